This design comes from an exercise in tuning for small area on the open sky130 flow, not from production work. Where RTL was checked, it was by simulation tests only, not by an equivalence proof against the original. Order is by start time. A run may have started before the one above it ended, and the first run may already hold edits. Some runs may be left out. An edit can pass the tests and still lose a function that they never use. For runs 9 to 14, 21 and 22, only the layout was checked, not whether the RTL still works. No driver is modelled on the clock port, so clocking that relies on it looks cheaper here than on a real chip. Power is estimated from default activity; no workload was simulated.

[flow/run.sh]
#!/bin/bash
# synth_recipe.tcl (not shown) runs the flow's synth.tcl, then flattens the netlist and writes it again
# the make line also repeats each setting of config.mk as NAME=value (left out here)
make -C /OpenROAD-flow-scripts/flow DESIGN_CONFIG=/design/flow/config.mk WORK_HOME=/design/flow/orfs CLKGATE_MAP_FILE= SYNTH_SCRIPT=/design/flow/synth_recipe.tcl finish
[flow/config.mk]
export PLATFORM = sky130hd
export DESIGN_NAME = CPU
export DESIGN_NICKNAME = CPU
export VERILOG_FILES = /design/flow/design.v
export SDC_FILE = /design/flow/constraint.sdc
export NUM_CORES = 4
export LEC_CHECK = 0
export CAP_MARGIN = 20
export CORE_MARGIN = 2
export CORE_UTILIZATION = 40
export SLEW_MARGIN = 20
[flow/constraint.sdc]
create_clock -name core_clock -period 6.0 [get_ports {clk}]
set_input_delay 1.2000 -clock core_clock [delete_from_list [all_inputs] [get_ports {clk}]]
set_output_delay 1.2000 -clock core_clock [all_outputs]
set_load 0.01 [all_outputs]
[flow/design.v]
module Controller (
    opcode,
    func,
    jump,
    store,
    inc,
    load,
    reg_write,
	ADD
);
    input [3:0] opcode;
    output [1:0] func;
    output jump;
    output store;
    output inc;
    output load;
    output reg_write;
	input ADD;
    assign func = opcode[1:0];
    assign load = opcode [2];
    assign store = opcode[1] & (~opcode[0]);
    assign jump = opcode[3];
    assign reg_write = opcode[3] | (~(opcode[3])& (~opcode[1]) );
    assign inc = ~opcode[3];
endmodule
module ALU(
func,
in1,
in2,
alu_out
);
input [1:0] func;
input [7:0] in1;
input [7:0] in2;
output reg [7:0] alu_out;
always @(*)
	begin
	alu_out <= 0;
	begin
      if(func == 2'b00) begin
	  alu_out <= in1 + in2;
	  end
      if(func == 2'b01) begin 
	  alu_out <= in1 - in2;
	  end
      if(func == 2'b10) begin
	  alu_out <= in1;
	  end
	  if(func ==2'b11) begin
	  alu_out <= 0;
	  end
	end
  end
endmodule
module Adder(in1,in2,out);
input [7:0] in1;
input [7:0] in2;
output reg [7:0] out;
always@(*)
	begin
	out <= in1 + in2 ;
	end
endmodule
module IR(	clk,
	reset,
	ir_in,
	ir_out
);
input reset, clk;
input [7:0] ir_in;
output reg [7:0] ir_out;
always @(posedge clk) 
		if (reset)
			ir_out <= 0;
		else
			ir_out <= ir_in;
endmodule
module PC(clk, c_inc, reset, c_jump,selected_address,pc_out);
input	clk;
input	reset;
input	c_inc;
output	reg [7:0]	pc_out;
input	[7:0]	selected_address;
input	c_jump;
always @(posedge clk)
	begin
		if (reset)
			pc_out <= 8'b0;
		else if (c_inc == 1)
			pc_out <= pc_out + 1;
		else if(c_jump == 1)
			pc_out <= selected_address;
	end
endmodule
module RegisterFile(clk,reset,reg_write,in_write,R1_out,R2_out,R1,R2);
input [1:0] R1;
input [1:0] R2;
input clk;
input reset;
input reg_write;
input [7:0]in_write;
output [7:0] R1_out;
output [7:0] R2_out;
reg [7:0] register [0:3];
assign R1_out = register[R1];
assign R2_out = register[R2];
always@(posedge clk)begin
	if (reset == 1) begin
		register[0] <= 0;
		register[1] <= 0;
		register[2] <= 0;
		register[3] <= 0;
	end
	else if(reg_write ==1)
	begin
		register[R1] <= in_write;
	end
end
endmodule
module Mux2(
in1,
in2,
sel,
out
);
input [7:0] in1;
input [7:0] in2;
input sel;
output reg [7:0] out;
always@ (*) 
	begin
		if(sel == 1)
			out <= in2; 
		else
			out <= in1;
	end
endmodule
module CPU(
    clk,
    inst,
    reset,
    address,
    out_data,
    store
);
    input clk;
    input reset;
    input [7:0] inst;
    output [7:0] address;
    output [7:0] out_data;
    output store;
    wire [7:0] ir_out;
    IR ir (.clk(clk), .reset(reset), .ir_in(inst), .ir_out(ir_out));
    wire [1:0] c_func;
    wire c_jump;
    wire c_store;
    wire c_inc;
    wire c_load;
    wire c_reg_write;
    wire ADD;
    Controller controller(.opcode(ir_out[7:4]), 
        .func(c_func), .jump(c_jump), .store(c_store), .inc(c_inc), .load(c_load) ,.reg_write(c_reg_write),.ADD(ADD));
    wire [7:0] alu_in1;
    wire [7:0] alu_in2;
    wire [7:0] alu_out;
    ALU alu(.func(c_func), .in1(alu_in1), .in2(alu_in2), .alu_out(alu_out));
    wire [7:0] selected_reg_write;
    Mux2 reg_file_selector(.in1(alu_out) ,.in2({6'd0,ir_out[1:0]}), .sel(c_load) ,.out(selected_reg_write));
    wire [7:0] R1_out;
    wire [7:0] R2_out;
    RegisterFile registerfile(.clk(clk), .reset(reset), .reg_write(c_reg_write), .in_write(selected_reg_write), 
        .R1(ir_out[3:2]), .R2(ir_out[1:0]) ,.R1_out(R1_out),.R2_out(R2_out));
    assign alu_in1 = R1_out;
    assign alu_in2 = R2_out;
    wire [7:0] selected_address;
    wire [7:0] pc_out; 
    PC pc(clk, c_inc, reset, c_jump,selected_address,pc_out);
    wire [7:0] added_address;
    Adder adder (.in1(pc_out), .in2({4'd0,ir_out[3:0]}), .out(added_address));
    Mux2 address_selector(.in1(pc_out) ,.in2(added_address),.sel(c_jump), .out(selected_address));
    assign out_data = alu_out;
    assign address = selected_address;
    assign store = c_store;
endmodule
==> summary.txt, run 1 <==
hold path depth=3; Synth async-reset ratio=0; Synth area leader=edfxtp_1; period utilisation layout=0.884; RSZ-0062 raised after global routing=no; commonest non-fill, non-tap cell in the layout=nor2_1; layout net count=364; worst-case clock buffer depth=2; initial antenna violation count=0; Yosys cell types=52; f_max=189 MHz; Synth Area in Adders=0.0926; H-tree levels=2; routed via count=2324; status=no timing/DRC/antenna violations; post-synthesis cell area=3220 sq um; Crit Path Category=flop to output pin; Gate Count Post-Synth=313; layout cells sized above 1=0.0931; ys flop type=edfxtp_1; P&R area growth vs syn=13.5%; largest cells by area after synthesis=edfxtp_1 30%, mux4_2 11%, dfxtp_1 10%; TritonCTS clock tree=built; hold buffer count at cts=0; complex-gate fraction of the synthesized area=0.126; TritonCTS Buffers=5; Die Area=8770 sq um; first-pass GRT wire length=10900 um; Top Ports=27; worst hold margin=565 ps; Critical Path Sink=out_data[6]; peak supply drop=0.128 mV; Hold Vio Cnt, Final=0; core area=7770 sq um; largest family of logic cells by synthesized area=simple AND/OR/NAND/NOR gates; area share of the largest cell type after synthesis=0.299; RePlAce Congestion=0.872; Chip Width=93.7 um; flops & latches, synth=48; crit path DAT=4100 ps; worst r2r dst=registerfile.register[2][6]$_SDFFCE_PN0P_; slew of the pin with the lowest slew margin=770 ps; Routed Antenna Nets=0; Lkg Pwr=1.40 nW; Post-synth EDFFs=32; Fin Clk Skew=16.4 ps; setup TNS=0 ps; Routed wire per std cell=16.0 um; Clk pin slew, worst setup/hold paths=90 ps; gr usage total=0.162; root buffer cell=clkbuf_8; I/O Buffers=26; post-CTS sizing=0; FF-to-FF Start=ir.ir_out[2]$_SDFF_PP0_; ANT cells=0; critical path startpoint category=flop; Sink Count=48; WP data required=4800 ps; CP endpoint kind=output pin; critical-path maximum fanout=13; Starting Density=0.414; Post-Syn Area per Cell=10.3 sq um; Vert. Die Dim=93.7 um; routed wire length=6970 um; syn nets=345; clock latency (worst-skew pair)=300 ps; site row count=32; postcts setup bufs=0; crit path launch=ir.ir_out[2]$_SDFF_PP0_; Hold WC Path Type=flop to flop; mux share of post-synthesis cell area=0.122; commonest cells after routing, fill and taps aside=35 x nor2_1, 32 x edfxtp_1, 26 x clkdlybuf4s50_1, 25 x inv_1, 21 x a21oi_1; via/cell ratio=5.34; Finish-stage setup viols=0; pin count of the biggest net entering global routing=23; register area share after synthesis=0.398; r2r worst-path depth=11; R2R setup slack=2410 ps; Synth Warn #=6; First-pass DRT Iterations=4; vias in the first global route=2143; grt total ovfl=0; min Tclk post-route=5300 ps; pwr dens=255 nW/um^2; XOR/XNOR share of the synthesized area=0.0490; register area=1280 sq um; max cap viols=0; Slew Viols, Final=0; relative slew slack=0.485; DR iter-0 viols=136; Multi-input gate area=1770 sq um; DR DRC count=0; dpl hpwl=5170 um; post-synthesis simple-gate area fraction=0.160; Filler cells=760
==> power by group <==
part | total [W] | leakage (nW) | internal (W) | switching (W)
clock | 0.000239 | 0.0588 | 0.000134 | 0.000105
combinational | 0.000292 | 0.871 | 0.000139 | 0.000153
sequential | 0.000399 | 0.467 | 0.000377 | 0.0000223
total | 0.000931 | 1.40 | 0.000650 | 0.000281
==> kinds of logic after synthesis <==
logic type      count (synthesis)
fa+ha+maj                      22
mux                            19
buf+inv                        40
flops                          48
xor+xnor                       18
compound gates                 61
simple gates                  105
==> critical path: stages (launching register included) <==
cell             delay [ps]
dfxtp_1                 800
mux4_2                  620
inv_1                    70
ha_1                    160
inv_1                    50
fa_1                    390
a21o_1                  190
a21oi_1                 220
o21bai_1                110
a2111oi_0               370
nand3b_1                270
nor2_1                   60
clkdlybuf4s50_1         500
==> registers in the layout, indices dropped and copies added (netlist names) <==
| signal | cells |
|---|---|
| ir.ir_out | 8 |
| pc.pc_out | 8 |
| registerfile.register | 32 |
==> layout make-up <==
| type | instances | area share |
|---|---|---|
| Sequential cell | 48 | 0.351 |
| Multi-Input combinational cell | 225 | 0.484 |
| Timing Repair Buffer | 26 | 0.0713 |
| Tap cell | 102 | 0.0350 |
| Clock inverter | 2 | 0.00925 |
| Clock buffer | 6 | 0.0226 |
| Inverter | 26 | 0.0267 |
==> synth_stat cells, types with 4 or more instances <==
master,instances
nor2b_1,14
nand2b_1,11
clkbuf_1,7
o21a_1,5
ha_1,19
xor2_1,4
xnor2_1,14
a21oi_1,21
edfxtp_1,32
dfxtp_1,16
buf_2,4
inv_1,25
nand2_1,19
nor3_1,10
mux4_2,16
o21ai_0,6
a21o_1,7
nor2_1,35
==> worst min path at each step <==
stage	from	to	slack, ps
2_1_floorplan	ir.ir_out[7]$_SDFF_PP0_	pc.pc_out[2]$_SDFF_PP0_	500
3_3_place_gp	pc.pc_out[6]$_SDFF_PP0_	pc.pc_out[6]$_SDFF_PP0_	540
3_5_place_dp	pc.pc_out[7]$_SDFF_PP0_	pc.pc_out[7]$_SDFF_PP0_	560
4_1_cts	pc.pc_out[7]$_SDFF_PP0_	pc.pc_out[7]$_SDFF_PP0_	570
5_1_grt	pc.pc_out[7]$_SDFF_PP0_	pc.pc_out[7]$_SDFF_PP0_	600
6_report	pc.pc_out[7]$_SDFF_PP0_	pc.pc_out[7]$_SDFF_PP0_	560
==> routing by layer <==
metal,GRT usage,wire length [um],part of all wire,up-vias
met1,0.231,3380,0.49,1116
met4,0.0459,78,0.011,0
met5,0,0,0,-
met2,0.258,3240,0.46,52
met3,0.0241,270,0.039,6
li1,-,-,-,1150
==> per-stage QoR <==
| step | instances | setup slack [ps] | total power [W] | utilization | instance area (sq um) |
|---|---|---|---|---|---|
| after floorplan | 313 | 1940 | 0.000605 | - | 3220 |
| after global placement | 427 | 1030 | 0.000694 | 0.455 | 3530 |
| after detailed placement | 427 | 976 | 0.000698 | 0.455 | 3530 |
| after CTS | 435 | 654 | 0.000935 | 0.470 | 3650 |
| after global routing | 435 | 331 | 0.000979 | 0.470 | 3650 |
| final | 435 | 696 | 0.000931 | 0.470 | 3650 |
==> run 2, diff against run 1 <==
==> flow/design.v (replaced) <==
module CPU(
    clk,
    inst,
    reset,
    address,
    out_data,
    store
);
    input clk;
    input reset;
    input [7:0] inst;
    output [7:0] address;
    output [7:0] out_data;
    output store;
    reg [7:0] ir;
    reg [7:0] pc;
    reg [7:0] r0, r1, r2, r3;
    wire [3:0] op = ir[7:4];
    always @(posedge clk) begin
        ir[3:0] <= inst[3:0];
        ir[6]   <= inst[6];
        ir[7]   <= inst[7] & ~reset;
        ir[5]   <= inst[5] | reset;
        ir[4]   <= inst[4] | reset;
    end
    reg [7:0] a, b;
    always @(*) begin
        case (ir[3:2])
            2'd0: a = r0;
            2'd1: a = r1;
            2'd2: a = r2;
            default: a = r3;
        endcase
        case (ir[1:0])
            2'd0: b = r0;
            2'd1: b = r1;
            2'd2: b = r2;
            default: b = r3;
        endcase
    end
    wire [7:0] sum = a + (b ^ {8{op[0]}}) + {7'd0, op[0]};
    wire [7:0] alu = op[1] ? (a & {8{~op[0]}}) : sum;
    wire we = op[3] | ~op[1];
    wire [7:0] wd = op[2] ? {6'd0, ir[1:0]} : alu;
    wire [7:0] wdr = wd & {8{~reset}};
    wire [3:0] sel = {ir[3:2] == 2'd3, ir[3:2] == 2'd2, ir[3:2] == 2'd1, ir[3:2] == 2'd0};
    wire [3:0] en = {4{reset}} | ({4{we}} & sel);
    always @(posedge clk) begin
        if (en[0]) r0 <= wdr;
        if (en[1]) r1 <= wdr;
        if (en[2]) r2 <= wdr;
        if (en[3]) r3 <= wdr;
    end
    wire [7:0] addr = pc + {4'd0, ir[3:0] & {4{op[3]}}};
    always @(posedge clk) begin
        if (reset)
            pc <= 8'd0;
        else
            pc <= addr + {7'd0, ~op[3]};
    end
    assign out_data = alu;
    assign address = addr;
    assign store = op[1] & ~op[0];
endmodule
==> run 2 against run 1 <==
  * Final cell count is 25% lower
  * Clock power decreased by about 20%
  * Critical path type unchanged
  * Power fell by 8.8%
  * Clock-buffer cell count is 1 lower
  * Synthesized area down 15%
  * Worst hold slack improved by 41 ps
  * Critical endpoint is now out_data[7]
  * Synthesized cell count down 30%
  * Global-route usage shrank 0.37 points
  * Setup slack gained 310 ps
  * Combinational power shrank 13%
  * Non-clock buffer count grew 3
  * Largest cell class unchanged
  * Wire length decreased by 21%
==> summary.txt, run 2 <==
gr usage total=0.158 (-0.00369); first-pass GRT wire length=9080 um (-17%); Top Ports=27 (unchanged); pin count of the biggest net entering global routing=18 (-22%); largest cells by area after synthesis=edfxtp_1 35%, dfxtp_1 12%, mux4_2 7.4%; via/cell ratio=5.49 (+2.7%); slowest stage delay, CP=720 ps (-80 ps); Clk pin slew, worst setup/hold paths=90 ps (about the same); min Tclk post-route=4990 ps (-309 ps); postcts setup bufs=0 (unchanged); ANT cells=0 (unchanged); most numerous cell in the Yosys netlist=edfxtp_1; Synth area leader=edfxtp_1; setup TNS=0 ps (unchanged); vias in the first global route=1802 (-16%); f_max=200 MHz (+6.2%); H-tree levels=2 (unchanged); Hold Vio Cnt, Final=0 (unchanged); WP data required=4800 ps (about the same); Die Area=7510 sq um (-14%); worst r2r dst=r0[7]$_DFFE_PP_; routed via count=1794 (-23%); Critical Path Sink=out_data[7]; RePlAce Congestion=0.825 (-5.3%); pwr dens=269 nW/um^2 (+5.5%); max cap viols=0 (unchanged); Post-synth EDFFs=32 (unchanged); Yosys cell types=43 (-17%); routed wire length=5510 um (-21%); grt total ovfl=0 (unchanged); RSZ-0062 raised after global routing=no; r2r worst-path depth=8 (-3); Routed Antenna Nets=0 (unchanged); hold buffer count at cts=0 (unchanged); met2 WL=2680 um (-17%); CP endpoint kind=output pin; initial antenna violation count=0 (unchanged); Routed wire per std cell=16.8 um (+5.0%); Synth Warn #=1 (-5); Place WS=1300 ps (+327 ps); layout cells sized above 1=0.101 (+0.00812); post-synthesis cell area=2730 sq um (-15%); Post-Syn Area per Cell=12.4 sq um (+21%); TritonCTS Buffers=5 (unchanged); worst path bufs/invs=1 (-2); P&R area growth vs syn=15.5%; commonest cells after routing, fill and taps aside=32 x edfxtp_1, 26 x clkdlybuf4s50_1, 17 x nand2_1, 16 x dfxtp_1; relative slew slack=0.391 (-0.0942); Metal-1 WL=2570 um (-24%); status=no timing/DRC/antenna violations; Fin Clk Skew=6.58 ps (-9.82 ps); Lkg Pwr=1.22 nW (-12%); Synth async-reset ratio=0 (unchanged); crit path DAT=3790 ps (-310 ps); Starting Density=0.407 (-0.00728); Chip Width=86.7 um (-7.5%); DR DRC count=0 (unchanged); Vert. Die Dim=86.7 um (-7.5%); Post-synth top cells=32 x edfxtp_1, 17 x nand2_1, 16 x dfxtp_1; Gate Count Post-Synth=220 (-30%); met3 WL=189 um (-30%); setup ws final=1010 ps (+309 ps); peak supply drop=0.156 mV (+22%); WP depth=9 (-3); Top Metal Used=met4; DR iter-0 viols=90 (-34%); critical-path maximum fanout=10 (-3); worst-case clock buffer depth=2 (unchanged); flops & latches, synth=48 (unchanged); core area=6720 sq um (-13%); First-pass DRT Iterations=4 (unchanged); crit path cell chain=mux4_1 > xor2_1 > ha_1 > a2111o_1 > o221ai_1 > o21ai_2 > xnor2_1 > o21ai_0 > clkdlybuf4s50_1; dpl hpwl=4070 um (-21%); TritonCTS clock tree=built; Slew Viols, Final=0 (unchanged); period utilisation layout=0.832 (-0.0516); CP max stage cell=dfxtp_1; register area share after synthesis=0.469 (+0.0704); area share of the largest cell type after synthesis=0.352 (+0.0528); post-CTS sizing=0 (unchanged); layout net count=270 (-26%); site row count=30 (-6.3%); root buffer cell=clkbuf_8; R2R setup slack=2230 ps (-180 ps); critical path startpoint category=flop; FF-to-FF Start=ir[0]$_DFF_P_; Finish-stage setup viols=0 (unchanged); slew of the pin with the lowest slew margin=901 ps (+132 ps); Tot Pwr=0.000849 W (-8.8%); commonest non-fill, non-tap cell in the layout=edfxtp_1; ys flop type=edfxtp_1; Hold WC Path Type=flop to flop; Crit Path Category=flop to output pin; Largest delay share family, worst path=compound AO/OA/AOI/OAI gates; clock latency (worst-skew pair)=300 ps (about the same); I/O Buffers=26 (unchanged); syn nets=244 (-29%); Sink Count=48 (unchanged); crit path launch=ir[0]$_DFF_P_
## run 2: worst min-delay path by stage
stage | start | end | depth (start not counted)
global placement | pc[7]$_SDFF_PP0_ | pc[7]$_SDFF_PP0_ | 3
finish | pc[7]$_SDFF_PP0_ | pc[7]$_SDFF_PP0_ | 3
CTS | pc[7]$_SDFF_PP0_ | pc[7]$_SDFF_PP0_ | 3
floorplan | pc[6]$_SDFF_PP0_ | pc[6]$_SDFF_PP0_ | 3
detailed placement | pc[7]$_SDFF_PP0_ | pc[7]$_SDFF_PP0_ | 3
global route | pc[7]$_SDFF_PP0_ | pc[7]$_SDFF_PP0_ | 3
## run 2: metrics by stage
step	area, sq um	cells	hold slack, ps	util
CTS	3160	327	603	0.470
finish	3160	327	605	0.470
global placement	3060	319	588	0.456
detailed placement	3060	319	584	0.456
floorplan	2730	220	591	-
global route	3160	327	640	0.470
## run 2: power by group
part	switching [W]	leakage [nW]	internal, W	total [W]
registers	0.0000216	0.467	0.000384	0.000405
logic	0.000124	0.716	0.000129	0.000253
clock network	0.000108	0.0404	0.0000825	0.000191
total	0.000254	1.22	0.000595	0.000849
## run 2: kinds of logic (layout without fill, tap and decap cells)
family | count (synthesis) | in the layout | share of synthesized area
xor gates and xnor gates | 22 | 22 | 0.0705
muxes | 19 | 19 | 0.152
and+or+nand+nor | 57 | 57 | 0.109
adders and majority gates | 14 | 14 | 0.0696
buffers and inverters | 22 | 49 | 0.0353
AOI/OAI and AO/OA | 38 | 38 | 0.0939
DFF | 48 | 48 | 0.469
## run 2: tightest hold or removal path, delay by kind of cell, from the launching register on
kind            cells  cell delay (ps)
xor+xnor            1              100
flops               1              330
compound gates      2              130
## run 2: cell type report
class	instances	area (sq um)
Timing Repair Buffer	29	283
Fill cell	624	3560
Clock buffer	5	68.8
Clock inverter	3	23.8
Multi-Input combinational cell	150	1360
Inverter	12	45.0
Sequential cell	48	1280
Tap cell	80	100
## run 2: per-layer routing
layer | GRT usage | vias to the layer above
met5 | 0 | -
met4 | 0.0469 | 0
met3 | 0.0267 | 6
met2 | 0.271 | 38
met1 | 0.206 | 874
li1 | - | 876
==> run 3, diff against run 2 <==
==> flow/design.v (replaced) <==
module CPU(
    clk,
    inst,
    reset,
    address,
    out_data,
    store
);
    input clk;
    input reset;
    input [7:0] inst;
    output [7:0] address;
    output [7:0] out_data;
    output store;
    reg [7:0] ir;
    reg [7:0] pc;
    reg [7:0] r0, r1, r2, r3;
    wire [3:0] op = ir[7:4];
    always @(posedge clk) begin
        ir[3:0] <= inst[3:0];
        ir[6]   <= inst[6];
        ir[7]   <= inst[7] & ~reset;
        ir[5]   <= inst[5] | reset;
        ir[4]   <= inst[4] | reset;
    end
    wire [3:0] irn;
    g_inv u_irn0 (.a(ir[0]), .y(irn[0]));
    g_inv u_irn1 (.a(ir[1]), .y(irn[1]));
    g_inv u_irn2 (.a(ir[2]), .y(irn[2]));
    g_inv u_irn3 (.a(ir[3]), .y(irn[3]));
    wire ena, enb, cin;
    g_nand2 u_ena (.a(op[1]), .b(op[0]), .y(ena));
    g_inv   u_enb (.a(op[1]), .y(enb));
    g_or2   u_cin (.a(op[1]), .b(op[0]), .y(cin));
    wire [3:0] na, nb;
    g_nand3 u_na0 (.a(irn[3]), .b(irn[2]), .c(ena), .y(na[0]));
    g_nand3 u_na1 (.a(irn[3]), .b(ir[2]),  .c(ena), .y(na[1]));
    g_nand3 u_na2 (.a(ir[3]),  .b(irn[2]), .c(ena), .y(na[2]));
    g_nand3 u_na3 (.a(ir[3]),  .b(ir[2]),  .c(ena), .y(na[3]));
    g_nand3 u_nb0 (.a(irn[1]), .b(irn[0]), .c(enb), .y(nb[0]));
    g_nand3 u_nb1 (.a(irn[1]), .b(ir[0]),  .c(enb), .y(nb[1]));
    g_nand3 u_nb2 (.a(ir[1]),  .b(irn[0]), .c(enb), .y(nb[2]));
    g_nand3 u_nb3 (.a(ir[1]),  .b(ir[0]),  .c(enb), .y(nb[3]));
    wire [7:0] a, b, bx, alu;
    wire [8:0] c;
    assign c[0] = cin;
    genvar i;
    generate
        for (i = 0; i < 8; i = i + 1) begin : g_bit
            rd_mux u_ma (.r0(r0[i]), .r1(r1[i]), .r2(r2[i]), .r3(r3[i]), .n(na), .y(a[i]));
            rd_mux u_mb (.r0(r0[i]), .r1(r1[i]), .r2(r2[i]), .r3(r3[i]), .n(nb), .y(b[i]));
            g_xor2 u_bx (.a(b[i]), .b(op[0]), .y(bx[i]));
            g_fa   u_fa (.a(a[i]), .b(bx[i]), .ci(c[i]), .s(alu[i]), .co(c[i+1]));
        end
    endgenerate
    wire keep, ldr, we, rstn;
    g_inv   u_rstn (.a(reset), .y(rstn));
    g_nor2  u_keep (.a(op[2]), .b(reset), .y(keep));
    g_and2  u_ldr  (.a(op[2]), .b(rstn), .y(ldr));
    g_orn   u_we   (.a(op[3]), .bn(op[1]), .y(we));
    wire [7:0] wdr;
    g_a22o u_wd0 (.a1(alu[0]), .a2(keep), .b1(ir[0]), .b2(ldr), .y(wdr[0]));
    g_a22o u_wd1 (.a1(alu[1]), .a2(keep), .b1(ir[1]), .b2(ldr), .y(wdr[1]));
    generate
        for (i = 2; i < 8; i = i + 1) begin : g_wd
            g_and2 u_wd (.a(alu[i]), .b(keep), .y(wdr[i]));
        end
    endgenerate
    wire [3:0] en;
    g_a31o u_en0 (.a1(we), .a2(irn[3]), .a3(irn[2]), .b(reset), .y(en[0]));
    g_a31o u_en1 (.a1(we), .a2(irn[3]), .a3(ir[2]),  .b(reset), .y(en[1]));
    g_a31o u_en2 (.a1(we), .a2(ir[3]),  .a3(irn[2]), .b(reset), .y(en[2]));
    g_a31o u_en3 (.a1(we), .a2(ir[3]),  .a3(ir[2]),  .b(reset), .y(en[3]));
    always @(posedge clk) begin
        if (en[0]) r0 <= wdr;
        if (en[1]) r1 <= wdr;
        if (en[2]) r2 <= wdr;
        if (en[3]) r3 <= wdr;
    end
    wire [3:0] imm;
    generate
        for (i = 0; i < 4; i = i + 1) begin : g_imm
            g_and2 u_imm (.a(ir[i]), .b(op[3]), .y(imm[i]));
        end
    endgenerate
    wire [7:0] addr, npc, pcd;
    wire [8:1] ca;
    wire [8:0] ci;
    g_ha  u_a0 (.a(pc[0]), .b(imm[0]), .s(addr[0]), .co(ca[1]));
    g_fa  u_a1 (.a(pc[1]), .b(imm[1]), .ci(ca[1]), .s(addr[1]), .co(ca[2]));
    g_fa  u_a2 (.a(pc[2]), .b(imm[2]), .ci(ca[2]), .s(addr[2]), .co(ca[3]));
    g_fa  u_a3 (.a(pc[3]), .b(imm[3]), .ci(ca[3]), .s(addr[3]), .co(ca[4]));
    g_ha  u_a4 (.a(pc[4]), .b(ca[4]), .s(addr[4]), .co(ca[5]));
    g_ha  u_a5 (.a(pc[5]), .b(ca[5]), .s(addr[5]), .co(ca[6]));
    g_ha  u_a6 (.a(pc[6]), .b(ca[6]), .s(addr[6]), .co(ca[7]));
    g_xor2 u_a7 (.a(pc[7]), .b(ca[7]), .y(addr[7]));
    g_inv u_ci (.a(op[3]), .y(ci[0]));
    generate
        for (i = 0; i < 7; i = i + 1) begin : g_inc
            g_ha u_inc (.a(addr[i]), .b(ci[i]), .s(npc[i]), .co(ci[i+1]));
        end
        for (i = 0; i < 8; i = i + 1) begin : g_pcr
            g_and2 u_pcr (.a(npc[i]), .b(rstn), .y(pcd[i]));
        end
    endgenerate
    g_xor2 u_inc7 (.a(addr[7]), .b(ci[7]), .y(npc[7]));
    always @(posedge clk)
        pc <= pcd;
    assign store = op[1] & ~op[0];
    assign out_data = alu;
    assign address = addr;
endmodule
module rd_mux(r0, r1, r2, r3, n, y);
    input r0, r1, r2, r3;
    input [3:0] n;
    output y;
    wire x01, x23;
    g_o22ai u_01 (.a1(r0), .a2(n[0]), .b1(r1), .b2(n[1]), .y(x01));
    g_o22ai u_23 (.a1(r2), .a2(n[2]), .b1(r3), .b2(n[3]), .y(x23));
    g_nor2  u_y  (.a(x01), .b(x23), .y(y));
endmodule
module g_inv(a, y);
    input a; output y;
    assign y = ~a;
endmodule
module g_nand2(a, b, y);
    input a, b; output y;
    assign y = ~(a & b);
endmodule
module g_nor2(a, b, y);
    input a, b; output y;
    assign y = ~(a | b);
endmodule
module g_or2(a, b, y);
    input a, b; output y;
    assign y = a | b;
endmodule
module g_and2(a, b, y);
    input a, b; output y;
    assign y = a & b;
endmodule
module g_orn(a, bn, y);
    input a, bn; output y;
    assign y = a | ~bn;
endmodule
module g_nand3(a, b, c, y);
    input a, b, c; output y;
    assign y = ~(a & b & c);
endmodule
module g_xor2(a, b, y);
    input a, b; output y;
    assign y = a ^ b;
endmodule
module g_o22ai(a1, a2, b1, b2, y);
    input a1, a2, b1, b2; output y;
    assign y = ~((a1 | a2) & (b1 | b2));
endmodule
module g_a22o(a1, a2, b1, b2, y);
    input a1, a2, b1, b2; output y;
    assign y = (a1 & a2) | (b1 & b2);
endmodule
module g_a31o(a1, a2, a3, b, y);
    input a1, a2, a3, b; output y;
    assign y = (a1 & a2 & a3) | b;
endmodule
module g_ha(a, b, s, co);
    input a, b; output s, co;
    assign s = a ^ b;
    assign co = a & b;
endmodule
module g_fa(a, b, ci, s, co);
    input a, b, ci; output s, co;
    assign s = a ^ b ^ ci;
    assign co = (a & b) | (ci & (a ^ b));
endmodule
--- a/flow/config.mk
+++ b/flow/config.mk
@@ -9,3 +9,4 @@
 export CORE_MARGIN = 2
 export CORE_UTILIZATION = 40
 export SLEW_MARGIN = 20
+export SYNTH_HIERARCHICAL = 1
==> run 3 against run 2 <==
  * Synthesized cell count decreased by 20%
  * Sequential power increased by 4.9%
  * Design area decreased by 10%
  * Critical path depth increased by 5
  * Flip-flop and latch count unchanged
  * Clock-buffer cell count increased by 1
==> summary.txt, run 3 <==
status=no timing/DRC/antenna violations; First-pass DRT Iterations=4 (unchanged); largest cells by area after synthesis=edfxtp_1 42%, dfxtp_1 14%, fa_1 9.7%; clock latency (worst-skew pair)=300 ps (about the same); worst r2r dst=r1[7]$_DFFE_PP_; CP endpoint kind=output pin; slew of the pin with the lowest slew margin=640 ps (-262 ps); crit path cell chain=inv_2 > nand3_2 > o22ai_2 > nor2_1 > xor2_1 > fa_2 > fa_2 > fa_1 > fa_2 > fa_2 > fa_1 > fa_2 > fa_1 > clkdlybuf4s15_2; Crit Path Category=flop to output pin; grt total ovfl=0 (unchanged); Top Ports=27 (unchanged); Most common cell on crit path=fa_2; pin count of the biggest net entering global routing=15 (-3); Synth async-reset ratio=0 (unchanged); routed wire length=5250 um (-4.7%); Hold WC Path Type=flop to flop; ys flop type=edfxtp_1; vias in the first global route=1623 (-9.9%); commonest non-fill, non-tap cell in the layout=edfxtp_1; Yosys cell types=16 (-63%); TritonCTS Buffers=5 (unchanged); Die Area=6290 sq um (-16%); Vert. Die Dim=79.3 um (-8.5%); DR iter-0 viols=108 (+20%); crit path DAT=4610 ps (+820 ps); pwr dens=313 nW/um^2 (+16%); routed via count=1586 (-12%); Finish-stage setup viols=0 (unchanged); Net Switching=0.000232 W (-8.5%); critical path startpoint category=flop; critical-path maximum fanout=5 (-5); RSZ-0062 raised after global routing=no; post-synthesis cell area=2270 sq um (-17%); switching fraction of total power=0.262 (-0.0375); design area=2840 sq um (-10%); dpl hpwl=3760 um (-7.7%); flops & latches, synth=48 (unchanged); syn nets=208 (-15%); max cap viols=0 (unchanged); register area=1280 sq um (+0.29%); commonest cells after routing, fill and taps aside=32 x edfxtp_1, 31 x o22ai_1, 25 x clkdlybuf4s50_1, 19 x and2_1, 17 x nor2_1; R2R setup slack=1520 ps (-710 ps); Internal Power=0.000656 W (+10%); worst hold margin=650 ps (+44.9 ps); WP depth=14 (+5); Post-synth EDFFs=32 (unchanged); area share of the largest cell type after synthesis=0.423 (+0.0717); worst path bufs/invs=2 (+1); gr usage total=0.180 (+0.0217); register area share after synthesis=0.564 (+0.0956); Comb power frac=0.257 (-0.041); Slew Viols, Final=0 (unchanged); worst-case clock buffer depth=2 (unchanged); Fin Clk Skew=8.10 ps (+1.52 ps); Clk pin slew, worst setup/hold paths=90 ps (about the same); period utilisation layout=0.969 (+0.136); r2r worst-path depth=14 (+6); Flop pwr share=0.478 (about the same); Hold Vio Cnt, Final=0 (unchanged); Synth area leader=edfxtp_1; ANT cells=0 (unchanged); relative slew slack=0.572 (+0.181); Starting Density=0.412 (+0.00548); core area=5510 sq um (-18%); layout net count=250 (-7.4%); via/cell ratio=5.45 (-0.66%); CP max stage cell=fa_1; first-pass GRT wire length=8280 um (-8.8%); TritonCTS clock tree=built; setup TNS=0 ps (unchanged); RePlAce Congestion=0.873 (+5.7%); clock network power share=0.265 (+0.040); initial antenna violation count=0 (unchanged); Lkg Pwr=1.12 nW (-8.8%); layout cells sized above 1=0.146 (+0.0449); FF-to-FF Start=ir[5]$_DFF_P_; Filler cells=488 (-22%); Synth Warn #=7 (+6); Gate Count Post-Synth=176 (-20%); Post-Syn Area per Cell=12.9 sq um (+3.8%); Chip Width=79.3 um (-8.5%); slowest stage delay, CP=560 ps (-160 ps); Critical Path Sink=out_data[7]; Routed Antenna Nets=0 (unchanged); P&R area growth vs syn=25.1%; Multi-input gate area=993 sq um (-27%); f_max=172 MHz (-14%); H-tree levels=2 (unchanged); Largest delay share family, worst path=adder cells; root buffer cell=clkbuf_8; Tot Pwr=0.000888 W (+4.6%); WP data required=4800 ps (about the same); DR DRC count=0 (unchanged); Sink Count=48 (unchanged); placed instance area=2690 sq um (-12%); crit path launch=ir[5]$_DFF_P_; I/O Buffers=26 (unchanged); peak supply drop=0.133 mV (-15%); site row count=27 (-10%); fin util=0.516 (+0.0460); min Tclk post-route=5810 ps (+818 ps); Routed wire per std cell=18.0 um (+7.1%); Post-synth top cells=32 x edfxtp_1, 32 x o22ai_1, 19 x and2_1
[run 3: cell count changes after synthesis, sizes merged, moves of 5 or more]
cell	before	now
buf	5	0
o22ai	0	32
clkbuf	5	0
inv	12	7
mux4	16	0
o21ai	16	0
nand2	17	1
xnor2	13	0
and2	6	19
nor2	10	17
fa	2	11
[run 3: worst min path at each step]
stage | startpoint | end | slack [ps] | depth (start not counted)
3_5_place_dp | ir[7]$_DFF_P_ | pc[0]$_DFF_P_ | 640 | 3
6_report | ir[7]$_DFF_P_ | pc[0]$_DFF_P_ | 650 | 3
5_1_grt | ir[7]$_DFF_P_ | pc[0]$_DFF_P_ | 690 | 3
3_3_place_gp | ir[7]$_DFF_P_ | pc[0]$_DFF_P_ | 640 | 3
2_1_floorplan | ir[7]$_DFF_P_ | pc[0]$_DFF_P_ | 590 | 3
4_1_cts | ir[7]$_DFF_P_ | pc[0]$_DFF_P_ | 660 | 3
[run 3: final cells by class]
cell class | count | area share
repair buffers | 35 | 0.116
inverters | 7 | 0.00925
clock inverters | 2 | 0.0119
multi-input cells | 121 | 0.350
clock buffers | 6 | 0.0291
well taps | 72 | 0.0317
flip-flops and latches | 48 | 0.452
[run 3: power groups by stage]
stage	logic, W	clock network, W	registers [W]
final	0.000228	0.000235	0.000425
after global routing	0.000254	0.000250	0.000430
after CTS	0.000227	0.000240	0.000424
after detailed placement	0.000226	0	0.000432
after global placement	0.000222	0	0.000428
after floorplan	0.000123	0	0.000425
[run 3: tightest hold or removal path: stages, from the launching register on]
cell     delay, ps
dfxtp_1        350
inv_1           60
ha_1           100
and2_1         110
[run 3: Yosys stat by module (local to each module, per instance), excerpt]
module / flip-flops and latches / times used / cell area [sq um]
g_and2: 0 / 19 / 6.26
g_a31o: 0 / 4 / 8.76
g_nor2: 0 / 17 / 3.75
g_or2: 0 / 1 / 6.26
g_xor2: 0 / 10 / 8.76
g_orn: 0 / 1 / 6.26
g_fa: 0 / 11 / 20.0
g_nand3: 0 / 8 / 5.00
g_o22ai: 0 / 32 / 6.26
g_nand2: 0 / 1 / 3.75
CPU: 48 / 1 / 1310
g_a22o: 0 / 2 / 8.76
g_ha: 0 / 11 / 12.5
g_inv: 0 / 7 / 3.75
[run 3: cell families after synthesis]
kind of cell / Yosys count / synth area share
compound gates: 38 / 0.111
buf+inv: 7 / 0.0116
fa+ha+maj: 22 / 0.158
xor+xnor: 10 / 0.0386
flops: 48 / 0.564
simple gates: 51 / 0.116
[run 3: per-stage QoR]
stage | worst slack, ps | instances
3_5_place_dp | -30.7 | 283
5_1_grt | 24.5 | 291
6_report | 187 | 291
4_1_cts | 17.5 | 291
3_3_place_gp | 77.2 | 283
2_1_floorplan | 503 | 176
[run 3: what timing repair did]
item                       4_1_cts  5_1_grt
setup endpoints to repair        2        2
pin swaps                        0        2
gates resized for setup          6       12
setup buffers                    0        0
hold buffers                     0        0
[run 3: routing by layer]
layer | track usage | share of wire | up-vias
li1 | - | - | 737
met1 | 0.232 | 0.42 | 786
met2 | 0.303 | 0.52 | 52
met3 | 0.0409 | 0.045 | 11
met4 | 0.0552 | 0.014 | 0
met5 | 0 | 0 | -
==> run 4, diff against run 3 <==
--- a/flow/design.v
+++ b/flow/design.v
@@ -42,7 +42,7 @@
     g_nand3 u_nb2 (.a(ir[1]),  .b(irn[0]), .c(enb), .y(nb[2]));
     g_nand3 u_nb3 (.a(ir[1]),  .b(ir[0]),  .c(enb), .y(nb[3]));
     wire [7:0] a, b, bx, alu;
-    wire [8:0] c;
+    wire [7:0] c;
     assign c[0] = cin;
     genvar i;
     generate
@@ -50,7 +50,13 @@
             rd_mux u_ma (.r0(r0[i]), .r1(r1[i]), .r2(r2[i]), .r3(r3[i]), .n(na), .y(a[i]));
             rd_mux u_mb (.r0(r0[i]), .r1(r1[i]), .r2(r2[i]), .r3(r3[i]), .n(nb), .y(b[i]));
             g_xor2 u_bx (.a(b[i]), .b(op[0]), .y(bx[i]));
-            g_fa   u_fa (.a(a[i]), .b(bx[i]), .ci(c[i]), .s(alu[i]), .co(c[i+1]));
+            if (i < 7) begin : g_lo
+                g_fa u_fa (.a(a[i]), .b(bx[i]), .ci(c[i]), .s(alu[i]), .co(c[i+1]));
+            end else begin : g_hi
+                wire t;
+                g_xor2 u_x0 (.a(a[i]), .b(c[i]), .y(t));
+                g_xor2 u_x1 (.a(t), .b(bx[i]), .y(alu[i]));
+            end
         end
     endgenerate
     wire keep, ldr, we, rstn;
@@ -66,44 +72,53 @@
             g_and2 u_wd (.a(alu[i]), .b(keep), .y(wdr[i]));
         end
     endgenerate
-    wire [3:0] en;
-    g_a31o u_en0 (.a1(we), .a2(irn[3]), .a3(irn[2]), .b(reset), .y(en[0]));
-    g_a31o u_en1 (.a1(we), .a2(irn[3]), .a3(ir[2]),  .b(reset), .y(en[1]));
-    g_a31o u_en2 (.a1(we), .a2(ir[3]),  .a3(irn[2]), .b(reset), .y(en[2]));
-    g_a31o u_en3 (.a1(we), .a2(ir[3]),  .a3(ir[2]),  .b(reset), .y(en[3]));
-    always @(posedge clk) begin
-        if (en[0]) r0 <= wdr;
-        if (en[1]) r1 <= wdr;
-        if (en[2]) r2 <= wdr;
-        if (en[3]) r3 <= wdr;
-    end
-    wire [3:0] imm;
+    wire [3:0] enn, en;
+    g_a31oi u_en0 (.a1(we), .a2(irn[3]), .a3(irn[2]), .b(reset), .y(enn[0]));
+    g_a31oi u_en1 (.a1(we), .a2(irn[3]), .a3(ir[2]),  .b(reset), .y(enn[1]));
+    g_a31oi u_en2 (.a1(we), .a2(ir[3]),  .a3(irn[2]), .b(reset), .y(enn[2]));
+    g_a31oi u_en3 (.a1(we), .a2(ir[3]),  .a3(ir[2]),  .b(reset), .y(enn[3]));
+    g_inv u_enp0 (.a(enn[0]), .y(en[0]));
+    g_inv u_enp1 (.a(enn[1]), .y(en[1]));
+    g_inv u_enp2 (.a(enn[2]), .y(en[2]));
+    g_inv u_enp3 (.a(enn[3]), .y(en[3]));
+    wire [7:0] d0, d1, d2, d3;
     generate
-        for (i = 0; i < 4; i = i + 1) begin : g_imm
-            g_and2 u_imm (.a(ir[i]), .b(op[3]), .y(imm[i]));
+        for (i = 0; i < 8; i = i + 1) begin : g_rf
+            g_a22o u_d0 (.a1(en[0]), .a2(wdr[i]), .b1(enn[0]), .b2(r0[i]), .y(d0[i]));
+            g_a22o u_d1 (.a1(en[1]), .a2(wdr[i]), .b1(enn[1]), .b2(r1[i]), .y(d1[i]));
+            g_a22o u_d2 (.a1(en[2]), .a2(wdr[i]), .b1(enn[2]), .b2(r2[i]), .y(d2[i]));
+            g_a22o u_d3 (.a1(en[3]), .a2(wdr[i]), .b1(enn[3]), .b2(r3[i]), .y(d3[i]));
         end
     endgenerate
-    wire [7:0] addr, npc, pcd;
-    wire [8:1] ca;
-    wire [8:0] ci;
-    g_ha  u_a0 (.a(pc[0]), .b(imm[0]), .s(addr[0]), .co(ca[1]));
-    g_fa  u_a1 (.a(pc[1]), .b(imm[1]), .ci(ca[1]), .s(addr[1]), .co(ca[2]));
-    g_fa  u_a2 (.a(pc[2]), .b(imm[2]), .ci(ca[2]), .s(addr[2]), .co(ca[3]));
-    g_fa  u_a3 (.a(pc[3]), .b(imm[3]), .ci(ca[3]), .s(addr[3]), .co(ca[4]));
-    g_ha  u_a4 (.a(pc[4]), .b(ca[4]), .s(addr[4]), .co(ca[5]));
-    g_ha  u_a5 (.a(pc[5]), .b(ca[5]), .s(addr[5]), .co(ca[6]));
-    g_ha  u_a6 (.a(pc[6]), .b(ca[6]), .s(addr[6]), .co(ca[7]));
-    g_xor2 u_a7 (.a(pc[7]), .b(ca[7]), .y(addr[7]));
-    g_inv u_ci (.a(op[3]), .y(ci[0]));
+    always @(posedge clk) begin
+        r0 <= d0;
+        r1 <= d1;
+        r2 <= d2;
+        r3 <= d3;
+    end
+    wire op3n;
+    g_inv u_op3n (.a(op[3]), .y(op3n));
+    wire [3:0] bi;
+    g_nand2 u_b0 (.a(irn[0]), .b(op[3]), .y(bi[0]));
+    g_nor2  u_b1 (.a(irn[1]), .b(op3n), .y(bi[1]));
+    g_nor2  u_b2 (.a(irn[2]), .b(op3n), .y(bi[2]));
+    g_nor2  u_b3 (.a(irn[3]), .b(op3n), .y(bi[3]));
+    wire [7:0] npc, pcd, addr;
+    wire [7:1] k;
+    g_ha  u_p0 (.a(pc[0]), .b(bi[0]), .s(npc[0]), .co(k[1]));
+    g_fa  u_p1 (.a(pc[1]), .b(bi[1]), .ci(k[1]), .s(npc[1]), .co(k[2]));
+    g_fa  u_p2 (.a(pc[2]), .b(bi[2]), .ci(k[2]), .s(npc[2]), .co(k[3]));
+    g_fa  u_p3 (.a(pc[3]), .b(bi[3]), .ci(k[3]), .s(npc[3]), .co(k[4]));
+    g_ha  u_p4 (.a(pc[4]), .b(k[4]), .s(npc[4]), .co(k[5]));
+    g_ha  u_p5 (.a(pc[5]), .b(k[5]), .s(npc[5]), .co(k[6]));
+    g_ha  u_p6 (.a(pc[6]), .b(k[6]), .s(npc[6]), .co(k[7]));
+    g_xor2 u_p7 (.a(pc[7]), .b(k[7]), .y(npc[7]));
     generate
-        for (i = 0; i < 7; i = i + 1) begin : g_inc
-            g_ha u_inc (.a(addr[i]), .b(ci[i]), .s(npc[i]), .co(ci[i+1]));
-        end
-        for (i = 0; i < 8; i = i + 1) begin : g_pcr
+        for (i = 0; i < 8; i = i + 1) begin : g_pc
             g_and2 u_pcr (.a(npc[i]), .b(rstn), .y(pcd[i]));
+            g_a22o u_adr (.a1(npc[i]), .a2(op[3]), .b1(pc[i]), .b2(op3n), .y(addr[i]));
         end
     endgenerate
-    g_xor2 u_inc7 (.a(addr[7]), .b(ci[7]), .y(npc[7]));
     always @(posedge clk)
         pc <= pcd;
     assign store = op[1] & ~op[0];
@@ -159,9 +174,9 @@
     input a1, a2, b1, b2; output y;
     assign y = (a1 & a2) | (b1 & b2);
 endmodule
-module g_a31o(a1, a2, a3, b, y);
+module g_a31oi(a1, a2, a3, b, y);
     input a1, a2, a3, b; output y;
-    assign y = (a1 & a2 & a3) | b;
+    assign y = ~((a1 & a2 & a3) | b);
 endmodule
 module g_ha(a, b, s, co);
     input a, b; output s, co;
==> run 4 against run 3 <==
  * Register-to-register slack got worse by 150 ps
  * Largest power group unchanged
  * Worst hold slack worse by 140 ps
  * Flip-flop and latch count unchanged
  * Sequential share of layout area down 9.8 points
  * Sequential power shrank 4%
  * Still clean on timing, DRC and antenna
  * Critical path depth rose by 1
  * Synthesized cell count is 21% higher
  * Wire length is 7.5% higher
  * Design area decreased by 4.4%
  * Global-route usage is 2.0 points higher
  * Largest cell class is now multi-input gates
  * Synthesized area is 3.3% lower
  * Clock skew decreased by 1.3 ps
==> summary.txt, run 4 <==
Synth async-reset ratio=0 (unchanged); TritonCTS clock tree=built; Crit Path Category=flop to output pin; site row count=26 (-3.7%); gr usage total=0.200 (+0.0197); H-tree levels=2 (unchanged); root buffer cell=clkbuf_8; crit path cell chain=inv_1 > nand3_1 > o22ai_1 > nor2_1 > xor2_1 > fa_1 > fa_1 > fa_1 > fa_1 > fa_1 > fa_1 > fa_1 > xor2_1 > xor2_1 > clkbuf_2; worst path bufs/invs=2 (unchanged); Post-synth EDFFs=0 (-100%); Largest delay share family, worst path=adder cells; P&R area growth vs syn=23.7%; routed via count=1831 (+15%); TritonCTS Buffers=5 (unchanged); core area=5200 sq um (-5.5%); RePlAce Congestion=0.838 (-4.0%); postcts setup bufs=0 (unchanged); Fin Clk Skew=6.75 ps (-1.35 ps); max cap viols=0 (unchanged); pwr dens=328 nW/um^2 (+5.0%); layout cells sized above 1=0.0820 (-0.0641); design area=2720 sq um (-4.4%); Routed wire per std cell=17.3 um (-4.0%); clock latency (worst-skew pair)=300 ps (about the same); critical-path maximum fanout=5 (unchanged); First-pass DRT Iterations=4 (unchanged); placed insts=318 (+12%); pin count of the biggest net entering global routing=15 (unchanged); Hold WC Path Type=flop to flop; min Tclk post-route=5790 ps (-20.7 ps); Finish-stage setup viols=0 (unchanged); setup TNS=0 ps (unchanged); CP max stage cell=fa_1; critical path startpoint category=flop; Sink Count=48 (unchanged); Die Area=6100 sq um (-3.1%); slew of the pin with the lowest slew margin=1100 ps (+465 ps); I/O Buffers=26 (unchanged); commonest cells after routing, fill and taps aside=46 x dfxtp_1, 42 x a22o_1, 31 x o22ai_1, 24 x clkdlybuf4s50_1, 20 x nor2_1; dpl hpwl=3850 um (+2.4%); CP endpoint kind=output pin; placed instance area=2610 sq um (-2.8%); area share of the largest cell type after synthesis=0.438 (+0.0142); via/cell ratio=5.62 (+3.1%); slowest stage delay, CP=430 ps (-130 ps); status=no timing/DRC/antenna violations; Gate Count Post-Synth=213 (+21%); commonest non-fill, non-tap cell in the layout=dfxtp_1; Post-Syn Area per Cell=10.3 sq um (-20%); worst-case clock buffer depth=2 (unchanged); Hold Vio Cnt, Final=0 (unchanged); first-pass GRT wire length=9230 um (+11%); flops & latches, synth=48 (unchanged); Post-synth top cells=48 x dfxtp_1, 42 x a22o_1, 32 x o22ai_1; Synth area leader=dfxtp_1; Post-Layout Cell Count=326 (+12%); Top Ports=27 (unchanged); R2R setup slack=1370 ps (-150 ps); Routed Antenna Nets=0 (unchanged); DR iter-0 viols=184 (+70%); crit path launch=ir[5]$_DFF_P_; grt total ovfl=0 (unchanged); Most common cell on crit path=fa_1; vias in the first global route=1822 (+12%); routed wire length=5640 um (+7.5%); ANT cells=0 (unchanged); f_max=173 MHz (+0.36%); Chip Width=78.1 um (-1.6%); worst r2r dst=r3[7]$_DFF_P_; r2r worst-path depth=16 (+2); peak supply drop=0.137 mV (+3.3%); Critical Path Sink=out_data[7]; register area share after synthesis=0.438 (-0.127); Lkg Pwr=1.13 nW (+1.5%); period utilisation layout=0.965 (-0.00345); DR DRC count=0 (unchanged); syn nets=237 (+14%); crit path DAT=4590 ps (-20 ps); Clk pin slew, worst setup/hold paths=80 ps (about the same); Yosys cell types=15 (-1); most numerous cell in the Yosys netlist=dfxtp_1; relative slew slack=0.260 (-0.312); post-synthesis cell area=2200 sq um (-3.3%); WP depth=15 (+1); FF-to-FF Start=ir[5]$_DFF_P_; Slew Viols, Final=0 (unchanged); Synth Warn #=7 (unchanged); initial antenna violation count=0 (unchanged); fin util=0.522 (+0.00608); Starting Density=0.422 (+0.00970); WP data required=4800 ps (about the same); Vert. Die Dim=78.1 um (-1.6%); layout net count=279 (+12%); hold buffer count at cts=0 (unchanged); largest cells by area after synthesis=dfxtp_1 44%, a22o_1 17%, fa_1 9.1%; ys flop type=dfxtp_1
## run 4: modules after synthesis (local to each module, per instance), a selection
| module | copies in the design | cell area (sq um) |
|---|---|---|
| g_inv | 11 | 3.75 |
| g_nor2 | 20 | 3.75 |
| g_a22o | 42 | 8.76 |
| g_orn | 1 | 6.26 |
| CPU | 1 | 986 |
| g_fa | 10 | 20.0 |
| g_a31oi | 4 | 6.26 |
| g_and2 | 15 | 6.26 |
| g_o22ai | 32 | 6.26 |
| g_ha | 4 | 12.5 |
| g_nand3 | 8 | 5.00 |
## run 4: timing repair
action | CTS | global route
pin swaps | 0 | 1
resized for setup | 1 | 7
endpoints found under the setup margin | 1 | 2
## run 4: worst reg2reg max path: stages (launching register included)
cell,delay [ps]
dfxtp_2,350
inv_1,110
nand3_1,110
o22ai_1,180
nor2_1,70
xor2_1,160
fa_1,430
fa_1,390
fa_1,380
fa_1,380
fa_1,390
fa_1,390
fa_1,390
xor2_1,180
xor2_1,180
and2_1,220
a22o_1,220
## run 4: power breakdown
part           internal (W)  total [W]  switching [W]
clock network     0.0000938   0.000203       0.000109
registers          0.000368   0.000409      0.0000408
logic              0.000151   0.000280       0.000130
## run 4: worst min-delay path by stage
stage | depth (start not counted) | to | start | slack, ps
final | 1 | r1[5]$_DFF_P_ | r1[5]$_DFF_P_ | 510
after global routing | 1 | r2[6]$_DFF_P_ | r2[6]$_DFF_P_ | 540
after CTS | 1 | r3[7]$_DFF_P_ | r3[7]$_DFF_P_ | 510
after detailed placement | 1 | r0[7]$_DFF_P_ | r0[7]$_DFF_P_ | 480
after global placement | 1 | r3[7]$_DFF_P_ | r3[7]$_DFF_P_ | 480
after floorplan | 1 | r1[0]$_DFF_P_ | r1[0]$_DFF_P_ | 460
## run 4: layout make-up
type / count / area, sq um
inverter: 11 / 41.3
clock buffer: 7 / 86.3
clock inverter: 1 / 7.51
tap: 70 / 87.6
multi-input combinational: 154 / 1200
timing repair buffer: 35 / 325
sequential: 48 / 963
fill: 498 / 2490
## run 4: cell families after synthesis
group | share of synthesized area
buffers and inverters | 0.0188
flip-flops | 0.438
adder cells (fa/ha/maj) | 0.114
AND/OR/NAND/NOR | 0.116
XOR/XNOR | 0.0439
AO/OA/AOI/OAI | 0.270
## run 4: metal layers
metal	GRT usage	vias to the layer above	share of wire
met3	0.0494	10	0.090
met4	0.0912	0	0.018
met1	0.291	853	0.47
li1	-	887	-
met5	0	-	0
met2	0.278	81	0.42
## run 4: metrics by stage
stage	total power, W	hold WS (ps)	worst slack (ps)
6_report	0.000892	510	208
5_1_grt	0.000946	536	-11.1
4_1_cts	0.000901	508	70.3
3_5_place_dp	0.000701	482	149
3_3_place_gp	0.000701	479	205
2_1_floorplan	0.000578	464	602
==> run 5, diff against run 4 <==
--- a/flow/config.mk
+++ b/flow/config.mk
@@ -8,5 +8,9 @@
 export CAP_MARGIN = 20
 export CORE_MARGIN = 2
 export CORE_UTILIZATION = 40
+export CTS_BUF_LIST = sky130_fd_sc_hd__clkbuf_8 sky130_fd_sc_hd__clkbuf_16
+export CTS_CLUSTER_DIAMETER = 300
+export CTS_CLUSTER_SIZE = 50
+export GPL_TIMING_DRIVEN = 0
 export SLEW_MARGIN = 20
 export SYNTH_HIERARCHICAL = 1
==> run 5 against run 4 <==
  * Setup slack lost 19 ps
  * Clock power up 18%
  * Design area increased by 5.8%
  * Critical endpoint unchanged
  * Highest routed layer unchanged
  * Register-to-register slack about the same
  * Sequential share of layout area down 1.7 points
  * Via count up 2.2%
  * Clock-buffer cell count fell by 2
  * Synthesized cell count unchanged
  * Critical path depth is the same
  * First-iteration DRC count shrank 29%
==> summary.txt, run 5 <==
Crit Path Category=flop to output pin; routed via count=1872 (+2.2%); Hold WC Path Type=flop to flop; worst r2r dst=r1[7]$_DFF_P_; placed instance area=2540 sq um (-2.6%); DR iter-0 viols=131 (-29%); TritonCTS Buffers=5 (unchanged); initial antenna violation count=0 (unchanged); gr usage total=0.196 (-0.00382); Chip Width=78.1 um (unchanged); largest cells by area after synthesis=dfxtp_1 44%, a22o_1 17%, fa_1 9.1%; period utilisation layout=0.968 (+0.00315); Post-synth top cells=48 x dfxtp_1, 42 x a22o_1, 32 x o22ai_1; Clk pin slew, worst setup/hold paths=100 ps (+20 ps); Slew Viols, Final=0 (unchanged); layout cells sized above 1=0.171 (+0.0885); site row count=26 (unchanged); crit path launch=ir[0]$_DFF_P_; vias in the first global route=1835 (+0.71%); min Tclk post-route=5810 ps (+18.9 ps); syn nets=237 (unchanged); Finish-stage setup viols=0 (unchanged); slowest stage delay, CP=400 ps (-30 ps); worst hold margin=512 ps (+1.54 ps); via/cell ratio=5.71 (+1.6%); routed wire length=5820 um (+3.1%); ys flop type=dfxtp_1; crit path cell chain=inv_2 > nand3_4 > o22ai_1 > nor2_1 > xor2_1 > fa_2 > fa_2 > fa_2 > fa_1 > fa_1 > fa_1 > fa_1 > xor2_1 > xor2_1 > buf_2; DR DRC count=0 (unchanged); fin util=0.552 (+0.0300); commonest cells after routing, fill and taps aside=42 x a22o_1, 42 x dfxtp_1, 31 x o22ai_1, 24 x clkdlybuf4s50_1, 20 x nor2_1; worst-case clock buffer depth=2 (unchanged); relative slew slack=0.298 (+0.0375); Most common cell on crit path=fa_1; TritonCTS clock tree=built; Die Area=6100 sq um (unchanged); Starting Density=0.422 (unchanged); design area=2870 sq um (+5.8%); hold path depth=1 (unchanged); Post-synth EDFFs=0 (unchanged); Synth area leader=dfxtp_1; slew of the pin with the lowest slew margin=1050 ps (-55.9 ps); status=no timing/DRC/antenna violations; WP data required=4800 ps (about the same); peak supply drop=0.212 mV (+55%); FF-to-FF Start=ir[0]$_DFF_P_; Fin Clk Skew=13.6 ps (+6.87 ps); Top Ports=27 (unchanged); Critical Path Sink=out_data[7]; Yosys cell types=15 (unchanged); P&R area growth vs syn=30.8%; pwr dens=326 nW/um^2 (-0.72%); Routed Antenna Nets=0 (unchanged); register area share after synthesis=0.438 (unchanged); grt total ovfl=0 (unchanged); Synth async-reset ratio=0 (unchanged); most numerous cell in the Yosys netlist=dfxtp_1; critical path startpoint category=flop; R2R setup slack=1360 ps (about the same); hold buffer count at cts=0 (unchanged); critical-path maximum fanout=4 (-1); Routed wire per std cell=17.7 um (+2.5%); Gate Count Post-Synth=213 (unchanged); Hold Vio Cnt, Final=0 (unchanged); CP endpoint kind=output pin; f_max=172 MHz (-0.33%); Filler cells=483 (-3.0%); Post-Syn Area per Cell=10.3 sq um (unchanged); max cap viols=0 (unchanged); first-pass GRT wire length=9140 um (-0.97%); Lkg Pwr=1.16 nW (+2.0%); clock latency (worst-skew pair)=300 ps (about the same); root buffer cell=clkbuf_8; ANT cells=0 (unchanged); Vert. Die Dim=78.1 um (unchanged); RePlAce Congestion=0.787 (-6.2%); flops & latches, synth=48 (unchanged); H-tree levels=2 (unchanged); layout net count=281 (+0.72%); crit path DAT=4610 ps (+20 ps); post-synthesis cell area=2200 sq um (unchanged); pin count of the biggest net entering global routing=17 (+2); I/O Buffers=26 (unchanged); CP max stage cell=fa_2; First-pass DRT Iterations=4 (unchanged); dpl hpwl=3650 um (-5.2%); setup TNS=0 ps (unchanged); Synth Warn #=7 (unchanged); r2r worst-path depth=16 (unchanged); Sink Count=48 (unchanged); core area=5200 sq um (unchanged); area share of the largest cell type after synthesis=0.438 (unchanged)
run 5: how the worst min path moves through the flow:
| stage | from | endpoint | slack (ps) |
|---|---|---|---|
| after global routing | r1[1]$_DFF_P_ | r1[1]$_DFF_P_ | 530 |
| after global placement | r3[6]$_DFF_P_ | r3[6]$_DFF_P_ | 480 |
| final | r0[7]$_DFF_P_ | r0[7]$_DFF_P_ | 510 |
| after CTS | r1[2]$_DFF_P_ | r1[2]$_DFF_P_ | 510 |
| after floorplan | r1[0]$_DFF_P_ | r1[0]$_DFF_P_ | 460 |
| after detailed placement | r1[1]$_DFF_P_ | r1[1]$_DFF_P_ | 480 |
run 5: kinds of logic (layout without fill, tap and decap cells):
kind of cell | count (synthesis) | after routing | share of synthesized area
and+or+nand+nor | 51 | 51 | 0.116
xor gates and xnor gates | 11 | 11 | 0.0439
DFF | 48 | 48 | 0.438
buffers and inverters | 11 | 56 | 0.0188
adders and majority gates | 14 | 14 | 0.114
AOI/OAI and AO/OA | 78 | 78 | 0.270
run 5: layout make-up:
type | count | area (sq um) | area share
clock buffer | 5 | 68.8 | 0.0240
inverter | 11 | 43.8 | 0.0152
clock inverter | 3 | 46.3 | 0.0161
tap | 70 | 87.6 | 0.0305
sequential | 48 | 971 | 0.338
multi-input combinational | 154 | 1320 | 0.458
timing repair buffer | 37 | 340 | 0.118
run 5: per-stage QoR:
stage	worst slack, ps	std cells	total power [W]
after global routing	-7.18	328	0.000992
after global placement	-519	309	0.000689
final	189	328	0.000936
after floorplan	602	213	0.000578
after CTS	8.26	320	0.000940
after detailed placement	-502	309	0.000692
run 5: repair_timing:
item / 4_1_cts / 5_1_grt
resized for setup: 34 / 6
pin swaps: 3 / 3
endpoints found under the setup margin: 3 / 2
buffers inserted: 3 / 8
run 5: critical path, delay by kind of cell (launching register included):
family,cells,cell delay (ps)
adders and majority gates,7,2720
AOI/OAI and AO/OA,1,200
xor gates and xnor gates,3,550
buffers and inverters,2,290
DFF,1,380
and+or+nand+nor,2,170
run 5: per-module statistics from Yosys (local to each module, per instance), excerpt:
module,times used,area [sq um],flops+latches,cells inside
g_a22o,42,8.76,0,1
g_ha,4,12.5,0,1
g_nand2,2,3.75,0,1
g_o22ai,32,6.26,0,1
g_nand3,8,5.00,0,1
g_xor2,11,8.76,0,1
g_a31oi,4,6.26,0,1
g_nor2,20,3.75,0,1
g_fa,10,20.0,0,1
CPU,1,986,48,52
run 5: routing by layer:
layer  track usage  wire [um]  vias to the layer above
met5             0          0                        -
met4        0.0632         70                        0
met3        0.0287        391                        6
met2         0.305       2740                       64
met1         0.280       2620                      910
li1              -          -                      892
run 5: power breakdown:
| part | total [W] | internal (W) | switching (W) | leakage [nW] |
|---|---|---|---|---|
| Combinational | 0.000287 | 0.000155 | 0.000133 | 0.705 |
| Clock | 0.000240 | 0.000126 | 0.000114 | 0.0548 |
| Sequential | 0.000409 | 0.000368 | 0.0000411 | 0.396 |
==> run 6, diff against run 5 <==
--- a/flow/config.mk
+++ b/flow/config.mk
@@ -8,9 +8,6 @@
 export CAP_MARGIN = 20
 export CORE_MARGIN = 2
 export CORE_UTILIZATION = 40
-export CTS_BUF_LIST = sky130_fd_sc_hd__clkbuf_8 sky130_fd_sc_hd__clkbuf_16
-export CTS_CLUSTER_DIAMETER = 300
-export CTS_CLUSTER_SIZE = 50
 export GPL_TIMING_DRIVEN = 0
 export SLEW_MARGIN = 20
 export SYNTH_HIERARCHICAL = 1
==> run 6 against run 5 <==
  * Synthesized area unchanged
  * Fmax unchanged
  * Design area is the same
  * Final cell count unchanged
  * Register-to-register slack is essentially flat
  * Die area unchanged
==> summary.txt, run 6 <==
hold endpoint=r0[7]$_DFF_P_; Sink Count=48 (unchanged); critical path startpoint category=flop; commonest cells after routing, fill and taps aside=42 x a22o_1, 42 x dfxtp_1, 31 x o22ai_1, 24 x clkdlybuf4s50_1, 20 x nor2_1; Crit Path Category=flop to output pin; Post-synth EDFFs=0 (unchanged); ys flop type=dfxtp_1; Gate Count Post-Synth=213 (unchanged); crit path DAT=4610 ps (about the same); CP endpoint kind=output pin; Clk pin slew, worst setup/hold paths=100 ps (about the same); Hold Vio Cnt, Final=0 (unchanged); Hold WC Path Type=flop to flop; gr usage total=0.196 (unchanged); peak supply drop=0.212 mV (unchanged); first-pass GRT wire length=9140 um (unchanged); Synth Warn #=7 (unchanged); Synth async-reset ratio=0 (unchanged); vias in the first global route=1835 (unchanged); slew of the pin with the lowest slew margin=1050 ps (unchanged); Slew Viols, Final=0 (unchanged); Top Ports=27 (unchanged); First-pass DRT Iterations=4 (unchanged); ANT cells=0 (unchanged); pwr dens=326 nW/um^2 (unchanged); worst-case clock buffer depth=2 (unchanged); worst hold margin=512 ps (unchanged); post-synthesis cell area=2200 sq um (unchanged); pin count of the biggest net entering global routing=17 (unchanged); Tot Pwr=0.000936 W (unchanged); Yosys cell types=15 (unchanged); Hold Crit Start=r0[7]$_DFF_P_; r2r worst-path depth=16 (unchanged); crit path launch=ir[0]$_DFF_P_; clock latency (worst-skew pair)=300 ps (about the same); f_max=172 MHz (unchanged); status=no timing/DRC/antenna violations; period utilisation layout=0.968 (unchanged); Routed Antenna Nets=0 (unchanged); max cap viols=0 (unchanged); M1 GR Usage=0.280 (unchanged); TritonCTS Buffers=5 (unchanged); placed instance area=2540 sq um (unchanged); met2 Use GR=0.305 (unchanged); flops & latches, synth=48 (unchanged); Post-synth top cells=48 x dfxtp_1, 42 x a22o_1, 32 x o22ai_1; Fin Clk Skew=13.6 ps (unchanged); via/cell ratio=5.71 (unchanged); Routed wire per std cell=17.7 um (unchanged); site row count=26 (unchanged); min Tclk post-route=5810 ps (unchanged); core area=5200 sq um (unchanged); largest cells by area after synthesis=dfxtp_1 44%, a22o_1 17%, fa_1 9.1%; Chip Width=78.1 um (unchanged); DR DRC count=0 (unchanged); met3 global-route usage=0.0287 (unchanged); setup TNS=0 ps (unchanged); RePlAce Congestion=0.787 (unchanged); DR iter-0 viols=131 (unchanged); most numerous cell in the Yosys netlist=dfxtp_1; design area=2870 sq um (unchanged); routed via count=1872 (unchanged); Vert. Die Dim=78.1 um (unchanged); I/O Buffers=26 (unchanged); area share of the largest cell type after synthesis=0.438 (unchanged); worst r2r dst=r1[7]$_DFF_P_; P&R area growth vs syn=30.8% (unchanged); Synth area leader=dfxtp_1; WP data required=4800 ps (about the same); register area share after synthesis=0.438 (unchanged); Post-Syn Area per Cell=10.3 sq um (unchanged); layout net count=281 (unchanged); critical-path maximum fanout=4 (unchanged); hold path depth=1 (unchanged); grt peak-use layer=met2; routed wire length=5820 um (unchanged); syn nets=237 (unchanged); dpl hpwl=3650 um (unchanged); FF-to-FF Start=ir[0]$_DFF_P_; Die Area=6100 sq um (unchanged); Finish-stage setup viols=0 (unchanged); initial antenna violation count=0 (unchanged); Starting Density=0.422 (unchanged); R2R setup slack=1360 ps (about the same); Lkg Pwr=1.16 nW (unchanged); fin util=0.552 (unchanged); grt total ovfl=0 (unchanged); Filler cells=483 (unchanged); TritonCTS clock tree=built; H-tree levels=2 (unchanged); relative slew slack=0.298 (unchanged); root buffer cell=clkbuf_8; layout cells sized above 1=0.171 (unchanged)
run 6: critical path, cell delays in order, from the launching register on:
cell     delay (ps)
dfxtp_2         380
inv_2           120
nand3_4          90
o22ai_1         200
nor2_1           80
xor2_1          160
fa_2            400
fa_2            360
fa_2            360
fa_1            400
fa_1            400
fa_1            400
fa_1            400
xor2_1          180
xor2_1          210
buf_2           170
run 6: final cells by class:
| cell class | count | area (sq um) | area share |
|---|---|---|---|
| clock buffer | 5 | 68.8 | 0.0240 |
| inverter | 11 | 43.8 | 0.0152 |
| timing repair buffer | 37 | 340 | 0.118 |
| sequential | 48 | 971 | 0.338 |
| clock inverter | 3 | 46.3 | 0.0161 |
| tap | 70 | 87.6 | 0.0305 |
| multi-input combinational | 154 | 1320 | 0.458 |
run 6: kinds of logic after synthesis:
kind of cell             count (synthesis)  share of synthesized area
AO/OA/AOI/OAI                           78                      0.270
XOR/XNOR                                11                     0.0439
adder cells (fa/ha/maj)                 14                      0.114
buffers and inverters                   11                     0.0188
flip-flops                              48                      0.438
AND/OR/NAND/NOR                         51                      0.116
run 6: repair_timing:
item,4_1_cts,5_1_grt
hold buffers,0,0
pin swaps,3,3
setup buffers,3,8
endpoints found under the hold margin,0,0
resized for setup,34,6
endpoints found under the setup margin,3,2
gates cloned,0,0
run 6: report_power, final:
part / internal (W) / switching [W]
logic: 0.000155 / 0.000133
registers: 0.000368 / 0.0000411
clock network: 0.000126 / 0.000114
total: 0.000648 / 0.000288
run 6: per-module statistics from Yosys, one instance, submodules excluded, a selection:
module   area (sq um)  cells
CPU               986     52
g_ha             12.5      1
g_a22o           8.76      1
g_or2            6.26      1
g_orn            6.26      1
g_a31oi          6.26      1
g_o22ai          6.26      1
g_nand3          5.00      1
g_nor2           3.75      1
run 6: worst max-delay path by stage:
stage	to	slack (ps)	cells past startpoint
floorplan	out_data[7]	600	13
global placement	out_data[7]	-520	14
detailed placement	out_data[7]	-500	14
CTS	out_data[7]	8	15
global route	out_data[7]	-7	15
finish	out_data[7]	190	15
run 6: per-layer routing:
layer / up-vias / share of wire
li1: 892 / -
met1: 910 / 0.45
met2: 64 / 0.47
met3: 6 / 0.067
met4: 0 / 0.012
met5: - / 0
run 6: per-stage QoR:
step / instances / worst slack [ps]
finish: 328 / 189
global route: 328 / -7.18
CTS: 320 / 8.26
detailed placement: 309 / -502
global placement: 309 / -519
floorplan: 213 / 602
==> run 7, diff against run 6 <==
==> flow/flow/run.sh (new file) <==
#!/bin/bash
set -e
export BUFFER_PORTS_ARGS="-buffer_cell sky130_fd_sc_hd__buf_1"
bash standard.sh > standard.log 2>&1
==> flow/standard.sh (new file) <==
#!/bin/bash
# synth_recipe.tcl (not shown) runs the flow's synth.tcl, then flattens the netlist and writes it again
# the make line also repeats each setting of config.mk as NAME=value (left out here)
make -C /OpenROAD-flow-scripts/flow DESIGN_CONFIG=/design/flow/config.mk WORK_HOME=/design/flow/orfs CLKGATE_MAP_FILE= SYNTH_SCRIPT=/design/flow/synth_recipe.tcl "${@:-finish}"
--- a/flow/config.mk
+++ b/flow/config.mk
@@ -8,6 +8,5 @@
 export CAP_MARGIN = 20
 export CORE_MARGIN = 2
 export CORE_UTILIZATION = 40
-export GPL_TIMING_DRIVEN = 0
 export SLEW_MARGIN = 20
 export SYNTH_HIERARCHICAL = 1
removed: flow/run.sh
==> run 7 against run 6 <==
  * Combinational power is 17% lower
  * Design area fell by 10%
  * Global-route usage hardly changed
==> summary.txt, run 7 <==
status=no timing/DRC/antenna violations; Synth Area in Adders=0.114 (unchanged); Comb power frac=0.271 (-0.036); largest family of logic cells by synthesized area=compound AO/OA/AOI/OAI gates; syn nets=237 (unchanged); core area=5200 sq um (unchanged); P&R area growth vs syn=17.6%; crit path cell chain=inv_1 > nand3_1 > o22ai_1 > nor2_1 > xor2_1 > fa_1 > fa_2 > fa_2 > fa_1 > fa_1 > fa_1 > fa_1 > xor2_1 > xor2_1 > buf_2; most numerous cell in the Yosys netlist=dfxtp_1; min Tclk post-route=5680 ps (-127 ps); first-pass GRT wire length=9140 um (about the same); layout cells sized above 1=0.0853 (-0.0853); Starting Density=0.422 (unchanged); largest cells by area after synthesis=dfxtp_1 44%, a22o_1 17%, fa_1 9.1%; area share of the largest cell type after synthesis=0.438 (unchanged); Fin Clk Skew=2.74 ps (-10.9 ps); Synth async-reset ratio=0 (unchanged); XOR/XNOR share of the synthesized area=0.0439 (unchanged); Hold WC Path Type=flop to flop; r2r worst-path depth=16 (unchanged); mux share of post-synthesis cell area=0 (unchanged); pwr dens=342 nW/um^2 (+4.9%); Chip Width=78.1 um (unchanged); slew of the pin with the lowest slew margin=1020 ps (-33.1 ps); CP endpoint kind=output pin; initial antenna violation count=0 (unchanged); max cap viols=0 (unchanged); routed wire length=5550 um (-4.6%); TritonCTS clock tree=built; period utilisation layout=0.947 (-0.0211); RSZ-0062 raised after global routing=no; relative slew slack=0.320 (+0.0222); register area share after synthesis=0.438 (unchanged); commonest non-fill, non-tap cell in the layout=dfxtp_1; Clk pin slew, worst setup/hold paths=90 ps (about the same); I/O Buffers=26 (unchanged); hold path depth=1 (unchanged); Most common cell on crit path=fa_1; pin count of the biggest net entering global routing=16 (-1); TritonCTS Buffers=5 (unchanged); critical-path maximum fanout=5 (+1); Net Switching=0.000282 W (-2.3%); Routed wire per std cell=16.9 um (-4.6%); post-synthesis cell area=2200 sq um (unchanged); Internal Power=0.000601 W (-7.2%); DR DRC count=0 (unchanged); root buffer cell=clkbuf_8; Flop pwr share=0.462 (+0.025); worst hold margin=509 ps (-2.80 ps); switching fraction of total power=0.319 (+0.0112); Top Ports=27 (unchanged); critical path startpoint category=flop; worst-case clock buffer depth=2 (unchanged); ANT cells=0 (unchanged); Gate Count Post-Synth=213 (unchanged); WP data required=4800 ps (about the same); gr usage total=0.196 (+0.000289); Sink Count=48 (unchanged); site row count=26 (unchanged); vias in the first global route=1733 (-5.6%); setup TNS=0 ps (unchanged); routed via count=1886 (+0.75%); dpl hpwl=3750 um (+2.9%); grt total ovfl=0 (unchanged); Routed Antenna Nets=0 (unchanged); Lkg Pwr=1.08 nW (-6.9%); clock network power share=0.267 (+0.011); design area=2580 sq um (-10%); peak supply drop=0.184 mV (-14%); commonest cells after routing, fill and taps aside=48 x dfxtp_1, 42 x a22o_1, 32 x o22ai_1, 25 x buf_1, 20 x nor2_1; Synth area leader=dfxtp_1; complex-gate fraction of the synthesized area=0.270 (unchanged); Synth Warn #=7 (unchanged); Yosys cell types=15 (unchanged); H-tree levels=2 (unchanged); Post-Syn Area per Cell=10.3 sq um (unchanged); flops & latches, synth=48 (unchanged); Finish-stage setup viols=0 (unchanged); post-synthesis simple-gate area fraction=0.116 (unchanged); ys flop type=dfxtp_1; Vert. Die Dim=78.1 um (unchanged); Die Area=6100 sq um (unchanged); via/cell ratio=5.75 (+0.75%); clock latency (worst-skew pair)=300 ps (about the same); f_max=176 MHz (+2.2%); placed instance area=2460 sq um (-3.1%); Crit Path Category=flop to output pin; RePlAce Congestion=0.834 (+6.0%); Slew Viols, Final=0 (unchanged); CP max stage cell=fa_1; DR iter-0 viols=184 (+40%); crit path DAT=4480 ps (-130 ps); layout net count=281 (unchanged); First-pass DRT Iterations=4 (unchanged); slowest stage delay, CP=430 ps (+30 ps); Post-synth top cells=48 x dfxtp_1, 42 x a22o_1, 32 x o22ai_1; Post-synth EDFFs=0 (unchanged); Hold Vio Cnt, Final=0 (unchanged); fin util=0.496 (-0.0560)
## run 7: cell types whose count changed in the layout (fill, tap and decap cells not counted), sizes merged
cell and delta:
clkinv +1, dlymetal6s2s -1, buf +25, clkdlybuf4s50 -24, inv -1
## run 7: through the flow
step	std cells	total power, W	setup WS [ps]
floorplan	213	0.000578	602
global placement	320	0.000652	594
detailed placement	320	0.000652	532
CTS	328	0.000888	159
global route	328	0.000941	50.5
finish	328	0.000883	316
## run 7: final cells by class
class / count / area [sq um]
Fill cell: 499 / 2620
Multi-Input combinational cell: 154 / 1200
Sequential cell: 48 / 961
Timing Repair Buffer: 37 / 181
Tap cell: 70 / 87.6
Clock buffer: 5 / 68.8
Clock inverter: 3 / 42.5
Inverter: 11 / 41.3
## run 7: Yosys stat by module (local to each module, per instance), excerpt
module / flip-flops and latches / copies in the design / cells inside / cell area [sq um]
g_o22ai: 0 / 32 / 1 / 6.26
g_nand3: 0 / 8 / 1 / 5.00
g_xor2: 0 / 11 / 1 / 8.76
g_nand2: 0 / 2 / 1 / 3.75
g_fa: 0 / 10 / 1 / 20.0
g_a31oi: 0 / 4 / 1 / 6.26
g_and2: 0 / 15 / 1 / 6.26
g_ha: 0 / 4 / 1 / 12.5
CPU: 48 / 1 / 52 / 986
g_inv: 0 / 11 / 1 / 3.75
g_nor2: 0 / 20 / 1 / 3.75
g_orn: 0 / 1 / 1 / 6.26
g_a22o: 0 / 42 / 1 / 8.76
## run 7: critical path, delay by kind of cell (launching register included)
family,cells,cell delay [ps]
AOI/OAI and AO/OA,1,180
xor gates and xnor gates,3,530
adders and majority gates,7,2660
buffers and inverters,2,270
DFF,1,350
and+or+nand+nor,2,180
## run 7: what timing repair did
| action | in CTS | in global routing |
|---|---|---|
| endpoints found under the setup margin | 0 | 1 |
| gates resized for setup | 0 | 4 |
| endpoints found under the hold margin | 0 | 0 |
| setup buffers | 0 | 0 |
| hold buffers | 0 | 0 |
## run 7: worst paths after layout
kind,startpoint,end,slack (ps)
min,r1[7]$_DFF_P_,r1[7]$_DFF_P_,510
max,ir[5]$_DFF_P_,out_data[7],320
min reg2reg,r1[7]$_DFF_P_,r1[7]$_DFF_P_,510
max reg2reg,ir[5]$_DFF_P_,r0[7]$_DFF_P_,1500
## run 7: layer usage
metal	share of wire	vias to the layer above	track usage
met4	0.024	0	0.0737
met3	0.082	16	0.0391
li1	-	895	-
met2	0.43	71	0.257
met5	0	-	0
met1	0.46	904	0.312
## run 7: cells by family (layout without fill, tap and decap cells)
kind of cell	count (synthesis)	in the layout
flops	48	48
compound gates	78	78
simple gates	51	51
buf+inv	11	56
xor+xnor	11	11
fa+ha+maj	14	14
## run 7: power by group through the flow
stage	combinational (W)	clock [W]	sequential [W]
after global placement	0.000238	0	0.000414
after CTS	0.000239	0.000242	0.000408
after detailed placement	0.000238	0	0.000414
after global routing	0.000269	0.000257	0.000415
final	0.000239	0.000236	0.000408
after floorplan	0.000173	0	0.000405
==> run 8, diff against run 7 <==
==> flow/flow/run.sh (replaced) <==
#!/bin/bash
set -e
export BUFFER_PORTS_ARGS="-buffer_cell sky130_fd_sc_hd__buf_1"
export CTS_ARGS="-sink_clustering_enable -repair_clock_nets -buf_list sky130_fd_sc_hd__clkbuf_8 -sink_clustering_size 30 -dont_use_dummy_load"
bash standard.sh > standard.log 2>&1
==> run 8 against run 7 <==
  * Utilization fell by 0.82 points
  * Global-route usage barely moved
  * Via count shrank 0.21%
  * Largest power group unchanged
  * Clock skew rose by 12 ps
  * Combinational power is essentially flat
  * Synthesized cell count unchanged
  * Critical path depth stayed put
  * Sequential share of layout area up 0.62 points
==> summary.txt, run 8 <==
H-tree levels=2 (unchanged); worst-case clock buffer depth=2 (unchanged); vias in the first global route=1731 (-0.12%); Filler cells=501 (+0.40%); pin count of the biggest net entering global routing=16 (unchanged); initial antenna violation count=0 (unchanged); Largest delay share family, worst path=adder cells; slew of the pin with the lowest slew margin=1040 ps (+25.5 ps); Post-synth top cells=48 x dfxtp_1, 42 x a22o_1, 32 x o22ai_1; crit path cell chain=inv_1 > nand3_1 > o22ai_1 > nor2_1 > xor2_1 > fa_1 > fa_2 > fa_2 > fa_1 > fa_1 > fa_1 > fa_1 > xor2_1 > xor2_1 > buf_2; first-pass GRT wire length=9110 um (-0.23%); most numerous cell in the Yosys netlist=dfxtp_1; Starting Density=0.422 (unchanged); critical-path maximum fanout=5 (unchanged); CP endpoint kind=output pin; CP max stage cell=fa_1; routed via count=1882 (-0.21%); post-synthesis cell area=2200 sq um (unchanged); Chip Width=78.1 um (unchanged); Hold Vio Cnt, Final=0 (unchanged); Hold WC Path Type=flop to flop; Post-Layout Cell Count=325 (-0.91%); hold buffer count at cts=0 (unchanged); crit path launch=ir[5]$_DFF_P_; RSZ-0062 raised after global routing=no; Hold Crit Start=r2[1]$_DFF_P_; layout cells sized above 1=0.0745 (-0.0108); routed wire length=5600 um (+0.87%); Tot Pwr=0.000823 W (-6.8%); root buffer cell=clkbuf_8; setup ws final=318 ps (+2.48 ps); Crit Path Category=flop to output pin; First-pass DRT Iterations=4 (unchanged); relative slew slack=0.303 (-0.0171); ys flop type=dfxtp_1; WP data required=4800 ps (about the same); clock latency (worst-skew pair)=300 ps (about the same); Yosys cell types=15 (unchanged); area share of the largest cell type after synthesis=0.438 (unchanged); status=no timing/DRC/antenna violations; f_max=176 MHz (about the same); grt total ovfl=0 (unchanged); Metal-1 WL=2640 um (+2.6%); postcts setup bufs=0 (unchanged); Multi-input gate area=1200 sq um (unchanged); slowest stage delay, CP=430 ps (about the same); largest cells by area after synthesis=dfxtp_1 44%, a22o_1 17%, fa_1 9.1%; via/cell ratio=5.79 (+0.71%); Most common cell on crit path=fa_1; met2 WL=2400 um (+0.67%); Synth Warn #=7 (unchanged); Gate Count Post-Synth=213 (unchanged); max cap viols=0 (unchanged); syn nets=237 (unchanged); Slew Viols, Final=0 (unchanged); min Tclk post-route=5680 ps (-2.48 ps); Synth async-reset ratio=0 (unchanged); P&R area growth vs syn=15.6%; RePlAce Congestion=0.834 (unchanged); Top Metal Used=met4; met3 WL=426 um (-6.6%); Clk pin slew, worst setup/hold paths=90 ps (about the same); Lkg Pwr=1.06 nW (-1.7%); Sink Count=48 (unchanged); hold path depth=1 (unchanged); period utilisation layout=0.947 (about the same); Synth area leader=dfxtp_1; WP depth=15 (unchanged); TritonCTS Buffers=5 (unchanged); peak supply drop=0.142 mV (-23%); Routed wire per std cell=17.2 um (+1.8%); gr usage total=0.196 (-0.000491); Post-synth EDFFs=0 (unchanged); register area=961 sq um (unchanged); DR DRC count=0 (unchanged); Top Ports=27 (unchanged); TritonCTS clock tree=built; Post-Syn Area per Cell=10.3 sq um (unchanged); placed insts=320 (unchanged); pwr dens=324 nW/um^2 (-5.2%); r2r worst-path depth=16 (unchanged); flops & latches, synth=48 (unchanged); layout net count=281 (unchanged); FF-to-FF Start=ir[5]$_DFF_P_; register area share after synthesis=0.438 (unchanged); Vert. Die Dim=78.1 um (unchanged); dpl hpwl=3750 um (unchanged); crit path DAT=4480 ps (about the same); core area=5200 sq um (unchanged); I/O Buffers=26 (unchanged); ANT cells=0 (unchanged); Finish-stage setup viols=0 (unchanged); site row count=26 (unchanged); Place WS=532 ps (unchanged); Routed Antenna Nets=0 (unchanged); commonest cells after routing, fill and taps aside=48 x dfxtp_1, 42 x a22o_1, 32 x o22ai_1, 25 x buf_1, 20 x nor2_1; Fin Clk Skew=14.8 ps (+12.0 ps); commonest non-fill, non-tap cell in the layout=dfxtp_1; critical path startpoint category=flop; setup TNS=0 ps (unchanged); worst path bufs/invs=2 (unchanged); DR iter-0 viols=209 (+14%); Die Area=6100 sq um (unchanged)
[run 8: logic make-up (layout without fill, tap and decap cells)]
group                      after synthesis  in the layout  share of synthesized area
AOI/OAI and AO/OA                       78             78                      0.270
and+or+nand+nor                         51             51                      0.116
DFF                                     48             48                      0.438
adders and majority gates               14             14                      0.114
xor gates and xnor gates                11             11                     0.0439
buffers and inverters                   11             53                     0.0188
[run 8: area by class of cell]
type                    instances  area share
repair buffers                 37      0.0715
clock buffers                   5      0.0271
flip-flops and latches         48       0.379
well taps                      70      0.0345
multi-input cells             154       0.472
inverters                      11      0.0163
[run 8: worst register-to-register path, stage by stage, from the launching register on]
cell and delay [ps]:
dfxtp_1 350, inv_1 110, nand3_1 110, o22ai_1 190, nor2_1 70, xor2_1 150
fa_1 430, fa_2 360, fa_2 340, fa_1 380, fa_1 380, fa_1 390
fa_1 380, xor2_1 160, xor2_1 180, and2_1 210, a22o_1 220
[run 8: timing repair]
action                                 4_1_cts  5_1_grt
gates resized for setup                      0        4
setup endpoints to repair                    0        1
endpoints found under the hold margin        0        0
[run 8: through the flow]
step / hold slack, ps / instance area (sq um) / utilization
after global routing: 519 / 2540 / 0.488
final: 506 / 2540 / 0.488
after floorplan: 464 / 2200 / -
after detailed placement: 484 / 2460 / 0.473
after CTS: 509 / 2530 / 0.487
after global placement: 480 / 2460 / 0.473
[run 8: worst paths after layout]
| path | endpoint | slack [ps] |
|---|---|---|
| worst min register to register | r2[1]$_DFF_P_ | 510 |
| worst max-delay path | out_data[7] | 320 |
| worst max register to register | r0[7]$_DFF_P_ | 1490 |
| worst min-delay path | r2[1]$_DFF_P_ | 510 |
[run 8: where the power goes]
group | switching [W] | internal, W | leakage (nW) | total [W]
sequential | 0.0000404 | 0.000368 | 0.396 | 0.000408
clock | 0.0000995 | 0.0000754 | 0.0359 | 0.000175
combinational | 0.000130 | 0.000110 | 0.625 | 0.000240
[run 8: Yosys stat by module, one instance, submodules excluded, a selection]
module   times used  area (sq um)  cells inside  flops+latches
g_a22o           42          8.76             1              0
g_nand3           8          5.00             1              0
g_and2           15          6.26             1              0
g_xor2           11          8.76             1              0
g_or2             1          6.26             1              0
g_a31oi           4          6.26             1              0
g_inv            11          3.75             1              0
CPU               1           986            52             48
g_fa             10          20.0             1              0
g_nand2           2          3.75             1              0
g_nor2           20          3.75             1              0
g_ha              4          12.5             1              0
g_orn             1          6.26             1              0
[run 8: layer usage]
layer	vias to the layer above	GRT usage
met5	-	0
met4	0	0.0737
met3	16	0.0391
li1	888	-
met2	69	0.256
met1	909	0.311
==> run 9, diff against run 8 <==
--- a/flow/design.v
+++ b/flow/design.v
@@ -64,14 +64,11 @@
     g_nor2  u_keep (.a(op[2]), .b(reset), .y(keep));
     g_and2  u_ldr  (.a(op[2]), .b(rstn), .y(ldr));
     g_orn   u_we   (.a(op[3]), .bn(op[1]), .y(we));
-    wire [7:0] wdr;
+    wire [1:0] wdr;
+    wire kn;
     g_a22o u_wd0 (.a1(alu[0]), .a2(keep), .b1(ir[0]), .b2(ldr), .y(wdr[0]));
     g_a22o u_wd1 (.a1(alu[1]), .a2(keep), .b1(ir[1]), .b2(ldr), .y(wdr[1]));
-    generate
-        for (i = 2; i < 8; i = i + 1) begin : g_wd
-            g_and2 u_wd (.a(alu[i]), .b(keep), .y(wdr[i]));
-        end
-    endgenerate
+    g_or2  u_kn  (.a(op[2]), .b(reset), .y(kn));
     wire [3:0] enn, en;
     g_a31oi u_en0 (.a1(we), .a2(irn[3]), .a3(irn[2]), .b(reset), .y(enn[0]));
     g_a31oi u_en1 (.a1(we), .a2(irn[3]), .a3(ir[2]),  .b(reset), .y(enn[1]));
@@ -81,13 +78,24 @@
     g_inv u_enp1 (.a(enn[1]), .y(en[1]));
     g_inv u_enp2 (.a(enn[2]), .y(en[2]));
     g_inv u_enp3 (.a(enn[3]), .y(en[3]));
+    wire [3:0] ek;
+    g_nor2 u_ek0 (.a(enn[0]), .b(kn), .y(ek[0]));
+    g_nor2 u_ek1 (.a(enn[1]), .b(kn), .y(ek[1]));
+    g_nor2 u_ek2 (.a(enn[2]), .b(kn), .y(ek[2]));
+    g_nor2 u_ek3 (.a(enn[3]), .b(kn), .y(ek[3]));
     wire [7:0] d0, d1, d2, d3;
     generate
-        for (i = 0; i < 8; i = i + 1) begin : g_rf
+        for (i = 0; i < 2; i = i + 1) begin : g_rfl
             g_a22o u_d0 (.a1(en[0]), .a2(wdr[i]), .b1(enn[0]), .b2(r0[i]), .y(d0[i]));
             g_a22o u_d1 (.a1(en[1]), .a2(wdr[i]), .b1(enn[1]), .b2(r1[i]), .y(d1[i]));
             g_a22o u_d2 (.a1(en[2]), .a2(wdr[i]), .b1(enn[2]), .b2(r2[i]), .y(d2[i]));
             g_a22o u_d3 (.a1(en[3]), .a2(wdr[i]), .b1(enn[3]), .b2(r3[i]), .y(d3[i]));
+        end
+        for (i = 2; i < 8; i = i + 1) begin : g_rfh
+            g_a22o u_d0 (.a1(ek[0]), .a2(alu[i]), .b1(enn[0]), .b2(r0[i]), .y(d0[i]));
+            g_a22o u_d1 (.a1(ek[1]), .a2(alu[i]), .b1(enn[1]), .b2(r1[i]), .y(d1[i]));
+            g_a22o u_d2 (.a1(ek[2]), .a2(alu[i]), .b1(enn[2]), .b2(r2[i]), .y(d2[i]));
+            g_a22o u_d3 (.a1(ek[3]), .a2(alu[i]), .b1(enn[3]), .b2(r3[i]), .y(d3[i]));
         end
     endgenerate
     always @(posedge clk) begin
==> flow/flow/run.sh (replaced) <==
#!/bin/bash
set -e
export BUFFER_PORTS_ARGS="-buffer_cell sky130_fd_sc_hd__buf_1"
export CTS_ARGS="-sink_clustering_enable -repair_clock_nets -root_buf sky130_fd_sc_hd__clkbuf_8 -buf_list sky130_fd_sc_hd__clkbuf_4 -sink_clustering_size 30 -dont_use_dummy_load"
bash standard.sh > standard.log 2>&1
--- a/flow/config.mk
+++ b/flow/config.mk
@@ -5,8 +5,8 @@
 export SDC_FILE = /design/flow/constraint.sdc
 export NUM_CORES = 4
 export LEC_CHECK = 0
-export CAP_MARGIN = 20
+export CAP_MARGIN = 0
 export CORE_MARGIN = 2
 export CORE_UTILIZATION = 40
-export SLEW_MARGIN = 20
+export SLEW_MARGIN = 0
 export SYNTH_HIERARCHICAL = 1
==> run 9 against run 8 <==
  * Sequential share of layout area down 0.11 points
  * Clock power down 3%
  * Synthesized area down 0.74%
  * Final cell count up 0.62%
  * Die area down 0.70%
  * Still clean on timing, DRC and antenna
  * Largest cell class unchanged
==> summary.txt, run 9 <==
status=no timing/DRC/antenna violations; Yosys cell types=15 (unchanged); initial antenna violation count=0 (unchanged); Lkg Pwr=1.06 nW (+0.46%); fin util=0.492 (+0.00452); max cap viols=0 (unchanged); Post-Syn Area per Cell=10.3 sq um (-0.27%); TritonCTS clock tree=built; RePlAce Congestion=0.794 (-4.8%); Internal Power=0.000565 W (+2.1%); core area=5170 sq um (-0.62%); largest cells by area after synthesis=dfxtp_1 44%, a22o_1 17%, fa_1 9.2%; crit path cell chain=inv_1 > nand3_1 > o22ai_2 > nor2_1 > xor2_1 > fa_1 > fa_1 > fa_1 > fa_1 > fa_1 > fa_1 > fa_1 > xor2_1 > xor2_1 > buf_2; f_max=173 MHz (-1.9%); R2R setup slack=1430 ps (-60 ps); peak supply drop=0.206 mV (+46%); Hold WC Path Type=flop to flop; Fin Clk Skew=24.3 ps (+9.54 ps); Gate Count Post-Synth=212 (-0.47%); Multi-input gate area=1180 sq um (-1.3%); worst path bufs/invs=2 (unchanged); clock latency (worst-skew pair)=300 ps (about the same); critical path startpoint category=flop; First-pass DRT Iterations=5 (+1); slowest stage delay, CP=410 ps (-20 ps); gr usage total=0.201 (+0.00491); Sink Count=48 (unchanged); Most common cell on crit path=fa_1; DR iter-0 viols=136 (-35%); first-pass GRT wire length=9290 um (+1.9%); Routed Antenna Nets=0 (unchanged); Comb power frac=0.317 (+0.026); Vert. Die Dim=77.8 um (-0.35%); Slew Viols, Final=0 (unchanged); Net Switching=0.000284 W (+5.4%); Starting Density=0.421 (-0.000491); slew of the pin with the lowest slew margin=600 ps (-441 ps); Post-synth top cells=48 x dfxtp_1, 42 x a22o_1, 32 x o22ai_1; clock network power share=0.200 (-0.013); routed wire length=5600 um (about the same); flops & latches, synth=48 (unchanged); post-synthesis cell area=2180 sq um (-0.74%); Clk pin slew, worst setup/hold paths=90 ps (about the same); Synth async-reset ratio=0 (unchanged); register area=961 sq um (unchanged); Top Ports=27 (unchanged); CP max stage cell=fa_1; placed insts=322 (+0.63%); hold endpoint=r1[7]$_DFF_P_; Routed wire per std cell=17.1 um (-0.58%); hold path depth=1 (unchanged); pin count of the biggest net entering global routing=15 (-1); syn nets=236 (-0.42%); Filler cells=513 (+2.4%); RSZ-0062 raised after global routing=no; min Tclk post-route=5790 ps (+110 ps); ys flop type=dfxtp_1; root buffer cell=clkbuf_8; commonest non-fill, non-tap cell in the layout=dfxtp_1; TritonCTS Buffers=5 (unchanged); site row count=26 (unchanged); H-tree levels=2 (unchanged); vias in the first global route=1786 (+3.2%); Hold Crit Start=r1[7]$_DFF_P_; WP data required=4800 ps (about the same); Largest delay share family, worst path=adder cells; Synth area leader=dfxtp_1; dpl hpwl=3890 um (+3.7%); Crit Path Category=flop to output pin; Synth Warn #=7 (unchanged); pwr dens=333 nW/um^2 (+2.8%); setup TNS=0 ps (unchanged); P&R area growth vs syn=16.8%; switching fraction of total power=0.335 (+0.00708); layout net count=283 (+0.71%); area share of the largest cell type after synthesis=0.441 (+0.00327); worst-case clock buffer depth=2 (unchanged); Die Area=6060 sq um (-0.70%); crit path DAT=4590 ps (+110 ps); routed via count=1887 (+0.27%); via/cell ratio=5.77 (-0.35%); DR DRC count=0 (unchanged); I/O Buffers=26 (unchanged); crit path launch=ir[1]$_DFF_P_; Finish-stage setup viols=0 (unchanged); commonest cells after routing, fill and taps aside=48 x dfxtp_1, 42 x a22o_1, 31 x o22ai_1, 25 x buf_1, 24 x nor2_1; CP endpoint kind=output pin; register area share after synthesis=0.441 (+0.00327); Chip Width=77.8 um (-0.35%); period utilisation layout=0.965 (+0.0183); FF-to-FF Start=ir[1]$_DFF_P_; relative slew slack=0.598 (+0.296); Post-synth EDFFs=0 (unchanged); Hold Vio Cnt, Final=0 (unchanged); r2r worst-path depth=16 (unchanged); layout cells sized above 1=0.0934 (+0.0189); Post-Layout Cell Count=327 (+0.62%); most numerous cell in the Yosys netlist=dfxtp_1; grt total ovfl=0 (unchanged); critical-path maximum fanout=4 (-1); worst r2r dst=r0[7]$_DFF_P_; Flop pwr share=0.483 (-0.013); ANT cells=0 (unchanged)
[run 9: logic make-up (layout without fill, tap and decap cells)]
| logic type | Yosys count | count (layout) | synth area share |
|---|---|---|---|
| xor+xnor | 11 | 11 | 0.0442 |
| simple gates | 50 | 50 | 0.109 |
| flops | 48 | 48 | 0.441 |
| buf+inv | 11 | 56 | 0.0189 |
| compound gates | 78 | 78 | 0.272 |
| fa+ha+maj | 14 | 14 | 0.115 |
[run 9: layer usage]
| layer | vias up | routed length [um] | track usage |
|---|---|---|---|
| met2 | 87 | 2490 | 0.288 |
| met4 | 0 | 74 | 0.0607 |
| met1 | 900 | 2560 | 0.290 |
| met3 | 8 | 466 | 0.0581 |
| li1 | 892 | - | - |
| met5 | - | 0 | 0 |
[run 9: repair_timing]
item,in CTS,in global routing
setup buffers,0,0
hold buffers,0,0
endpoints found under the setup margin,0,1
resized for setup,0,6
[run 9: final cells by class]
cell class | count | share of cell area
clock buffers | 5 | 0.0270
inverters | 11 | 0.0162
multi-input cells | 153 | 0.465
flip-flops and latches | 48 | 0.377
well taps | 70 | 0.0344
repair buffers | 40 | 0.0801
[run 9: power groups by stage]
stage               Sequential [W]  Combinational [W]  Clock, W
floorplan                 0.000405           0.000186         0
global placement          0.000415           0.000263         0
detailed placement        0.000414           0.000267         0
CTS                       0.000408           0.000268  0.000177
global route              0.000416           0.000300  0.000192
finish                    0.000410           0.000269  0.000170
[run 9: Yosys stat by module (local to each module, per instance), excerpt]
| module | cells | area [sq um] |
|---|---|---|
| g_a22o | 1 | 8.76 |
| g_nand3 | 1 | 5.00 |
| g_o22ai | 1 | 6.26 |
| g_or2 | 1 | 6.26 |
| g_and2 | 1 | 6.26 |
| g_fa | 1 | 20.0 |
| g_nand2 | 1 | 3.75 |
| CPU | 52 | 986 |
| g_nor2 | 1 | 3.75 |
| g_orn | 1 | 6.26 |
| g_inv | 1 | 3.75 |
| g_ha | 1 | 12.5 |
[run 9: how the worst max path moves through the flow]
stage / endpoint / slack (ps) / depth (start not counted)
global route: out_data[7] / 8 / 15
CTS: out_data[7] / 150 / 15
finish: out_data[7] / 210 / 15
detailed placement: out_data[7] / 520 / 15
global placement: out_data[7] / 580 / 15
floorplan: out_data[7] / 490 / 13
[run 9: metrics by stage]
stage	power (W)	setup slack, ps	hold WS, ps	area [sq um]
global placement	0.000678	578	478	2470
finish	0.000849	209	508	2550
floorplan	0.000591	493	464	2180
global route	0.000908	7.93	521	2550
CTS	0.000853	155	508	2540
detailed placement	0.000681	516	484	2470
==> run 10, diff against run 9 <==
==> flow/flow/run.sh (replaced) <==
#!/bin/bash
set -e
export BUFFER_PORTS_ARGS="-buffer_cell sky130_fd_sc_hd__buf_1"
export CTS_ARGS="-sink_clustering_enable -repair_clock_nets -buf_list sky130_fd_sc_hd__clkbuf_8 -sink_clustering_size 30 -dont_use_dummy_load"
bash standard.sh > standard.log 2>&1
==> run 10 against run 9 <==
  * Sequential share of layout area unchanged
  * Wire length is the same
  * Via count stayed put
  * Final cell count unchanged
  * Clock skew unchanged
  * Register-to-register slack about the same
  * Combinational power about the same
  * Sequential power about the same
  * First-iteration DRC count unchanged
  * Critical path type unchanged
  * Largest cell class unchanged
  * Flip-flop and latch count unchanged
  * Fmax stayed put
==> summary.txt, run 10 <==
core area=5170 sq um (unchanged); worst path bufs/invs=2 (unchanged); CP endpoint kind=output pin; Top Ports=27 (unchanged); root buffer cell=clkbuf_8; most numerous cell in the Yosys netlist=dfxtp_1; syn nets=236 (unchanged); period utilisation layout=0.965 (unchanged); critical-path maximum fanout=4 (unchanged); max cap viols=0 (unchanged); pin count of the biggest net entering global routing=15 (unchanged); Metal-1 WL=2560 um (unchanged); Lkg Pwr=1.06 nW (unchanged); Starting Density=0.421 (unchanged); met3 WL=466 um (unchanged); clock network power share=0.200 (about the same); Comb power frac=0.317 (about the same); H-tree levels=2 (unchanged); RePlAce Congestion=0.794 (unchanged); crit path cell chain=inv_1 > nand3_1 > o22ai_2 > nor2_1 > xor2_1 > fa_1 > fa_1 > fa_1 > fa_1 > fa_1 > fa_1 > fa_1 > xor2_1 > xor2_1 > buf_2; Finish-stage setup viols=0 (unchanged); Die Area=6060 sq um (unchanged); r2r worst-path depth=16 (unchanged); routed via count=1887 (unchanged); slowest stage delay, CP=410 ps (about the same); crit path DAT=4590 ps (about the same); post-synthesis cell area=2180 sq um (unchanged); largest cells by area after synthesis=dfxtp_1 44%, a22o_1 17%, fa_1 9.2%; Synth area leader=dfxtp_1; First-pass DRT Iterations=5 (unchanged); postcts setup bufs=0 (unchanged); switching fraction of total power=0.335 (unchanged); Fin Clk Skew=24.3 ps (unchanged); Chip Width=77.8 um (unchanged); Hold Crit Start=r1[7]$_DFF_P_; worst r2r dst=r0[7]$_DFF_P_; R2R setup slack=1430 ps (about the same); initial antenna violation count=0 (unchanged); clock latency (worst-skew pair)=300 ps (about the same); I/O Buffers=26 (unchanged); WP data required=4800 ps (about the same); ANT cells=0 (unchanged); flops & latches, synth=48 (unchanged); Top Metal Used=met4; DR iter-0 viols=136 (unchanged); Routed wire per std cell=17.1 um (unchanged); Clk pin slew, worst setup/hold paths=90 ps (about the same); RSZ-0062 raised after global routing=no; layout cells sized above 1=0.0934 (unchanged); via/cell ratio=5.77 (unchanged); peak supply drop=0.206 mV (unchanged); Gate Count Post-Synth=212 (unchanged); TritonCTS clock tree=built; DR DRC count=0 (unchanged); Net Switching=0.000284 W (unchanged); f_max=173 MHz (unchanged); pwr dens=333 nW/um^2 (unchanged); FF-to-FF Start=ir[1]$_DFF_P_; Internal Power=0.000565 W (unchanged); layout net count=283 (unchanged); hold endpoint=r1[7]$_DFF_P_; area share of the largest cell type after synthesis=0.441 (unchanged); met2 WL=2490 um (unchanged); commonest cells after routing, fill and taps aside=48 x dfxtp_1, 42 x a22o_1, 31 x o22ai_1, 25 x buf_1, 24 x nor2_1; register area share after synthesis=0.441 (unchanged); critical path startpoint category=flop; worst-case clock buffer depth=2 (unchanged); ys flop type=dfxtp_1; Hold WC Path Type=flop to flop; Slew Viols, Final=0 (unchanged); Routed Antenna Nets=0 (unchanged); status=no timing/DRC/antenna violations; Vert. Die Dim=77.8 um (unchanged); dpl hpwl=3890 um (unchanged); first-pass GRT wire length=9290 um (unchanged); Yosys cell types=15 (unchanged); hold path depth=1 (unchanged); Hold Vio Cnt, Final=0 (unchanged); Synth Warn #=7 (unchanged); Synth async-reset ratio=0 (unchanged); Flop pwr share=0.483 (about the same); slew of the pin with the lowest slew margin=600 ps (unchanged); Largest delay share family, worst path=adder cells; Sink Count=48 (unchanged); vias in the first global route=1786 (unchanged); CP max stage cell=fa_1; Post-Syn Area per Cell=10.3 sq um (unchanged); min Tclk post-route=5790 ps (unchanged); Post-synth EDFFs=0 (unchanged); site row count=26 (unchanged); TritonCTS Buffers=5 (unchanged); routed wire length=5600 um (unchanged); Most common cell on crit path=fa_1; commonest non-fill, non-tap cell in the layout=dfxtp_1; grt total ovfl=0 (unchanged); setup TNS=0 ps (unchanged); relative slew slack=0.598 (unchanged); Crit Path Category=flop to output pin; gr usage total=0.201 (unchanged); worst hold margin=508 ps (unchanged); Post-synth top cells=48 x dfxtp_1, 42 x a22o_1, 32 x o22ai_1; P&R area growth vs syn=16.8% (unchanged)
==> run 10: repair_timing <==
item / CTS / global route
resized for setup: 0 / 6
hold buffers: 0 / 0
setup endpoints to repair: 0 / 1
hold endpoints to repair: 0 / 0
==> run 10: layout make-up <==
| class | count | area, sq um |
|---|---|---|
| multi-input cells | 153 | 1180 |
| clock buffers | 5 | 68.8 |
| inverters | 11 | 41.3 |
| repair buffers | 40 | 204 |
| flip-flops and latches | 48 | 961 |
| fillers | 513 | 2630 |
| well taps | 70 | 87.6 |
==> run 10: routing by layer <==
metal,vias up,global-route usage
li1,892,-
met1,900,0.290
met2,87,0.288
met3,8,0.0581
met4,0,0.0607
met5,-,0
==> run 10: cell families (layout without fill, tap and decap cells) <==
group | Yosys count | count (layout) | synth area share
AOI/OAI and AO/OA | 78 | 78 | 0.272
buffers and inverters | 11 | 56 | 0.0189
xor gates and xnor gates | 11 | 11 | 0.0442
adders and majority gates | 14 | 14 | 0.115
and+or+nand+nor | 50 | 50 | 0.109
DFF | 48 | 48 | 0.441
==> run 10: worst register-to-register path, stage by stage (launching register included) <==
cell and delay (ps):
dfxtp_1 340, inv_1 100, nand3_1 120, o22ai_2 200, nor2_1 70, xor2_1 150
fa_1 410, fa_1 390, fa_1 390, fa_1 400, fa_1 400, fa_1 400
fa_1 380, xor2_1 160, xor2_1 170, buf_4 160, a22o_1 200
==> run 10: worst max-delay path by stage <==
stage,cells past startpoint,end,from,slack [ps]
2_1_floorplan,13,out_data[7],ir[4]$_DFF_P_,490
3_3_place_gp,15,out_data[7],ir[5]$_DFF_P_,580
3_5_place_dp,15,out_data[7],ir[5]$_DFF_P_,520
4_1_cts,15,out_data[7],ir[5]$_DFF_P_,150
5_1_grt,15,out_data[7],ir[5]$_DFF_P_,8
6_report,15,out_data[7],ir[1]$_DFF_P_,210
==> run 10: metrics by stage <==
step | utilization | cell area [sq um] | power (W) | instances | worst slack [ps]
after CTS | 0.491 | 2540 | 0.000853 | 327 | 155
after global routing | 0.492 | 2550 | 0.000908 | 327 | 7.93
after detailed placement | 0.478 | 2470 | 0.000681 | 322 | 516
final | 0.492 | 2550 | 0.000849 | 327 | 209
after floorplan | - | 2180 | 0.000591 | 212 | 493
after global placement | 0.478 | 2470 | 0.000678 | 322 | 578
==> run 10: power by group through the flow <==
stage / Clock (W) / Combinational [W] / Sequential (W)
floorplan: 0 / 0.000186 / 0.000405
global placement: 0 / 0.000263 / 0.000415
detailed placement: 0 / 0.000267 / 0.000414
CTS: 0.000177 / 0.000268 / 0.000408
global route: 0.000192 / 0.000300 / 0.000416
finish: 0.000170 / 0.000269 / 0.000410
==> run 10: per-module statistics from Yosys, one instance, submodules excluded, excerpt <==
module / area [sq um] / cells inside / times used / flip-flops and latches
g_fa: 20.0 / 1 / 10 / 0
g_orn: 6.26 / 1 / 1 / 0
g_inv: 3.75 / 1 / 11 / 0
g_a22o: 8.76 / 1 / 42 / 0
g_nand2: 3.75 / 1 / 2 / 0
CPU: 986 / 52 / 1 / 48
g_xor2: 8.76 / 1 / 11 / 0
g_ha: 12.5 / 1 / 4 / 0
g_nor2: 3.75 / 1 / 24 / 0
==> run 11, diff against run 10 <==
--- a/flow/config.mk
+++ b/flow/config.mk
@@ -5,8 +5,9 @@
 export SDC_FILE = /design/flow/constraint.sdc
 export NUM_CORES = 4
 export LEC_CHECK = 0
-export CAP_MARGIN = 0
+export CAP_MARGIN = 20
 export CORE_MARGIN = 2
 export CORE_UTILIZATION = 40
-export SLEW_MARGIN = 0
+export GPL_TIMING_DRIVEN = 0
+export SLEW_MARGIN = 20
 export SYNTH_HIERARCHICAL = 1
==> run 11 against run 10 <==
  * Setup slack lost 51 ps
  * Largest power group unchanged
  * Critical endpoint unchanged
  * Register-to-register slack lost 80 ps
  * Largest cell class unchanged
  * Still clean
  * Critical path type unchanged
  * Synthesized cell count is the same
==> summary.txt, run 11 <==
status=no timing/DRC/antenna violations; Top Ports=27 (unchanged); DR iter-0 viols=103 (-24%); mux share of post-synthesis cell area=0 (unchanged); period utilisation layout=0.974 (+0.00852); WP data required=4800 ps (about the same); Crit Path Category=flop to output pin; Sink Count=48 (unchanged); layout cells sized above 1=0.145 (+0.0518); Slew Viols, Final=0 (unchanged); pin count of the biggest net entering global routing=16 (+1); largest family of logic cells by synthesized area=compound AO/OA/AOI/OAI gates; Yosys cell types=15 (unchanged); via/cell ratio=5.74 (-0.49%); ys flop type=dfxtp_1; gr usage total=0.191 (-0.00909); min Tclk post-route=5840 ps (+51.1 ps); ANT cells=0 (unchanged); Finish-stage setup viols=0 (unchanged); complex-gate fraction of the synthesized area=0.272 (unchanged); routed wire length=5480 um (-2.1%); layout net count=274 (-3.2%); Post-Syn Area per Cell=10.3 sq um (unchanged); commonest cells after routing, fill and taps aside=43 x dfxtp_1, 42 x a22o_1, 32 x o22ai_1, 25 x buf_1, 24 x nor2_1; most numerous cell in the Yosys netlist=dfxtp_1; peak supply drop=0.179 mV (-13%); placed insts=308 (-4.3%); Routed wire per std cell=17.2 um (+0.70%); TritonCTS clock tree=built; routed via count=1826 (-3.2%); RePlAce Congestion=0.830 (+4.5%); Filler cells=497 (-3.1%); clock latency (worst-skew pair)=300 ps (about the same); Synth Warn #=7 (unchanged); Gate Count Post-Synth=212 (unchanged); post-synthesis simple-gate area fraction=0.109 (unchanged); Synth async-reset ratio=0 (unchanged); slew of the pin with the lowest slew margin=1070 ps (+465 ps); Post-synth top cells=48 x dfxtp_1, 42 x a22o_1, 32 x o22ai_1; Clk pin slew, worst setup/hold paths=70 ps (-20 ps); max cap viols=0 (unchanged); first-pass GRT wire length=8830 um (-5.0%); initial antenna violation count=0 (unchanged); commonest non-fill, non-tap cell in the layout=dfxtp_1; pwr dens=327 nW/um^2 (-1.9%); fin util=0.509 (+0.0169); critical-path maximum fanout=8 (+4); relative slew slack=0.286 (-0.312); register area share after synthesis=0.441 (unchanged); Post-Layout Cell Count=318 (-2.8%); Chip Width=77.8 um (unchanged); core area=5170 sq um (unchanged); critical path startpoint category=flop; slowest stage delay, CP=420 ps (about the same); post-synthesis cell area=2180 sq um (unchanged); Synth area leader=dfxtp_1; grt total ovfl=0 (unchanged); largest cells by area after synthesis=dfxtp_1 44%, a22o_1 17%, fa_1 9.2%; f_max=171 MHz (-0.88%); I/O Buffers=26 (unchanged); Fin Clk Skew=25.2 ps (+0.896 ps); Post-synth EDFFs=0 (unchanged); flops & latches, synth=48 (unchanged); syn nets=236 (unchanged); H-tree levels=2 (unchanged); CP max stage cell=fa_1; Vert. Die Dim=77.8 um (unchanged); Synth Area in Adders=0.115 (unchanged); worst-case clock buffer depth=2 (unchanged); Starting Density=0.421 (unchanged); site row count=26 (unchanged); Routed Antenna Nets=0 (unchanged); TritonCTS Buffers=5 (unchanged); Most common cell on crit path=fa_1; CP endpoint kind=output pin; RSZ-0062 raised after global routing=no; Hold WC Path Type=flop to flop; DR DRC count=0 (unchanged); vias in the first global route=1787 (+0.056%); Lkg Pwr=1.03 nW (-2.8%); crit path cell chain=inv_2 > nand3_4 > o22ai_1 > nor2_1 > xor2_1 > fa_1 > fa_1 > fa_1 > fa_1 > fa_1 > fa_2 > fa_2 > xor2_2 > xor2_2 > buf_2; First-pass DRT Iterations=4 (-1); P&R area growth vs syn=20.8%; Tot Pwr=0.000862 W (+1.5%); hold buffer count at cts=0 (unchanged); XOR/XNOR share of the synthesized area=0.0442 (unchanged); crit path DAT=4640 ps (+50 ps); dpl hpwl=3510 um (-10%); area share of the largest cell type after synthesis=0.441 (unchanged); Hold Vio Cnt, Final=0 (unchanged); root buffer cell=clkbuf_8; Die Area=6060 sq um (unchanged)
==> run 11: metrics by stage <==
| stage | setup slack, ps | setup TNS (ps) | hold slack, ps | area, sq um |
|---|---|---|---|---|
| final | 157 | 0 | 505 | 2630 |
| after global routing | 1.38 | 0 | 518 | 2630 |
| after CTS | 10.4 | 0 | 505 | 2570 |
| after detailed placement | -218 | -218 | 484 | 2360 |
| after global placement | -173 | -173 | 477 | 2360 |
| after floorplan | 493 | 0 | 464 | 2180 |
==> run 11: per-module statistics from Yosys (local to each module, per instance), a selection <==
| module | cells | flip-flops and latches | area, sq um | times used |
|---|---|---|---|---|
| g_inv | 1 | 0 | 3.75 | 11 |
| g_xor2 | 1 | 0 | 8.76 | 11 |
| g_fa | 1 | 0 | 20.0 | 10 |
| g_nand2 | 1 | 0 | 3.75 | 2 |
| g_a22o | 1 | 0 | 8.76 | 42 |
| g_orn | 1 | 0 | 6.26 | 1 |
| g_nor2 | 1 | 0 | 3.75 | 24 |
| g_ha | 1 | 0 | 12.5 | 4 |
| g_a31oi | 1 | 0 | 6.26 | 4 |
| g_o22ai | 1 | 0 | 6.26 | 32 |
| g_or2 | 1 | 0 | 6.26 | 2 |
==> run 11: metal layers <==
layer	up-vias	GRT usage	routed length, um
li1	873	-	-
met1	897	0.256	2530
met2	49	0.292	2540
met3	7	0.0453	337
met4	0	0.0893	75
met5	-	0	0
==> run 11: layout make-up <==
cell class / count / area, sq um / area share
clock buffer: 5 / 68.8 / 0.0261
inverter: 11 / 51.3 / 0.0195
multi-input combinational: 153 / 1320 / 0.500
sequential: 48 / 972 / 0.369
tap: 70 / 87.6 / 0.0333
timing repair buffer: 31 / 136 / 0.0518
==> run 11: path summary, 6_finish.rpt <==
check / startpoint / end / slack [ps] / cells past startpoint
setup / recovery: ir[0]$_DFF_P_ / out_data[7] / 160 / 15
hold / removal: r0[6]$_DFF_P_ / r0[6]$_DFF_P_ / 500 / 1
setup reg to reg: ir[0]$_DFF_P_ / r3[7]$_DFF_P_ / 1350 / 16
hold reg to reg: r0[6]$_DFF_P_ / r0[6]$_DFF_P_ / 500 / 1
==> run 11: timing repair <==
| item | in CTS | in global routing |
|---|---|---|
| setup buffers | 1 | 4 |
| pin swaps | 0 | 2 |
| gates resized for setup | 31 | 8 |
| endpoints found under the setup margin | 2 | 1 |
==> run 11: kinds of logic (layout without fill, tap and decap cells) <==
| group | count (synthesis) | count (layout) |
|---|---|---|
| AOI/OAI and AO/OA | 78 | 78 |
| and+or+nand+nor | 50 | 50 |
| DFF | 48 | 48 |
| adders and majority gates | 14 | 14 |
| xor gates and xnor gates | 11 | 11 |
| buffers and inverters | 11 | 47 |
==> run 11: report_power, final <==
group / switching [W] / internal, W / leakage [nW] / total (W)
combinational: 0.000152 / 0.000126 / 0.600 / 0.000278
sequential: 0.0000435 / 0.000368 / 0.396 / 0.000411
clock: 0.0000967 / 0.0000753 / 0.0359 / 0.000172
==> run 11: critical path, delay by kind of cell (launching register included) <==
kind	cells	cell delay (ps)
buf+inv	2	270
flops	1	370
simple gates	2	210
fa+ha+maj	7	2750
xor+xnor	3	530
compound gates	1	200
==> run 12, diff against run 11 <==
--- a/flow/config.mk
+++ b/flow/config.mk
@@ -8,6 +8,5 @@
 export CAP_MARGIN = 20
 export CORE_MARGIN = 2
 export CORE_UTILIZATION = 40
-export GPL_TIMING_DRIVEN = 0
 export SLEW_MARGIN = 20
 export SYNTH_HIERARCHICAL = 1
==> run 12 against run 11 <==
  * Highest routed layer unchanged
  * Critical endpoint unchanged
  * First-iteration DRC count increased by 32%
  * Synthesized area unchanged
  * Register-to-register slack improved by 80 ps
  * Non-clock buffer count increased by 9
  * Clock power about the same
  * Worst hold slack improved by 2.6 ps
  * Sequential power about the same
  * Design area decreased by 3.3%
  * Power decreased by 1.5%
  * Clock-buffer cell count unchanged
==> summary.txt, run 12 <==
commonest non-fill, non-tap cell in the layout=dfxtp_1; pwr dens=333 nW/um^2 (+1.9%); CP endpoint kind=output pin; layout cells sized above 1=0.0934 (-0.0518); Synth Warn #=7 (unchanged); switching fraction of total power=0.335 (-0.00470); Post-synth top cells=48 x dfxtp_1, 42 x a22o_1, 32 x o22ai_1; largest family of logic cells by synthesized area=compound AO/OA/AOI/OAI gates; Top Ports=27 (unchanged); ANT cells=0 (unchanged); placed instance area=2470 sq um (+4.4%); clock latency (worst-skew pair)=300 ps (about the same); RePlAce Congestion=0.794 (-4.4%); placed insts=322 (+4.5%); Net Switching=0.000284 W (-2.8%); Crit Path Category=flop to output pin; Chip Width=77.8 um (unchanged); met3 global-route usage=0.0581 (+0.0128); Finish-stage setup viols=0 (unchanged); commonest cells after routing, fill and taps aside=48 x dfxtp_1, 42 x a22o_1, 31 x o22ai_1, 25 x buf_1, 24 x nor2_1; largest cells by area after synthesis=dfxtp_1 44%, a22o_1 17%, fa_1 9.2%; critical path startpoint category=flop; Routed wire per std cell=17.1 um (-0.69%); relative slew slack=0.598 (+0.312); area share of the largest cell type after synthesis=0.441 (unchanged); initial antenna violation count=0 (unchanged); grt peak-use layer=met1; FF-to-FF Start=ir[1]$_DFF_P_; Lkg Pwr=1.06 nW (+2.9%); post-synthesis simple-gate area fraction=0.109 (unchanged); Internal Power=0.000565 W (-0.77%); pin count of the biggest net entering global routing=15 (-1); setup ws final=209 ps (+51.1 ps); worst-case clock buffer depth=2 (unchanged); hold buffer count at cts=0 (unchanged); fin util=0.492 (-0.0169); mux share of post-synthesis cell area=0 (unchanged); Post-Layout Cell Count=327 (+2.8%); Sink Count=48 (unchanged); root buffer cell=clkbuf_8; M1 GR Usage=0.290 (+0.0341); setup TNS=0 ps (unchanged); most numerous cell in the Yosys netlist=dfxtp_1; syn nets=236 (unchanged); dpl hpwl=3890 um (+11%); hold path depth=1 (unchanged); status=no timing/DRC/antenna violations; XOR/XNOR share of the synthesized area=0.0442 (unchanged); First-pass DRT Iterations=5 (+1); TritonCTS Buffers=5 (unchanged); ys flop type=dfxtp_1; DR iter-0 viols=136 (+32%); H-tree levels=2 (unchanged); crit path cell chain=inv_1 > nand3_1 > o22ai_2 > nor2_1 > xor2_1 > fa_1 > fa_1 > fa_1 > fa_1 > fa_1 > fa_1 > fa_1 > xor2_1 > xor2_1 > buf_2; Routed Antenna Nets=0 (unchanged); routed wire length=5600 um (+2.1%); Hold WC Path Type=flop to flop; P&R area growth vs syn=16.8%; Fin Clk Skew=24.3 ps (-0.896 ps); Place WS=516 ps (+733 ps); TritonCTS clock tree=built; crit path DAT=4590 ps (-50 ps); WP data required=4800 ps (about the same); slowest stage delay, CP=410 ps (about the same); post-CTS sizing=0 (-100%); worst path bufs/invs=2 (unchanged); Comb power frac=0.317 (-0.006); Largest delay share family, worst path=adder cells; critical-path maximum fanout=4 (-4); met2 Use GR=0.288 (-0.00431); I/O Buffers=26 (unchanged); complex-gate fraction of the synthesized area=0.272 (unchanged); gr usage total=0.201 (+0.00909); r2r worst-path depth=16 (unchanged); first-pass GRT wire length=9290 um (+5.2%); Post-Syn Area per Cell=10.3 sq um (unchanged); Most common cell on crit path=fa_1; design area=2550 sq um (-3.3%); site row count=26 (unchanged); Hold Crit Start=r1[7]$_DFF_P_; clock network power share=0.200 (about the same); Filler cells=513 (+3.2%); f_max=173 MHz (+0.88%); min Tclk post-route=5790 ps (-51.1 ps); Vert. Die Dim=77.8 um (unchanged); via/cell ratio=5.77 (+0.50%); flops & latches, synth=48 (unchanged); RSZ-0062 raised after global routing=no; Die Area=6060 sq um (unchanged); Synth Area in Adders=0.115 (unchanged); Synth area leader=dfxtp_1; Yosys cell types=15 (unchanged); Gate Count Post-Synth=212 (unchanged); DR DRC count=0 (unchanged); peak supply drop=0.206 mV (+15%); max cap viols=0 (unchanged); register area share after synthesis=0.441 (unchanged); Post-synth EDFFs=0 (unchanged); post-synthesis cell area=2180 sq um (unchanged); Hold Vio Cnt, Final=0 (unchanged); hold endpoint=r1[7]$_DFF_P_; routed via count=1887 (+3.3%); postcts setup bufs=0 (-1); CP max stage cell=fa_1; Clk pin slew, worst setup/hold paths=90 ps (+20 ps); worst r2r dst=r0[7]$_DFF_P_; vias in the first global route=1786 (-0.056%); Slew Viols, Final=0 (unchanged); Synth async-reset ratio=0 (unchanged); period utilisation layout=0.965 (-0.00852); layout net count=283 (+3.3%); R2R setup slack=1430 ps (+80 ps); WP depth=15 (unchanged); Starting Density=0.421 (unchanged); core area=5170 sq um (unchanged); Flop pwr share=0.483 (+0.005); slew of the pin with the lowest slew margin=600 ps (-465 ps); grt total ovfl=0 (unchanged)
## run 12: cell counts after synthesis
Identical to the previous run, type by type.
## run 12: worst max-delay path by stage
stage,from,to,slack [ps]
after detailed placement,ir[5]$_DFF_P_,out_data[7],520
after global placement,ir[5]$_DFF_P_,out_data[7],580
after floorplan,ir[4]$_DFF_P_,out_data[7],490
after CTS,ir[5]$_DFF_P_,out_data[7],150
final,ir[1]$_DFF_P_,out_data[7],210
after global routing,ir[5]$_DFF_P_,out_data[7],8
## run 12: power groups by stage
stage	registers (W)	logic, W	clock network, W
after floorplan	0.000405	0.000186	0
after global placement	0.000415	0.000263	0
after detailed placement	0.000414	0.000267	0
after CTS	0.000408	0.000268	0.000177
after global routing	0.000416	0.000300	0.000192
final	0.000410	0.000269	0.000170
## run 12: Yosys stat by module, one instance, submodules excluded, excerpt
module,flip-flops and latches,area (sq um),times used,cells inside
g_ha,0,12.5,4,1
CPU,48,986,1,52
g_a22o,0,8.76,42,1
g_nand2,0,3.75,2,1
g_fa,0,20.0,10,1
g_nand3,0,5.00,8,1
## run 12: final cells by class
cell class                      count  area (sq um)  area share
Clock buffer                        5          68.8      0.0270
Sequential cell                    48           961       0.377
Timing Repair Buffer               40           204      0.0801
Inverter                           11          41.3      0.0162
Tap cell                           70          87.6      0.0344
Multi-Input combinational cell    153          1180       0.465
## run 12: layer usage
metal  vias up  share of wire  wire length [um]
met5         -              0                 0
met4         0          0.013                74
met3         8          0.083               466
met2        87           0.45              2490
met1       900           0.46              2560
li1        892              -                 -
## run 12: logic make-up (layout without fill, tap and decap cells)
family,after synthesis,in the layout
AOI/OAI and AO/OA,78,78
and+or+nand+nor,50,50
DFF,48,48
adders and majority gates,14,14
xor gates and xnor gates,11,11
buffers and inverters,11,56
## run 12: per-stage QoR
stage / hold WS, ps / power, W
6_report: 508 / 0.000849
3_5_place_dp: 484 / 0.000681
5_1_grt: 521 / 0.000908
4_1_cts: 508 / 0.000853
2_1_floorplan: 464 / 0.000591
3_3_place_gp: 478 / 0.000678
==> run 13, diff against run 12 <==
==> flow/flow/run.sh (replaced) <==
#!/bin/bash
set -e
export BUFFER_PORTS_ARGS="-buffer_cell sky130_fd_sc_hd__buf_1"
export CTS_ARGS="-sink_clustering_enable -repair_clock_nets -buf_list sky130_fd_sc_hd__clkbuf_8 -sink_clustering_size 30 -dont_use_dummy_load"
export GPL_KEEP_OVERFLOW=0
bash standard.sh > standard.log 2>&1
==> run 13 against run 12 <==
  * Sequential share of layout area decreased by 0.56 points
  * Clock power barely moved
  * Global-route usage shrank 0.82 points
  * Worst hold slack better by 1.3 ps
==> summary.txt, run 13 <==
status=no timing/DRC/antenna violations; clock network power share=0.194 (-0.006); layout cells sized above 1=0.143 (+0.0495); Filler cells=494 (-3.7%); design area=2610 sq um (+2.6%); clock latency (worst-skew pair)=300 ps (about the same); flops & latches, synth=48 (unchanged); area share of the largest cell type after synthesis=0.441 (unchanged); H-tree levels=2 (unchanged); Routed wire per std cell=17.3 um (+0.79%); Routed Antenna Nets=0 (unchanged); via/cell ratio=5.82 (+0.78%); gr usage total=0.192 (-0.00820); Synth async-reset ratio=0 (unchanged); Place WS=-67.0 ps (-583 ps); most numerous cell in the Yosys netlist=dfxtp_1; First-pass DRT Iterations=5 (unchanged); initial antenna violation count=0 (unchanged); Hold Vio Cnt, Final=0 (unchanged); WP data required=4800 ps (about the same); vias in the first global route=1734 (-2.9%); setup ws final=237 ps (+28.4 ps); Fin Clk Skew=26.1 ps (+1.81 ps); Lkg Pwr=1.02 nW (-3.9%); root buffer cell=clkbuf_8; min Tclk post-route=5760 ps (-28.4 ps); routed via count=1832 (-2.9%); f_max=174 MHz (+0.49%); Finish-stage setup viols=0 (unchanged); register area share after synthesis=0.441 (unchanged); Slew Viols, Final=0 (unchanged); Flop pwr share=0.479 (-0.004); relative slew slack=0.234 (-0.364); worst-case clock buffer depth=2 (unchanged); grt total ovfl=0 (unchanged); syn nets=236 (unchanged); routed wire length=5440 um (-2.9%); DR iter-0 viols=127 (-6.6%); switching fraction of total power=0.338 (+0.00355); critical-path maximum fanout=8 (+4); crit path DAT=4560 ps (-30 ps); commonest cells after routing, fill and taps aside=42 x a22o_1, 42 x dfxtp_1, 31 x o22ai_1, 25 x buf_1, 24 x nor2_1; core area=5170 sq um (unchanged); Comb power frac=0.327 (+0.010); dpl hpwl=3630 um (-6.9%); TritonCTS clock tree=built; post-synthesis cell area=2180 sq um (unchanged); Die Area=6060 sq um (unchanged); Vert. Die Dim=77.8 um (unchanged); Yosys cell types=15 (unchanged); Starting Density=0.421 (unchanged); Synth Warn #=7 (unchanged); hold buffer count at cts=0 (unchanged); max cap viols=0 (unchanged); layout net count=271 (-4.2%); ys flop type=dfxtp_1; DR DRC count=0 (unchanged); Sink Count=48 (unchanged); P&R area growth vs syn=19.8%; critical path startpoint category=flop; largest cells by area after synthesis=dfxtp_1 44%, a22o_1 17%, fa_1 9.2%; Hold WC Path Type=flop to flop; Synth area leader=dfxtp_1; placed instance area=2360 sq um (-4.3%); Post-Layout Cell Count=315 (-3.7%); placed insts=308 (-4.3%); CP endpoint kind=output pin; site row count=26 (unchanged); Net Switching=0.000293 W (+3.0%); peak supply drop=0.187 mV (-9.6%); pwr dens=331 nW/um^2 (-0.59%); Chip Width=77.8 um (unchanged); TritonCTS Buffers=5 (unchanged); Post-synth EDFFs=0 (unchanged); ANT cells=0 (unchanged); period utilisation layout=0.961 (-0.00474); Internal Power=0.000573 W (+1.4%); Gate Count Post-Synth=212 (unchanged); Post-synth top cells=48 x dfxtp_1, 42 x a22o_1, 32 x o22ai_1; slew of the pin with the lowest slew margin=1140 ps (+543 ps); first-pass GRT wire length=9070 um (-2.3%); RSZ-0062 raised after global routing=no; Post-Syn Area per Cell=10.3 sq um (unchanged); I/O Buffers=26 (unchanged); Top Ports=27 (unchanged); RePlAce Congestion=0.851 (+7.2%); Clk pin slew, worst setup/hold paths=90 ps (about the same); pin count of the biggest net entering global routing=16 (+1); Crit Path Category=flop to output pin
## run 13: final timing paths
path / start / slack [ps] / end / cells past startpoint
worst max-delay path: ir[5]$_DFF_P_ / 240 / out_data[7] / 15
worst max register to register: ir[5]$_DFF_P_ / 1320 / r1[7]$_DFF_P_ / 17
worst min register to register: r2[0]$_DFF_P_ / 510 / r2[0]$_DFF_P_ / 1
worst min-delay path: r2[0]$_DFF_P_ / 510 / r2[0]$_DFF_P_ / 1
## run 13: power groups by stage
stage / sequential [W] / combinational [W] / clock [W]
6_report: 0.000414 / 0.000283 / 0.000168
4_1_cts: 0.000412 / 0.000267 / 0.000174
5_1_grt: 0.000422 / 0.000315 / 0.000188
3_3_place_gp: 0.000419 / 0.000250 / 0
3_5_place_dp: 0.000416 / 0.000252 / 0
2_1_floorplan: 0.000405 / 0.000186 / 0
## run 13: final cells by class
cell class	count	area (sq um)	area share
clock buffer	5	68.8	0.0264
inverter	11	46.3	0.0177
multi-input combinational	153	1320	0.507
sequential	48	971	0.372
timing repair buffer	28	114	0.0436
tap	70	87.6	0.0335
## run 13: kinds of logic (layout without fill, tap and decap cells)
logic type               after synthesis  count (layout)  synth area share
AND/OR/NAND/NOR                       50              50             0.109
XOR/XNOR                              11              11            0.0442
flip-flops                            48              48             0.441
buffers and inverters                 11              44            0.0189
adder cells (fa/ha/maj)               14              14             0.115
AO/OA/AOI/OAI                         78              78             0.272
## run 13: metrics by stage
stage	utilization	power [W]	TNS [ps]	hold slack, ps
2_1_floorplan	-	0.000591	0	464
4_1_cts	0.493	0.000853	0	505
6_report	0.505	0.000865	0	509
5_1_grt	0.505	0.000925	0	526
3_5_place_dp	0.457	0.000668	-67.0	486
3_3_place_gp	0.457	0.000669	-10.3	486
## run 13: per-module statistics from Yosys (local to each module, per instance), a selection
module / times used / area, sq um / cells inside / flops+latches
g_nand2: 2 / 3.75 / 1 / 0
CPU: 1 / 986 / 52 / 48
g_fa: 10 / 20.0 / 1 / 0
g_o22ai: 32 / 6.26 / 1 / 0
g_or2: 2 / 6.26 / 1 / 0
g_ha: 4 / 12.5 / 1 / 0
g_nor2: 24 / 3.75 / 1 / 0
g_nand3: 8 / 5.00 / 1 / 0
g_a22o: 42 / 8.76 / 1 / 0
## run 13: worst max-delay path: stages, from the launching register on
cell and delay [ps]:
dfxtp_2 370, inv_4 120, nand3_4 140, o22ai_1 190
nor2_1 80, xor2_1 150, fa_1 420, fa_2 350
fa_1 380, fa_1 380, fa_1 380, fa_1 410
fa_2 370, xor2_2 170, xor2_2 180, clkbuf_2 160
## run 13: per-layer routing
metal	track usage	wire [um]
met5	0	0
met2	0.273	2440
met3	0.0465	361
met1	0.279	2530
met4	0.0768	105
## run 13: repair_timing
| item | CTS | global route |
|---|---|---|
| setup endpoints to repair | 2 | 2 |
| pin swaps | 0 | 1 |
| setup buffers | 1 | 1 |
| hold endpoints to repair | 0 | 0 |
| resized for setup | 22 | 16 |
==> run 14, diff against run 13 <==
==> flow/flow/run.sh (replaced) <==
#!/bin/bash
set -e
export BUFFER_PORTS_ARGS="-buffer_cell sky130_fd_sc_hd__buf_1"
export CTS_ARGS="-sink_clustering_enable -repair_clock_nets -buf_list sky130_fd_sc_hd__clkbuf_8 -sink_clustering_size 30 -dont_use_dummy_load"
bash standard.sh > standard.log 2>&1
--- a/flow/config.mk
+++ b/flow/config.mk
@@ -7,6 +7,6 @@
 export LEC_CHECK = 0
 export CAP_MARGIN = 20
 export CORE_MARGIN = 2
-export CORE_UTILIZATION = 40
+export CORE_UTILIZATION = 65
 export SLEW_MARGIN = 20
 export SYNTH_HIERARCHICAL = 1
==> run 14 against run 13 <==
  * Critical endpoint unchanged
  * Highest routed layer unchanged
  * Clock skew is 9.8 ps lower
  * Sequential share of layout area grew 0.83 points
  * Global-route usage grew 13 points
  * Design area decreased by 3.1%
  * Clock-buffer cell count did not move
  * Utilization up 27 points
  * Critical path depth is the same
  * Final cell count is 3.8% lower
  * Register-to-register slack better by 190 ps
  * Worst hold slack got worse by 1.3 ps
  * Largest power group unchanged
  * Synthesized cell count did not move
==> summary.txt, run 14 <==
dpl hpwl=4000 um (+10%); ANT cells=0 (unchanged); Yosys cell types=15 (unchanged); Lkg Pwr=1.06 nW (+4.3%); pwr dens=340 nW/um^2 (+2.5%); Vert. Die Dim=61.9 um (-20%); peak supply drop=0.210 mV (+12%); Tot Pwr=0.000859 W (-0.68%); Fin Clk Skew=16.3 ps (-9.84 ps); H-tree levels=2 (unchanged); P&R area growth vs syn=16.1%; pin count of the biggest net entering global routing=16 (unchanged); area share of the largest cell type after synthesis=0.441 (unchanged); ys flop type=dfxtp_1; site row count=21 (-19%); DR DRC count=0 (unchanged); clock latency (worst-skew pair)=300 ps (about the same); Chip Width=61.9 um (-20%); CP endpoint kind=output pin; Crit Path Category=flop to output pin; met3 global-route usage=0.0766 (+0.0301); worst-case clock buffer depth=2 (unchanged); Post-Syn Area per Cell=10.3 sq um (unchanged); Synth area leader=dfxtp_1; post-synthesis cell area=2180 sq um (unchanged); layout cells sized above 1=0.101 (-0.0417); initial antenna violation count=0 (unchanged); RePlAce Congestion=0.852 (about the same); f_max=173 MHz (-0.34%); crit path cell chain=inv_1 > nand3_1 > o22ai_1 > nor2_1 > xor2_1 > fa_1 > fa_1 > fa_2 > fa_1 > fa_1 > fa_1 > fa_2 > xor2_2 > xor2_2 > clkbuf_2; relative slew slack=0.583 (+0.348); Filler cells=251 (-49%); syn nets=236 (unchanged); critical-path maximum fanout=4 (-4); commonest cells after routing, fill and taps aside=47 x dfxtp_1, 42 x a22o_1, 32 x o22ai_1, 25 x buf_1, 24 x nor2_1; First-pass DRT Iterations=5 (unchanged); most numerous cell in the Yosys netlist=dfxtp_1; routed wire length=5770 um (+6.2%); Slew Viols, Final=0 (unchanged); setup TNS=0 ps (unchanged); Routed wire per std cell=19.1 um (+10%); via/cell ratio=6.55 (+13%); Clk pin slew, worst setup/hold paths=90 ps (about the same); met2 Use GR=0.517 (+0.244); critical path startpoint category=flop; grt peak-use layer=met2; Post-synth EDFFs=0 (unchanged); Top Ports=27 (unchanged); vias in the first global route=1871 (+7.9%); TritonCTS clock tree=built; slowest stage delay, CP=430 ps (about the same); slew of the pin with the lowest slew margin=624 ps (-519 ps); grt total ovfl=0 (unchanged); Most common cell on crit path=fa_1; Routed Antenna Nets=0 (unchanged); TritonCTS Buffers=5 (unchanged); Gate Count Post-Synth=212 (unchanged); gr usage total=0.325 (+0.133); Die Area=3830 sq um (-37%); register area share after synthesis=0.441 (unchanged); Synth async-reset ratio=0 (unchanged); period utilisation layout=0.964 (+0.00327); Synth Warn #=7 (unchanged); root buffer cell=clkbuf_8; largest cells by area after synthesis=dfxtp_1 44%, a22o_1 17%, fa_1 9.2%; layout net count=283 (+4.4%); status=no timing/DRC/antenna violations; min Tclk post-route=5780 ps (+19.6 ps); I/O Buffers=26 (unchanged); Post-synth top cells=48 x dfxtp_1, 42 x a22o_1, 32 x o22ai_1; first-pass GRT wire length=8740 um (-3.6%); DR iter-0 viols=280 (+120%); crit path DAT=4580 ps (+20 ps); routed via count=1984 (+8.3%); Hold Vio Cnt, Final=0 (unchanged); placed insts=297 (-3.6%); Hold WC Path Type=flop to flop; flops & latches, synth=48 (unchanged); max cap viols=0 (unchanged); M1 GR Usage=0.409 (+0.131); Sink Count=48 (unchanged); Post-Layout Cell Count=303 (-3.8%); Finish-stage setup viols=0 (unchanged); WP data required=4800 ps (about the same); Starting Density=0.664 (+0.242); CP max stage cell=fa_1; commonest non-fill, non-tap cell in the layout=dfxtp_1; core area=3280 sq um (-37%)
## run 14: changes by cell type in the layout (fill, tap and decap cells not counted), moves of 2 or more
cell / change
inv_2: -2
dfxtp_1: +5
buf_4: +12
inv_4: -2
inv_1: +4
nand3_1: +8
dfxtp_2: -4
a31oi_1: +2
nand3_4: -8
a31oi_2: -2
## run 14: per-module statistics from Yosys (local to each module, per instance), a selection
module | cell area, sq um | times used | flip-flops and latches | cells inside
g_or2 | 6.26 | 2 | 0 | 1
g_xor2 | 8.76 | 11 | 0 | 1
g_a31oi | 6.26 | 4 | 0 | 1
g_nand3 | 5.00 | 8 | 0 | 1
g_nand2 | 3.75 | 2 | 0 | 1
g_o22ai | 6.26 | 32 | 0 | 1
g_a22o | 8.76 | 42 | 0 | 1
g_fa | 20.0 | 10 | 0 | 1
g_ha | 12.5 | 4 | 0 | 1
g_and2 | 6.26 | 9 | 0 | 1
g_nor2 | 3.75 | 24 | 0 | 1
g_inv | 3.75 | 11 | 0 | 1
## run 14: layer usage
layer | vias up | share of wire | wire length [um]
li1 | 890 | - | -
met1 | 943 | 0.41 | 2370
met2 | 127 | 0.46 | 2670
met3 | 24 | 0.097 | 561
met4 | 0 | 0.029 | 165
met5 | - | 0 | 0
## run 14: worst max-delay path, delay by kind of cell (launching register included)
| kind | cells | cell delay, ps |
|---|---|---|
| simple gates | 2 | 180 |
| compound gates | 1 | 180 |
| buf+inv | 2 | 270 |
| xor+xnor | 3 | 580 |
| flops | 1 | 350 |
| fa+ha+maj | 7 | 2720 |
## run 14: report_power, final
group / switching, W / total [W] / internal [W]
clock network: 0.0000992 / 0.000175 / 0.0000753
registers: 0.0000429 / 0.000411 / 0.000368
logic: 0.000149 / 0.000274 / 0.000125
## run 14: stage by stage
step / hold WS (ps) / util / setup slack (ps) / area (sq um)
2_1_floorplan: 464 / - / 493 / 2180
3_3_place_gp: 479 / 0.741 / 489 / 2430
3_5_place_dp: 484 / 0.741 / 335 / 2430
4_1_cts: 507 / 0.764 / 25.5 / 2510
5_1_grt: 525 / 0.771 / -15.5 / 2530
6_report: 508 / 0.771 / 217 / 2530
## run 14: cell type report
type / instances / area (sq um) / share of cell area
tap: 46 / 57.6 / 0.0227
sequential: 48 / 962 / 0.380
multi-input combinational: 153 / 1200 / 0.473
timing repair buffer: 40 / 204 / 0.0806
inverter: 11 / 41.3 / 0.0163
clock buffer: 5 / 68.8 / 0.0272
## run 14: cells by family after synthesis
group                      count (synthesis)  share of synthesized area
buffers and inverters                     11                     0.0189
DFF                                       48                      0.441
AOI/OAI and AO/OA                         78                      0.272
adders and majority gates                 14                      0.115
xor gates and xnor gates                  11                     0.0442
and+or+nand+nor                           50                      0.109
## run 14: path summary, 6_finish.rpt
path	from	slack, ps	depth (start not counted)	to
setup / recovery	ir[1]$_DFF_P_	220	15	out_data[7]
hold reg to reg	r3[3]$_DFF_P_	510	1	r3[3]$_DFF_P_
hold / removal	r3[3]$_DFF_P_	510	1	r3[3]$_DFF_P_
setup reg to reg	ir[1]$_DFF_P_	1510	16	r2[7]$_DFF_P_
## run 14: what timing repair did
item,in CTS,in global routing
gates resized for setup,1,6
hold buffers,0,0
buffers inserted,0,1
pin swaps,0,1
endpoints found under the setup margin,1,1
==> run 15, diff against run 14 <==
--- a/flow/design.v
+++ b/flow/design.v
@@ -32,7 +32,15 @@
     g_nand2 u_ena (.a(op[1]), .b(op[0]), .y(ena));
     g_inv   u_enb (.a(op[1]), .y(enb));
     g_or2   u_cin (.a(op[1]), .b(op[0]), .y(cin));
-    wire [3:0] na, nb;
+    wire [3:0] na, nb, nal, nbl;
+    g_nand3 u_nal0 (.a(irn[3]), .b(irn[2]), .c(ena), .y(nal[0]));
+    g_nand3 u_nal1 (.a(irn[3]), .b(ir[2]),  .c(ena), .y(nal[1]));
+    g_nand3 u_nal2 (.a(ir[3]),  .b(irn[2]), .c(ena), .y(nal[2]));
+    g_nand3 u_nal3 (.a(ir[3]),  .b(ir[2]),  .c(ena), .y(nal[3]));
+    g_nand3 u_nbl0 (.a(irn[1]), .b(irn[0]), .c(enb), .y(nbl[0]));
+    g_nand3 u_nbl1 (.a(irn[1]), .b(ir[0]),  .c(enb), .y(nbl[1]));
+    g_nand3 u_nbl2 (.a(ir[1]),  .b(irn[0]), .c(enb), .y(nbl[2]));
+    g_nand3 u_nbl3 (.a(ir[1]),  .b(ir[0]),  .c(enb), .y(nbl[3]));
     g_nand3 u_na0 (.a(irn[3]), .b(irn[2]), .c(ena), .y(na[0]));
     g_nand3 u_na1 (.a(irn[3]), .b(ir[2]),  .c(ena), .y(na[1]));
     g_nand3 u_na2 (.a(ir[3]),  .b(irn[2]), .c(ena), .y(na[2]));
@@ -47,8 +55,8 @@
     genvar i;
     generate
         for (i = 0; i < 8; i = i + 1) begin : g_bit
-            rd_mux u_ma (.r0(r0[i]), .r1(r1[i]), .r2(r2[i]), .r3(r3[i]), .n(na), .y(a[i]));
-            rd_mux u_mb (.r0(r0[i]), .r1(r1[i]), .r2(r2[i]), .r3(r3[i]), .n(nb), .y(b[i]));
+            rd_mux u_ma (.r0(r0[i]), .r1(r1[i]), .r2(r2[i]), .r3(r3[i]), .n(i < 2 ? nal : na), .y(a[i]));
+            rd_mux u_mb (.r0(r0[i]), .r1(r1[i]), .r2(r2[i]), .r3(r3[i]), .n(i < 2 ? nbl : nb), .y(b[i]));
             g_xor2 u_bx (.a(b[i]), .b(op[0]), .y(bx[i]));
             if (i < 7) begin : g_lo
                 g_fa u_fa (.a(a[i]), .b(bx[i]), .ci(c[i]), .s(alu[i]), .co(c[i+1]));
==> flow/flow/run.sh (replaced) <==
#!/bin/bash
set -e
export BUFFER_PORTS_ARGS="-buffer_cell sky130_fd_sc_hd__buf_1"
export CTS_ARGS="-sink_clustering_enable -repair_clock_nets -buf_list sky130_fd_sc_hd__clkbuf_8 -sink_clustering_size 30 -dont_use_dummy_load"
export GPL_KEEP_OVERFLOW=0
bash standard.sh > standard.log 2>&1
--- a/flow/config.mk
+++ b/flow/config.mk
@@ -7,6 +7,6 @@
 export LEC_CHECK = 0
 export CAP_MARGIN = 20
 export CORE_MARGIN = 2
-export CORE_UTILIZATION = 65
+export CORE_UTILIZATION = 40
 export SLEW_MARGIN = 20
 export SYNTH_HIERARCHICAL = 1
==> run 15 against run 14 <==
  * Still clean
  * Non-clock buffer count down 11
  * Via count down 8.1%
  * Fmax up 1.3%
  * Utilization down 31 points
  * Sequential power about the same
  * Largest cell class unchanged
==> summary.txt, run 15 <==
DR iter-0 viols=189 (-33%); Gate Count Post-Synth=220 (+3.8%); routed wire length=5090 um (-12%); TritonCTS clock tree=built; first-pass GRT wire length=8450 um (-3.4%); Hold WC Path Type=flop to flop; Finish-stage setup viols=0 (unchanged); root buffer cell=clkbuf_8; Routed Antenna Nets=0 (unchanged); setup TNS=0 ps (unchanged); Fin Clk Skew=11.8 ps (-4.46 ps); core area=5440 sq um (+66%); pin count of the biggest net entering global routing=14 (-2); Routed wire per std cell=15.6 um (-18%); via/cell ratio=5.60 (-15%); gr usage total=0.177 (-0.148); Sink Count=48 (unchanged); relative slew slack=0.319 (-0.263); largest cells by area after synthesis=dfxtp_1 43%, a22o_1 17%, fa_1 9.0%; commonest non-fill, non-tap cell in the layout=dfxtp_1; r2r worst-path depth=16 (unchanged); flops & latches, synth=48 (unchanged); pwr dens=340 nW/um^2 (+0.12%); f_max=175 MHz (+1.3%); ANT cells=0 (unchanged); status=no timing/DRC/antenna violations; Die Area=6160 sq um (+61%); Starting Density=0.408 (-0.256); Slew Viols, Final=0 (unchanged); Synth area leader=dfxtp_1; ys flop type=dfxtp_1; worst hold margin=509 ps (+1.30 ps); Post-Syn Area per Cell=10.1 sq um (-1.9%); routed via count=1824 (-8.1%); Hold Vio Cnt, Final=0 (unchanged); layout net count=280 (-1.1%); peak supply drop=0.142 mV (-32%); Synth Warn #=7 (unchanged); worst-case clock buffer depth=2 (unchanged); TritonCTS Buffers=5 (unchanged); hold buffer count at cts=0 (unchanged); Clk pin slew, worst setup/hold paths=80 ps (about the same); register area share after synthesis=0.433 (-0.00795); post-synthesis cell area=2220 sq um (+1.8%); initial antenna violation count=0 (unchanged); dpl hpwl=3690 um (-7.8%); Synth async-reset ratio=0 (unchanged); critical path startpoint category=flop; slowest stage delay, CP=430 ps (about the same); CP max stage cell=fa_1; Vert. Die Dim=78.5 um (+27%); Multi-input gate area=1240 sq um (+4.0%); syn nets=244 (+3.4%); Post-synth EDFFs=0 (unchanged); Crit Path Category=flop to output pin; H-tree levels=2 (unchanged); clock latency (worst-skew pair)=300 ps (about the same); slew of the pin with the lowest slew margin=1020 ps (+393 ps); RePlAce Congestion=0.815 (-4.4%); Post-synth top cells=48 x dfxtp_1, 42 x a22o_1, 32 x o22ai_1; vias in the first global route=1657 (-11%); layout cells sized above 1=0.0827 (-0.0185); register area=963 sq um (+0.13%); RSZ-0062 raised after global routing=no; grt total ovfl=0 (unchanged); site row count=27 (+29%); Lkg Pwr=1.02 nW (-4.2%); max cap viols=0 (unchanged); Chip Width=78.5 um (+27%); crit path DAT=4510 ps (-70 ps); WP data required=4800 ps (about the same); commonest cells after routing, fill and taps aside=46 x dfxtp_1, 42 x a22o_1, 32 x o22ai_1, 25 x buf_1, 24 x nor2_1; CP endpoint kind=output pin; P&R area growth vs syn=14.0%; min Tclk post-route=5710 ps (-76.5 ps); area share of the largest cell type after synthesis=0.433 (-0.00795); Most common cell on crit path=fa_1; First-pass DRT Iterations=5 (unchanged); most numerous cell in the Yosys netlist=dfxtp_1; I/O Buffers=26 (unchanged); hold path depth=1 (unchanged); DR DRC count=0 (unchanged); critical-path maximum fanout=8 (+4); Top Ports=27 (unchanged); Filler cells=524 (+110%); Yosys cell types=15 (unchanged); period utilisation layout=0.951 (-0.0127); crit path cell chain=inv_2 > nand3_1 > o22ai_1 > nor2_1 > xor2_1 > fa_1 > fa_1 > fa_1 > fa_2 > fa_1 > fa_1 > fa_2 > xor2_2 > xor2_2 > clkbuf_2
run 15: timing repair:
| item | in CTS | in global routing |
|---|---|---|
| gates resized for setup | 3 | 11 |
| setup endpoints to repair | 1 | 2 |
| cloned | 0 | 0 |
| buffers inserted | 1 | 2 |
| pin swaps | 1 | 2 |
run 15: cell type report:
cell class | instances | area share
Tap cell | 72 | 0.0356
Multi-Input combinational cell | 161 | 0.492
Inverter | 11 | 0.0163
Timing Repair Buffer | 29 | 0.0480
Sequential cell | 48 | 0.381
Clock buffer | 5 | 0.0272
run 15: path summary, 6_finish.rpt:
| path | startpoint | slack [ps] | end |
|---|---|---|---|
| worst max-delay path | ir[5]$_DFF_P_ | 290 | out_data[7] |
| worst min-delay path | r1[4]$_DFF_P_ | 510 | r1[4]$_DFF_P_ |
| worst max register to register | ir[5]$_DFF_P_ | 1500 | r0[7]$_DFF_P_ |
| worst min register to register | r1[4]$_DFF_P_ | 510 | r1[4]$_DFF_P_ |
run 15: kinds of logic after synthesis:
logic type               share of synthesized area
AND/OR/NAND/NOR                              0.125
flip-flops                                   0.433
buffers and inverters                       0.0186
AO/OA/AOI/OAI                                0.267
adder cells (fa/ha/maj)                      0.113
XOR/XNOR                                    0.0434
run 15: where the power goes:
group / internal (W) / switching, W
clock network: 0.0000752 / 0.0000954
logic: 0.000124 / 0.000151
registers: 0.000368 / 0.0000454
run 15: per-module statistics from Yosys, one instance, submodules excluded, excerpt:
module / flops+latches / cells / area [sq um] / times used
g_xor2: 0 / 1 / 8.76 / 11
g_a22o: 0 / 1 / 8.76 / 42
g_a31oi: 0 / 1 / 6.26 / 4
g_o22ai: 0 / 1 / 6.26 / 32
g_and2: 0 / 1 / 6.26 / 9
g_nand3: 0 / 1 / 5.00 / 16
g_inv: 0 / 1 / 3.75 / 11
g_nand2: 0 / 1 / 3.75 / 2
run 15: worst max-delay path: cells and delay by family, from the launching register on:
kind / cells / cell delay, ps
flip-flops: 1 / 360
AO/OA/AOI/OAI: 1 / 190
AND/OR/NAND/NOR: 2 / 190
XOR/XNOR: 3 / 500
adder cells (fa/ha/maj): 7 / 2710
buffers and inverters: 2 / 260
run 15: metrics by stage:
step / utilization / setup WS [ps] / area, sq um / std cells / power, W
2_1_floorplan: - / 555 / 2220 / 220 / 0.000594
3_3_place_gp: 0.443 / 158 / 2410 / 318 / 0.000672
3_5_place_dp: 0.443 / 111 / 2410 / 318 / 0.000673
4_1_cts: 0.459 / 37.0 / 2490 / 324 / 0.000855
5_1_grt: 0.465 / 47.4 / 2530 / 326 / 0.000914
6_report: 0.465 / 294 / 2530 / 326 / 0.000860
run 15: metal layers:
layer	GRT usage	up-vias	wire length, um
li1	-	902	-
met1	0.266	845	2600
met2	0.236	68	2100
met3	0.0391	9	293
met4	0.0842	0	95
met5	0	-	0
==> run 16, diff against run 15 <==
==> flow/flow/run.sh (replaced) <==
#!/bin/bash
set -e
export BUFFER_PORTS_ARGS="-buffer_cell sky130_fd_sc_hd__buf_1"
export CTS_ARGS="-sink_clustering_enable -repair_clock_nets -buf_list sky130_fd_sc_hd__clkbuf_8 -sink_clustering_size 30 -dont_use_dummy_load"
bash standard.sh > standard.log 2>&1
==> run 16 against run 15 <==
  * Clock-buffer cell count is the same
  * Flip-flop and latch count unchanged
  * Fmax shrank 1.6%
  * Largest cell class unchanged
  * Design area fell by 0.89%
  * Combinational power decreased by 3%
  * Via count decreased by 0.93%
  * Sequential power hardly changed
  * Sequential share of layout area rose by 0.34 points
  * Critical endpoint unchanged
  * Final cell count stayed put
  * Critical path type unchanged
==> summary.txt, run 16 <==
DR iter-0 viols=86 (-54%); clock latency (worst-skew pair)=300 ps (about the same); Synth Warn #=7 (unchanged); design area=2510 sq um (-0.89%); commonest non-fill, non-tap cell in the layout=dfxtp_1; postcts setup bufs=0 (-1); relative slew slack=0.430 (+0.110); Place WS=431 ps (+320 ps); pwr dens=339 nW/um^2 (-0.16%); dpl hpwl=3760 um (+1.8%); critical path startpoint category=flop; critical-path maximum fanout=6 (-2); P&R area growth vs syn=13.0%; layout net count=280 (unchanged); placed instance area=2430 sq um (+0.94%); most numerous cell in the Yosys netlist=dfxtp_1; Routed Antenna Nets=0 (unchanged); CP endpoint kind=output pin; grt total ovfl=0 (unchanged); Hold Vio Cnt, Final=0 (unchanged); max cap viols=0 (unchanged); TritonCTS Buffers=5 (unchanged); pin count of the biggest net entering global routing=15 (+1); Chip Width=78.5 um (unchanged); Slew Viols, Final=0 (unchanged); root buffer cell=clkbuf_8; post-synthesis cell area=2220 sq um (unchanged); Sink Count=48 (unchanged); Yosys cell types=15 (unchanged); slew of the pin with the lowest slew margin=852 ps (-165 ps); r2r worst-path depth=16 (unchanged); setup TNS=0 ps (unchanged); Synth async-reset ratio=0 (unchanged); Post-synth EDFFs=0 (unchanged); status=no timing/DRC/antenna violations; routed wire length=4970 um (-2.4%); Crit Path Category=flop to output pin; H-tree levels=2 (unchanged); R2R setup slack=1420 ps (-80 ps); Vert. Die Dim=78.5 um (unchanged); ANT cells=0 (unchanged); Starting Density=0.408 (unchanged); layout cells sized above 1=0.0630 (-0.0197); Filler cells=552 (+5.3%); DR DRC count=0 (unchanged); crit path DAT=4600 ps (+90 ps); register area share after synthesis=0.433 (unchanged); syn nets=244 (unchanged); met3 WL=226 um (-23%); Clk pin slew, worst setup/hold paths=80 ps (about the same); post-CTS sizing=0 (-3); first-pass GRT wire length=8270 um (-2.0%); worst-case clock buffer depth=2 (unchanged); Synth area leader=dfxtp_1; Top Metal Used=met4; I/O Buffers=26 (unchanged); Metal-1 WL=2610 um (+0.23%); vias in the first global route=1619 (-2.3%); routed via count=1807 (-0.93%); Top Ports=27 (unchanged); TritonCTS clock tree=built; core area=5440 sq um (unchanged); flops & latches, synth=48 (unchanged); setup ws final=199 ps (-94.8 ps); peak supply drop=0.130 mV (-8.3%); Finish-stage setup viols=0 (unchanged); Routed wire per std cell=15.2 um (-2.4%); initial antenna violation count=0 (unchanged); largest cells by area after synthesis=dfxtp_1 43%, a22o_1 17%, fa_1 9.0%; First-pass DRT Iterations=4 (-1); f_max=172 MHz (-1.6%); ys flop type=dfxtp_1; hold buffer count at cts=0 (unchanged); area share of the largest cell type after synthesis=0.433 (unchanged); Fin Clk Skew=18.2 ps (+6.37 ps); Lkg Pwr=1.02 nW (-0.29%); WP data required=4800 ps (about the same); via/cell ratio=5.54 (-0.93%); site row count=27 (unchanged); min Tclk post-route=5800 ps (+94.8 ps); Post-Syn Area per Cell=10.1 sq um (unchanged); gr usage total=0.173 (-0.00390); Post-synth top cells=48 x dfxtp_1, 42 x a22o_1, 32 x o22ai_1; Gate Count Post-Synth=220 (unchanged); RePlAce Congestion=0.894 (+9.7%); Die Area=6160 sq um (unchanged); commonest cells after routing, fill and taps aside=46 x dfxtp_1, 42 x a22o_1, 32 x o22ai_1, 25 x buf_1, 24 x nor2_1; period utilisation layout=0.967 (+0.0158); RSZ-0062 raised after global routing=no; met2 WL=2030 um (-3.6%); Hold WC Path Type=flop to flop; hold path depth=1 (unchanged)
==> run 16: cells by family after synthesis <==
family	share of synthesized area
AO/OA/AOI/OAI	0.267
XOR/XNOR	0.0434
adder cells (fa/ha/maj)	0.113
buffers and inverters	0.0186
flip-flops	0.433
AND/OR/NAND/NOR	0.125
==> run 16: layer usage <==
layer | vias up | track usage
met5 | - | 0
met4 | 0 | 0.0737
met3 | 11 | 0.0379
met2 | 47 | 0.243
met1 | 845 | 0.255
li1 | 904 | -
==> run 16: path summary, 6_finish.rpt <==
path                 startpoint            end
hold / removal    r1[7]$_DFF_P_  r1[7]$_DFF_P_
setup reg to reg  ir[1]$_DFF_P_  r0[7]$_DFF_P_
setup / recovery  ir[1]$_DFF_P_    out_data[7]
hold reg to reg   r1[7]$_DFF_P_  r1[7]$_DFF_P_
==> run 16: Yosys stat by module (local to each module, per instance), excerpt <==
module	cells inside	flip-flops and latches	cell area, sq um
g_o22ai	1	0	6.26
g_a22o	1	0	8.76
g_xor2	1	0	8.76
g_inv	1	0	3.75
g_ha	1	0	12.5
g_nand2	1	0	3.75
g_nand3	1	0	5.00
CPU	52	48	986
g_a31oi	1	0	6.26
g_orn	1	0	6.26
g_and2	1	0	6.26
g_fa	1	0	20.0
g_or2	1	0	6.26
g_nor2	1	0	3.75
==> run 16: final cells by class <==
class                      instances  area, sq um  area share
clock buffer                       5         68.8      0.0274
timing repair buffer              29          121      0.0484
tap                               72         90.1      0.0359
sequential                        48          963       0.384
multi-input combinational        161         1220       0.487
inverter                          11         43.8      0.0175
==> run 16: stage by stage <==
step / hold WS, ps / util / instances / power [W]
after floorplan: 464 / - / 220 / 0.000594
after global placement: 480 / 0.447 / 321 / 0.000682
after detailed placement: 482 / 0.447 / 321 / 0.000682
after CTS: 507 / 0.459 / 326 / 0.000853
after global routing: 524 / 0.461 / 326 / 0.000903
final: 505 / 0.461 / 326 / 0.000851
==> run 16: critical path: stages (launching register included) <==
cell and delay, ps:
dfxtp_2 350, inv_1 130, nand3_1 110, o22ai_1 170, nor2_1 70, xor2_1 150
fa_1 430, fa_1 400, fa_1 390, fa_1 390, fa_1 400, fa_1 390
fa_1 390, xor2_1 190, xor2_1 190, buf_2 160
==> run 16: power by group <==
group	internal [W]	switching, W
clock	0.0000752	0.0000952
sequential	0.000368	0.0000438
combinational	0.000120	0.000149
==> run 17, diff against run 16 <==
==> flow/flow/run.sh (replaced) <==
#!/bin/bash
set -e
export BUFFER_PORTS_ARGS="-buffer_cell sky130_fd_sc_hd__buf_1"
export CTS_ARGS="-sink_clustering_enable -repair_clock_nets -buf_list sky130_fd_sc_hd__clkbuf_16 -sink_clustering_size 30 -sink_clustering_max_diameter 200 -dont_use_dummy_load"
bash standard.sh > standard.log 2>&1
==> run 17 against run 16 <==
  * Via count is 0.44% higher
  * Clock-buffer cell count stayed put
  * Die area stayed put
  * Largest power group unchanged
  * Power is 9.9% higher
  * Critical path depth stayed put
  * Worst hold slack worse by 1.8 ps
  * Synthesized area stayed put
  * Synthesized cell count stayed put
  * Sequential power hardly changed
  * Still clean
  * Highest routed layer unchanged
  * Non-clock buffer count stayed put
  * Global-route usage hardly changed
  * Sequential share of layout area is 0.87 points lower
==> summary.txt, run 17 <==
TritonCTS Buffers=5 (unchanged); CP max stage cell=fa_1; most numerous cell in the Yosys netlist=dfxtp_1; Fin Clk Skew=11.8 ps (-6.36 ps); routed via count=1815 (+0.44%); largest cells by area after synthesis=dfxtp_1 43%, a22o_1 17%, fa_1 9.0%; P&R area growth vs syn=15.4%; grt total ovfl=0 (unchanged); WP data required=4800 ps (about the same); Top Ports=27 (unchanged); Synth async-reset ratio=0 (unchanged); RePlAce Congestion=0.894 (unchanged); commonest non-fill, non-tap cell in the layout=dfxtp_1; setup ws final=243 ps (+43.6 ps); Synth Warn #=7 (unchanged); Post-Syn Area per Cell=10.1 sq um (unchanged); Post-synth top cells=48 x dfxtp_1, 42 x a22o_1, 32 x o22ai_1; slowest stage delay, CP=420 ps (about the same); placed insts=321 (unchanged); Hold WC Path Type=flop to flop; clock latency (worst-skew pair)=290 ps (about the same); ANT cells=0 (unchanged); Die Area=6160 sq um (unchanged); status=no timing/DRC/antenna violations; critical path startpoint category=flop; root buffer cell=clkbuf_16; site row count=27 (unchanged); layout net count=280 (unchanged); Net Switching=0.000298 W (+3.5%); slew of the pin with the lowest slew margin=844 ps (-7.22 ps); crit path DAT=4560 ps (-40 ps); vias in the first global route=1628 (+0.56%); critical-path maximum fanout=8 (+2); f_max=174 MHz (+0.76%); via/cell ratio=5.57 (+0.44%); dpl hpwl=3760 um (unchanged); Routed wire per std cell=15.3 um (+0.58%); Clk pin slew, worst setup/hold paths=60 ps (-20 ps); routed wire length=5000 um (+0.58%); relative slew slack=0.434 (+0.00484); clock network power share=0.269 (+0.069); grt peak-use layer=met1; syn nets=244 (unchanged); r2r worst-path depth=16 (unchanged); R2R setup slack=1440 ps (+20 ps); placed instance area=2430 sq um (unchanged); initial antenna violation count=0 (unchanged); Most common cell on crit path=fa_1; pin count of the biggest net entering global routing=15 (unchanged); CP endpoint kind=output pin; core area=5440 sq um (unchanged); gr usage total=0.173 (-0.000490); Synth area leader=dfxtp_1; design area=2560 sq um (+2.2%); Post-Layout Cell Count=326 (unchanged); H-tree levels=2 (unchanged); Routed Antenna Nets=0 (unchanged); Place WS=431 ps (unchanged); layout cells sized above 1=0.0591 (-0.00394); Internal Power=0.000637 W (+13%); I/O Buffers=26 (unchanged); First-pass DRT Iterations=4 (unchanged); TritonCTS clock tree=built; max cap viols=0 (unchanged); Filler cells=542 (-1.8%); hold buffer count at cts=0 (unchanged); post-synthesis cell area=2220 sq um (unchanged); period utilisation layout=0.960 (-0.00726); first-pass GRT wire length=8280 um (about the same); Yosys cell types=15 (unchanged); pwr dens=365 nW/um^2 (+7.5%); ys flop type=dfxtp_1; commonest cells after routing, fill and taps aside=47 x dfxtp_1, 42 x a22o_1, 32 x o22ai_1, 25 x buf_1, 24 x nor2_1; setup TNS=0 ps (unchanged); Hold Vio Cnt, Final=0 (unchanged); Crit Path Category=flop to output pin; register area share after synthesis=0.433 (unchanged); met3 global-route usage=0.0379 (unchanged); DR DRC count=0 (unchanged); Comb power frac=0.290 (-0.026); Chip Width=78.5 um (unchanged); M1 GR Usage=0.255 (unchanged); Flop pwr share=0.441 (-0.043); crit path cell chain=inv_2 > nand3_1 > o22ai_1 > nor2_1 > xor2_1 > fa_1 > fa_1 > fa_1 > fa_1 > fa_2 > fa_1 > fa_1 > xor2_1 > xor2_1 > buf_2; area share of the largest cell type after synthesis=0.433 (unchanged); hold path depth=1 (unchanged); met2 Use GR=0.247 (+0.00345); worst-case clock buffer depth=2 (unchanged); switching fraction of total power=0.319 (-0.0195); Vert. Die Dim=78.5 um (unchanged); Slew Viols, Final=0 (unchanged); min Tclk post-route=5760 ps (-43.6 ps); Sink Count=48 (unchanged); Finish-stage setup viols=0 (unchanged); RSZ-0062 raised after global routing=no; Lkg Pwr=1.04 nW (+2.6%); peak supply drop=0.145 mV (+11%); Gate Count Post-Synth=220 (unchanged); worst hold margin=503 ps (-1.75 ps); Starting Density=0.408 (unchanged); DR iter-0 viols=98 (+14%); Post-synth EDFFs=0 (unchanged); flops & latches, synth=48 (unchanged)
## run 17: cell counts after synthesis
Identical to the previous run, type by type.
## run 17: power by group through the flow
stage / Sequential [W] / Combinational [W] / Clock (W)
2_1_floorplan: 0.000405 / 0.000188 / 0
3_3_place_gp: 0.000417 / 0.000265 / 0
3_5_place_dp: 0.000415 / 0.000267 / 0
4_1_cts: 0.000410 / 0.000268 / 0.000256
5_1_grt: 0.000418 / 0.000299 / 0.000269
6_report: 0.000412 / 0.000271 / 0.000252
## run 17: logic make-up (layout without fill, tap and decap cells)
logic type,count (synthesis),count (layout),synth area share
buffers and inverters,11,45,0.0186
AND/OR/NAND/NOR,58,58,0.125
flip-flops,48,48,0.433
adder cells (fa/ha/maj),14,14,0.113
XOR/XNOR,11,11,0.0434
AO/OA/AOI/OAI,78,78,0.267
## run 17: path summary, 6_finish.rpt
kind	endpoint	from
worst max register to register	r0[7]$_DFF_P_	ir[5]$_DFF_P_
worst max-delay path	out_data[7]	ir[5]$_DFF_P_
worst min-delay path	r0[6]$_DFF_P_	r0[6]$_DFF_P_
worst min register to register	r0[6]$_DFF_P_	r0[6]$_DFF_P_
## run 17: repair_timing
action	4_1_cts	5_1_grt
endpoints found under the setup margin	0	1
buffers inserted	0	0
gates resized for setup	0	8
## run 17: area by class of cell
type                    count  area (sq um)  area share
well taps                  72          90.1      0.0352
inverters                  11          41.3      0.0161
clock buffers               5           125      0.0488
flip-flops and latches     48           962       0.375
repair buffers             29           121      0.0474
multi-input cells         161          1220       0.477
## run 17: Yosys stat by module (local to each module, per instance), excerpt
module	cells inside	flip-flops and latches	cell area, sq um	copies in the design
g_inv	1	0	3.75	11
g_fa	1	0	20.0	10
g_nand2	1	0	3.75	2
g_xor2	1	0	8.76	11
g_nor2	1	0	3.75	24
g_or2	1	0	6.26	2
g_a31oi	1	0	6.26	4
g_nand3	1	0	5.00	16
g_o22ai	1	0	6.26	32
g_ha	1	0	12.5	4
g_and2	1	0	6.26	9
g_a22o	1	0	8.76	42
## run 17: critical path, delay by kind of cell, from the launching register on
kind                       cells  cell delay [ps]
adders and majority gates      7             2740
and+or+nand+nor                2              180
xor gates and xnor gates       3              530
AOI/OAI and AO/OA              1              180
DFF                            1              350
buffers and inverters          2              290
## run 17: metrics by stage
step                 util  total power (W)
global placement    0.447         0.000682
detailed placement  0.447         0.000682
CTS                 0.470         0.000934
floorplan               -         0.000594
finish              0.471         0.000935
global route        0.471         0.000985
## run 17: per-layer routing
layer / vias to the layer above / wire length, um
met3: 10 / 258
met4: 0 / 95
li1: 907 / -
met5: - / 0
met2: 58 / 2040
met1: 840 / 2610
==> run 18, diff against run 17 <==
==> flow/flow/run.sh (replaced) <==
#!/bin/bash
set -e
export BUFFER_PORTS_ARGS="-buffer_cell sky130_fd_sc_hd__buf_1"
export CTS_ARGS="-repair_clock_nets -buf_list sky130_fd_sc_hd__clkbuf_8 -dont_use_dummy_load"
bash standard.sh > standard.log 2>&1
==> run 18 against run 17 <==
  * Still clean
  * Global-route usage hardly changed
  * Sequential power hardly changed
  * Combinational power hardly changed
  * First-iteration DRC count is 12% lower
  * Final cell count stayed put
  * Sequential share of layout area is 0.87 points higher
  * Synthesized area stayed put
  * Non-clock buffer count stayed put
  * Clock power is 33% lower
  * Fmax is 0.75% lower
  * Largest power group unchanged
  * Highest routed layer unchanged
==> summary.txt, run 18 <==
status=no timing/DRC/antenna violations; Post-synth top cells=48 x dfxtp_1, 42 x a22o_1, 32 x o22ai_1; crit path DAT=4600 ps (+40 ps); peak supply drop=0.130 mV (-10%); clock network power share=0.200 (-0.069); root buffer cell=clkbuf_8; post-CTS sizing=0 (unchanged); flops & latches, synth=48 (unchanged); via/cell ratio=5.54 (-0.44%); setup TNS=0 ps (unchanged); syn nets=244 (unchanged); pin count of the biggest net entering global routing=15 (unchanged); Vert. Die Dim=78.5 um (unchanged); Hold Vio Cnt, Final=0 (unchanged); routed wire length=4970 um (-0.58%); max cap viols=0 (unchanged); DR iter-0 viols=86 (-12%); layout net count=280 (unchanged); gr usage total=0.173 (+0.000490); layout cells sized above 1=0.0630 (+0.00394); TritonCTS clock tree=built; Fin Clk Skew=18.2 ps (+6.36 ps); core area=5440 sq um (unchanged); Routed Antenna Nets=0 (unchanged); postcts setup bufs=0 (unchanged); DR DRC count=0 (unchanged); Top Ports=27 (unchanged); site row count=27 (unchanged); Clk pin slew, worst setup/hold paths=80 ps (+20 ps); Starting Density=0.408 (unchanged); Chip Width=78.5 um (unchanged); H-tree levels=2 (unchanged); commonest non-fill, non-tap cell in the layout=dfxtp_1; P&R area growth vs syn=13.0%; Finish-stage setup viols=0 (unchanged); Multi-input gate area=1220 sq um (-0.20%); register area share after synthesis=0.433 (unchanged); grt total ovfl=0 (unchanged); Lkg Pwr=1.02 nW (-2.5%); WP data required=4800 ps (about the same); period utilisation layout=0.967 (+0.00726); vias in the first global route=1619 (-0.55%); I/O Buffers=26 (unchanged); Sink Count=48 (unchanged); post-synthesis cell area=2220 sq um (unchanged); Flop pwr share=0.484 (+0.043); Crit Path Category=flop to output pin; Hold WC Path Type=flop to flop; Synth async-reset ratio=0 (unchanged); RePlAce Congestion=0.894 (unchanged); Comb power frac=0.316 (+0.026); register area=963 sq um (+0.13%); setup ws final=199 ps (-43.6 ps); routed via count=1807 (-0.44%); Internal Power=0.000563 W (-12%); R2R setup slack=1420 ps (-20 ps); hold buffer count at cts=0 (unchanged); Synth Warn #=7 (unchanged); Synth area leader=dfxtp_1; largest cells by area after synthesis=dfxtp_1 43%, a22o_1 17%, fa_1 9.0%; Gate Count Post-Synth=220 (unchanged); critical-path maximum fanout=6 (-2); clock latency (worst-skew pair)=300 ps (about the same); Slew Viols, Final=0 (unchanged); First-pass DRT Iterations=4 (unchanged); Yosys cell types=15 (unchanged); min Tclk post-route=5800 ps (+43.6 ps); commonest cells after routing, fill and taps aside=46 x dfxtp_1, 42 x a22o_1, 32 x o22ai_1, 25 x buf_1, 24 x nor2_1; ys flop type=dfxtp_1; Filler cells=552 (+1.8%); Die Area=6160 sq um (unchanged); Routed wire per std cell=15.2 um (-0.58%); Post-synth EDFFs=0 (unchanged); relative slew slack=0.430 (-0.00484); area share of the largest cell type after synthesis=0.433 (unchanged); worst-case clock buffer depth=2 (unchanged); Place WS=431 ps (unchanged); most numerous cell in the Yosys netlist=dfxtp_1; first-pass GRT wire length=8270 um (about the same); CP endpoint kind=output pin; ANT cells=0 (unchanged); critical path startpoint category=flop; slew of the pin with the lowest slew margin=852 ps (+7.22 ps); f_max=172 MHz (-0.75%); RSZ-0062 raised after global routing=no; TritonCTS Buffers=5 (unchanged); dpl hpwl=3760 um (unchanged); pwr dens=339 nW/um^2 (-7.0%); switching fraction of total power=0.339 (+0.0195); Net Switching=0.000288 W (-3.4%); initial antenna violation count=0 (unchanged); Post-Syn Area per Cell=10.1 sq um (unchanged)
-- run 18: cell counts after synthesis --
No cell type changed its count.
-- run 18: power groups by stage --
stage,registers [W],clock network (W),logic (W)
6_report,0.000412,0.000170,0.000269
4_1_cts,0.000410,0.000176,0.000268
3_5_place_dp,0.000415,0,0.000267
2_1_floorplan,0.000405,0,0.000188
3_3_place_gp,0.000417,0,0.000265
5_1_grt,0.000418,0.000188,0.000297
-- run 18: logic make-up after synthesis --
| logic type | synth area share |
|---|---|
| buf+inv | 0.0186 |
| fa+ha+maj | 0.113 |
| compound gates | 0.267 |
| simple gates | 0.125 |
| xor+xnor | 0.0434 |
| flops | 0.433 |
-- run 18: final cells by class --
type                    count  area share
well taps                  72      0.0359
multi-input cells         161       0.487
clock buffers               5      0.0274
inverters                  11      0.0175
flip-flops and latches     48       0.384
repair buffers             29      0.0484
-- run 18: metrics by stage --
step	utilization	std cells	cell area (sq um)	hold slack (ps)	total power, W
2_1_floorplan	-	220	2220	464	0.000594
3_3_place_gp	0.447	321	2430	480	0.000682
3_5_place_dp	0.447	321	2430	482	0.000682
4_1_cts	0.459	326	2500	507	0.000853
5_1_grt	0.461	326	2510	524	0.000903
6_report	0.461	326	2510	505	0.000851
-- run 18: critical path: stages, from the launching register on --
cell     delay, ps
dfxtp_2        350
inv_1          130
nand3_1        110
o22ai_1        170
nor2_1          70
xor2_1         150
fa_1           430
fa_1           400
fa_1           390
fa_1           390
fa_1           400
fa_1           390
fa_1           390
xor2_1         190
xor2_1         190
buf_2          160
-- run 18: metal layers --
metal  vias up  track usage  part of all wire  wire length, um
met4         0       0.0737             0.022              109
met2        47        0.243              0.41             2030
li1        904            -                 -                -
met1       845        0.255              0.52             2610
met3        11       0.0379             0.045              226
met5         -            0                 0                0
-- run 18: Yosys stat by module, one instance, submodules excluded, a selection --
module   area (sq um)  cells  flops+latches
CPU               986     52             48
g_nor2           3.75      1              0
g_xor2           8.76      1              0
g_nand3          5.00      1              0
g_and2           6.26      1              0
g_o22ai          6.26      1              0
-- run 18: final timing paths --
kind | startpoint | to | cells past startpoint
worst max-delay path | ir[1]$_DFF_P_ | out_data[7] | 15
worst min-delay path | r1[7]$_DFF_P_ | r1[7]$_DFF_P_ | 1
worst min register to register | r1[7]$_DFF_P_ | r1[7]$_DFF_P_ | 1
worst max register to register | ir[1]$_DFF_P_ | r0[7]$_DFF_P_ | 16
==> run 19, diff against run 18 <==
==> flow/flow/run.sh (replaced) <==
#!/bin/bash
set -e
export BUFFER_PORTS_ARGS="-buffer_cell sky130_fd_sc_hd__buf_1"
export CTS_ARGS="-sink_clustering_enable -repair_clock_nets -buf_list sky130_fd_sc_hd__clkbuf_8 -sink_clustering_size 30 -dont_use_dummy_load -sink_buffer_max_cap_derate 1.0"
bash standard.sh > standard.log 2>&1
==> run 19 against run 18 <==
  * Final cell count is the same
  * Global-route usage is the same
  * Clock skew is the same
  * Sequential power is essentially flat
  * Clock-buffer cell count is the same
  * Worst hold slack is the same
  * Sequential share of layout area is the same
  * Power is the same
  * Via count is the same
  * Flip-flop and latch count is the same
  * Combinational power is essentially flat
  * Critical path type unchanged
  * Largest cell class unchanged
==> summary.txt, run 19 <==
hold buffer count at cts=0 (unchanged); largest cells by area after synthesis=dfxtp_1 43%, a22o_1 17%, fa_1 9.0%; most numerous cell in the Yosys netlist=dfxtp_1; slew of the pin with the lowest slew margin=852 ps (unchanged); switching fraction of total power=0.339 (unchanged); H-tree levels=2 (unchanged); clock latency (worst-skew pair)=300 ps (about the same); slowest stage delay, CP=430 ps (about the same); crit path cell chain=inv_1 > nand3_1 > o22ai_1 > nor2_1 > xor2_1 > fa_1 > fa_1 > fa_1 > fa_1 > fa_1 > fa_1 > fa_1 > xor2_1 > xor2_1 > buf_2; Crit Path Category=flop to output pin; first-pass GRT wire length=8270 um (unchanged); setup ws final=199 ps (unchanged); Most common cell on crit path=fa_1; Top Ports=27 (unchanged); routed wire length=4970 um (unchanged); Finish-stage setup viols=0 (unchanged); WP data required=4800 ps (about the same); Post-synth EDFFs=0 (unchanged); flops & latches, synth=48 (unchanged); worst path bufs/invs=2 (unchanged); Largest delay share family, worst path=adder cells; Vert. Die Dim=78.5 um (unchanged); Routed Antenna Nets=0 (unchanged); CP max stage cell=fa_1; layout net count=280 (unchanged); WP depth=15 (unchanged); gr usage total=0.173 (unchanged); Post-synth top cells=48 x dfxtp_1, 42 x a22o_1, 32 x o22ai_1; Hold WC Path Type=flop to flop; Chip Width=78.5 um (unchanged); grt total ovfl=0 (unchanged); via/cell ratio=5.54 (unchanged); clock network power share=0.200 (about the same); crit path DAT=4600 ps (about the same); post-synthesis cell area=2220 sq um (unchanged); DR iter-0 viols=86 (unchanged); layout cells sized above 1=0.0630 (unchanged); commonest non-fill, non-tap cell in the layout=dfxtp_1; syn nets=244 (unchanged); Hold Vio Cnt, Final=0 (unchanged); min Tclk post-route=5800 ps (unchanged); register area share after synthesis=0.433 (unchanged); r2r worst-path depth=16 (unchanged); site row count=27 (unchanged); Starting Density=0.408 (unchanged); Yosys cell types=15 (unchanged); worst-case clock buffer depth=2 (unchanged); Flop pwr share=0.484 (about the same); Net Switching=0.000288 W (unchanged); TritonCTS clock tree=built; TritonCTS Buffers=5 (unchanged); routed via count=1807 (unchanged); Gate Count Post-Synth=220 (unchanged); Post-Syn Area per Cell=10.1 sq um (unchanged); max cap viols=0 (unchanged); DR DRC count=0 (unchanged); Tot Pwr=0.000851 W (unchanged); P&R area growth vs syn=13.0% (unchanged); Die Area=6160 sq um (unchanged); Slew Viols, Final=0 (unchanged); f_max=172 MHz (unchanged); Place WS=431 ps (unchanged); setup TNS=0 ps (unchanged); critical path startpoint category=flop; Filler cells=552 (unchanged); commonest cells after routing, fill and taps aside=46 x dfxtp_1, 42 x a22o_1, 32 x o22ai_1, 25 x buf_1, 24 x nor2_1; hold path depth=1 (unchanged); vias in the first global route=1619 (unchanged); Routed wire per std cell=15.2 um (unchanged); period utilisation layout=0.967 (unchanged); peak supply drop=0.130 mV (unchanged); root buffer cell=clkbuf_8; fin util=0.461 (unchanged); area share of the largest cell type after synthesis=0.433 (unchanged); Lkg Pwr=1.02 nW (unchanged); ANT cells=0 (unchanged); Fin Clk Skew=18.2 ps (unchanged); dpl hpwl=3760 um (unchanged); Comb power frac=0.316 (about the same); pwr dens=339 nW/um^2 (unchanged); RePlAce Congestion=0.894 (unchanged); RSZ-0062 raised after global routing=no; ys flop type=dfxtp_1; core area=5440 sq um (unchanged); status=no timing/DRC/antenna violations; Synth Warn #=7 (unchanged); Sink Count=48 (unchanged); worst hold margin=505 ps (unchanged); First-pass DRT Iterations=4 (unchanged); CP endpoint kind=output pin; initial antenna violation count=0 (unchanged); Synth area leader=dfxtp_1; Synth async-reset ratio=0 (unchanged); Clk pin slew, worst setup/hold paths=80 ps (about the same); relative slew slack=0.430 (unchanged); pin count of the biggest net entering global routing=15 (unchanged); critical-path maximum fanout=6 (unchanged); I/O Buffers=26 (unchanged); Internal Power=0.000563 W (unchanged)
## run 19: cell counts in the layout (fill, tap and decap cells not counted)
No cell type changed its count.
## run 19: logic make-up (layout without fill, tap and decap cells)
family,count (synthesis),after routing,share of synthesized area
simple gates,58,58,0.125
fa+ha+maj,14,14,0.113
buf+inv,11,45,0.0186
xor+xnor,11,11,0.0434
flops,48,48,0.433
compound gates,78,78,0.267
## run 19: modules after synthesis (local to each module, per instance), a selection
module / cells / flops+latches
g_and2: 1 / 0
g_a22o: 1 / 0
g_o22ai: 1 / 0
g_or2: 1 / 0
g_a31oi: 1 / 0
g_fa: 1 / 0
CPU: 52 / 48
g_inv: 1 / 0
g_ha: 1 / 0
g_orn: 1 / 0
g_nand2: 1 / 0
## run 19: repair_timing
action | 4_1_cts | 5_1_grt
setup endpoints to repair | 0 | 1
buffers inserted | 0 | 0
resized for setup | 0 | 10
## run 19: power groups by stage
stage,clock network [W],registers (W),logic [W]
after global placement,0,0.000417,0.000265
after floorplan,0,0.000405,0.000188
after CTS,0.000176,0.000410,0.000268
after detailed placement,0,0.000415,0.000267
after global routing,0.000188,0.000418,0.000297
final,0.000170,0.000412,0.000269
## run 19: final timing paths
kind,from,endpoint,slack (ps)
worst max-delay path,ir[1]$_DFF_P_,out_data[7],200
worst min-delay path,r1[7]$_DFF_P_,r1[7]$_DFF_P_,510
worst max register to register,ir[1]$_DFF_P_,r0[7]$_DFF_P_,1420
worst min register to register,r1[7]$_DFF_P_,r1[7]$_DFF_P_,510
## run 19: through the flow
stage	area, sq um	cells
detailed placement	2430	321
CTS	2500	326
floorplan	2220	220
global placement	2430	321
global route	2510	326
finish	2510	326
## run 19: cell type report
cell class | count | area, sq um | area share
inverter | 11 | 43.8 | 0.0175
timing repair buffer | 29 | 121 | 0.0484
clock buffer | 5 | 68.8 | 0.0274
multi-input combinational | 161 | 1220 | 0.487
sequential | 48 | 963 | 0.384
tap | 72 | 90.1 | 0.0359
## run 19: routing by layer
| layer | global-route usage | up-vias | routed length, um |
|---|---|---|---|
| met4 | 0.0737 | 0 | 109 |
| met5 | 0 | - | 0 |
| met3 | 0.0379 | 11 | 226 |
| met1 | 0.255 | 845 | 2610 |
| li1 | - | 904 | - |
| met2 | 0.243 | 47 | 2030 |
==> run 20, diff against run 19 <==
==> flow/flow/run.sh (replaced) <==
#!/bin/bash
set -e
export BUFFER_PORTS_ARGS="-buffer_cell sky130_fd_sc_hd__buf_1"
export CTS_ARGS="-sink_clustering_enable -repair_clock_nets -buf_list sky130_fd_sc_hd__clkbuf_8 -sink_clustering_size 24 -sink_clustering_max_diameter 100 -dont_use_dummy_load -sink_buffer_max_cap_derate 0.5 -balance_levels"
bash standard.sh > standard.log 2>&1
==> run 20 against run 19 <==
  * Utilization stayed put
  * Die area unchanged
  * Synthesized area unchanged
  * Worst hold slack unchanged
  * Sequential power barely moved
  * Clock-buffer cell count unchanged
  * Synthesized cell count did not move
  * Wire length unchanged
  * Critical path depth is the same
  * Flip-flop and latch count stayed put
==> summary.txt, run 20 <==
TritonCTS clock tree=built; clock latency (worst-skew pair)=300 ps (about the same); setup ws final=199 ps (unchanged); relative slew slack=0.430 (unchanged); post-synthesis cell area=2220 sq um (unchanged); Net Switching=0.000288 W (unchanged); switching fraction of total power=0.339 (unchanged); Comb power frac=0.316 (about the same); P&R area growth vs syn=13.0% (unchanged); Lkg Pwr=1.02 nW (unchanged); FF-to-FF Start=ir[1]$_DFF_P_; vias in the first global route=1619 (unchanged); Post-synth top cells=48 x dfxtp_1, 42 x a22o_1, 32 x o22ai_1; Fin Clk Skew=18.2 ps (unchanged); First-pass DRT Iterations=4 (unchanged); Post-synth EDFFs=0 (unchanged); worst-case clock buffer depth=2 (unchanged); Top Ports=27 (unchanged); CP endpoint kind=output pin; crit path DAT=4600 ps (about the same); RePlAce Congestion=0.894 (unchanged); commonest cells after routing, fill and taps aside=46 x dfxtp_1, 42 x a22o_1, 32 x o22ai_1, 25 x buf_1, 24 x nor2_1; Synth async-reset ratio=0 (unchanged); Synth Warn #=7 (unchanged); Flop pwr share=0.484 (about the same); root buffer cell=clkbuf_8; Slew Viols, Final=0 (unchanged); worst r2r dst=r0[7]$_DFF_P_; Hold Vio Cnt, Final=0 (unchanged); critical path startpoint category=flop; grt total ovfl=0 (unchanged); f_max=172 MHz (unchanged); pin count of the biggest net entering global routing=15 (unchanged); Internal Power=0.000563 W (unchanged); Routed wire per std cell=15.2 um (unchanged); pwr dens=339 nW/um^2 (unchanged); syn nets=244 (unchanged); largest cells by area after synthesis=dfxtp_1 43%, a22o_1 17%, fa_1 9.0%; critical-path maximum fanout=6 (unchanged); R2R setup slack=1420 ps (about the same); TritonCTS Buffers=5 (unchanged); Clk pin slew, worst setup/hold paths=80 ps (about the same); Filler cells=552 (unchanged); clock network power share=0.200 (about the same); register area share after synthesis=0.433 (unchanged); ANT cells=0 (unchanged); Finish-stage setup viols=0 (unchanged); Routed Antenna Nets=0 (unchanged); Crit Path Category=flop to output pin; layout cells sized above 1=0.0630 (unchanged); Yosys cell types=15 (unchanged); core area=5440 sq um (unchanged); max cap viols=0 (unchanged); site row count=27 (unchanged); DR DRC count=0 (unchanged); Sink Count=48 (unchanged); status=no timing/DRC/antenna violations; area share of the largest cell type after synthesis=0.433 (unchanged); crit path launch=ir[1]$_DFF_P_; Post-Syn Area per Cell=10.1 sq um (unchanged); most numerous cell in the Yosys netlist=dfxtp_1; RSZ-0062 raised after global routing=no; Starting Density=0.408 (unchanged); Place WS=431 ps (unchanged); setup TNS=0 ps (unchanged); Hold Crit Start=r1[7]$_DFF_P_; r2r worst-path depth=16 (unchanged); period utilisation layout=0.967 (unchanged); layout net count=280 (unchanged); slew of the pin with the lowest slew margin=852 ps (unchanged); Gate Count Post-Synth=220 (unchanged); peak supply drop=0.130 mV (unchanged); WP data required=4800 ps (about the same); hold buffer count at cts=0 (unchanged); initial antenna violation count=0 (unchanged); Hold WC Path Type=flop to flop; Synth area leader=dfxtp_1; Chip Width=78.5 um (unchanged); commonest non-fill, non-tap cell in the layout=dfxtp_1; DR iter-0 viols=86 (unchanged); I/O Buffers=26 (unchanged); ys flop type=dfxtp_1; Vert. Die Dim=78.5 um (unchanged); H-tree levels=2 (unchanged); gr usage total=0.173 (unchanged); Die Area=6160 sq um (unchanged); routed wire length=4970 um (unchanged); Critical Path Sink=out_data[7]; flops & latches, synth=48 (unchanged); routed via count=1807 (unchanged); dpl hpwl=3760 um (unchanged); first-pass GRT wire length=8270 um (unchanged); via/cell ratio=5.54 (unchanged); min Tclk post-route=5800 ps (unchanged)
## run 20: area by class of cell
cell class / instances / area, sq um / share of cell area
multi-input combinational: 161 / 1220 / 0.487
sequential: 48 / 963 / 0.384
timing repair buffer: 29 / 121 / 0.0484
tap: 72 / 90.1 / 0.0359
clock buffer: 5 / 68.8 / 0.0274
inverter: 11 / 43.8 / 0.0175
## run 20: critical path: stages, from the launching register on
cell and delay [ps]:
dfxtp_2 350, inv_1 130, nand3_1 110, o22ai_1 170
nor2_1 70, xor2_1 150, fa_1 430, fa_1 400
fa_1 390, fa_1 390, fa_1 400, fa_1 390
fa_1 390, xor2_1 190, xor2_1 190, buf_2 160
## run 20: per-module statistics from Yosys, one instance, submodules excluded, a selection
module	copies in the design	cell area [sq um]
g_fa	10	20.0
g_a31oi	4	6.26
g_orn	1	6.26
g_o22ai	32	6.26
g_nand3	16	5.00
g_nand2	2	3.75
g_ha	4	12.5
g_or2	2	6.26
## run 20: logic make-up after synthesis
logic type / after synthesis / synth area share
flip-flops: 48 / 0.433
XOR/XNOR: 11 / 0.0434
AO/OA/AOI/OAI: 78 / 0.267
buffers and inverters: 11 / 0.0186
adder cells (fa/ha/maj): 14 / 0.113
AND/OR/NAND/NOR: 58 / 0.125
## run 20: how the worst min path moves through the flow
stage,to,slack (ps),depth (start not counted)
finish,r1[7]$_DFF_P_,510,1
global placement,r0[5]$_DFF_P_,480,1
global route,r1[7]$_DFF_P_,520,1
detailed placement,r0[5]$_DFF_P_,480,1
CTS,r1[7]$_DFF_P_,510,1
floorplan,r1[0]$_DFF_P_,460,1
## run 20: power groups by stage
stage	Clock, W	Combinational (W)	Sequential (W)
finish	0.000170	0.000269	0.000412
floorplan	0	0.000188	0.000405
global placement	0	0.000265	0.000417
CTS	0.000176	0.000268	0.000410
detailed placement	0	0.000267	0.000415
global route	0.000188	0.000297	0.000418
## run 20: repair_timing
| item | CTS | global route |
|---|---|---|
| hold endpoints to repair | 0 | 0 |
| gates resized for setup | 0 | 10 |
| setup endpoints to repair | 0 | 1 |
| buffers inserted | 0 | 0 |
## run 20: per-stage QoR
step	cells	hold slack [ps]	total power (W)	cell area, sq um	utilization
floorplan	220	464	0.000594	2220	-
global placement	321	480	0.000682	2430	0.447
detailed placement	321	482	0.000682	2430	0.447
CTS	326	507	0.000853	2500	0.459
global route	326	524	0.000903	2510	0.461
finish	326	505	0.000851	2510	0.461
## run 20: per-layer routing
layer / track usage / up-vias / routed length [um]
met4: 0.0737 / 0 / 109
met1: 0.255 / 845 / 2610
met3: 0.0379 / 11 / 226
met2: 0.243 / 47 / 2030
met5: 0 / - / 0
li1: - / 904 / -
==> run 21, diff against run 20 <==
--- a/flow/design.v
+++ b/flow/design.v
@@ -32,15 +32,7 @@
     g_nand2 u_ena (.a(op[1]), .b(op[0]), .y(ena));
     g_inv   u_enb (.a(op[1]), .y(enb));
     g_or2   u_cin (.a(op[1]), .b(op[0]), .y(cin));
-    wire [3:0] na, nb, nal, nbl;
-    g_nand3 u_nal0 (.a(irn[3]), .b(irn[2]), .c(ena), .y(nal[0]));
-    g_nand3 u_nal1 (.a(irn[3]), .b(ir[2]),  .c(ena), .y(nal[1]));
-    g_nand3 u_nal2 (.a(ir[3]),  .b(irn[2]), .c(ena), .y(nal[2]));
-    g_nand3 u_nal3 (.a(ir[3]),  .b(ir[2]),  .c(ena), .y(nal[3]));
-    g_nand3 u_nbl0 (.a(irn[1]), .b(irn[0]), .c(enb), .y(nbl[0]));
-    g_nand3 u_nbl1 (.a(irn[1]), .b(ir[0]),  .c(enb), .y(nbl[1]));
-    g_nand3 u_nbl2 (.a(ir[1]),  .b(irn[0]), .c(enb), .y(nbl[2]));
-    g_nand3 u_nbl3 (.a(ir[1]),  .b(ir[0]),  .c(enb), .y(nbl[3]));
+    wire [3:0] na, nb;
     g_nand3 u_na0 (.a(irn[3]), .b(irn[2]), .c(ena), .y(na[0]));
     g_nand3 u_na1 (.a(irn[3]), .b(ir[2]),  .c(ena), .y(na[1]));
     g_nand3 u_na2 (.a(ir[3]),  .b(irn[2]), .c(ena), .y(na[2]));
@@ -55,15 +47,15 @@
     genvar i;
     generate
         for (i = 0; i < 8; i = i + 1) begin : g_bit
-            rd_mux u_ma (.r0(r0[i]), .r1(r1[i]), .r2(r2[i]), .r3(r3[i]), .n(i < 2 ? nal : na), .y(a[i]));
-            rd_mux u_mb (.r0(r0[i]), .r1(r1[i]), .r2(r2[i]), .r3(r3[i]), .n(i < 2 ? nbl : nb), .y(b[i]));
+            rd_mux u_ma (.r0(r0[i]), .r1(r1[i]), .r2(r2[i]), .r3(r3[i]), .n(na), .y(a[i]));
+            rd_mux u_mb (.r0(r0[i]), .r1(r1[i]), .r2(r2[i]), .r3(r3[i]), .n(nb), .y(b[i]));
             g_xor2 u_bx (.a(b[i]), .b(op[0]), .y(bx[i]));
             if (i < 7) begin : g_lo
                 g_fa u_fa (.a(a[i]), .b(bx[i]), .ci(c[i]), .s(alu[i]), .co(c[i+1]));
             end else begin : g_hi
                 wire t;
-                g_xor2 u_x0 (.a(a[i]), .b(c[i]), .y(t));
-                g_xor2 u_x1 (.a(t), .b(bx[i]), .y(alu[i]));
+                g_xor2 u_x0 (.a(a[i]), .b(bx[i]), .y(t));
+                g_xor2 u_x1 (.a(t), .b(c[i]), .y(alu[i]));
             end
         end
     endgenerate
==> flow/flow/run.sh (replaced) <==
#!/bin/bash
set -e
export BUFFER_PORTS_ARGS="-buffer_cell sky130_fd_sc_hd__buf_1"
export CTS_ARGS="-sink_clustering_enable -repair_clock_nets -buf_list sky130_fd_sc_hd__clkbuf_8 -sink_clustering_size 30 -dont_use_dummy_load"
bash standard.sh > standard.log 2>&1
==> run 21 against run 20 <==
  * Still clean
  * First-iteration DRC count grew 14%
  * Via count increased by 0.44%
  * Flip-flop and latch count unchanged
  * Design area up 0.85%
  * Wire length grew 6.7%
  * Non-clock buffer count rose by 8
  * Sequential power barely moved
  * Global-route usage up 1.6 points
  * Clock-buffer cell count did not move
  * Clock power grew 3%
  * Final cell count shrank 0.61%
  * Critical path type unchanged
  * Largest cell class unchanged
==> summary.txt, run 21 <==
worst-case clock buffer depth=2 (unchanged); Tot Pwr=0.000850 W (about the same); register area share after synthesis=0.441 (+0.00795); slowest stage delay, CP=410 ps (-20 ps); syn nets=236 (-3.3%); flops & latches, synth=48 (unchanged); post-synthesis cell area=2180 sq um (-1.8%); FF-to-FF Start=ir[5]$_DFF_P_; Hold Vio Cnt, Final=0 (unchanged); CP endpoint kind=output pin; most numerous cell in the Yosys netlist=dfxtp_1; Most common cell on crit path=fa_1; Place WS=299 ps (-132 ps); clock latency (worst-skew pair)=310 ps (about the same); First-pass DRT Iterations=4 (unchanged); area share of the largest cell type after synthesis=0.441 (+0.00795); Post-synth EDFFs=0 (unchanged); largest cells by area after synthesis=dfxtp_1 44%, a22o_1 17%, fa_1 9.2%; layout net count=280 (unchanged); pwr dens=336 nW/um^2 (-0.94%); core area=5170 sq um (-4.9%); Synth async-reset ratio=0 (unchanged); I/O Buffers=26 (unchanged); RePlAce Congestion=0.862 (-3.5%); slew of the pin with the lowest slew margin=1000 ps (+150 ps); routed wire length=5300 um (+6.7%); worst hold margin=504 ps (-1.14 ps); crit path launch=ir[5]$_DFF_P_; Top Ports=27 (unchanged); TritonCTS Buffers=5 (unchanged); pin count of the biggest net entering global routing=14 (-1); Clk pin slew, worst setup/hold paths=80 ps (about the same); Finish-stage setup viols=0 (unchanged); peak supply drop=0.143 mV (+10%); worst path bufs/invs=2 (unchanged); vias in the first global route=1734 (+7.1%); Lkg Pwr=1.05 nW (+3.3%); Gate Count Post-Synth=212 (-3.6%); critical-path maximum fanout=8 (+2); Chip Width=77.8 um (-0.86%); max cap viols=0 (unchanged); root buffer cell=clkbuf_8; initial antenna violation count=0 (unchanged); ys flop type=dfxtp_1; RSZ-0062 raised after global routing=no; min Tclk post-route=5770 ps (-34.6 ps); first-pass GRT wire length=8760 um (+5.9%); P&R area growth vs syn=16.0%; site row count=26 (-3.7%); TritonCTS clock tree=built; relative slew slack=0.329 (-0.100); Die Area=6060 sq um (-1.7%); Hold Crit Start=r1[5]$_DFF_P_; period utilisation layout=0.961 (-0.00577); dpl hpwl=3750 um (-0.25%); Largest delay share family, worst path=adder cells; Vert. Die Dim=77.8 um (-0.86%); crit path cell chain=inv_1 > nand3_2 > o22ai_1 > nor2_1 > xor2_1 > fa_1 > fa_1 > fa_1 > fa_1 > fa_1 > fa_1 > fa_1 > xor2_2 > buf_1; Starting Density=0.421 (+0.0133); setup ws final=234 ps (+34.6 ps); H-tree levels=2 (unchanged); via/cell ratio=5.60 (+1.1%); hold buffer count at cts=0 (unchanged); Yosys cell types=15 (unchanged); crit path DAT=4570 ps (-30 ps); Fin Clk Skew=8.59 ps (-9.59 ps); fin util=0.489 (+0.0279); grt total ovfl=0 (unchanged); gr usage total=0.189 (+0.0156); critical path startpoint category=flop; Post-Syn Area per Cell=10.3 sq um (+1.9%); DR DRC count=0 (unchanged); commonest cells after routing, fill and taps aside=48 x dfxtp_1, 42 x a22o_1, 32 x o22ai_1, 26 x buf_1, 24 x nor2_1; Slew Viols, Final=0 (unchanged); DR iter-0 viols=98 (+14%); routed via count=1815 (+0.44%); Hold WC Path Type=flop to flop; Crit Path Category=flop to output pin; setup TNS=0 ps (unchanged); Routed wire per std cell=16.4 um (+7.4%); WP data required=4800 ps (about the same); Sink Count=48 (unchanged); f_max=173 MHz (+0.60%); Routed Antenna Nets=0 (unchanged); Synth area leader=dfxtp_1; CP max stage cell=fa_1; ANT cells=0 (unchanged); status=no timing/DRC/antenna violations; layout cells sized above 1=0.0709 (+0.00787); commonest non-fill, non-tap cell in the layout=dfxtp_1; Synth Warn #=7 (unchanged); Post-synth top cells=48 x dfxtp_1, 42 x a22o_1, 32 x o22ai_1
==> run 21: cell types whose count changed in the layout (fill, tap and decap cells not counted), sizes merged <==
cell   delta
nand3     -8
buf       +8
==> run 21: what timing repair did <==
action                                  in CTS  in global routing
resized for setup                            1                  1
gates cloned                                 0                  0
pin swaps                                    0                  1
setup buffers                                0                  1
endpoints found under the setup margin       1                  2
==> run 21: kinds of logic after synthesis <==
group           after synthesis  share of synthesized area
compound gates               78                      0.272
simple gates                 50                      0.109
flops                        48                      0.441
fa+ha+maj                    14                      0.115
xor+xnor                     11                     0.0442
buf+inv                      11                     0.0189
==> run 21: metrics by stage <==
step           area (sq um)  instances
5_1_grt                2530        324
3_5_place_dp           2440        318
2_1_floorplan          2180        212
6_report               2530        324
4_1_cts                2520        323
3_3_place_gp           2440        318
==> run 21: routing by layer <==
layer | GRT usage | wire (um) | vias to the layer above
met5 | 0 | 0 | -
met4 | 0.0750 | 80 | 0
met3 | 0.0384 | 441 | 8
met2 | 0.279 | 2340 | 66
met1 | 0.269 | 2440 | 856
li1 | - | - | 885
==> run 21: worst paths after layout <==
kind,to,slack (ps),depth (start not counted)
setup / recovery,out_data[7],230,14
hold / removal,r1[5]$_DFF_P_,500,1
setup reg to reg,r0[7]$_DFF_P_,1470,15
hold reg to reg,r1[5]$_DFF_P_,500,1
==> run 21: final cells by class <==
cell class | instances | area, sq um
Multi-Input combinational cell | 153 | 1190
Clock buffer | 5 | 68.8
Fill cell | 485 | 2640
Inverter | 11 | 41.3
Tap cell | 70 | 87.6
Timing Repair Buffer | 37 | 180
Sequential cell | 48 | 961
==> run 21: power by group <==
part	internal (W)	switching (W)
Clock	0.0000752	0.0000996
Combinational	0.000119	0.000147
Sequential	0.000368	0.0000409
==> run 21: worst reg2reg max path: stages (launching register included) <==
cell and delay, ps:
dfxtp_1 350, inv_1 130, nand3_2 210, o22ai_1 200
nor2_1 70, xor2_1 150, fa_1 410, fa_1 390
fa_1 390, fa_1 390, fa_1 380, fa_1 390
fa_1 410, xor2_2 180, buf_4 160, a22o_1 200
==> run 21: Yosys stat by module (local to each module, per instance), a selection <==
| module | cell area (sq um) | cells |
|---|---|---|
| CPU | 986 | 52 |
| g_nand2 | 3.75 | 1 |
| g_nand3 | 5.00 | 1 |
| g_orn | 6.26 | 1 |
| g_and2 | 6.26 | 1 |
| g_o22ai | 6.26 | 1 |
| g_ha | 12.5 | 1 |
==> run 22, diff against run 21 <==
--- a/flow/design.v
+++ b/flow/design.v
@@ -32,7 +32,11 @@
     g_nand2 u_ena (.a(op[1]), .b(op[0]), .y(ena));
     g_inv   u_enb (.a(op[1]), .y(enb));
     g_or2   u_cin (.a(op[1]), .b(op[0]), .y(cin));
-    wire [3:0] na, nb;
+    wire [3:0] na, nb, nbl;
+    g_nand3 u_nbl0 (.a(irn[1]), .b(irn[0]), .c(enb), .y(nbl[0]));
+    g_nand3 u_nbl1 (.a(irn[1]), .b(ir[0]),  .c(enb), .y(nbl[1]));
+    g_nand3 u_nbl2 (.a(ir[1]),  .b(irn[0]), .c(enb), .y(nbl[2]));
+    g_nand3 u_nbl3 (.a(ir[1]),  .b(ir[0]),  .c(enb), .y(nbl[3]));
     g_nand3 u_na0 (.a(irn[3]), .b(irn[2]), .c(ena), .y(na[0]));
     g_nand3 u_na1 (.a(irn[3]), .b(ir[2]),  .c(ena), .y(na[1]));
     g_nand3 u_na2 (.a(ir[3]),  .b(irn[2]), .c(ena), .y(na[2]));
@@ -48,7 +52,7 @@
     generate
         for (i = 0; i < 8; i = i + 1) begin : g_bit
             rd_mux u_ma (.r0(r0[i]), .r1(r1[i]), .r2(r2[i]), .r3(r3[i]), .n(na), .y(a[i]));
-            rd_mux u_mb (.r0(r0[i]), .r1(r1[i]), .r2(r2[i]), .r3(r3[i]), .n(nb), .y(b[i]));
+            rd_mux u_mb (.r0(r0[i]), .r1(r1[i]), .r2(r2[i]), .r3(r3[i]), .n(i < 2 ? nbl : nb), .y(b[i]));
             g_xor2 u_bx (.a(b[i]), .b(op[0]), .y(bx[i]));
             if (i < 7) begin : g_lo
                 g_fa u_fa (.a(a[i]), .b(bx[i]), .ci(c[i]), .s(alu[i]), .co(c[i+1]));
==> run 22 against run 21 <==
  * Critical path type unchanged
  * Power shrank 0.58%
  * Critical endpoint unchanged
  * Die area grew 0.88%
  * Utilization shrank 0.31 points
  * Largest power group unchanged
==> summary.txt, run 22 <==
worst-case clock buffer depth=2 (unchanged); Post-synth top cells=48 x dfxtp_1, 42 x a22o_1, 32 x o22ai_1; Routed Antenna Nets=0 (unchanged); DR DRC count=0 (unchanged); clock latency (worst-skew pair)=310 ps (about the same); FF-to-FF Start=ir[5]$_DFF_P_; Synth async-reset ratio=0 (unchanged); area share of the largest cell type after synthesis=0.437 (-0.00401); grt total ovfl=0 (unchanged); setup ws final=230 ps (-3.83 ps); slew of the pin with the lowest slew margin=640 ps (-361 ps); Fin Clk Skew=20.6 ps (+12.0 ps); Vert. Die Dim=78.2 um (+0.44%); Tot Pwr=0.000845 W (-0.58%); Place WS=494 ps (+195 ps); Post-Layout Cell Count=326 (+0.62%); Internal Power=0.000558 W (-0.87%); CP max stage cell=fa_1; RePlAce Congestion=0.897 (+4.0%); Comb power frac=0.309 (-0.005); post-CTS sizing=0 (-1); min Tclk post-route=5770 ps (+3.83 ps); Gate Count Post-Synth=216 (+1.9%); status=no timing/DRC/antenna violations; r2r worst-path depth=14 (-1); Die Area=6110 sq um (+0.88%); pin count of the biggest net entering global routing=16 (+2); Clk pin slew, worst setup/hold paths=90 ps (about the same); H-tree levels=2 (unchanged); DR iter-0 viols=147 (+50%); max cap viols=0 (unchanged); most numerous cell in the Yosys netlist=dfxtp_1; worst path bufs/invs=2 (unchanged); commonest cells after routing, fill and taps aside=48 x dfxtp_1, 42 x a22o_1, 32 x o22ai_1, 26 x buf_1, 24 x nor2_1; Synth Warn #=7 (unchanged); critical path startpoint category=flop; Routed wire per std cell=17.3 um (+5.6%); layout net count=282 (+0.71%); flops & latches, synth=48 (unchanged); postcts setup bufs=0 (unchanged); Slew Viols, Final=0 (unchanged); I/O Buffers=26 (unchanged); crit path cell chain=inv_1 > nand3_1 > o22ai_1 > nor2_1 > xor2_1 > fa_1 > fa_1 > fa_1 > fa_1 > fa_1 > fa_1 > fa_1 > xor2_2 > buf_1; f_max=173 MHz (about the same); Starting Density=0.423 (+0.00121); first-pass GRT wire length=9240 um (+5.4%); Hold Crit Start=r1[2]$_DFF_P_; critical-path maximum fanout=8 (unchanged); Net Switching=0.000288 W (about the same); root buffer cell=clkbuf_8; Filler cells=512 (+5.6%); setup TNS=0 ps (unchanged); TritonCTS Buffers=5 (unchanged); routed via count=1858 (+2.4%); pwr dens=334 nW/um^2 (-0.58%); Hold Vio Cnt, Final=0 (unchanged); Post-synth EDFFs=0 (unchanged); First-pass DRT Iterations=4 (unchanged); core area=5200 sq um (+0.63%); ys flop type=dfxtp_1; ANT cells=0 (unchanged); largest cells by area after synthesis=dfxtp_1 44%, a22o_1 17%, fa_1 9.1%; Largest delay share family, worst path=adder cells; P&R area growth vs syn=15.0%; gr usage total=0.198 (+0.00916); Synth area leader=dfxtp_1; via/cell ratio=5.70 (+1.7%); Finish-stage setup viols=0 (unchanged); Sink Count=48 (unchanged); peak supply drop=0.179 mV (+25%); worst r2r dst=r0[7]$_DFF_P_; commonest non-fill, non-tap cell in the layout=dfxtp_1; RSZ-0062 raised after global routing=no; site row count=26 (unchanged); WP data required=4800 ps (about the same); routed wire length=5640 um (+6.3%); Flop pwr share=0.485 (+0.004); register area share after synthesis=0.437 (-0.00401); hold path depth=1 (unchanged); clock network power share=0.206 (about the same); hold buffer count at cts=0 (unchanged); Hold WC Path Type=flop to flop; TritonCTS clock tree=built; crit path DAT=4570 ps (about the same); switching fraction of total power=0.340 (+0.00195); period utilisation layout=0.962 (about the same); Lkg Pwr=1.04 nW (-0.58%); initial antenna violation count=0 (unchanged); layout cells sized above 1=0.0586 (-0.0123); Most common cell on crit path=fa_1; Top Ports=27 (unchanged); post-synthesis cell area=2200 sq um (+0.92%); vias in the first global route=1760 (+1.5%); CP endpoint kind=output pin; Chip Width=78.2 um (+0.44%); hold endpoint=r1[2]$_DFF_P_; placed insts=321 (+0.94%); Yosys cell types=15 (unchanged); Crit Path Category=flop to output pin; slowest stage delay, CP=410 ps (about the same); Post-Syn Area per Cell=10.2 sq um (-0.95%); dpl hpwl=3860 um (+2.9%); R2R setup slack=1620 ps (+150 ps); relative slew slack=0.572 (+0.242); syn nets=240 (+1.7%)
## run 22: changes by cell type after synthesis, sizes merged
| cell | before | now |
|---|---|---|
| nand3 | 8 | 12 |
## run 22: per-layer routing
metal,track usage,up-vias,part of all wire
met3,0.0529,12,0.089
met5,0,-,0
li1,-,894,-
met1,0.287,860,0.48
met4,0.0825,0,0.017
met2,0.276,92,0.42
## run 22: cell families (layout without fill, tap and decap cells)
group / Yosys count / count (layout) / synth area share
AOI/OAI and AO/OA: 78 / 78 / 0.270
xor gates and xnor gates: 11 / 11 / 0.0438
adders and majority gates: 14 / 14 / 0.114
buffers and inverters: 11 / 51 / 0.0188
DFF: 48 / 48 / 0.437
and+or+nand+nor: 54 / 54 / 0.117
## run 22: per-stage QoR
step | instance area [sq um] | hold slack (ps) | utilization
3_3_place_gp | 2450 | 483 | 0.471
5_1_grt | 2530 | 520 | 0.486
3_5_place_dp | 2450 | 482 | 0.471
6_report | 2530 | 506 | 0.486
4_1_cts | 2520 | 508 | 0.484
2_1_floorplan | 2200 | 464 | -
## run 22: cell type report
| cell class | count | area [sq um] | area share |
|---|---|---|---|
| Tap cell | 70 | 87.6 | 0.0346 |
| Multi-Input combinational cell | 157 | 1200 | 0.476 |
| Inverter | 11 | 41.3 | 0.0163 |
| Timing Repair Buffer | 35 | 165 | 0.0653 |
| Clock buffer | 5 | 68.8 | 0.0272 |
| Sequential cell | 48 | 961 | 0.380 |
## run 22: power groups by stage
stage	clock network (W)	logic (W)	registers, W
5_1_grt	0.000190	0.000292	0.000417
3_3_place_gp	0	0.000256	0.000416
6_report	0.000175	0.000261	0.000410
2_1_floorplan	0	0.000186	0.000405
3_5_place_dp	0	0.000258	0.000414
4_1_cts	0.000179	0.000258	0.000408
## run 22: modules after synthesis, one instance, submodules excluded, a selection
| module | cells | times used | flip-flops and latches |
|---|---|---|---|
| g_ha | 1 | 4 | 0 |
| g_orn | 1 | 1 | 0 |
| CPU | 52 | 1 | 48 |
| g_a31oi | 1 | 4 | 0 |
| g_nand3 | 1 | 12 | 0 |
| g_or2 | 1 | 2 | 0 |
| g_nand2 | 1 | 2 | 0 |
| g_fa | 1 | 10 | 0 |
| g_o22ai | 1 | 32 | 0 |
## run 22: worst max-delay path by stage
stage / startpoint / end / depth (start not counted)
floorplan: ir[4]$_DFF_P_ / out_data[7] / 12
global placement: ir[5]$_DFF_P_ / out_data[7] / 14
detailed placement: ir[5]$_DFF_P_ / out_data[7] / 14
CTS: ir[5]$_DFF_P_ / out_data[7] / 14
global route: ir[5]$_DFF_P_ / out_data[7] / 14
finish: ir[5]$_DFF_P_ / out_data[7] / 14
==> run 23, diff against run 22 <==
--- a/flow/design.v
+++ b/flow/design.v
@@ -32,7 +32,11 @@
     g_nand2 u_ena (.a(op[1]), .b(op[0]), .y(ena));
     g_inv   u_enb (.a(op[1]), .y(enb));
     g_or2   u_cin (.a(op[1]), .b(op[0]), .y(cin));
-    wire [3:0] na, nb, nbl;
+    wire [3:0] na, nb, nal, nbl;
+    g_nand3 u_nal0 (.a(irn[3]), .b(irn[2]), .c(ena), .y(nal[0]));
+    g_nand3 u_nal1 (.a(irn[3]), .b(ir[2]),  .c(ena), .y(nal[1]));
+    g_nand3 u_nal2 (.a(ir[3]),  .b(irn[2]), .c(ena), .y(nal[2]));
+    g_nand3 u_nal3 (.a(ir[3]),  .b(ir[2]),  .c(ena), .y(nal[3]));
     g_nand3 u_nbl0 (.a(irn[1]), .b(irn[0]), .c(enb), .y(nbl[0]));
     g_nand3 u_nbl1 (.a(irn[1]), .b(ir[0]),  .c(enb), .y(nbl[1]));
     g_nand3 u_nbl2 (.a(ir[1]),  .b(irn[0]), .c(enb), .y(nbl[2]));
@@ -51,7 +55,7 @@
     genvar i;
     generate
         for (i = 0; i < 8; i = i + 1) begin : g_bit
-            rd_mux u_ma (.r0(r0[i]), .r1(r1[i]), .r2(r2[i]), .r3(r3[i]), .n(na), .y(a[i]));
+            rd_mux u_ma (.r0(r0[i]), .r1(r1[i]), .r2(r2[i]), .r3(r3[i]), .n(i < 2 ? nal : na), .y(a[i]));
             rd_mux u_mb (.r0(r0[i]), .r1(r1[i]), .r2(r2[i]), .r3(r3[i]), .n(i < 2 ? nbl : nb), .y(b[i]));
             g_xor2 u_bx (.a(b[i]), .b(op[0]), .y(bx[i]));
             if (i < 7) begin : g_lo
==> run 23 against run 22 <==
  * Via count up 1.3%
  * First-iteration DRC count up 39%
  * Power rose by 0.78%
  * Setup slack better by 6.0 ps
  * Utilization fell by 2.7 points
  * Global-route usage is 1.3 points lower
  * Sequential share of layout area up 0.56 points
  * Sequential power hardly changed
  * Clock power hardly changed
  * Worst hold slack improved by 0.91 ps
  * Still clean on timing, DRC and antenna
  * Synthesized cell count rose by 1.9%
==> summary.txt, run 23 <==
status=no timing/DRC/antenna violations; Chip Width=78.5 um (+0.43%); postcts setup bufs=0 (unchanged); layout cells sized above 1=0.0356 (-0.0230); crit path DAT=4560 ps (about the same); critical path startpoint category=flop; CP endpoint kind=output pin; slowest stage delay, CP=410 ps (about the same); ys flop type=dfxtp_1; met2 WL=2320 um (-1.1%); Yosys cell types=15 (unchanged); Fin Clk Skew=27.4 ps (+6.81 ps); most numerous cell in the Yosys netlist=dfxtp_1; grt total ovfl=0 (unchanged); peak supply drop=0.174 mV (-2.6%); routed via count=1882 (+1.3%); pwr dens=341 nW/um^2 (+2.1%); largest cells by area after synthesis=dfxtp_1 43%, a22o_1 17%, fa_1 9.0%; commonest cells after routing, fill and taps aside=47 x dfxtp_1, 42 x a22o_1, 32 x o22ai_1, 26 x buf_1, 24 x nor2_1; Synth async-reset ratio=0 (unchanged); routed wire length=5290 um (-6.1%); Sink Count=48 (unchanged); crit path cell chain=inv_1 > nand3_1 > o22ai_1 > nor2_1 > xor2_1 > fa_1 > fa_1 > fa_1 > fa_1 > fa_1 > fa_1 > fa_1 > xor2_1 > buf_1; TritonCTS clock tree=built; RePlAce Congestion=0.935 (+4.2%); Vert. Die Dim=78.5 um (+0.43%); root buffer cell=clkbuf_8; register area share after synthesis=0.433 (-0.00394); hold path depth=1 (unchanged); fin util=0.459 (-0.0271); flops & latches, synth=48 (unchanged); Top Metal Used=met4; min Tclk post-route=5760 ps (-6.04 ps); Clk pin slew, worst setup/hold paths=70 ps (-20 ps); clock latency (worst-skew pair)=310 ps (about the same); f_max=173 MHz (+0.11%); r2r worst-path depth=15 (+1); dpl hpwl=3900 um (+1.1%); Top Ports=27 (unchanged); first-pass GRT wire length=8890 um (-3.8%); area share of the largest cell type after synthesis=0.433 (-0.00394); max cap viols=0 (unchanged); Die Area=6160 sq um (+0.86%); hold buffer count at cts=0 (unchanged); setup TNS=0 ps (unchanged); Lkg Pwr=1.01 nW (-2.8%); vias in the first global route=1720 (-2.3%); Most common cell on crit path=fa_1; I/O Buffers=26 (unchanged); Slew Viols, Final=0 (unchanged); layout net count=279 (-1.1%); DR DRC count=0 (unchanged); RSZ-0062 raised after global routing=no; H-tree levels=2 (unchanged); ANT cells=0 (unchanged); core area=5440 sq um (+4.5%); syn nets=244 (+1.7%); met3 WL=301 um (-40%); Starting Density=0.408 (-0.0145); post-synthesis cell area=2220 sq um (+0.91%); pin count of the biggest net entering global routing=18 (+2); Post-Syn Area per Cell=10.1 sq um (-0.92%); P&R area growth vs syn=12.4%; critical-path maximum fanout=8 (unchanged); Post-synth EDFFs=0 (unchanged); Crit Path Category=flop to output pin; First-pass DRT Iterations=5 (+1); TritonCTS Buffers=5 (unchanged); Metal-1 WL=2590 um (-3.6%); CP max stage cell=fa_1; via/cell ratio=5.79 (+1.6%); gr usage total=0.185 (-0.0130); worst-case clock buffer depth=2 (unchanged); slew of the pin with the lowest slew margin=1060 ps (+424 ps); WP data required=4800 ps (about the same); Routed Antenna Nets=0 (unchanged); Synth area leader=dfxtp_1; Post-synth top cells=48 x dfxtp_1, 42 x a22o_1, 32 x o22ai_1; site row count=27 (+3.8%); Synth Warn #=7 (unchanged); Routed wire per std cell=16.3 um (-5.8%); initial antenna violation count=0 (unchanged); Finish-stage setup viols=0 (unchanged); Place WS=536 ps (+42.5 ps); DR iter-0 viols=205 (+39%); Hold Vio Cnt, Final=0 (unchanged); Gate Count Post-Synth=220 (+1.9%); Hold WC Path Type=flop to flop; commonest non-fill, non-tap cell in the layout=dfxtp_1; relative slew slack=0.287 (-0.284); setup ws final=236 ps (+6.04 ps); period utilisation layout=0.961 (-0.00101)
==> run 23: cell types whose count changed after synthesis <==
cell	change
nand3_1	+4
==> run 23: worst max-delay path, delay by kind of cell, from the launching register on <==
kind            cells  cell delay [ps]
xor+xnor            2              360
buf+inv             2              360
flops               1              360
simple gates        2              220
fa+ha+maj           7             2770
compound gates      1              190
==> run 23: logic make-up after synthesis <==
| logic type | share of synthesized area |
|---|---|
| AND/OR/NAND/NOR | 0.125 |
| buffers and inverters | 0.0186 |
| flip-flops | 0.433 |
| XOR/XNOR | 0.0434 |
| adder cells (fa/ha/maj) | 0.113 |
| AO/OA/AOI/OAI | 0.267 |
==> run 23: routing by layer <==
layer,vias to the layer above,global-route usage
met5,-,0
met4,0,0.0772
met3,8,0.0322
met2,71,0.267
met1,903,0.271
li1,900,-
==> run 23: final timing paths <==
path                               startpoint            end  slack [ps]
worst max-delay path            ir[5]$_DFF_P_    out_data[7]         240
worst min-delay path            r3[5]$_DFF_P_  r3[5]$_DFF_P_         510
worst max register to register  ir[5]$_DFF_P_  r2[7]$_DFF_P_        1450
worst min register to register  r3[5]$_DFF_P_  r3[5]$_DFF_P_         510
==> run 23: layout make-up <==
class / count / area, sq um
fillers: 524 / 2940
multi-input cells: 161 / 1220
flip-flops and latches: 48 / 962
repair buffers: 28 / 113
well taps: 72 / 90.1
clock buffers: 5 / 68.8
inverters: 11 / 41.3
==> run 23: what timing repair did <==
| item | 4_1_cts | 5_1_grt |
|---|---|---|
| hold endpoints to repair | 0 | 0 |
| resized for setup | 0 | 2 |
| setup endpoints to repair | 0 | 2 |
==> run 23: Yosys stat by module (local to each module, per instance), a selection <==
module | flops+latches | cells | copies in the design
g_or2 | 0 | 1 | 2
CPU | 48 | 52 | 1
g_a22o | 0 | 1 | 42
g_fa | 0 | 1 | 10
g_orn | 0 | 1 | 1
g_a31oi | 0 | 1 | 4
g_xor2 | 0 | 1 | 11
g_ha | 0 | 1 | 4
==> run 23: power breakdown <==
group / switching [W] / leakage (nW) / total [W] / internal (W)
logic: 0.000150 / 0.583 / 0.000267 / 0.000117
clock network: 0.0000976 / 0.0359 / 0.000173 / 0.0000753
registers: 0.0000440 / 0.396 / 0.000412 / 0.000368
total: 0.000291 / 1.01 / 0.000852 / 0.000561
==> run 23: through the flow <==
stage               total power (W)  hold WS, ps  cells  instance area [sq um]
floorplan                  0.000593          464    220                   2220
global placement           0.000680          480    320                   2420
detailed placement         0.000681          482    320                   2420
CTS                        0.000855          508    325                   2490
global route               0.000904          527    325                   2490
finish                     0.000852          507    325                   2490
==> run 24, diff against run 23 <==
==> flow/flow/run.sh (replaced) <==
#!/bin/bash
set -e
export BUFFER_PORTS_ARGS="-buffer_cell sky130_fd_sc_hd__buf_1"
export CTS_ARGS="-sink_clustering_enable -repair_clock_nets -buf_list sky130_fd_sc_hd__clkbuf_8 -sink_clustering_size 30 -dont_use_dummy_load"
export PRE_CTS_TCL="$PWD/flow/pre_cts.tcl"
bash standard.sh > standard.log 2>&1
==> flow/flow/pre_cts.tcl (new file) <==
# Let CTS put more sinks on one clock buffer.
set_max_fanout 30 [current_design]
==> run 24 against run 23 <==
  * Synthesized area did not move
  * Non-clock buffer count did not move
  * Global-route usage did not move
  * Clock power barely moved
  * Die area did not move
  * Sequential power barely moved
  * Synthesized cell count did not move
==> summary.txt, run 24 <==
period utilisation layout=0.961 (unchanged); clock latency (worst-skew pair)=310 ps (about the same); routed wire length=5290 um (unchanged); Synth area leader=dfxtp_1; Internal Power=0.000561 W (unchanged); flops & latches, synth=48 (unchanged); First-pass DRT Iterations=5 (unchanged); Comb power frac=0.313 (about the same); ys flop type=dfxtp_1; area share of the largest cell type after synthesis=0.433 (unchanged); Post-Syn Area per Cell=10.1 sq um (unchanged); fin util=0.459 (unchanged); P&R area growth vs syn=12.4% (unchanged); ANT cells=0 (unchanged); Post-Layout Cell Count=325 (unchanged); Finish-stage setup viols=0 (unchanged); DR DRC count=0 (unchanged); I/O Buffers=26 (unchanged); first-pass GRT wire length=8890 um (unchanged); worst hold margin=507 ps (unchanged); commonest non-fill, non-tap cell in the layout=dfxtp_1; largest cells by area after synthesis=dfxtp_1 43%, a22o_1 17%, fa_1 9.0%; Vert. Die Dim=78.5 um (unchanged); critical path startpoint category=flop; register area=962 sq um (unchanged); Multi-input gate area=1220 sq um (unchanged); Flop pwr share=0.484 (about the same); most numerous cell in the Yosys netlist=dfxtp_1; critical-path maximum fanout=8 (unchanged); Slew Viols, Final=0 (unchanged); pin count of the biggest net entering global routing=18 (unchanged); setup TNS=0 ps (unchanged); M1 GR Usage=0.271 (unchanged); Clk pin slew, worst setup/hold paths=70 ps (about the same); syn nets=244 (unchanged); Post-synth top cells=48 x dfxtp_1, 42 x a22o_1, 32 x o22ai_1; crit path DAT=4560 ps (about the same); via/cell ratio=5.79 (unchanged); Sink Count=48 (unchanged); core area=5440 sq um (unchanged); gr usage total=0.185 (unchanged); layout cells sized above 1=0.0356 (unchanged); grt peak-use layer=met1; site row count=27 (unchanged); Lkg Pwr=1.01 nW (unchanged); relative slew slack=0.287 (unchanged); DR iter-0 viols=205 (unchanged); met2 Use GR=0.267 (unchanged); slew of the pin with the lowest slew margin=1060 ps (unchanged); status=no timing/DRC/antenna violations; Hold WC Path Type=flop to flop; Crit Path Category=flop to output pin; f_max=173 MHz (unchanged); switching fraction of total power=0.342 (unchanged); RePlAce Congestion=0.935 (unchanged); min Tclk post-route=5760 ps (unchanged); layout net count=279 (unchanged); Gate Count Post-Synth=220 (unchanged); Tot Pwr=0.000852 W (unchanged); WP data required=4800 ps (about the same); dpl hpwl=3900 um (unchanged); placed insts=320 (unchanged); RSZ-0062 raised after global routing=no; grt total ovfl=0 (unchanged); Routed Antenna Nets=0 (unchanged); post-CTS sizing=0 (unchanged); initial antenna violation count=0 (unchanged); Synth Warn #=7 (unchanged); CP endpoint kind=output pin; pwr dens=341 nW/um^2 (unchanged); TritonCTS clock tree=built; Post-synth EDFFs=0 (unchanged); post-synthesis cell area=2220 sq um (unchanged); Fin Clk Skew=27.4 ps (unchanged); postcts setup bufs=0 (unchanged); Yosys cell types=15 (unchanged); Starting Density=0.408 (unchanged); TritonCTS Buffers=5 (unchanged); max cap viols=0 (unchanged); Hold Vio Cnt, Final=0 (unchanged); routed via count=1882 (unchanged); peak supply drop=0.174 mV (unchanged); met3 global-route usage=0.0322 (unchanged); register area share after synthesis=0.433 (unchanged); hold buffer count at cts=0 (unchanged); vias in the first global route=1720 (unchanged); Chip Width=78.5 um (unchanged); Die Area=6160 sq um (unchanged); Synth async-reset ratio=0 (unchanged); Net Switching=0.000291 W (unchanged); Top Ports=27 (unchanged); Filler cells=524 (unchanged); commonest cells after routing, fill and taps aside=47 x dfxtp_1, 42 x a22o_1, 32 x o22ai_1, 26 x buf_1, 24 x nor2_1; Routed wire per std cell=16.3 um (unchanged); clock network power share=0.203 (about the same)
==> run 24: cell counts after synthesis <==
No cell type changed its count.
==> run 24: routing by layer <==
layer,share of wire,vias to the layer above
met3,0.057,8
met1,0.49,903
met5,0,-
li1,-,900
met4,0.015,0
met2,0.44,71
==> run 24: power groups by stage <==
stage | logic, W | clock network (W) | registers [W]
floorplan | 0.000187 | 0 | 0.000405
global placement | 0.000264 | 0 | 0.000417
detailed placement | 0.000265 | 0 | 0.000416
CTS | 0.000266 | 0.000178 | 0.000411
global route | 0.000297 | 0.000190 | 0.000418
finish | 0.000267 | 0.000173 | 0.000412
==> run 24: per-module statistics from Yosys, one instance, submodules excluded, excerpt <==
module	times used	cells	area, sq um
g_nor2	24	1	3.75
g_and2	9	1	6.26
g_fa	10	1	20.0
g_or2	2	1	6.26
g_nand2	2	1	3.75
g_inv	11	1	3.75
g_a31oi	4	1	6.26
g_orn	1	1	6.26
g_xor2	11	1	8.76
==> run 24: layout make-up <==
type	count	share of cell area
multi-input cells	161	0.489
inverters	11	0.0165
clock buffers	5	0.0276
repair buffers	28	0.0451
flip-flops and latches	48	0.386
well taps	72	0.0361
==> run 24: logic make-up (layout without fill, tap and decap cells) <==
group | Yosys count | in the layout | share of synthesized area
flops | 48 | 48 | 0.433
compound gates | 78 | 78 | 0.267
buf+inv | 11 | 44 | 0.0186
xor+xnor | 11 | 11 | 0.0434
fa+ha+maj | 14 | 14 | 0.113
simple gates | 58 | 58 | 0.125
==> run 24: worst paths after layout <==
check / start / end / slack [ps] / depth (start not counted)
setup / recovery: ir[5]$_DFF_P_ / out_data[7] / 240 / 14
hold reg to reg: r3[5]$_DFF_P_ / r3[5]$_DFF_P_ / 510 / 1
setup reg to reg: ir[5]$_DFF_P_ / r2[7]$_DFF_P_ / 1450 / 15
hold / removal: r3[5]$_DFF_P_ / r3[5]$_DFF_P_ / 510 / 1
==> run 24: metrics by stage <==
step | cell area (sq um) | setup WS (ps)
6_report | 2490 | 236
3_5_place_dp | 2420 | 536
2_1_floorplan | 2220 | 732
3_3_place_gp | 2420 | 593
4_1_cts | 2490 | 180
5_1_grt | 2490 | 61.3
==> run 24: critical path: stages, from the launching register on <==
cell and delay, ps:
dfxtp_1 360, inv_1 190, nand3_1 140, o22ai_1 190, nor2_1 80, xor2_1 160
fa_1 410, fa_1 390, fa_1 390, fa_1 400, fa_1 400, fa_1 390
fa_1 390, xor2_1 200, buf_1 170
==> run 25, diff against run 24 <==
==> flow/flow/run.sh (replaced) <==
#!/bin/bash
set -e
export BUFFER_PORTS_ARGS="-buffer_cell sky130_fd_sc_hd__buf_1"
export CTS_ARGS="-sink_clustering_enable -repair_clock_nets -buf_list sky130_fd_sc_hd__clkbuf_8 -sink_clustering_size 30 -dont_use_dummy_load"
bash standard.sh > standard.log 2>&1
--- a/flow/config.mk
+++ b/flow/config.mk
@@ -7,6 +7,6 @@
 export LEC_CHECK = 0
 export CAP_MARGIN = 20
 export CORE_MARGIN = 2
-export CORE_UTILIZATION = 40
+export CORE_UTILIZATION = 50
 export SLEW_MARGIN = 20
 export SYNTH_HIERARCHICAL = 1
removed: flow/flow/pre_cts.tcl
==> run 25 against run 24 <==
  * Clock skew decreased by 18 ps
  * Power is 0.30% lower
  * Critical path depth unchanged
  * Fmax increased by 0.35%
  * Via count is 5.1% higher
  * Wire length increased by 12%
  * Critical path type unchanged
  * Largest cell class unchanged
==> summary.txt, run 25 <==
Die Area=4990 sq um (-19%); worst hold margin=506 ps (-1.16 ps); Critical Path Sink=out_data[7]; CP endpoint kind=output pin; critical path startpoint category=flop; Post-Syn Area per Cell=10.1 sq um (unchanged); site row count=24 (-11%); dpl hpwl=4250 um (+9.1%); flops & latches, synth=48 (unchanged); crit path cell chain=inv_1 > nand3_1 > o22ai_1 > nor2_1 > xor2_1 > fa_1 > fa_1 > fa_1 > fa_1 > fa_1 > fa_1 > fa_1 > xor2_2 > buf_1; layout cells sized above 1=0.0467 (+0.0111); Flop pwr share=0.486 (+0.002); met2 Use GR=0.377 (+0.110); Vert. Die Dim=70.6 um (-10%); core area=4320 sq um (-20%); Filler cells=386 (-26%); critical-path maximum fanout=8 (unchanged); switching fraction of total power=0.339 (-0.00294); most numerous cell in the Yosys netlist=dfxtp_1; Comb power frac=0.315 (+0.002); root buffer cell=clkbuf_8; largest cells by area after synthesis=dfxtp_1 43%, a22o_1 17%, fa_1 9.0%; crit path DAT=4540 ps (-20 ps); slew of the pin with the lowest slew margin=627 ps (-436 ps); Routed wire per std cell=19.2 um (+18%); Lkg Pwr=1.04 nW (+2.1%); pwr dens=339 nW/um^2 (-0.65%); clock latency (worst-skew pair)=290 ps (-20 ps); Place WS=418 ps (-118 ps); Routed Antenna Nets=0 (unchanged); setup TNS=0 ps (unchanged); met3 global-route usage=0.0684 (+0.0362); Finish-stage setup viols=0 (unchanged); f_max=174 MHz (+0.35%); relative slew slack=0.580 (+0.293); H-tree levels=2; fin util=0.579 (+0.120); via/cell ratio=6.40 (+11%); Gate Count Post-Synth=220 (unchanged); Starting Density=0.513 (+0.105); crit path launch=ir[5]$_DFF_P_; Synth area leader=dfxtp_1; Net Switching=0.000288 W (-1.2%); clock network power share=0.200 (-0.003); routed wire length=5930 um (+12%); Hold Vio Cnt, Final=0 (unchanged); layout net count=283 (+1.4%); P&R area growth vs syn=12.8%; Fin Clk Skew=9.36 ps (-18.1 ps); Sink Count=48 (unchanged); First-pass DRT Iterations=4 (-1); Synth async-reset ratio=0 (unchanged); syn nets=244 (unchanged); FF-to-FF Start=ir[5]$_DFF_P_; WP data required=4800 ps (about the same); I/O Buffers=26 (unchanged); area share of the largest cell type after synthesis=0.433 (unchanged); gr usage total=0.251 (+0.0657); Post-synth top cells=48 x dfxtp_1, 42 x a22o_1, 32 x o22ai_1; worst r2r dst=r1[7]$_DFF_P_; ANT cells=0 (unchanged); Most common cell on crit path=fa_1; Post-synth EDFFs=0 (unchanged); r2r worst-path depth=15 (unchanged); commonest non-fill, non-tap cell in the layout=dfxtp_1; grt total ovfl=0 (unchanged); pin count of the biggest net entering global routing=14 (-4); RePlAce Congestion=0.913 (-2.3%); R2R setup slack=1450 ps (about the same); Clk pin slew, worst setup/hold paths=80 ps (about the same); vias in the first global route=2098 (+22%); M1 GR Usage=0.332 (+0.0608); TritonCTS clock tree=built; Hold WC Path Type=flop to flop; ys flop type=dfxtp_1; CP max stage cell=fa_1; routed via count=1978 (+5.1%); register area share after synthesis=0.433 (unchanged); TritonCTS Buffers=5 (unchanged); initial antenna violation count=0 (unchanged); setup ws final=256 ps (+19.8 ps); Top Ports=27 (unchanged); grt peak-use layer=met2; hold buffer count at cts=0 (unchanged); Chip Width=70.6 um (-10%); DR iter-0 viols=304 (+48%); post-synthesis cell area=2220 sq um (unchanged); commonest cells after routing, fill and taps aside=48 x dfxtp_1, 42 x a22o_1, 32 x o22ai_1, 26 x buf_1, 24 x nor2_1; Crit Path Category=flop to output pin; period utilisation layout=0.957 (-0.00330); first-pass GRT wire length=9830 um (+11%); peak supply drop=0.203 mV (+16%); Synth Warn #=7 (unchanged); max cap viols=0 (unchanged); Yosys cell types=15 (unchanged); DR DRC count=0 (unchanged); Internal Power=0.000562 W (+0.14%); slowest stage delay, CP=420 ps (about the same); worst-case clock buffer depth=2; status=no timing/DRC/antenna violations; min Tclk post-route=5740 ps (-19.8 ps); Slew Viols, Final=0 (unchanged)
run 25: power by group through the flow:
| stage | Sequential, W | Clock (W) | Combinational [W] |
|---|---|---|---|
| 6_report | 0.000413 | 0.000170 | 0.000267 |
| 5_1_grt | 0.000419 | 0.000185 | 0.000297 |
| 4_1_cts | 0.000410 | 0.000176 | 0.000254 |
| 3_5_place_dp | 0.000417 | 0 | 0.000253 |
| 3_3_place_gp | 0.000414 | 0 | 0.000245 |
| 2_1_floorplan | 0.000405 | 0 | 0.000187 |
run 25: cell type report:
type / instances / area [sq um] / area share
repair buffers: 32 / 143 / 0.0570
clock buffers: 5 / 68.8 / 0.0275
multi-input cells: 161 / 1220 / 0.489
well taps: 52 / 65.1 / 0.0260
flip-flops and latches: 48 / 961 / 0.384
inverters: 11 / 41.3 / 0.0165
run 25: worst min path at each step:
| stage | depth (start not counted) | endpoint | from |
|---|---|---|---|
| 2_1_floorplan | 1 | r1[0]$_DFF_P_ | r1[0]$_DFF_P_ |
| 3_3_place_gp | 1 | r2[7]$_DFF_P_ | r2[7]$_DFF_P_ |
| 3_5_place_dp | 1 | r1[3]$_DFF_P_ | r1[3]$_DFF_P_ |
| 4_1_cts | 1 | r1[3]$_DFF_P_ | r1[3]$_DFF_P_ |
| 5_1_grt | 1 | r2[5]$_DFF_P_ | r2[5]$_DFF_P_ |
| 6_report | 1 | r1[3]$_DFF_P_ | r1[3]$_DFF_P_ |
run 25: repair_timing:
action | CTS | global route
setup buffers | 0 | 1
setup endpoints to repair | 0 | 1
gates resized for setup | 0 | 1
run 25: metal layers:
layer | share of wire | wire, um
met5 | 0 | 0
met4 | 0.025 | 147
met3 | 0.11 | 656
met2 | 0.45 | 2670
met1 | 0.41 | 2460
run 25: worst max-delay path, delay by kind of cell (launching register included):
family	cells	cell delay (ps)
AOI/OAI and AO/OA	1	190
adders and majority gates	7	2800
and+or+nand+nor	2	210
xor gates and xnor gates	2	350
buffers and inverters	2	360
DFF	1	350
run 25: kinds of logic after synthesis:
kind of cell             after synthesis  share of synthesized area
flip-flops                            48                      0.433
XOR/XNOR                              11                     0.0434
AO/OA/AOI/OAI                         78                      0.267
AND/OR/NAND/NOR                       58                      0.125
buffers and inverters                 11                     0.0186
adder cells (fa/ha/maj)               14                      0.113
run 25: metrics by stage:
step	power (W)	instance area, sq um	std cells
2_1_floorplan	0.000593	2220	220
3_5_place_dp	0.000670	2420	303
3_3_place_gp	0.000659	2420	303
6_report	0.000849	2500	309
4_1_cts	0.000840	2490	308
5_1_grt	0.000901	2500	309
run 25: per-module statistics from Yosys (local to each module, per instance), a selection:
module   area (sq um)  copies in the design
CPU               986                     1
g_a22o           8.76                    42
g_fa             20.0                    10
g_ha             12.5                     4
g_inv            3.75                    11
g_nand3          5.00                    16
g_nor2           3.75                    24
g_or2            6.26                     2
g_orn            6.26                     1
g_xor2           8.76                    11
==> run 26, diff against run 25 <==
--- a/flow/config.mk
+++ b/flow/config.mk
@@ -7,6 +7,6 @@
 export LEC_CHECK = 0
 export CAP_MARGIN = 20
 export CORE_MARGIN = 2
-export CORE_UTILIZATION = 50
+export CORE_UTILIZATION = 30
 export SLEW_MARGIN = 20
 export SYNTH_HIERARCHICAL = 1
==> run 26 against run 25 <==
  * Non-clock buffer count shrank 4
  * First-iteration DRC count shrank 49%
  * Clock skew is 7.0 ps higher
  * Flip-flop and latch count stayed put
  * Fmax shrank 0.71%
  * Largest power group unchanged
==> summary.txt, run 26 <==
slowest stage delay, CP=620 ps (+200 ps); critical path startpoint category=flop; crit path cell chain=inv_1 > nand3_1 > o22ai_1 > nor2_1 > xor2_1 > fa_1 > fa_1 > fa_1 > fa_1 > fa_1 > fa_1 > fa_1 > buf_1; pin count of the biggest net entering global routing=16 (+2); hold endpoint=r1[3]$_DFF_P_; Die Area=8100 sq um (+62%); RePlAce Congestion=0.822 (-10%); CP endpoint kind=output pin; worst r2r dst=r1[7]$_DFF_P_; WP data required=4800 ps (about the same); commonest cells after routing, fill and taps aside=48 x dfxtp_1, 42 x a22o_1, 32 x o22ai_1, 26 x buf_1, 24 x nor2_1; initial antenna violation count=0 (unchanged); Top Ports=27 (unchanged); routed via count=1812 (-8.4%); grt total ovfl=0 (unchanged); register area share after synthesis=0.433 (unchanged); Fin Clk Skew=16.4 ps (+7.05 ps); r2r worst-path depth=15 (unchanged); placed instance area=2460 sq um (+1.5%); Synth area leader=dfxtp_1; via/cell ratio=5.15 (-20%); CP max stage cell=fa_1; Hold Vio Cnt, Final=0 (unchanged); First-pass DRT Iterations=4 (unchanged); TritonCTS clock tree=built; setup TNS=0 ps (unchanged); slew of the pin with the lowest slew margin=912 ps (+285 ps); min Tclk post-route=5790 ps (+41.0 ps); met2 WL=2290 um (-14%); vias in the first global route=1781 (-15%); area share of the largest cell type after synthesis=0.433 (unchanged); Hold Crit Start=r1[3]$_DFF_P_; syn nets=244 (unchanged); ys flop type=dfxtp_1; R2R setup slack=1440 ps (about the same); peak supply drop=0.120 mV (-41%); layout cells sized above 1=0.0277 (-0.0190); P&R area growth vs syn=13.8%; RSZ-0062 raised after global routing=no; commonest non-fill, non-tap cell in the layout=dfxtp_1; TritonCTS Buffers=5 (unchanged); relative slew slack=0.389 (-0.191); Routed wire per std cell=14.3 um (-26%); worst-case clock buffer depth=2 (unchanged); first-pass GRT wire length=8710 um (-11%); Starting Density=0.308 (-0.206); setup ws final=215 ps (-41.0 ps); Synth Warn #=7 (unchanged); Filler cells=773 (+100%); layout net count=279 (-1.4%); hold path depth=1 (unchanged); critical-path maximum fanout=8 (unchanged); postcts setup bufs=0 (unchanged); Post-Syn Area per Cell=10.1 sq um (unchanged); dpl hpwl=3900 um (-8.3%); max cap viols=0 (unchanged); crit path DAT=4590 ps (+50 ps); H-tree levels=2 (unchanged); ANT cells=0 (unchanged); DR iter-0 viols=156 (-49%); Gate Count Post-Synth=220 (unchanged); status=no timing/DRC/antenna violations; Routed Antenna Nets=0 (unchanged); Place WS=576 ps (+158 ps); Post-synth EDFFs=0 (unchanged); design area=2520 sq um (+0.85%); post-synthesis cell area=2220 sq um (unchanged); pwr dens=335 nW/um^2 (-1.3%); Chip Width=90.0 um (+27%); most numerous cell in the Yosys netlist=dfxtp_1; Metal-1 WL=2490 um (+1.2%); Clk pin slew, worst setup/hold paths=90 ps (about the same); Lkg Pwr=1.01 nW (-2.0%); core area=7210 sq um (+67%); post-CTS sizing=0 (unchanged); Slew Viols, Final=0 (unchanged); gr usage total=0.130 (-0.121); period utilisation layout=0.964 (+0.00684); root buffer cell=clkbuf_8; met3 WL=177 um (-73%); Sink Count=48 (unchanged); Synth async-reset ratio=0 (unchanged); worst hold margin=499 ps (-6.75 ps); hold buffer count at cts=0 (unchanged); DR DRC count=0 (unchanged); site row count=31 (+29%); Top Metal Used=met4; Crit Path Category=flop to output pin; I/O Buffers=26 (unchanged); Yosys cell types=15 (unchanged); routed wire length=5030 um (-15%); clock latency (worst-skew pair)=300 ps (about the same); f_max=173 MHz (-0.71%); largest cells by area after synthesis=dfxtp_1 43%, a22o_1 17%, fa_1 9.0%; Post-synth top cells=48 x dfxtp_1, 42 x a22o_1, 32 x o22ai_1; Most common cell on crit path=fa_1; Finish-stage setup viols=0 (unchanged); flops & latches, synth=48 (unchanged); crit path launch=ir[5]$_DFF_P_; Vert. Die Dim=90.0 um (+27%); Hold WC Path Type=flop to flop; FF-to-FF Start=ir[5]$_DFF_P_
-- run 26: cell counts after synthesis --
Identical to the previous run, type by type.
-- run 26: power breakdown --
group          internal [W]  switching, W  total, W
sequential         0.000368     0.0000422  0.000410
clock             0.0000753     0.0000960  0.000171
combinational      0.000116      0.000147  0.000264
total              0.000560      0.000286  0.000845
-- run 26: per-layer routing --
| layer | vias to the layer above | track usage |
|---|---|---|
| met1 | 866 | 0.175 |
| met2 | 38 | 0.204 |
| met5 | - | 0 |
| met4 | 0 | 0.0526 |
| li1 | 902 | - |
| met3 | 6 | 0.0260 |
-- run 26: worst max-delay path by stage --
stage | end | slack (ps) | cells after the start
after global routing | out_data[6] | 30 | 13
final | out_data[6] | 210 | 13
after global placement | out_data[6] | 640 | 13
after CTS | out_data[6] | 230 | 13
after detailed placement | out_data[6] | 580 | 13
after floorplan | out_data[7] | 730 | 12
-- run 26: layout make-up --
type                    count  area [sq um]  share of cell area
multi-input cells         161          1220               0.482
inverters                  11          41.3              0.0164
well taps                  99           124              0.0491
clock buffers               5          68.8              0.0273
repair buffers             28           113              0.0446
flip-flops and latches     48           961               0.381
-- run 26: worst max-delay path, delay by kind of cell (launching register included) --
| kind | cells | cell delay [ps] |
|---|---|---|
| XOR/XNOR | 1 | 160 |
| AND/OR/NAND/NOR | 2 | 210 |
| flip-flops | 1 | 350 |
| buffers and inverters | 2 | 370 |
| AO/OA/AOI/OAI | 1 | 180 |
| adder cells (fa/ha/maj) | 7 | 3020 |
-- run 26: logic make-up after synthesis --
family | count (synthesis) | synth area share
buffers and inverters | 11 | 0.0186
adders and majority gates | 14 | 0.113
xor gates and xnor gates | 11 | 0.0434
DFF | 48 | 0.433
and+or+nand+nor | 58 | 0.125
AOI/OAI and AO/OA | 78 | 0.267
-- run 26: through the flow --
step / std cells / utilization / power [W]
after detailed placement: 347 / 0.340 / 0.000681
after global routing: 352 / 0.350 / 0.000900
after floorplan: 220 / - / 0.000593
final: 352 / 0.350 / 0.000845
after global placement: 347 / 0.340 / 0.000678
after CTS: 352 / 0.350 / 0.000850
-- run 26: per-module statistics from Yosys (local to each module, per instance), a selection --
module,copies in the design,cells
g_fa,10,1
g_ha,4,1
g_orn,1,1
g_or2,2,1
g_nand3,16,1
g_inv,11,1
g_nor2,24,1
==> run 27, diff against run 26 <==
--- a/flow/design.v
+++ b/flow/design.v
@@ -137,7 +137,7 @@
     endgenerate
     always @(posedge clk)
         pc <= pcd;
-    assign store = op[1] & ~op[0];
+    g_nor2 u_st (.a(enb), .b(op[0]), .y(store));
     assign out_data = alu;
     assign address = addr;
 endmodule
--- a/flow/config.mk
+++ b/flow/config.mk
@@ -7,6 +7,6 @@
 export LEC_CHECK = 0
 export CAP_MARGIN = 20
 export CORE_MARGIN = 2
-export CORE_UTILIZATION = 30
+export CORE_UTILIZATION = 40
 export SLEW_MARGIN = 20
 export SYNTH_HIERARCHICAL = 1
==> run 27 against run 26 <==
  * Via count grew 3.2%
  * Clock power is essentially flat
  * Design area shrank 0.94%
  * Power grew 0.63%
  * Final cell count shrank 7.4%
  * Wire length shrank 0.85%
  * Worst hold slack gained 9.1 ps
  * Clock-buffer cell count is the same
  * Critical path type unchanged
  * Critical endpoint unchanged
  * Largest cell class unchanged
  * Largest power group unchanged
==> summary.txt, run 27 <==
Synth async-reset ratio=0 (unchanged); via/cell ratio=5.74 (+11%); Routed Antenna Nets=0 (unchanged); largest cells by area after synthesis=dfxtp_1 43%, a22o_1 17%, fa_1 9.0%; hold buffer count at cts=0 (unchanged); most numerous cell in the Yosys netlist=dfxtp_1; TritonCTS clock tree=built; gr usage total=0.169 (+0.0396); register area share after synthesis=0.433 (+0.000489); commonest non-fill, non-tap cell in the layout=dfxtp_1; placed instance area=2430 sq um (-1.2%); relative slew slack=0.360 (-0.0291); status=no timing/DRC/antenna violations; Post-synth EDFFs=0 (unchanged); fin util=0.460 (+0.110); setup TNS=0 ps (unchanged); CP max stage cell=fa_2; routed wire length=4990 um (-0.85%); peak supply drop=0.142 mV (+18%); Finish-stage setup viols=0 (unchanged); TritonCTS Buffers=5 (unchanged); Top Ports=27 (unchanged); core area=5440 sq um (-25%); flops & latches, synth=48 (unchanged); initial antenna violation count=0 (unchanged); Most common cell on crit path=fa_1; clock latency (worst-skew pair)=290 ps (about the same); crit path DAT=4540 ps (-50 ps); routed via count=1870 (+3.2%); slowest stage delay, CP=600 ps (-20 ps); vias in the first global route=1661 (-6.7%); Sink Count=48 (unchanged); area share of the largest cell type after synthesis=0.433 (+0.000489); f_max=174 MHz (+0.83%); pwr dens=340 nW/um^2 (+1.6%); r2r worst-path depth=14 (-1); Gate Count Post-Synth=220 (unchanged); pin count of the biggest net entering global routing=14 (-2); crit path cell chain=nand2_2 > nand3_1 > o22ai_1 > nor2_1 > fa_1 > fa_1 > fa_1 > fa_1 > fa_1 > fa_1 > fa_2 > buf_1; layout cells sized above 1=0.0433 (+0.0156); H-tree levels=2 (unchanged); ANT cells=0 (unchanged); max cap viols=0 (unchanged); Fin Clk Skew=6.27 ps (-10.1 ps); WP data required=4800 ps (about the same); Synth area leader=dfxtp_1; Routed wire per std cell=15.3 um (+7.1%); post-synthesis cell area=2220 sq um (-0.11%); Slew Viols, Final=0 (unchanged); Synth Warn #=7 (unchanged); Post-synth top cells=48 x dfxtp_1, 42 x a22o_1, 32 x o22ai_1; first-pass GRT wire length=8240 um (-5.5%); layout net count=280 (+0.36%); DR DRC count=0 (unchanged); Yosys cell types=15 (unchanged); design area=2500 sq um (-0.94%); CP endpoint kind=output pin; commonest cells after routing, fill and taps aside=48 x dfxtp_1, 42 x a22o_1, 32 x o22ai_1, 26 x buf_1, 25 x nor2_1; Lkg Pwr=1.02 nW (+0.24%); syn nets=244 (unchanged); site row count=27 (-13%); hold path depth=1 (unchanged); Vert. Die Dim=78.5 um (-13%); Starting Density=0.408 (+0.100); Crit Path Category=flop to output pin; slew of the pin with the lowest slew margin=956 ps (+43.4 ps); Hold Vio Cnt, Final=0 (unchanged); Chip Width=78.5 um (-13%); RePlAce Congestion=0.936 (+14%); period utilisation layout=0.956 (-0.00796); dpl hpwl=3750 um (-3.9%); DR iter-0 viols=173 (+11%); grt total ovfl=0 (unchanged); worst-case clock buffer depth=2 (unchanged); Hold WC Path Type=flop to flop; critical path startpoint category=flop; root buffer cell=clkbuf_8; ys flop type=dfxtp_1; P&R area growth vs syn=12.8%; Die Area=6150 sq um (-24%); Clk pin slew, worst setup/hold paths=80 ps (about the same); First-pass DRT Iterations=4 (unchanged); Filler cells=529 (-32%); I/O Buffers=26 (unchanged); critical-path maximum fanout=11 (+3); min Tclk post-route=5740 ps (-47.7 ps); Post-Syn Area per Cell=10.1 sq um (-0.11%)
-- run 27: final timing paths --
kind / endpoint / slack, ps / from
worst max-delay path: out_data[6] / 260 / ir[4]$_DFF_P_
worst min-delay path: r0[3]$_DFF_P_ / 510 / r0[3]$_DFF_P_
worst max register to register: r0[7]$_DFF_P_ / 1530 / ir[4]$_DFF_P_
worst min register to register: r0[3]$_DFF_P_ / 510 / r0[3]$_DFF_P_
-- run 27: worst max-delay path, delay by kind of cell, from the launching register on --
kind	cells	cell delay, ps
buffers and inverters	1	160
adder cells (fa/ha/maj)	7	2990
flip-flops	1	460
AO/OA/AOI/OAI	1	190
AND/OR/NAND/NOR	3	420
-- run 27: logic make-up (layout without fill, tap and decap cells) --
family                     count (synthesis)  in the layout  synth area share
adders and majority gates                 14             14             0.113
buffers and inverters                     11             45            0.0186
AOI/OAI and AO/OA                         78             78             0.267
xor gates and xnor gates                  11             11            0.0435
DFF                                       48             48             0.433
and+or+nand+nor                           58             58             0.124
-- run 27: final cells by class --
| type | instances | area (sq um) | area share |
|---|---|---|---|
| Clock buffer | 5 | 68.8 | 0.0275 |
| Inverter | 11 | 41.3 | 0.0165 |
| Multi-Input combinational cell | 161 | 1220 | 0.488 |
| Sequential cell | 48 | 961 | 0.384 |
| Tap cell | 72 | 90.1 | 0.0360 |
| Timing Repair Buffer | 29 | 120 | 0.0480 |
-- run 27: power by group --
| part | total, W | switching (W) | internal (W) |
|---|---|---|---|
| clock network | 0.000170 | 0.0000951 | 0.0000752 |
| logic | 0.000268 | 0.000150 | 0.000119 |
| registers | 0.000412 | 0.0000439 | 0.000368 |
| total | 0.000851 | 0.000289 | 0.000562 |
-- run 27: per-module statistics from Yosys (local to each module, per instance), excerpt --
module / flip-flops and latches / copies in the design / cells
CPU: 48 / 1 / 51
g_a22o: 0 / 42 / 1
g_and2: 0 / 9 / 1
g_fa: 0 / 10 / 1
g_nand2: 0 / 2 / 1
g_nor2: 0 / 25 / 1
-- run 27: routing by layer --
metal	share of wire	up-vias	GRT usage
met5	0	-	0
met2	0.42	57	0.239
li1	-	903	-
met1	0.52	903	0.257
met4	0.013	0	0.0526
met3	0.050	7	0.0356
-- run 27: stage by stage --
step / hold WS [ps] / total power (W) / cells / setup WS, ps
final: 508 / 0.000851 / 326 / 262
after global placement: 481 / 0.000682 / 321 / 586
after global routing: 532 / 0.000901 / 326 / -1.31
after floorplan: 464 / 0.000593 / 220 / 732
after CTS: 508 / 0.000850 / 326 / 194
after detailed placement: 483 / 0.000681 / 321 / 518
-- run 27: what timing repair did --
item / 4_1_cts / 5_1_grt
buffers inserted: 0 / 0
endpoints found under the hold margin: 0 / 0
endpoints found under the setup margin: 0 / 2
gates resized for setup: 0 / 3

==> what the ideal ports hide <==
The flow's constraints put no driver on any port. The routed layouts listed below were extracted and timed again, unchanged, in two steps.
Step 1 (the two cells are an assumption about what drives the block):
set clk [get_ports {clk}]
set_driving_cell -lib_cell sky130_fd_sc_hd__clkbuf_16 $clk
set_driving_cell -lib_cell sky130_fd_sc_hd__buf_2 [delete_from_list [all_inputs] $clk]
Step 2 also shifts input and output timing later by t, the mid clock arrival at the registers, as if the neighbouring blocks saw the same clock.
a / b / c = ideal / step 1 / step 2; a / b = the first two.
run | shift t [ns] | setup WS [ns] | worst hold slack (ns)
run 1 | 0.325 | 0.696 / 0.665 / 0.990 | 0.565 / 0.565 / 0.565
run 2 | 0.322 | 1.006 / 0.977 / 1.299 | 0.605 / 0.605 / 0.605
run 3 | 0.320 | 0.187 / 0.160 / 0.479 | 0.650 / 0.650 / 0.650
run 4 | 0.330 | 0.208 / 0.178 / 0.508 | 0.510 / 0.510 / 0.510
run 5 | 0.328 | 0.189 / 0.160 / 0.487 | 0.512 / 0.512 / 0.512
run 6 | 0.328 | 0.189 / 0.160 / 0.487 | 0.512 / 0.512 / 0.512
run 7 | 0.326 | 0.316 / 0.289 / 0.615 | 0.509 / 0.509 / 0.509
run 8 | 0.319 | 0.318 / 0.291 / 0.610 | 0.506 / 0.506 / 0.506
run 9 | 0.317 | 0.209 / 0.179 / 0.496 | 0.508 / 0.508 / 0.508
run 10 | 0.317 | 0.209 / 0.179 / 0.496 | 0.508 / 0.508 / 0.508
run 11 | 0.321 | 0.157 / 0.129 / 0.449 | 0.505 / 0.505 / 0.505
run 12 | 0.317 | 0.209 / 0.179 / 0.496 | 0.508 / 0.508 / 0.508
run 13 | 0.315 | 0.237 / 0.208 / 0.523 | 0.509 / 0.509 / 0.509
run 14 | 0.324 | 0.217 / 0.190 / 0.514 | 0.508 / 0.508 / 0.508
run 15 | 0.322 | 0.294 / 0.264 / 0.586 | 0.509 / 0.509 / 0.509
run 16 | 0.324 | 0.199 / 0.169 / 0.493 | 0.505 / 0.505 / 0.505
run 17 | 0.315 | 0.243 / 0.209 / 0.523 | 0.503 / 0.503 / 0.503
run 18 | 0.324 | 0.199 / 0.169 / 0.493 | 0.505 / 0.505 / 0.505
run 19 | 0.324 | 0.199 / 0.169 / 0.493 | 0.505 / 0.505 / 0.505
run 20 | 0.324 | 0.199 / 0.169 / 0.493 | 0.505 / 0.505 / 0.505
run 21 | 0.331 | 0.234 / 0.207 / 0.537 | 0.504 / 0.504 / 0.504
run 22 | 0.326 | 0.230 / 0.203 / 0.529 | 0.506 / 0.506 / 0.506
run 23 | 0.328 | 0.236 / 0.207 / 0.534 | 0.507 / 0.507 / 0.507
run 24 | 0.328 | 0.236 / 0.207 / 0.534 | 0.507 / 0.507 / 0.507
run 25 | 0.316 | 0.256 / 0.229 / 0.544 | 0.506 / 0.506 / 0.506
run 26 | 0.324 | 0.215 / 0.185 / 0.509 | 0.499 / 0.499 / 0.499
run 27 | 0.317 | 0.262 / 0.236 / 0.553 | 0.508 / 0.508 / 0.508
After both steps every run listed still meets setup and hold.
